Source: an optimization exercise on an open RTL-to-GDS flow (aim: small area, a short achievable clock period and few clock cycles). Production flows keep margins and buffers that such runs may drop.
RTL that was checked went through simulation tests only; none was proved equivalent to the original.
Runs are listed by start time; runs that overlapped did not see each other's results, and the first one shown may already differ from the original design.
Some runs may be left out. An edit can pass the tests and still lose a function that they never use.
The RTL of runs 2 to 5, 8, 9, 19, 22 to 25 and 28 was laid out without a check of its function.
Power and IR drop assume default switching activity.

==> design.v <==
`timescale 1ns / 1ps
module top(clk,rst,imem_addr,imem_data,led,halted);
        input clk;
        input rst;
        output [0:7] imem_addr;
        input [0:31] imem_data;
        output [0:7]led;
        output halted;
        reg [0:7] led;
        reg halted;
        reg [0:7] regfile [0:31];
        reg [0:7] pc;
		  reg [0:3] sw;
		  reg [0:31] temp;
		  reg [0:4] inp1;
		  reg [0:4] inp2;
		  reg [0:4] out;
		  reg [0:7] imm;
        reg [0:7] add;
        integer k;
        assign imem_addr = pc;
        reg [0:7] arr_add;
        always @(*) begin
                case (add)
                8'd0: arr_add = 8'b10011100;
                8'd1: arr_add = 8'b10001111;
                8'd2: arr_add = 8'b01110000;
                8'd3: arr_add = 8'b00111011;
                8'd4: arr_add = 8'b00100000;
                8'd5: arr_add = 8'b01010000;
                8'd6: arr_add = 8'b00000111;
                8'd7: arr_add = 8'b00001000;
                8'd8: arr_add = 8'b00001001;
                8'd9: arr_add = 8'b00001010;
                8'd10: arr_add = 8'b00000110;
                default: arr_add = 8'b00000000;
                endcase
        end
        always @(posedge clk) begin
                        if (rst) begin
                                pc<=12;
                                led<=1;
                                sw<=0;
                                halted<=0;
                                for (k=0; k<32; k=k+1)
                                        regfile[k]<=8'b00000000;
                        end
                        else begin
								if(sw==0) begin
									temp<=imem_data;
									sw<=sw+1;
								end
								if (sw==1) begin
									if(temp[0:5]==9) begin
										inp1<=temp[6:10];
										out<=temp[11:15];
										imm<=temp[24:31];
									end
									else if(temp[0:5]==0)begin
										if(temp[26:31]==42) begin
											inp1<=temp[6:10];
											out<=temp[16:20];
											inp2<=temp[11:15];
										end
										if(temp[26:31]==33) begin
											inp1<=temp[6:10];
											out<=temp[16:20];
											inp2<=temp[11:15];
										end
										if(temp[26:31]==8) begin
											inp1<=temp[6:10];
											out<=temp[16:20];
											inp2<=temp[11:15];
										end
									end
									else if (temp[0:5]==4)begin
										inp1<=temp[6:10];
										inp2<=temp[11:15];
										imm<=temp[24:31];
									end
									else if(temp[0:5]==35)begin
										inp1<=temp[6:10];
										out<=temp[11:15];
										imm<=temp[24:31];
									end
									else if (temp[0:5]==5)begin
										inp1<=temp[6:10];
										inp2<=temp[11:15];
										imm<=temp[24:31];
									end
									else if(temp[0:5]==3)begin
										imm<=temp[24:31];
									end
									sw<=sw+1;
								end
								if(sw==2) begin
									if(temp[0:5]==9) begin
										regfile[out]<=regfile[inp1]+imm;
										pc<=pc+1;
									end
									else if(temp[0:5]==0)begin
										if(temp[26:31]==42) begin
											if($signed(regfile[inp1])<$signed(regfile[inp2])) begin
												regfile[out]<=1;
												pc<=pc+1;
											end
											else begin
												regfile[out]<=0;
												pc<=pc+1;
											end
										end
										if(temp[26:31]==33) begin
											regfile[out]<=regfile[inp1]+regfile[inp2];
											pc<=pc+1;
										end
										if(temp[26:31]==8) begin
											pc<=regfile[31];
										end
									end
									else if (temp[0:5]==4)begin
										if(regfile[inp1]==regfile[inp2])begin
											pc<=pc+imm;
										end
										else begin
											pc<=pc+1;
										end
									end
									else if(temp[0:5]==35)begin
											add<=imm+regfile[inp1];
											pc<=pc+1;
									end
									else if (temp[0:5]==5)begin
										if(regfile[inp1] != regfile[inp2])begin
											pc<=pc+imm;
										end
										else begin
											pc<=pc+1;
										end
									end
									else if(temp[0:5]==3)begin
										regfile[31]<=pc+1;
										pc<=imm;
									end
									sw<=sw+1;
								end
                        if(sw==3) begin
									sw<=sw+1;
                        end
								if(sw==4) begin
									if(temp[0:5]==35)begin
										regfile[out]<=arr_add;
									end
									sw<=sw+1;
								end
                        if(sw==5) begin
									if(pc<14)begin
										sw<=0;
									end
									else begin
										sw<=6;
									end
                        end
								if(sw==6)begin
									led<=regfile[2];
									halted<=1;
								end
                        end
         end
endmodule
==> run.sh <==
#!/bin/bash
# synth_recipe.tcl (not shown) runs the flow's synth.tcl, then flattens the netlist and writes it again
# the make line also repeats each setting of config.mk as NAME=value (left out here)
make -C /OpenROAD-flow-scripts/flow DESIGN_CONFIG=/design/flow/config.mk WORK_HOME=/design/flow/orfs CLKGATE_MAP_FILE= SYNTH_SCRIPT=/design/flow/synth_recipe.tcl finish
==> config.mk <==
export PLATFORM = sky130hd
export DESIGN_NAME = top
export DESIGN_NICKNAME = top
export VERILOG_FILES = /design/flow/design.v
export SDC_FILE = /design/flow/constraint.sdc
export NUM_CORES = 4
export LEC_CHECK = 0
export CAP_MARGIN = 20
export CORE_MARGIN = 2
export CORE_UTILIZATION = 40
export SLEW_MARGIN = 20
==> constraint.sdc <==
create_clock -name core_clock -period 7.0 [get_ports {clk}]
set_input_delay 1.4000 -clock core_clock [delete_from_list [all_inputs] [get_ports {clk}]]
set_output_delay 1.4000 -clock core_clock [all_outputs]
set_load 0.01 [all_outputs]
==> results of run 1 <==
## through the flow
stage               instances  power, mW  hold WS (ns)  instance area, um2  worst slack (ns)
global placement         1989       3.11         0.409               19700              1.45
detailed placement       1990       3.13         0.408               19800              1.37
floorplan                1400       2.88         0.400               18600              2.35
finish                   2062       5.24         0.433               21100              1.39
CTS                      2062       5.27         0.437               21100              1.37
global route             2062       5.40         0.439               21100              1.02
## power by group
part	total, mW	switching [mW]	internal [mW]	leakage (nW)
Sequential	2.48	0.0785	2.40	3.52
Clock	2.15	0.860	1.29	0.654
Combinational	0.610	0.387	0.223	3.61
## flip-flops by register name (all words and copies together), names as in the netlist, named ones only
signal	count
halted	1
out	5
inp1	5
regfile	256
add	8
temp	29
imm	8
inp2	5
pc	8
led	8
sw	4
## worst max-delay path by stage
stage	to	slack, ns	from	cells after the start
finish	regfile[31][4]	1.39	flip-flop	15
global route	regfile[31][5]	1.02	flip-flop	14
CTS	regfile[31][4]	1.37	flip-flop	15
detailed placement	regfile[31][4]	1.37	flip-flop	15
global placement	regfile[31][4]	1.45	flip-flop	15
floorplan	regfile[3][7]	2.35	flip-flop	16
## final cells by class
cell class	count	area [um2]	share of cell area [%]
repair buffers	74	706	3.34
inverters	41	154	0.729
clock buffers	56	1140	5.42
flip-flops and latches	355	10300	48.7
well taps	600	751	3.56
clock inverters	16	193	0.913
multi-input cells	920	7870	37.3
## critical path, delay by kind of cell (launching register included)
kind	cells	cell delay [ns]
adders and majority gates	2	0.67
buffers and inverters	3	0.88
DFF	1	0.95
AOI/OAI and AO/OA	5	1.25
muxes	3	1.31
xor gates and xnor gates	1	0.13
and+or+nand+nor	1	0.10
## logic make-up (layout without fill, tap and decap cells)
logic type / count (synthesis) / after routing
simple gates: 531 / 531
xor+xnor: 26 / 26
flops: 355 / 355
buf+inv: 125 / 187
fa+ha+maj: 41 / 41
mux: 185 / 185
compound gates: 137 / 137
## cell usage after synthesis (4+ instances only)
cell | number | share of area (%)
a211oi_1 | 7 | 0.28
a21o_1 | 8 | 0.32
a21oi_1 | 45 | 1.2
and2_1 | 4 | 0.13
and3_1 | 9 | 0.30
buf_1 | 15 | 0.30
buf_2 | 25 | 0.67
buf_4 | 6 | 0.24
clkbuf_1 | 38 | 0.77
dfxtp_1 | 39 | 4.2
edfxtp_1 | 316 | 51
ha_1 | 38 | 2.6
inv_1 | 41 | 0.83
mux2_2 | 8 | 0.48
mux2i_1 | 20 | 1.1
mux4_2 | 157 | 19
nand2_1 | 122 | 2.5
nand2_2 | 33 | 1.1
nand3_1 | 27 | 0.73
nand4_1 | 4 | 0.13
nor2_1 | 291 | 5.9
nor2b_1 | 5 | 0.17
nor3_1 | 9 | 0.24
nor3b_1 | 9 | 0.36
o211ai_1 | 4 | 0.16
o21ai_0 | 21 | 0.57
o21bai_1 | 4 | 0.16
o221ai_1 | 6 | 0.28
o22ai_1 | 9 | 0.30
xnor2_1 | 14 | 0.66
xor2_1 | 11 | 0.52
## per-layer routing
| layer | vias up | GRT usage, % | routed length, um |
|---|---|---|---|
| met2 | 588 | 33.8 | 23600 |
| met3 | 72 | 4.61 | 4590 |
| met1 | 6220 | 29.2 | 20600 |
| met5 | - | 0 | 0 |
| met4 | 0 | 6.58 | 1330 |
| li1 | 5352 | - | - |
==> flow_summary_export.csv, run 1 <==
group,metric,value,unit
yosys,yosys_warnings,1,
finish,drive_above_1_share,20.6,%
timing,min_period_over_period,80.1,%
critical_path,crit_path_end_kind,"flip-flop",
worst_hold_path,min_to,"imm[0]",
yosys,postSynth.asyncResetShare,0,%
clock_tree,clock_latency,0.57,ns
clock_tree,cts_hold_buf,0,
status,status,"no timing/DRC/antenna violations",
floorplan,initial_utilization,40.8,%
critical_path,slowest_stage,"dfxtp_4",
yosys,synthCells,1400,
clock_tree,h-tree-depth,2,
grt,overflow,0,
route,drt_iter0_drc,1393,
placement,gp_congestion,0.924,
critical_path,slowest_delay,0.95,ns
timing,slew_viol_final,0,
clock_tree,cts_buffers,39,
clock_tree,clk_pin_slew,0.06,ns
power_and_ir_drop,powerDensity,248,mW/mm2
critical_path,cp.required,7.30,ns
yosys,yosys.area_share.simple,12.4,%
timing,min_period,5.61,ns
route,vias,12200,
timing,clock-skew-final,0.0245,ns
yosys,synth-edff-count,316,
critical_path,r2r_cells,15,
grt,grt_pass1_wl,75200,um
yosys,synth_top_family_by_area,"multiplexers",
finish,diodes,0,
finish,final_common_cell,"edfxtp_1",
floorplan,coreArea,0.0456,mm2
yosys,synth_cell_types,62,
yosys,syn_area_per_cell,13.3,um2
clock_tree,clockBufferDepth,3,
timing,rsz0062_at_grt,"false",
critical_path,setup.worst_path.start_class,"flip-flop",
floorplan,die_h,220,um
timing,finalHoldViolations,0,
floorplan,ios,51,
grt,grt_pass1_vias,12000,
floorplan,rows,78,
grt,grt_start_max_net_pins,61,
finish,utilization,46.3,%
finish,nFillCells,3973,
yosys,synth_ff_type,"edfxtp_1",
worst_hold_path,hold_path_depth,0,
placement,dpl.hpwl,35200,um
timing,setup_violations,0,
critical_path,crit_chain,"buf_4 > mux4_2 > mux4_2 > mux2i_1 > inv_1 > ha_1 > fa_1 > a21o_1 > a21oi_1 > xnor2_1 > nand2_1 > o21ai_0 > a21oi_4 > buf_4 > o22ai_1",
placement,portBuffers,47,
worst_hold_path,hold_start,"temp[24]",
yosys,muxShareOfSynthArea,20.6,%
yosys,syn_nets,1475,
timing,fmax,178,MHz
clock_tree,ctsResizeCount,0,
route,drt_wl_total,50000,um
finish,final_cell_mix,"316 x edfxtp_1, 291 x nor2_1, 157 x mux4_2, 122 x nand2_1, 47 x clkdlybuf4s50_1",
power_and_ir_drop,ir_drop,213,uV
clock_tree,clkSinkCount,355,
floorplan,design.die.area,0.0482,mm2
floorplan,die_x,220,um
power_and_ir_drop,p_leak,7.78,nW
timing,tightest_slew,1.07,ns
finish,nets,1506,
yosys,synth_compound_area_share,4.78,%
timing,max-slew-margin-rel,28.0,%
route,wl_per_cell,24.3,um
timing,tns,0,ns
worst_hold_path,hp-class,"flip-flop to flip-flop",
job,drv_cap,0,
critical_path,r2r-end,"regfile[31][4]",
route,drc,0,
clock_tree,cts_tree,"done",
route,antenna_left,0,
grt,antenna_found_initial,0,
yosys,ys_seq_elements,355,
clock_tree,cts-root-buf,"clkbuf_16",
critical_path,r2r_setup_slack,1.39,ns
yosys,netlist_area,0.0186,mm2
finish,area_growth,13.6,%
critical_path,setup.worst_path.class,"flip-flop to flip-flop",
yosys,ys_seq_area_share,55.3,%
yosys,yosys.area_share.xor_xnor,1.30,%
critical_path,critPathArrivalTime,5.91,ns
yosys,synth_fa_ha_area_share,2.88,%
route,via_per_inst,5.93,
route,drt_first_pass_iters,5,
clock_tree,cts_setup_buffers,0,
critical_path,critPathMaxFanout,46,
grt,grtUsageTotal,21.2,%
Testbench counts, summed over its fixed seeds: cycles 286,912.
==> inputs of run 2 (changes only) <==
==> design.v (replaced) <==
`timescale 1ns / 1ps
module top(clk,rst,imem_addr,imem_data,led,halted);
        input clk;
        input rst;
        output [0:7] imem_addr;
        input [0:31] imem_data;
        output [0:7] led;
        output halted;
        wire [31:0] ins = imem_data;
        wire [5:0] op  = ins[31:26];
        wire [4:0] rs  = ins[25:21];
        wire [4:0] rt  = ins[20:16];
        wire [4:0] rd  = ins[15:11];
        wire [7:0] imm = ins[7:0];
        wire [5:0] fn  = ins[5:0];
        reg  [7:0] R [0:31];
        reg  [7:0] x_a, x_b;           
        reg  [7:0] x_seq;              
        reg  [7:0] x_tgt;              
        reg  [4:0] x_dst;
        reg        x_we, x_lw, x_slt, x_jal, x_beq, x_bne, x_jr, x_w2;
        wire [7:0] sum = x_a + x_b;
        reg [7:0] rom;
        always @(*) begin
                case (sum)
                8'd0: rom = 8'b10011100;
                8'd1: rom = 8'b10001111;
                8'd2: rom = 8'b01110000;
                8'd3: rom = 8'b00111011;
                8'd4: rom = 8'b00100000;
                8'd5: rom = 8'b01010000;
                8'd6: rom = 8'b00000111;
                8'd7: rom = 8'b00001000;
                8'd8: rom = 8'b00001001;
                8'd9: rom = 8'b00001010;
                8'd10: rom = 8'b00000110;
                default: rom = 8'b00000000;
                endcase
        end
        wire lt = $signed(x_a) < $signed(x_b);
        wire [7:0] res = x_lw  ? rom :
                         x_slt ? {7'b0, lt} :
                         x_jal ? x_seq : sum;
        wire eq = (x_a == x_b);
        wire taken = x_jal | (x_beq & eq) | (x_bne & ~eq);
        wire [7:0] npc = x_jr ? R[31] : taken ? x_tgt : x_seq;
        wire stop = (npc >= 8'd14);
        assign imem_addr = npc;
        assign halted = stop & ~x_w2;
        assign led = R[2];
        wire d_lw   = op[5];                           
        wire d_addi = op[3];                           
        wire d_jal  = op[1] & ~op[5];                  
        wire d_beq  = op[2] & ~op[0];                  
        wire d_bne  = op[2] & op[0];                   
        wire d_r    = ~(op[5] | op[3] | op[2] | op[1]);  
        wire d_jr   = d_r & ~fn[5];                    
        wire d_slt  = d_r & fn[5] & fn[1];             
        wire d_we   = d_lw | d_addi | d_jal | (d_r & fn[5]);
        wire [4:0] d_dst = d_r ? rd : d_jal ? 5'd31 : rt;
        wire d_imm  = d_lw | d_addi;
        wire fwd_a = x_we & (x_dst == rs);
        wire fwd_b = x_we & (x_dst == rt);
        wire [7:0] rf_a = R[rs];
        wire [7:0] rf_b = R[rt];
        wire [7:0] d_a = fwd_a ? res : rf_a;
        wire [7:0] d_b = d_imm ? imm : fwd_b ? res : rf_b;
        always @(posedge clk) begin
                if (rst | stop) begin
                        x_we  <= 1'b0;
                        x_lw  <= 1'b0;
                        x_slt <= 1'b0;
                        x_jal <= 1'b0;
                        x_beq <= 1'b0;
                        x_bne <= 1'b0;
                        x_jr  <= 1'b0;
                        x_w2  <= 1'b0;
                        x_seq <= rst ? 8'd12 : npc;
                end
                else begin
                        x_we  <= d_we;
                        x_lw  <= d_lw;
                        x_slt <= d_slt;
                        x_jal <= d_jal;
                        x_beq <= d_beq;
                        x_bne <= d_bne;
                        x_jr  <= d_jr;
                        x_w2  <= d_we & (d_dst == 5'd2);
                        x_seq <= npc + 8'd1;
                end
                x_dst <= d_dst;
                x_a   <= d_a;
                x_b   <= d_b;
                x_tgt <= d_jal ? imm : npc + imm;
        end
        wire [7:0] wd = rst ? 8'd0 : res;
        genvar k;
        generate
                for (k = 0; k < 32; k = k + 1) begin : g_rf
                        always @(posedge clk)
                                if (rst | (x_we & (x_dst == k)))
                                        R[k] <= wd;
                end
        endgenerate
endmodule
==> flow_summary_export.csv, run 2 <==
group,metric,value,unit
clock_tree,cts_buffers,35,
yosys,postSynth.asyncResetShare,0,%
clock_tree,h-tree-depth,2,
grt,grt_start_max_net_pins,50,
yosys,yosysMostFrequentCell,"edfxtp_1",
route,via_per_inst,6.87,
critical_path,slowest_stage,"a2111oi_4",
grt,grtUsageTotal,34.9,%
route,drc,0,
timing,min_period_over_period,79.0,%
finish,largest_reg_flops,256,
worst_hold_path,hp-class,"flip-flop to flip-flop",
yosys,netlist_area,0.0148,mm2
timing,fmax,181,MHz
timing,tns,0,ns
route,top_layer_used,"met5",
grt,grt_pass1_wl,93200,um
status,status,"no timing/DRC/antenna violations",
yosys,synth_cell_types,79,
yosys,synthCells,1280,
clock_tree,clk_pin_slew,0.06,ns
clock_tree,cts_hold_buf,0,
floorplan,rows,70,
critical_path,crit_buf_inv,2,
critical_path,crit_path_end_kind,"output port",
timing,finalHoldViolations,0,
finish,top_register,"R",
yosys,yosys-top-cells-area,"edfxtp_1 52%, a22oi_1 11%, dfxtp_1 6.1%",
power_and_ir_drop,seqPwrFrac,45.8,%
timing,rsz0062_at_grt,"false",
yosys,ys_seq_area_share,57.9,%
yosys,ys_seq_elements,301,
clock_tree,clockBufferDepth,3,
floorplan,initial_utilization,40.5,%
yosys,yosys_warnings,2,
job,drv_cap,0,
route,wl_per_cell,36.3,um
critical_path,crit_chain,"inv_1 > ha_1 > nand4_1 > o21ai_1 > nand2_2 > a2111oi_4 > ha_1 > o211ai_1 > a21oi_1 > clkdlybuf4s50_1",
power_and_ir_drop,powerDensity,393,mW/mm2
finish,area_growth,16.9,%
timing,min_period,5.53,ns
timing,slew_viol_final,0,
power_and_ir_drop,ir_drop,233,uV
yosys,synth_top_area_share,51.8,%
critical_path,cp.required,5.60,ns
placement,dpl.hpwl,48200,um
finish,final_cell_mix,"256 x edfxtp_1, 222 x a22oi_1, 115 x nand2_1, 100 x nor2_1",
route,vias,12800,
power_and_ir_drop,total_power,6.82,mW
power_and_ir_drop,p_leak,6.43,nW
yosys,synth-edff-count,256,
timing,tightest_slew,1.35,ns
floorplan,coreArea,0.0366,mm2
timing,clock-skew-final,0.0224,ns
critical_path,slowest_delay,0.70,ns
floorplan,design.die.area,0.0387,mm2
floorplan,ios,51,
critical_path,setup.worst_path.class,"flip-flop to output port",
route,drt_wl_total,67700,um
power_and_ir_drop,netSwitchingPower,2.37,mW
clock_tree,clkSinkCount,301,
yosys,syn_nets,1343,
route,wl_met1,25800,um
power_and_ir_drop,p_sw_share,34.7,%
critical_path,critPathMaxFanout,11,
placement,portBuffers,46,
finish,utilization,47.4,%
timing,hold_slack,0.602,ns
finish,fin_area,0.0174,mm2
critical_path,critPathArrivalTime,4.13,ns
clock_tree,clock_latency,0.53,ns
floorplan,die_x,197,um
route,routed-wl-met2,29300,um
placement,gp_congestion,1.03,
critical_path,path_common_cell,"ha_1",
power_and_ir_drop,internal_power,4.45,mW
critical_path,path_delay_family,"compound AO/OA/AOI/OAI gates",
route,met3_length,8470,um
finish,drive_above_1_share,12.3,%
yosys,synth_top_area_cell,"edfxtp_1",
grt,antenna_found_initial,4,
yosys,syn_area_per_cell,11.6,um2
route,antenna_left,0,
finish,final_common_cell,"edfxtp_1",
grt,grt_pass1_vias,12000,
power_and_ir_drop,pwr-share-clk,28.0,%
yosys,synth_ff_type,"edfxtp_1",
critical_path,setup.worst_path.start_class,"flip-flop",
placement,placed_area,0.0161,mm2
floorplan,die_h,197,um
route,drt_first_pass_iters,7,
clock_tree,ctsResizeCount,0,
route,drt_iter0_drc,1951,
yosys,yosys-top-cells-count,"256 x edfxtp_1, 222 x a22oi_1, 115 x nand2_1, 107 x nor2_1, 45 x dfxtp_1",
timing,setup_violations,0,
clock_tree,cts-root-buf,"clkbuf_16",
power_and_ir_drop,p_comb_share,26.1,%
clock_tree,cts_tree,"done",
grt,overflow,0,
timing,max-slew-margin-rel,9.98,%
finish,nets,1432,
clock_tree,cts_setup_buffers,0,
==> run 2: cell count changes in the layout (fill, tap and decap cells not counted), sizes merged, moves of 17 or more <==
cell	delta
nor4	+18
mux4	-157
nor3	+20
nand2	-37
nand4	+20
nand2b	+17
a22oi	+219
buf	+21
edfxtp	-60
nor2	-184
==> run 2: power by group through the flow <==
stage               Sequential [mW]  Clock (mW)  Combinational, mW
floorplan                      2.92           0               1.12
finish                         3.13        1.91               1.78
global placement               3.14           0               1.73
CTS                            3.10        1.92               1.75
global route                   3.16        1.99               1.92
detailed placement             3.13           0               1.74
==> run 2: metal layers <==
layer / vias to the layer above / track usage (%)
li1: 5281 / -
met1: 6244 / 45.8
met2: 1034 / 52.6
met3: 231 / 10.5
met4: 8 / 17.6
met5: - / 0.639
==> run 2: tightest hold or removal path, cell delays in order, from the launching register on <==
cell and delay, ns:
edfxtp_1 0.34, o211ai_1 0.11, o21ai_1 0.11
==> run 2: kinds of logic after synthesis <==
family	after synthesis	share of synthesized area, %
xor+xnor	19	1.12
fa+ha+maj	29	2.55
buf+inv	69	1.95
mux	12	0.860
compound gates	402	20.2
simple gates	448	15.4
flops	301	57.9
==> run 2: cell type report <==
type	count	area (um2)
Antenna cell	3	7.51
Clock buffer	44	1040
Clock inverter	17	156
Tap cell	468	586
Multi-Input combinational cell	910	6050
Timing Repair Buffer	93	816
Inverter	28	105
Fill cell	3353	19300
Sequential cell	301	8590
==> run 2: metrics by stage <==
step	instances	setup slack (ns)
after global routing	1861	1.26
after global placement	1796	2.06
after detailed placement	1799	2.02
final	1864	1.47
after floorplan	1280	2.95
after CTS	1860	1.46
==> run 2: path summary, 6_finish.rpt <==
| check | start | end | slack (ns) | cells after the start |
|---|---|---|---|---|
| worst min-delay path | R[0][3] | x_a[3] | 0.60 | 2 |
| worst min register to register | R[0][3] | x_a[3] | 0.60 | 2 |
| worst max register to register | x_b[6] | x_tgt[6] | 2.89 | 15 |
| worst max-delay path | x_b[6] | halted | 1.47 | 10 |
==> inputs of run 3 (changes only) <==
--- a/config.mk
+++ b/config.mk
@@ -5,7 +5,9 @@
 export SDC_FILE = /design/flow/constraint.sdc
 export NUM_CORES = 4
 export LEC_CHECK = 0
+export ABC_CLOCK_PERIOD_IN_PS = 3000
 export CAP_MARGIN = 20
 export CORE_MARGIN = 2
 export CORE_UTILIZATION = 40
+export SETUP_SLACK_MARGIN = 4.0
 export SLEW_MARGIN = 20
==> flow_summary_export.csv, run 3 <==
group,metric,value,unit
finish,final_cell_mix,"256 x edfxtp_1, 215 x a22oi_1, 118 x buf_4, 112 x nand2_1, 55 x nor2_1",
timing,max-slew-margin-rel,23.2,%
yosys,syn_area_per_cell,11.6,um2
grt,overflow,0,
placement,portBuffers,46,
grt,antenna_found_initial,1,
yosys,netlist_area,0.0148,mm2
finish,nets,1565,
route,vias,13900,
clock_tree,clockBufferDepth,3,
yosys,synth_top_area_share,51.8,%
finish,final_common_cell,"edfxtp_1",
timing,rsz0062_at_grt,"true",
route,drt_iter0_drc,2189,
clock_tree,cts_tree,"done",
critical_path,cp.required,5.60,ns
critical_path,crit_path_end_kind,"output port",
critical_path,cp-startpoint,"x_b[5]",
finish,area_growth,35.1,%
floorplan,ios,51,
floorplan,die_x,197,um
finish,nFillCells,3067,
yosys,ys_seq_area_share,57.9,%
timing,layout_setup_ws,2.65,ns
yosys,yosysMostFrequentCell,"edfxtp_1",
power_and_ir_drop,ir_drop,233,uV
yosys,synth_ff_type,"edfxtp_1",
placement,dpl.hpwl,48000,um
floorplan,design.die.area,0.0387,mm2
route,via_per_inst,6.93,
critical_path,setup.worst_path.class,"flip-flop to output port",
clock_tree,h-tree-depth,2,
timing,tightest_slew,1.15,ns
critical_path,critPathArrivalTime,2.95,ns
timing,min_period_over_period,62.2,%
yosys,synth-edff-count,256,
yosys,yosys-top-cells-area,"edfxtp_1 52%, a22oi_1 11%, dfxtp_1 6.1%",
grt,grtUsageTotal,36.9,%
yosys,postSynth.asyncResetShare,0,%
power_and_ir_drop,powerDensity,415,mW/mm2
floorplan,initial_utilization,40.5,%
job,drv_cap,0,
clock_tree,clkSinkCount,301,
floorplan,rows,70,
timing,setup_violations,0,
power_and_ir_drop,p_leak,7.48,nW
yosys,ys_seq_elements,301,
route,wl_per_cell,36.7,um
timing,slew_viol_final,0,
timing,clock-skew-final,0.0322,ns
yosys,syn_nets,1343,
route,drc,0,
route,drt_wl_total,73400,um
clock_tree,cts-root-buf,"clkbuf_16",
critical_path,critPathMaxFanout,5,
timing,min_period,4.35,ns
floorplan,coreArea,0.0366,mm2
timing,finalHoldViolations,0,
placement,gp_congestion,1.06,
finish,largest_reg_flops,256,
clock_tree,cts_buffers,36,
placement,dpl_worst_slack,2.22,ns
finish,drive_above_1_share,30.9,%
timing,fmax,230,MHz
grt,grt_start_max_net_pins,56,
finish,top_register,"R",
yosys,synth_cell_types,79,
grt,grt_pass1_vias,12900,
yosys,yosys_warnings,2,
route,antenna_left,0,
yosys,yosys-top-cells-count,"256 x edfxtp_1, 222 x a22oi_1, 115 x nand2_1, 107 x nor2_1, 45 x dfxtp_1",
worst_hold_path,hold_start,"R[0][3]",
clock_tree,cts_hold_buf,0,
clock_tree,clk_pin_slew,0.06,ns
critical_path,setup.worst_path.start_class,"flip-flop",
yosys,synth_top_area_cell,"edfxtp_1",
clock_tree,clock_latency,0.58,ns
status,status,"no timing/DRC/antenna violations",
grt,grt_pass1_wl,98200,um
route,drt_first_pass_iters,7,
yosys,synthCells,1280,
worst_hold_path,hp-class,"flip-flop to flip-flop",
timing,tns,0,ns
floorplan,die_h,197,um
critical_path,reg2reg_from,"x_b[5]",
-- run 3: cells by family (layout without fill, tap and decap cells) --
family	count (synthesis)	count (layout)	share of synthesized area, %
flops	301	301	57.9
mux	12	12	0.860
buf+inv	69	312	1.95
fa+ha+maj	29	29	2.55
xor+xnor	19	19	1.12
simple gates	448	454	15.4
compound gates	402	402	20.2
other cells	0	2	0
-- run 3: area by class of cell --
| cell class | count | area, um2 | share of cell area [%] |
|---|---|---|---|
| Sequential cell | 301 | 8610 | 42.9 |
| Multi-Input combinational cell | 916 | 7240 | 36.1 |
| Timing Repair Buffer | 219 | 2220 | 11.1 |
| Clock buffer | 43 | 980 | 4.89 |
| Tap cell | 468 | 586 | 2.92 |
| Clock inverter | 22 | 307 | 1.53 |
| Inverter | 28 | 108 | 0.537 |
| Antenna cell | 2 | 5.00 | 0.0250 |
-- run 3: worst paths after layout --
check                  end  slack [ns]  depth (start not counted)
setup / recovery    halted        2.65                         10
hold / removal      x_a[3]        0.64                          2
setup reg to reg  x_tgt[7]        3.34                         20
hold reg to reg     x_a[3]        0.64                          2
-- run 3: layer usage --
metal / GRT usage, % / routed length [um] / share of wire, % / vias to the layer above
li1: - / - / - / 5553
met1: 47.1 / 27200 / 37 / 6816
met2: 54.6 / 30800 / 42 / 1182
met3: 13.0 / 10200 / 14 / 300
met4: 21.0 / 5120 / 7.0 / 0
met5: 0.639 / 0 / 0 / -
-- run 3: report_power, final --
part | leakage [nW] | internal (mW) | switching, mW
combinational | 3.87 | 1.42 | 1.69
clock | 0.619 | 1.26 | 0.796
sequential | 2.99 | 2.70 | 0.457
-- run 3: stage by stage --
stage / hold slack (ns) / power [mW] / std cells / utilization (%) / cell area, um2
detailed placement: 0.658 / 4.97 / 1785 / 44.5 / 16300
global route: 0.659 / 8.57 / 1998 / 54.8 / 20000
finish: 0.642 / 8.33 / 1999 / 54.8 / 20100
global placement: 0.618 / 4.97 / 1784 / 44.4 / 16300
floorplan: 0.500 / 4.16 / 1280 / - / 15300
CTS: 0.684 / 7.79 / 1951 / 52.4 / 19200
-- run 3: critical path, stage by stage (launching register included) --
cell and delay (ns):
dfxtp_2 0.34, inv_2 0.04, ha_4 0.26, nand4_1 0.21, o21ai_2 0.29, nand2_4 0.12
a2111oi_4 0.38, ha_2 0.26, o211ai_1 0.15, a21oi_2 0.18, buf_2 0.14
-- run 3: timing repair --
action,in CTS,in global routing
endpoints found under the hold margin,0,0
cloned,6,8
endpoints found under the setup margin,300,303
resized for setup,265,85
buffers inserted,95,38
pin swaps,60,44
==> inputs of run 4 (changes only) <==
--- a/design.v
+++ b/design.v
@@ -14,11 +14,10 @@
         wire [7:0] imm = ins[7:0];
         wire [5:0] fn  = ins[5:0];
         reg  [7:0] R [0:31];
+        reg  [7:0] pc;
         reg  [7:0] x_a, x_b;           
-        reg  [7:0] x_seq;              
-        reg  [7:0] x_tgt;              
         reg  [4:0] x_dst;
-        reg        x_we, x_lw, x_slt, x_jal, x_beq, x_bne, x_jr, x_w2;
+        reg        x_we, x_lw, x_slt, x_w2;
         wire [7:0] sum = x_a + x_b;
         reg [7:0] rom;
         always @(*) begin
@@ -39,15 +38,8 @@
         end
         wire lt = $signed(x_a) < $signed(x_b);
         wire [7:0] res = x_lw  ? rom :
-                         x_slt ? {7'b0, lt} :
-                         x_jal ? x_seq : sum;
-        wire eq = (x_a == x_b);
-        wire taken = x_jal | (x_beq & eq) | (x_bne & ~eq);
-        wire [7:0] npc = x_jr ? R[31] : taken ? x_tgt : x_seq;
-        wire stop = (npc >= 8'd14);
-        assign imem_addr = npc;
-        assign halted = stop & ~x_w2;
-        assign led = R[2];
+                         x_slt ? {7'b0, lt} : sum;
+        wire stop = (pc >= 8'd14);
         wire d_lw   = op[5];                           
         wire d_addi = op[3];                           
         wire d_jal  = op[1] & ~op[5];                  
@@ -59,39 +51,43 @@
         wire d_we   = d_lw | d_addi | d_jal | (d_r & fn[5]);
         wire [4:0] d_dst = d_r ? rd : d_jal ? 5'd31 : rt;
         wire d_imm  = d_lw | d_addi;
-        wire fwd_a = x_we & (x_dst == rs);
-        wire fwd_b = x_we & (x_dst == rt);
+        wire fwd_a  = x_we & (x_dst == rs);
+        wire fwd_b  = x_we & (x_dst == rt);
+        wire fwd_31 = x_we & (x_dst == 5'd31);
         wire [7:0] rf_a = R[rs];
         wire [7:0] rf_b = R[rt];
         wire [7:0] d_a = fwd_a ? res : rf_a;
-        wire [7:0] d_b = d_imm ? imm : fwd_b ? res : rf_b;
+        wire [7:0] d_b = fwd_b ? res : rf_b;
+        wire [7:0] r31 = fwd_31 ? res : R[31];
+        wire eq_rr = (rf_a == rf_b);
+        wire eq_xr = (res == rf_b);
+        wire eq_rx = (rf_a == res);
+        wire eq = fwd_a ? (fwd_b | eq_xr) : (fwd_b ? eq_rx : eq_rr);
+        wire [7:0] pc1 = pc + 8'd1;
+        wire [7:0] tgt = d_jal ? imm : pc + imm;
+        wire taken = d_jal | (d_beq & eq) | (d_bne & ~eq);
+        wire [7:0] npc = d_jr ? r31 : taken ? tgt : pc1;
+        assign imem_addr = pc;
+        assign halted = stop & ~x_w2;
+        assign led = R[2];
         always @(posedge clk) begin
                 if (rst | stop) begin
                         x_we  <= 1'b0;
                         x_lw  <= 1'b0;
                         x_slt <= 1'b0;
-                        x_jal <= 1'b0;
-                        x_beq <= 1'b0;
-                        x_bne <= 1'b0;
-                        x_jr  <= 1'b0;
                         x_w2  <= 1'b0;
-                        x_seq <= rst ? 8'd12 : npc;
+                        if (rst) pc <= 8'd12;
                 end
                 else begin
                         x_we  <= d_we;
                         x_lw  <= d_lw;
                         x_slt <= d_slt;
-                        x_jal <= d_jal;
-                        x_beq <= d_beq;
-                        x_bne <= d_bne;
-                        x_jr  <= d_jr;
                         x_w2  <= d_we & (d_dst == 5'd2);
-                        x_seq <= npc + 8'd1;
+                        pc    <= npc;
                 end
                 x_dst <= d_dst;
-                x_a   <= d_a;
-                x_b   <= d_b;
-                x_tgt <= d_jal ? imm : npc + imm;
+                x_a   <= d_jal ? pc1 : d_a;
+                x_b   <= d_imm ? imm : d_jal ? 8'd0 : d_b;
         end
         wire [7:0] wd = rst ? 8'd0 : res;
         genvar k;
==> config.mk (replaced) <==
export PLATFORM = sky130hd
export DESIGN_NAME = top
export DESIGN_NICKNAME = top
export VERILOG_FILES = /design/flow/design.v
export SDC_FILE = /design/flow/constraint.sdc
export NUM_CORES = 4
export LEC_CHECK = 0
export CAP_MARGIN = 20
export CORE_MARGIN = 2
export CORE_UTILIZATION = 40
export SLEW_MARGIN = 20
==> flow_summary_export.csv, run 4 <==
group,metric,value,unit
status,status,"no timing/DRC/antenna violations",
yosys,postSynth.asyncResetShare,0,%
route,wl_per_cell,39.5,um
timing,min_period_over_period,82.2,%
critical_path,cp.required,7.30,ns
yosys,yosys_warnings,2,
critical_path,critPathArrivalTime,6.06,ns
finish,drive_above_1_share,14.2,%
yosys,synth_fa_ha_area_share,2.39,%
yosys,netlist_area,0.0163,mm2
critical_path,setup.worst_path.class,"input pin to flip-flop",
clock_tree,cts-root-buf,"clkbuf_16",
clock_tree,cts_buffers,36,
finish,largest_reg_flops,256,
clock_tree,clockBufferDepth,3,
finish,top_register,"R",
grt,grt_pass1_wl,115000,um
placement,dpl.hpwl,59800,um
grt,grt_start_max_net_pins,44,
critical_path,setup.worst_path.start_class,"input pin",
timing,min_period,5.75,ns
grt,overflow,0,
finish,nets,1646,
grt,grt_pass1_vias,14300,
clock_tree,cts_setup_buffers,0,
grt,use_met2,61.7,%
finish,area_growth,15.7,%
yosys,synthCells,1522,
grt,antenna_found_initial,4,
route,drt_first_pass_iters,6,
yosys,yosys.area_share.simple,18.7,%
clock_tree,clkSinkCount,289,
timing,max-slew-margin-rel,12.6,%
floorplan,coreArea,0.0400,mm2
finish,fin_area,0.0189,mm2
clock_tree,cts_tree,"done",
yosys,syn_nets,1586,
timing,rsz0062_at_grt,"false",
yosys,ys_seq_area_share,51.7,%
finish,nFillCells,3774,
timing,fmax,174,MHz
yosys,ys_seq_elements,289,
grt,grtUsageTotal,40.0,%
finish,final_cell_mix,"264 x edfxtp_1, 163 x nand3_1, 88 x nand2_1, 86 x nor2_1, 85 x buf_4",
timing,slew_viol_final,0,
yosys,yosys.area_share.xor_xnor,2.31,%
timing,finalHoldViolations,0,
worst_hold_path,hp-class,"flip-flop to flip-flop",
yosys,synth_top_area_cell,"edfxtp_1",
floorplan,rows,73,
grt,use_met1,48.3,%
yosys,synth_cell_types,89,
timing,tns,0,ns
clock_tree,cts_hold_buf,0,
route,drt_iter0_drc,2159,
power_and_ir_drop,powerDensity,306,mW/mm2
yosys,yosysMostFrequentCell,"edfxtp_1",
clock_tree,clock_latency,0.55,ns
grt,grt.busiest_layer,"met2",
yosys,synth_top_family_by_area,"simple AND/OR/NAND/NOR gates",
route,via_per_inst,7.01,
yosys,synth_ff_type,"edfxtp_1",
floorplan,initial_utilization,40.8,%
yosys,synth_top_area_share,48.6,%
timing,tightest_slew,1.31,ns
route,vias,14900,
placement,portBuffers,46,
route,antenna_left,0,
floorplan,die_h,206,um
finish,multi_input_area,0.00741,mm2
clock_tree,ctsResizeCount,0,
clock_tree,clk_pin_slew,0.06,ns
yosys,yosys-top-cells-area,"edfxtp_1 49%, nand3_1 5.0%, dfxtp_1 3.1%",
yosys,yosys-top-cells-count,"264 x edfxtp_1, 163 x nand3_1, 92 x nor2_1, 88 x nand2_1",
finish,diodes,0,
route,drc,0,
job,drv_cap,0,
floorplan,die_x,206,um
power_and_ir_drop,ir_drop,191,uV
critical_path,critPathMaxFanout,22,
timing,clock-skew-final,0.0199,ns
floorplan,design.die.area,0.0424,mm2
finish,seq_area,0.00843,mm2
grt,met3_usage,10.7,%
yosys,muxShareOfSynthArea,4.01,%
placement,placed_area,0.0177,mm2
placement,gp_congestion,1.02,
route,drt_wl_total,84300,um
yosys,synth_compound_area_share,17.1,%
timing,setup_violations,0,
critical_path,crit_path_end_kind,"flip-flop",
finish,final_common_cell,"edfxtp_1",
power_and_ir_drop,p_leak,6.77,nW
clock_tree,h-tree-depth,2,
yosys,synth-edff-count,264,
yosys,syn_area_per_cell,10.7,um2
floorplan,ios,51,
[run 4: per-layer routing]
layer	share of wire, %	routed length [um]	up-vias
met5	0.018	15	-
met4	8.7	7370	2
met3	11	9390	325
met2	44	36800	1162
met1	36	30700	7383
li1	-	-	6075
[run 4: final timing paths]
check	start	end	slack, ns	cells past startpoint
max	imem_data[12]	pc[1]	1.25	13
min	pc[7]	x_a[7]	0.79	2
max reg2reg	x_b[3]	pc[1]	2.27	15
min reg2reg	pc[7]	x_a[7]	0.79	2
[run 4: final cells by class]
type / count / area share [%]
Tap cell: 525 / 3.48
Inverter: 32 / 0.637
Clock buffer: 42 / 5.01
Multi-Input combinational cell: 1089 / 39.3
Sequential cell: 289 / 44.7
Clock inverter: 22 / 1.03
Timing Repair Buffer: 134 / 5.88
[run 4: stage by stage]
stage | instances | util, % | power, mW | hold slack [ns] | setup slack [ns]
2_1_floorplan | 1522 | - | 3.22 | 0.605 | 2.40
3_3_place_gp | 2069 | 44.2 | 3.89 | 0.738 | 0.950
3_5_place_dp | 2069 | 44.2 | 3.89 | 0.742 | 0.895
4_1_cts | 2133 | 47.1 | 5.72 | 0.802 | 1.47
5_1_grt | 2133 | 47.2 | 5.91 | 0.831 | 1.08
6_report | 2133 | 47.2 | 5.77 | 0.792 | 1.25
[run 4: power by group]
group	switching, mW	internal (mW)	leakage [nW]	total (mW)
registers	0.265	2.33	2.90	2.59
logic	0.895	0.429	3.31	1.32
clock network	0.773	1.08	0.560	1.85
[run 4: worst max-delay path, cell delays in order]
cell	delay, ns
buf_2	0.20
buf_4	0.29
nor3_4	0.98
nand2_1	0.76
nor2_1	0.24
a31oi_1	0.13
or3b_1	0.42
a2111oi_0	0.42
nand4_1	0.20
and3_4	0.24
o21ai_4	0.31
mux2i_1	0.13
a32o_1	0.26
[run 4: kinds of logic after synthesis]
family	after synthesis
xor gates and xnor gates	43
DFF	289
buffers and inverters	144
and+or+nand+nor	578
AOI/OAI and AO/OA	379
adders and majority gates	30
muxes	59
==> inputs of run 5 (changes only) <==
--- a/config.mk
+++ b/config.mk
@@ -8,4 +8,5 @@
 export CAP_MARGIN = 20
 export CORE_MARGIN = 2
 export CORE_UTILIZATION = 40
+export SETUP_SLACK_MARGIN = 3.6
 export SLEW_MARGIN = 20
==> flow_summary_export.csv, run 5 <==
group,metric,value,unit
job,drv_cap,0,
yosys,synth_top_area_cell,"edfxtp_1",
placement,dpl.hpwl,57200,um
grt,grt_start_max_net_pins,45,
power_and_ir_drop,ir_drop,225,uV
yosys,synth_compound_area_share,17.1,%
timing,tns,0,ns
yosys,yosys-top-cells-area,"edfxtp_1 49%, nand3_1 5.0%, dfxtp_1 3.1%",
timing,min_period,4.52,ns
yosys,ys_seq_area_share,51.7,%
floorplan,die_x,206,um
timing,finalHoldViolations,0,
floorplan,rows,73,
floorplan,coreArea,0.0400,mm2
finish,final_cell_mix,"264 x edfxtp_1, 159 x nand3_1, 150 x buf_4, 85 x nand2_1, 76 x nor2_1",
grt,grt_pass1_vias,14500,
power_and_ir_drop,netSwitchingPower,2.05,mW
yosys,synth_top_area_share,48.6,%
power_and_ir_drop,total_power,6.03,mW
route,wl_per_cell,37.9,um
finish,area_growth,30.2,%
status,status,"no timing/DRC/antenna violations",
grt,grt.busiest_layer,"met2",
clock_tree,clock_latency,0.60,ns
critical_path,cp.required,7.29,ns
route,antenna_left,0,
critical_path,setup.worst_path.class,"input pin to flip-flop",
timing,max-slew-margin-rel,20.1,%
finish,drive_above_1_share,26.4,%
critical_path,crit_path_end_kind,"flip-flop",
critical_path,r2r-end,"pc[0]",
yosys,synth_fa_ha_area_share,2.39,%
route,via_per_inst,7.10,
finish,nets,1770,
grt,antenna_found_initial,2,
yosys,yosys.area_share.simple,18.7,%
timing,slew_viol_final,0,
clock_tree,cts-root-buf,"clkbuf_16",
critical_path,critPathArrivalTime,4.81,ns
grt,overflow,0,
yosys,synth_top_family_by_area,"simple AND/OR/NAND/NOR gates",
timing,min_period_over_period,64.6,%
yosys,netlist_area,0.0163,mm2
placement,dpl_worst_slack,0.769,ns
critical_path,crit_chain,"buf_16 > nor3b_4 > buf_6 > nand3_1 > nand4_1 > nor4_4 > a31oi_4 > buf_6 > nand3_1 > a2111oi_4 > nand4_1 > and3_4 > o21ai_4 > mux2i_1 > o41ai_2",
yosys,synth_ff_type,"edfxtp_1",
critical_path,slowest_delay,0.58,ns
timing,clock-skew-final,0.0369,ns
route,drt_iter0_drc,3096,
finish,largest_reg_flops,256,
finish,top_register,"R",
power_and_ir_drop,p_leak,7.82,nW
route,vias,16000,
placement,gp_congestion,1.05,
yosys,ys_seq_elements,289,
critical_path,setup.worst_path.start_class,"input pin",
floorplan,ios,51,
yosys,synthCells,1522,
route,drt_first_pass_iters,9,
clock_tree,cts_tree,"done",
placement,place_inst,2070,
critical_path,worstSetupEndpoint,"pc[0]",
worst_hold_path,hp-class,"flip-flop to flip-flop",
finish,fin_area,0.0212,mm2
critical_path,r2r_setup_slack,2.77,ns
critical_path,cp-startpoint,"imem_data[13]",
grt,grt_pass1_wl,114000,um
power_and_ir_drop,internal_power,3.98,mW
critical_path,critPathMaxFanout,16,
grt,grtUsageTotal,39.3,%
timing,tightest_slew,1.20,ns
clock_tree,clockBufferDepth,3,
yosys,yosys-top-cells-count,"264 x edfxtp_1, 163 x nand3_1, 92 x nor2_1, 88 x nand2_1",
floorplan,die_h,206,um
route,drc,0,
finish,final_common_cell,"edfxtp_1",
yosys,yosys_warnings,2,
clock_tree,clk_pin_slew,0.06,ns
power_and_ir_drop,pwr-share-clk,31.0,%
timing,rsz0062_at_grt,"true",
floorplan,initial_utilization,40.8,%
timing,setup_violations,0,
timing,layout_setup_ws,2.48,ns
clock_tree,cts_hold_buf,0,
placement,placed_area,0.0177,mm2
critical_path,slowest_stage,"nor3b_4",
yosys,syn_area_per_cell,10.7,um2
yosys,yosys.area_share.xor_xnor,2.31,%
clock_tree,cts_buffers,34,
grt,use_met2,55.1,%
yosys,synth-edff-count,264,
yosys,syn_nets,1586,
yosys,yosysMostFrequentCell,"edfxtp_1",
floorplan,design.die.area,0.0424,mm2
timing,fmax,221,MHz
grt,met3_usage,13.5,%
power_and_ir_drop,p_sw_share,34.0,%
yosys,synth_cell_types,89,
yosys,postSynth.asyncResetShare,0,%
grt,use_met1,51.0,%
finish,fin_cells,2258,
yosys,muxShareOfSynthArea,4.01,%
power_and_ir_drop,powerDensity,284,mW/mm2
clock_tree,h-tree-depth,2,
power_and_ir_drop,p_comb_share,25.9,%
power_and_ir_drop,seqPwrFrac,43.1,%
clock_tree,clkSinkCount,289,
route,drt_wl_total,85700,um
critical_path,r2r_cells,14,
placement,portBuffers,46,
critical_path,reg2reg_from,"x_b[1]",
## run 5: cell types whose count changed in the layout (fill, tap and decap cells not counted), moves of 7 or more
cell	delta
buf_12	+20
nor2b_4	+7
buf_16	+10
buf_4	+65
buf_6	+24
nor2_1	-10
buf_2	-8
## run 5: cells by family after synthesis
logic type                 count (synthesis)
and+or+nand+nor                          578
xor gates and xnor gates                  43
DFF                                      289
adders and majority gates                 30
muxes                                     59
AOI/OAI and AO/OA                        379
buffers and inverters                    144
## run 5: timing repair
action | in CTS | in global routing
cloned | 5 | 7
setup endpoints to repair | 153 | 143
pin swaps | 32 | 42
gates resized for setup | 182 | 94
setup buffers | 36 | 77
## run 5: layout make-up
class | instances | area (um2)
Fill cell | 3549 | 18800
Sequential cell | 289 | 8430
Multi-Input combinational cell | 1092 | 8130
Timing Repair Buffer | 257 | 2760
Clock buffer | 39 | 891
Tap cell | 525 | 657
Clock inverter | 22 | 240
Inverter | 32 | 120
Antenna cell | 2 | 5.00
## run 5: worst min path at each step
stage,to,cells past startpoint,from,slack [ns]
2_1_floorplan,x_a[0],1,pc[0],0.60
3_3_place_gp,x_a[0],1,pc[0],0.70
3_5_place_dp,x_a[0],1,pc[0],0.71
4_1_cts,x_a[0],2,pc[0],0.68
5_1_grt,x_a[0],2,pc[0],0.72
6_report,x_a[0],2,pc[0],0.69
## run 5: power by group through the flow
| stage | logic [mW] | registers (mW) | clock network [mW] |
|---|---|---|---|
| after global placement | 1.24 | 2.61 | 0 |
| final | 1.56 | 2.60 | 1.87 |
| after global routing | 1.61 | 2.61 | 1.94 |
| after CTS | 1.37 | 2.57 | 1.86 |
| after detailed placement | 1.24 | 2.61 | 0 |
| after floorplan | 0.757 | 2.47 | 0 |
## run 5: stage by stage
step                      hold WS, ns  utilization, %
after detailed placement        0.705            44.3
after global routing            0.720            53.1
after global placement          0.700            44.2
final                           0.687            53.1
after floorplan                 0.605               -
after CTS                       0.681            49.9
## run 5: critical path: cells and delay by family
kind	cells	cell delay [ns]
simple gates	7	1.60
mux	1	0.26
buf+inv	3	0.53
compound gates	4	1.00
## run 5: metal layers
metal | share of wire, % | routed length [um] | vias to the layer above
li1 | - | - | 6327
met1 | 37 | 31300 | 7823
met2 | 40 | 33900 | 1461
met3 | 15 | 12900 | 424
met4 | 8.9 | 7630 | 2
met5 | 0.0093 | 8 | -
==> inputs of run 6 (changes only) <==
--- a/design.v
+++ b/design.v
@@ -16,8 +16,9 @@
         reg  [7:0] R [0:31];
         reg  [7:0] pc;
         reg  [7:0] x_a, x_b;           
+        reg  [7:0] x_alt;              
         reg  [4:0] x_dst;
-        reg        x_we, x_lw, x_slt, x_w2;
+        reg        x_we, x_lw, x_slt, x_w2, x_br, x_bne, x_pt;
         wire [7:0] sum = x_a + x_b;
         reg [7:0] rom;
         always @(*) begin
@@ -39,11 +40,13 @@
         wire lt = $signed(x_a) < $signed(x_b);
         wire [7:0] res = x_lw  ? rom :
                          x_slt ? {7'b0, lt} : sum;
+        wire eq = (x_a == x_b);
+        wire miss = x_br & (eq ^ x_bne ^ x_pt);
         wire stop = (pc >= 8'd14);
         wire d_lw   = op[5];                           
         wire d_addi = op[3];                           
         wire d_jal  = op[1] & ~op[5];                  
-        wire d_beq  = op[2] & ~op[0];                  
+        wire d_br   = op[2];                           
         wire d_bne  = op[2] & op[0];                   
         wire d_r    = ~(op[5] | op[3] | op[2] | op[1]);  
         wire d_jr   = d_r & ~fn[5];                    
@@ -51,6 +54,7 @@
         wire d_we   = d_lw | d_addi | d_jal | (d_r & fn[5]);
         wire [4:0] d_dst = d_r ? rd : d_jal ? 5'd31 : rt;
         wire d_imm  = d_lw | d_addi;
+        wire d_pt   = imm[7];                          
         wire fwd_a  = x_we & (x_dst == rs);
         wire fwd_b  = x_we & (x_dst == rt);
         wire fwd_31 = x_we & (x_dst == 5'd31);
@@ -59,32 +63,33 @@
         wire [7:0] d_a = fwd_a ? res : rf_a;
         wire [7:0] d_b = fwd_b ? res : rf_b;
         wire [7:0] r31 = fwd_31 ? res : R[31];
-        wire eq_rr = (rf_a == rf_b);
-        wire eq_xr = (res == rf_b);
-        wire eq_rx = (rf_a == res);
-        wire eq = fwd_a ? (fwd_b | eq_xr) : (fwd_b ? eq_rx : eq_rr);
         wire [7:0] pc1 = pc + 8'd1;
-        wire [7:0] tgt = d_jal ? imm : pc + imm;
-        wire taken = d_jal | (d_beq & eq) | (d_bne & ~eq);
-        wire [7:0] npc = d_jr ? r31 : taken ? tgt : pc1;
+        wire [7:0] pci = pc + imm;
+        wire [7:0] npc = d_jr ? r31 : d_jal ? imm : (d_br & d_pt) ? pci : pc1;
         assign imem_addr = pc;
-        assign halted = stop & ~x_w2;
+        assign halted = stop & ~x_br & ~x_w2;
         assign led = R[2];
         always @(posedge clk) begin
-                if (rst | stop) begin
+                if (rst | miss | stop) begin
                         x_we  <= 1'b0;
                         x_lw  <= 1'b0;
                         x_slt <= 1'b0;
                         x_w2  <= 1'b0;
+                        x_br  <= 1'b0;
                         if (rst) pc <= 8'd12;
+                        else if (miss) pc <= x_alt;
                 end
                 else begin
                         x_we  <= d_we;
                         x_lw  <= d_lw;
                         x_slt <= d_slt;
                         x_w2  <= d_we & (d_dst == 5'd2);
+                        x_br  <= d_br;
                         pc    <= npc;
                 end
+                x_bne <= d_bne;
+                x_pt  <= d_pt;
+                x_alt <= d_pt ? pc1 : pci;
                 x_dst <= d_dst;
                 x_a   <= d_jal ? pc1 : d_a;
                 x_b   <= d_imm ? imm : d_jal ? 8'd0 : d_b;
--- a/config.mk
+++ b/config.mk
@@ -8,5 +8,5 @@
 export CAP_MARGIN = 20
 export CORE_MARGIN = 2
 export CORE_UTILIZATION = 40
-export SETUP_SLACK_MARGIN = 3.6
+export SETUP_SLACK_MARGIN = 4.0
 export SLEW_MARGIN = 20
==> flow_summary_export.csv, run 6 <==
group,metric,value,unit
critical_path,setup.worst_path.class,"input pin to flip-flop",
timing,finalHoldViolations,0,
clock_tree,clock_latency,0.55,ns
finish,final_common_cell,"edfxtp_1",
yosys,netlist_area,0.0149,mm2
finish,largest_reg_flops,256,
route,drt_iter0_drc,2120,
grt,grtUsageTotal,37.9,%
finish,drive_above_1_share,26.4,%
finish,fin_cells,2006,
yosys,synthCells,1324,
route,drc,0,
timing,tightest_slew,1.15,ns
timing,clock-skew-final,0.0207,ns
grt,antenna_found_initial,1,
power_and_ir_drop,p_leak,7.06,nW
clock_tree,clk_pin_slew,0.06,ns
route,vias,13900,
floorplan,die_x,197,um
finish,area_growth,29.7,%
power_and_ir_drop,ir_drop,187,uV
yosys,syn_area_per_cell,11.3,um2
critical_path,r2r_setup_slack,4.13,ns
critical_path,path_delay_family,"compound AO/OA/AOI/OAI gates",
yosys,ys_seq_area_share,58.0,%
yosys,synth_top_family_by_area,"compound AO/OA/AOI/OAI gates",
yosys,postSynth.asyncResetShare,0,%
floorplan,die_h,197,um
job,drv_cap,0,
floorplan,rows,70,
timing,rsz0062_at_grt,"true",
yosys,yosys-top-cells-area,"edfxtp_1 53%, a22oi_1 11%, dfxtp_1 4.8%",
yosys,synth_cell_types,72,
clock_tree,clockBufferDepth,3,
placement,portBuffers,46,
route,antenna_left,0,
yosys,yosys.area_share.xor_xnor,1.82,%
power_and_ir_drop,total_power,6.26,mW
power_and_ir_drop,powerDensity,324,mW/mm2
floorplan,coreArea,0.0367,mm2
yosys,yosys_warnings,2,
yosys,yosys-top-cells-count,"264 x edfxtp_1, 212 x a22oi_1, 131 x nor2_1, 126 x nand2_1, 40 x o21ai_0",
yosys,synth_fa_ha_area_share,2.57,%
route,drt_wl_total,74000,um
timing,tns,0,ns
floorplan,initial_utilization,40.7,%
timing,slew_viol_final,0,
route,via_per_inst,6.90,
critical_path,critPathMaxFanout,6,
worst_hold_path,hp-class,"flip-flop to flip-flop",
finish,nets,1578,
critical_path,crit_path_end_kind,"flip-flop",
yosys,yosys.area_share.simple,15.3,%
clock_tree,h-tree-depth,2,
yosys,muxShareOfSynthArea,0.554,%
grt,grt_pass1_wl,101000,um
critical_path,critPathArrivalTime,3.48,ns
yosys,yosysMostFrequentCell,"edfxtp_1",
grt,grt_start_max_net_pins,33,
placement,place_inst,1851,
yosys,synth_top_area_share,53.1,%
timing,min_period_over_period,43.8,%
finish,nFillCells,3211,
grt,overflow,0,
floorplan,ios,51,
status,status,"no timing/DRC/antenna violations",
yosys,synth_top_area_cell,"edfxtp_1",
clock_tree,clkSinkCount,300,
clock_tree,cts_buffers,35,
finish,top_register,"R",
critical_path,crit_buf_inv,2,
yosys,syn_nets,1388,
grt,grt_pass1_vias,13000,
timing,fmax,326,MHz
timing,setup_violations,0,
floorplan,design.die.area,0.0389,mm2
critical_path,cp.required,7.41,ns
yosys,synth_compound_area_share,19.6,%
critical_path,slowest_delay,0.57,ns
yosys,ys_seq_elements,300,
yosys,synth_ff_type,"edfxtp_1",
route,wl_per_cell,36.9,um
placement,dpl.hpwl,49700,um
timing,max-slew-margin-rel,23.1,%
finish,final_cell_mix,"264 x edfxtp_1, 198 x a22oi_1, 132 x buf_4, 106 x nand2_1, 82 x nor2_1",
critical_path,setup.worst_path.start_class,"input pin",
critical_path,slowest_stage,"a222oi_1",
placement,gp_congestion,1.04,
route,drt_first_pass_iters,7,
clock_tree,cts_tree,"done",
clock_tree,cts-root-buf,"clkbuf_16",
timing,min_period,3.06,ns
yosys,synth-edff-count,264,
critical_path,crit_chain,"buf_8 > buf_12 > or3b_4 > nor2_4 > a222oi_1 > nand3_1 > nor3_4 > a211oi_2 > a221o_1",
==> run 6: cell count changes after synthesis, sizes merged, moves of 31 or more <==
cell and delta:
a22oi +158, buf -32, mux2i -31, nand2 +38
nand3 -124, nor2 +40
==> run 6: cell type report <==
cell class,instances,area [um2],share of cell area [%]
sequential,300,8650,44.7
multi-input combinational,946,6970,36.0
timing repair buffer,204,1920,9.92
clock buffer,40,895,4.62
tap,468,586,3.03
clock inverter,20,226,1.17
inverter,27,101,0.524
antenna,1,2.50,0.0129
==> run 6: stage by stage <==
step / setup WS (ns) / hold WS (ns) / util [%] / area, um2
global route: 3.88 / 0.576 / 52.7 / 19300
global placement: 1.83 / 0.554 / 44.4 / 16300
CTS: 3.91 / 0.576 / 50.8 / 18600
floorplan: 3.98 / 0.515 / - / 15000
finish: 3.94 / 0.575 / 52.7 / 19400
detailed placement: 1.86 / 0.563 / 44.4 / 16300
==> run 6: worst paths after layout <==
path                 from       to  cells after the start
max          imem_data[8]   x_a[6]                      9
min              x_alt[0]    pc[0]                      2
max reg2reg        x_b[1]  R[5][0]                     10
min reg2reg      x_alt[0]    pc[0]                      2
==> run 6: logic make-up after synthesis <==
| group | Yosys count |
|---|---|
| AND/OR/NAND/NOR | 472 |
| AO/OA/AOI/OAI | 405 |
| flip-flops | 300 |
| buffers and inverters | 78 |
| XOR/XNOR | 31 |
| adder cells (fa/ha/maj) | 30 |
| multiplexers | 8 |
==> run 6: report_power, final <==
| group | total (mW) | internal [mW] | switching (mW) |
|---|---|---|---|
| combinational | 1.55 | 0.565 | 0.983 |
| clock | 1.86 | 1.10 | 0.761 |
| sequential | 2.85 | 2.52 | 0.327 |
| total | 6.26 | 4.19 | 2.07 |
==> run 6: routing by layer <==
| metal | part of all wire, % | vias to the layer above | global-route usage, % |
|---|---|---|---|
| met5 | 0.11 | - | 0 |
| met4 | 7.9 | 2 | 23.7 |
| met3 | 14 | 320 | 12.8 |
| met2 | 42 | 1198 | 56.3 |
| met1 | 35 | 6691 | 47.5 |
| li1 | - | 5639 | - |
==> run 6: timing repair <==
action | 4_1_cts | 5_1_grt
hold buffers | 0 | 0
resized for setup | 241 | 89
endpoints found under the setup margin | 473 | 312
buffers inserted | 56 | 35
cloned | 2 | 1
pin swaps | 35 | 35
==> run 6: worst min-delay path: cells and delay by family, from the launching register on <==
kind	cells	cell delay (ns)
compound gates	2	0.16
flops	1	0.31
Testbench counts for the RTL of run 6, summed over its fixed seeds: cycles 53,224.
==> inputs of run 7 (changes only) <==
--- a/config.mk
+++ b/config.mk
@@ -8,5 +8,5 @@
 export CAP_MARGIN = 20
 export CORE_MARGIN = 2
 export CORE_UTILIZATION = 40
-export SETUP_SLACK_MARGIN = 4.0
+export SETUP_SLACK_MARGIN = 4.4
 export SLEW_MARGIN = 20
==> flow_summary_export.csv, run 7 <==
group,metric,value,unit
yosys,postSynth.asyncResetShare,0,%
timing,rsz0062_at_grt,"true",
clock_tree,clk_pin_slew,0.06,ns
critical_path,critPathArrivalTime,1.70,ns
yosys,synth_top_area_share,53.1,%
grt,grt_pass1_wl,111000,um
timing,clock-skew-final,0.0224,ns
timing,setup_violations,0,
finish,final_common_cell,"edfxtp_1",
yosys,yosys-top-cells-count,"264 x edfxtp_1, 212 x a22oi_1, 131 x nor2_1, 126 x nand2_1, 40 x o21ai_0",
timing,tightest_slew,1.09,ns
yosys,synth-edff-count,264,
finish,nets,1767,
floorplan,coreArea,0.0367,mm2
floorplan,initial_utilization,40.7,%
critical_path,crit_chain,"ha_4 > o211ai_1 > a211oi_2 > buf_2",
clock_tree,clock_latency,0.57,ns
placement,gp_congestion,0.966,
yosys,synth_top_area_cell,"edfxtp_1",
clock_tree,clockBufferDepth,3,
timing,hold_slack,0.603,ns
yosys,yosys-top-cells-area,"edfxtp_1 53%, a22oi_1 11%, dfxtp_1 4.8%",
route,vias,15500,
finish,area_growth,54.0,%
yosys,yosys_warnings,2,
critical_path,critPathMaxFanout,3,
yosys,synth_cell_types,72,
critical_path,setup.worst_path.class,"flip-flop to output port",
timing,tns,0,ns
timing,slew_viol_final,0,
yosys,netlist_area,0.0149,mm2
clock_tree,cts_tree,"done",
power_and_ir_drop,ir_drop,218,uV
power_and_ir_drop,p_leak,8.45,nW
finish,top_register,"R",
floorplan,design.die.area,0.0389,mm2
critical_path,slowest_delay,0.48,ns
critical_path,r2r_setup_slack,4.32,ns
yosys,ys_seq_area_share,58.0,%
route,drt_wl_total,84800,um
placement,dpl_worst_slack,1.81,ns
yosys,synth_ff_type,"edfxtp_1",
route,via_per_inst,7.06,
worst_hold_path,hp-class,"flip-flop to flip-flop",
grt,grt_start_max_net_pins,35,
job,drv_cap,0,
timing,layout_setup_ws,3.90,ns
timing,min_period_over_period,44.3,%
timing,fmax,322,MHz
floorplan,ios,51,
yosys,syn_area_per_cell,11.3,um2
floorplan,die_h,197,um
yosys,ys_seq_elements,300,
route,drc,0,
clock_tree,cts-root-buf,"clkbuf_16",
route,antenna_left,0,
grt,antenna_found_initial,2,
placement,dpl.hpwl,50500,um
grt,grt_pass1_vias,14300,
critical_path,cp.required,5.60,ns
finish,utilization,62.6,%
grt,grtUsageTotal,42.1,%
yosys,yosysMostFrequentCell,"edfxtp_1",
finish,largest_reg_flops,256,
clock_tree,cts_buffers,36,
yosys,syn_nets,1388,
clock_tree,clkSinkCount,300,
timing,max-slew-margin-rel,27.0,%
route,drt_iter0_drc,2714,
critical_path,setup.worst_path.start_class,"flip-flop",
power_and_ir_drop,powerDensity,300,mW/mm2
floorplan,rows,70,
yosys,synthCells,1324,
timing,min_period,3.10,ns
clock_tree,h-tree-depth,2,
status,status,"no timing/DRC/antenna violations",
timing,finalHoldViolations,0,
critical_path,crit_path_end_kind,"output port",
route,drt_first_pass_iters,6,
route,wl_per_cell,38.6,um
placement,portBuffers,46,
grt,overflow,0,
floorplan,die_x,197,um
finish,final_cell_mix,"264 x edfxtp_1, 205 x buf_4, 144 x a22oi_1, 88 x nand2_1, 77 x buf_6",
finish,drive_above_1_share,46.2,%
critical_path,slowest_stage,"edfxtp_1",
-- run 7: final timing paths --
path,start,to,depth (start not counted)
worst min register to register,x_alt[1],pc[1],2
worst min-delay path,x_alt[1],pc[1],2
worst max register to register,pc[0],pc[6],13
worst max-delay path,pc[1],halted,4
-- run 7: logic make-up after synthesis --
logic type,share of synthesized area [%]
AO/OA/AOI/OAI,19.6
XOR/XNOR,1.82
adder cells (fa/ha/maj),2.57
buffers and inverters,2.17
flip-flops,58.0
multiplexers,0.554
AND/OR/NAND/NOR,15.3
-- run 7: final cells by class --
class | count | area [um2]
Antenna cell | 2 | 5.00
Timing Repair Buffer | 385 | 4140
Tap cell | 468 | 586
Fill cell | 2765 | 13700
Multi-Input combinational cell | 953 | 8370
Sequential cell | 300 | 8650
Clock inverter | 15 | 114
Clock buffer | 50 | 1000
Inverter | 27 | 101
-- run 7: timing repair --
item	4_1_cts	5_1_grt
pin swaps	174	126
gates cloned	8	5
setup buffers	231	77
setup endpoints to repair	575	324
hold buffers	0	0
resized for setup	481	173
-- run 7: through the flow --
step                      cell area [um2]  total power [mW]  cells
final                               23000              6.88   2200
after global routing                23000              7.04   2199
after CTS                           21600              6.44   2116
after detailed placement            16600              4.14   1812
after global placement              16600              4.13   1811
after floorplan                     15800              3.53   1324
-- run 7: routing by layer --
metal / up-vias / global-route usage [%] / wire (um)
li1: 6026 / - / -
met1: 7506 / 53.4 / 29500
met2: 1514 / 59.5 / 34600
met3: 477 / 15.7 / 13100
met4: 8 / 28.8 / 7530
met5: - / 0.383 / 146
-- run 7: critical path: cells and delay by family (launching register included) --
| kind | cells | cell delay [ns] |
|---|---|---|
| buffers and inverters | 1 | 0.15 |
| adder cells (fa/ha/maj) | 1 | 0.20 |
| AO/OA/AOI/OAI | 2 | 0.31 |
| flip-flops | 1 | 0.48 |
-- run 7: power by group --
part | internal (mW) | switching, mW
registers | 2.53 | 0.348
logic | 0.936 | 1.25
clock network | 1.04 | 0.781
==> inputs of run 8 (changes only) <==
--- a/design.v
+++ b/design.v
@@ -18,7 +18,8 @@
         reg  [7:0] x_a, x_b;           
         reg  [7:0] x_alt;              
         reg  [4:0] x_dst;
-        reg        x_we, x_lw, x_slt, x_w2, x_br, x_bne, x_pt;
+        reg        x_we, x_lw, x_slt, x_w2, x_br, x_bne, x_pt, x_alt_end;
+        reg        stop, hq;
         wire [7:0] sum = x_a + x_b;
         reg [7:0] rom;
         always @(*) begin
@@ -42,7 +43,6 @@
                          x_slt ? {7'b0, lt} : sum;
         wire eq = (x_a == x_b);
         wire miss = x_br & (eq ^ x_bne ^ x_pt);
-        wire stop = (pc >= 8'd14);
         wire d_lw   = op[5];                           
         wire d_addi = op[3];                           
         wire d_jal  = op[1] & ~op[5];                  
@@ -66,11 +66,20 @@
         wire [7:0] pc1 = pc + 8'd1;
         wire [7:0] pci = pc + imm;
         wire [7:0] npc = d_jr ? r31 : d_jal ? imm : (d_br & d_pt) ? pci : pc1;
+        wire [7:0] alt = d_pt ? pc1 : pci;
+        wire npc_end = d_jr ? (r31 >= 8'd14) : d_jal ? (imm >= 8'd14) :
+                       (d_br & d_pt) ? (pci >= 8'd14) : (pc1 >= 8'd14);
+        wire kill = rst | miss | stop;
+        wire stop_n = rst ? 1'b0 : miss ? x_alt_end : stop ? 1'b1 : npc_end;
+        wire br_n = ~kill & d_br;
+        wire w2_n = ~kill & d_we & (d_dst == 5'd2);
         assign imem_addr = pc;
-        assign halted = stop & ~x_br & ~x_w2;
+        assign halted = hq;
         assign led = R[2];
         always @(posedge clk) begin
-                if (rst | miss | stop) begin
+                stop <= stop_n;
+                hq   <= stop_n & ~br_n & ~w2_n;
+                if (kill) begin
                         x_we  <= 1'b0;
                         x_lw  <= 1'b0;
                         x_slt <= 1'b0;
@@ -83,13 +92,14 @@
                         x_we  <= d_we;
                         x_lw  <= d_lw;
                         x_slt <= d_slt;
-                        x_w2  <= d_we & (d_dst == 5'd2);
-                        x_br  <= d_br;
+                        x_w2  <= w2_n;
+                        x_br  <= br_n;
                         pc    <= npc;
                 end
                 x_bne <= d_bne;
                 x_pt  <= d_pt;
-                x_alt <= d_pt ? pc1 : pci;
+                x_alt <= alt;
+                x_alt_end <= (alt >= 8'd14);
                 x_dst <= d_dst;
                 x_a   <= d_jal ? pc1 : d_a;
                 x_b   <= d_imm ? imm : d_jal ? 8'd0 : d_b;
--- a/config.mk
+++ b/config.mk
@@ -8,5 +8,5 @@
 export CAP_MARGIN = 20
 export CORE_MARGIN = 2
 export CORE_UTILIZATION = 40
-export SETUP_SLACK_MARGIN = 4.4
+export SETUP_SLACK_MARGIN = 4.0
 export SLEW_MARGIN = 20
==> flow_summary_export.csv, run 8 <==
group,metric,value,unit
grt,grt_pass1_vias,12800,
finish,area_growth,34.0,%
placement,gp_congestion,1.02,
timing,tns,0,ns
yosys,synth_cell_types,79,
finish,final_common_cell,"edfxtp_1",
grt,overflow,0,
floorplan,coreArea,0.0374,mm2
yosys,ys_seq_area_share,57.7,%
route,wl_met1,25500,um
yosys,muxShareOfSynthArea,0.939,%
yosys,postSynth.asyncResetShare,0,%
critical_path,slowest_delay,0.38,ns
critical_path,crit_path_end_kind,"flip-flop",
route,drc,0,
floorplan,design.die.area,0.0392,mm2
yosys,ys_seq_elements,302,
yosys,yosys_warnings,2,
critical_path,critPathMaxFanout,7,
status,status,"no timing/DRC/antenna violations",
critical_path,setup.worst_path.start_class,"input pin",
critical_path,r2r_setup_slack,3.99,ns
yosys,yosys-top-cells-area,"edfxtp_1 53%, dfxtp_1 5.1%, a221oi_1 4.4%",
floorplan,ios,51,
clock_tree,clock_latency,0.55,ns
clock_tree,cts_tree,"done",
worst_hold_path,hold_start,"x_alt[1]",
yosys,synth_top_area_cell,"edfxtp_1",
timing,fmax,318,MHz
clock_tree,h-tree-depth,2,
worst_hold_path,hold_path_depth,2,
power_and_ir_drop,seqPwrFrac,43.4,%
grt,grtUsageTotal,36.5,%
floorplan,die_h,198,um
finish,drive_above_1_share,31.6,%
clock_tree,clockBufferDepth,3,
power_and_ir_drop,internal_power,4.22,mW
power_and_ir_drop,powerDensity,309,mW/mm2
finish,nets,1524,
power_and_ir_drop,pwr-share-clk,30.1,%
route,wl_per_cell,36.2,um
placement,portBuffers,46,
finish,utilization,53.9,%
power_and_ir_drop,netSwitchingPower,2.01,mW
finish,fin_cells,2001,
grt,antenna_found_initial,3,
timing,min_period_over_period,45.0,%
critical_path,slowest_stage,"nor4_4",
clock_tree,clkSinkCount,302,
route,via_per_inst,6.87,
placement,place_inst,1794,
yosys,synth_ff_type,"edfxtp_1",
timing,max-slew-margin-rel,23.4,%
route,drt_wl_total,72400,um
placement,dpl.hpwl,45500,um
clock_tree,cts_hold_buf,0,
yosys,yosys.area_share.simple,13.0,%
floorplan,die_x,198,um
finish,final_cell_mix,"264 x edfxtp_1, 123 x buf_4, 78 x a22oi_1, 73 x a22o_1, 67 x nor2_1",
route,antenna_left,0,
floorplan,rows,71,
finish,top_register,"R",
critical_path,setup.worst_path.class,"input pin to flip-flop",
power_and_ir_drop,p_comb_share,26.5,%
power_and_ir_drop,p_sw_share,32.3,%
critical_path,cp.required,7.41,ns
clock_tree,cts_buffers,34,
yosys,syn_nets,1326,
floorplan,initial_utilization,40.3,%
yosys,synth_top_area_share,52.7,%
yosys,synth_top_family_by_area,"compound AO/OA/AOI/OAI gates",
worst_hold_path,min_to,"pc[1]",
critical_path,r2r_cells,11,
route,routed-wl-met2,31100,um
critical_path,critPathArrivalTime,3.56,ns
route,top_layer_used,"met4",
finish,largest_reg_flops,256,
yosys,syn_area_per_cell,11.9,um2
route,drt_iter0_drc,1919,
clock_tree,cts-root-buf,"clkbuf_16",
power_and_ir_drop,total_power,6.23,mW
timing,rsz0062_at_grt,"true",
timing,finalHoldViolations,0,
power_and_ir_drop,ir_drop,192,uV
yosys,synth_fa_ha_area_share,2.54,%
grt,grt_start_max_net_pins,56,
timing,tightest_slew,1.15,ns
grt,grt_pass1_wl,98200,um
route,vias,13800,
timing,clock-skew-final,0.0241,ns
critical_path,path_delay_family,"simple AND/OR/NAND/NOR gates",
critical_path,crit_buf_inv,3,
yosys,yosys.area_share.xor_xnor,1.90,%
timing,slew_viol_final,0,
timing,setup_violations,0,
critical_path,reg2reg_from,"x_b[0]",
yosys,synth_compound_area_share,21.7,%
critical_path,r2r-end,"pc[6]",
job,drv_cap,0,
critical_path,crit_chain,"buf_12 > buf_2 > nand3_2 > nor2_1 > buf_4 > a22o_1 > a221oi_1 > nand4_1 > nor4_4 > nor3_1 > a21oi_1 > o21ai_0",
yosys,synthCells,1262,
yosys,yosys-top-cells-count,"264 x edfxtp_1, 122 x nor2_1, 80 x a22oi_1, 76 x a221oi_1, 73 x a22o_1",
clock_tree,clk_pin_slew,0.06,ns
yosys,synth-edff-count,264,
route,met3_length,9970,um
yosys,yosysMostFrequentCell,"edfxtp_1",
power_and_ir_drop,p_leak,7.30,nW
timing,min_period,3.15,ns
route,drt_first_pass_iters,6,
yosys,netlist_area,0.0151,mm2
worst_hold_path,hp-class,"flip-flop to flip-flop",
run 8: how the worst max path moves through the flow:
stage | startpoint | to | cells after the start
finish | imem_data[14] | x_b[1] | 12
global route | imem_data[13] | x_b[1] | 11
CTS | imem_data[14] | x_b[1] | 11
detailed placement | imem_data[11] | x_b[1] | 11
global placement | imem_data[6] | x_a[5] | 9
floorplan | imem_data[31] | x_alt_end | 11
run 8: worst min-delay path: stages (launching register included):
cell     delay, ns
dfxtp_1       0.30
nand2_1       0.05
a21oi_1       0.06
run 8: through the flow:
step,cell area (um2),setup WS (ns),hold slack [ns]
after floorplan,15600,3.70,0.518
after global placement,16600,1.94,0.546
after detailed placement,16600,1.96,0.556
after CTS,19200,3.91,0.564
after global routing,20200,3.83,0.595
final,20200,3.85,0.563
run 8: final cells by class:
cell class | instances | area (um2)
flip-flops and latches | 302 | 8690
well taps | 511 | 639
clock buffers | 45 | 933
repair buffers | 212 | 2150
fillers | 3119 | 17200
inverters | 23 | 86.3
diodes | 4 | 10.0
clock inverters | 17 | 214
multi-input cells | 887 | 7460
run 8: what timing repair did:
item,CTS,global route
endpoints found under the setup margin,291,239
gates resized for setup,214,90
pin swaps,55,64
buffers inserted,78,56
cloned,3,4
run 8: power groups by stage:
stage	Combinational, mW	Clock [mW]	Sequential, mW
floorplan	0.771	0	2.61
global placement	1.15	0	2.72
detailed placement	1.16	0	2.72
CTS	1.42	1.87	2.69
global route	1.73	1.94	2.73
finish	1.65	1.88	2.70
run 8: logic make-up after synthesis:
logic type | Yosys count
compound gates | 420
simple gates | 387
flops | 302
buf+inv | 78
xor+xnor | 31
fa+ha+maj | 30
mux | 14
run 8: routing by layer:
metal | track usage, % | up-vias
li1 | - | 5537
met1 | 44.5 | 6655
met2 | 56.1 | 1178
met3 | 12.3 | 384
met4 | 22.0 | 0
met5 | 0.383 | -
==> inputs of run 9 (changes only) <==
--- a/design.v
+++ b/design.v
@@ -17,10 +17,14 @@
         reg  [7:0] pc;
         reg  [7:0] x_a, x_b;           
         reg  [7:0] x_alt;              
+        reg  [7:0] x_last;             
+        reg        x_fa, x_fb, x_jal;
         reg  [4:0] x_dst;
         reg        x_we, x_lw, x_slt, x_w2, x_br, x_bne, x_pt, x_alt_end;
         reg        stop, hq;
-        wire [7:0] sum = x_a + x_b;
+        wire [7:0] ea = x_fa ? x_last : x_a;
+        wire [7:0] eb = x_fb ? x_last : x_b;
+        wire [7:0] sum = ea + eb;
         reg [7:0] rom;
         always @(*) begin
                 case (sum)
@@ -38,10 +42,11 @@
                 default: rom = 8'b00000000;
                 endcase
         end
-        wire lt = $signed(x_a) < $signed(x_b);
+        wire lt = $signed(ea) < $signed(eb);
         wire [7:0] res = x_lw  ? rom :
-                         x_slt ? {7'b0, lt} : sum;
-        wire eq = (x_a == x_b);
+                         x_slt ? {7'b0, lt} :
+                         x_jal ? x_alt : sum;
+        wire eq = (ea == eb);
         wire miss = x_br & (eq ^ x_bne ^ x_pt);
         wire d_lw   = op[5];                           
         wire d_addi = op[3];                           
@@ -60,13 +65,11 @@
         wire fwd_31 = x_we & (x_dst == 5'd31);
         wire [7:0] rf_a = R[rs];
         wire [7:0] rf_b = R[rt];
-        wire [7:0] d_a = fwd_a ? res : rf_a;
-        wire [7:0] d_b = fwd_b ? res : rf_b;
         wire [7:0] r31 = fwd_31 ? res : R[31];
         wire [7:0] pc1 = pc + 8'd1;
         wire [7:0] pci = pc + imm;
         wire [7:0] npc = d_jr ? r31 : d_jal ? imm : (d_br & d_pt) ? pci : pc1;
-        wire [7:0] alt = d_pt ? pc1 : pci;
+        wire [7:0] alt = (d_pt | d_jal) ? pc1 : pci;
         wire npc_end = d_jr ? (r31 >= 8'd14) : d_jal ? (imm >= 8'd14) :
                        (d_br & d_pt) ? (pci >= 8'd14) : (pc1 >= 8'd14);
         wire kill = rst | miss | stop;
@@ -85,6 +88,7 @@
                         x_slt <= 1'b0;
                         x_w2  <= 1'b0;
                         x_br  <= 1'b0;
+                        x_jal <= 1'b0;
                         if (rst) pc <= 8'd12;
                         else if (miss) pc <= x_alt;
                 end
@@ -94,6 +98,7 @@
                         x_slt <= d_slt;
                         x_w2  <= w2_n;
                         x_br  <= br_n;
+                        x_jal <= d_jal;
                         pc    <= npc;
                 end
                 x_bne <= d_bne;
@@ -101,8 +106,11 @@
                 x_alt <= alt;
                 x_alt_end <= (alt >= 8'd14);
                 x_dst <= d_dst;
-                x_a   <= d_jal ? pc1 : d_a;
-                x_b   <= d_imm ? imm : d_jal ? 8'd0 : d_b;
+                x_a   <= rf_a;
+                x_b   <= d_imm ? imm : rf_b;
+                x_fa  <= fwd_a;
+                x_fb  <= fwd_b & ~d_imm;
+                x_last <= res;
         end
         wire [7:0] wd = rst ? 8'd0 : res;
         genvar k;
==> flow_summary_export.csv, run 9 <==
group,metric,value,unit
placement,dpl.hpwl,44900,um
yosys,yosysMostFrequentCell,"edfxtp_1",
timing,clock-skew-final,0.0158,ns
grt,antenna_found_initial,2,
placement,gp_congestion,1.01,
yosys,postSynth.asyncResetShare,0,%
critical_path,setup.worst_path.start_class,"flip-flop",
critical_path,cp.required,7.45,ns
yosys,yosys-top-cells-area,"edfxtp_1 53%, dfxtp_1 6.5%, a221oi_1 5.8%",
grt,grtUsageTotal,36.1,%
placement,placed_area,0.0165,mm2
yosys,synth_top_area_share,52.8,%
timing,setup_violations,0,
grt,grt_start_max_net_pins,63,
critical_path,crit_chain,"mux2_4 > ha_4 > inv_4 > a311o_1 > a221oi_2 > xor2_1 > buf_4 > or4_4 > o32ai_4 > buf_6 > buf_6 > nor2b_4 > buf_6",
route,vias,13500,
clock_tree,clockBufferDepth,3,
critical_path,r2r_cells,13,
power_and_ir_drop,ir_drop,153,uV
yosys,yosys_warnings,2,
timing,slew_viol_final,0,
finish,drive_above_1_share,27.7,%
clock_tree,cts_buffers,31,
worst_hold_path,hold_path_depth,1,
finish,utilization,53.1,%
grt,grt_pass1_vias,12600,
yosys,synth-edff-count,264,
route,drt_first_pass_iters,8,
worst_hold_path,hp-class,"flip-flop to flip-flop",
critical_path,r2r_setup_slack,3.45,ns
critical_path,cp-startpoint,"x_fa",
finish,final_cell_mix,"264 x edfxtp_1, 103 x buf_4, 97 x a22o_1, 89 x a221oi_1, 84 x nor2_1",
power_and_ir_drop,total_power,6.42,mW
clock_tree,cts_hold_buf,0,
yosys,synthCells,1214,
yosys,netlist_area,0.0150,mm2
clock_tree,clkSinkCount,313,
timing,rsz0062_at_grt,"true",
critical_path,crit_buf_inv,5,
timing,tns,0,ns
clock_tree,clock_latency,0.59,ns
finish,final_common_cell,"edfxtp_1",
timing,hold_slack,0.559,ns
route,antenna_left,0,
floorplan,die_h,198,um
route,drc,0,
finish,fin_area,0.0195,mm2
critical_path,setup.worst_path.class,"flip-flop to flip-flop",
floorplan,die_x,198,um
placement,portBuffers,46,
yosys,ys_seq_elements,313,
critical_path,path_delay_family,"compound AO/OA/AOI/OAI gates",
power_and_ir_drop,powerDensity,328,mW/mm2
grt,overflow,0,
finish,area_growth,30.0,%
route,via_per_inst,7.13,
floorplan,ios,51,
critical_path,r2r-end,"R[0][0]",
critical_path,critPathMaxFanout,8,
floorplan,initial_utilization,40.8,%
power_and_ir_drop,p_leak,7.11,nW
status,status,"no timing/DRC/antenna violations",
critical_path,path_common_cell,"buf_6",
critical_path,critPathArrivalTime,4.00,ns
floorplan,design.die.area,0.0391,mm2
yosys,ys_seq_area_share,59.3,%
worst_hold_path,min_to,"x_a[6]",
worst_hold_path,hold_start,"R[0][6]",
yosys,syn_nets,1278,
clock_tree,cts_tree,"done",
job,drv_cap,0,
timing,min_period_over_period,50.7,%
clock_tree,cts-root-buf,"clkbuf_16",
route,drt_iter0_drc,2303,
timing,fmax,282,MHz
finish,top_register,"R",
timing,tightest_slew,1.18,ns
timing,min_period,3.55,ns
critical_path,crit_path_end_kind,"flip-flop",
yosys,synth_cell_types,71,
route,drt_wl_total,71600,um
critical_path,slowest_delay,0.55,ns
clock_tree,h-tree-depth,1,
floorplan,coreArea,0.0368,mm2
timing,finalHoldViolations,0,
yosys,syn_area_per_cell,12.4,um2
finish,largest_reg_flops,256,
yosys,synth_top_area_cell,"edfxtp_1",
finish,nets,1470,
yosys,synth_ff_type,"edfxtp_1",
timing,max-slew-margin-rel,21.3,%
critical_path,slowest_stage,"or4_4",
yosys,yosys-top-cells-count,"264 x edfxtp_1, 108 x nor2_1, 99 x a221oi_1, 97 x a22o_1, 54 x nand2_1",
floorplan,rows,70,
route,wl_per_cell,37.8,um
critical_path,reg2reg_from,"x_fa",
clock_tree,clk_pin_slew,0.07,ns
grt,grt_pass1_wl,97200,um
==> run 9: worst max path at each step <==
| stage | end | slack [ns] | cells after the start |
|---|---|---|---|
| after CTS | R[20][0] | 3.43 | 12 |
| final | R[0][0] | 3.45 | 13 |
| after detailed placement | hq | 2.42 | 7 |
| after global routing | R[17][0] | 3.34 | 13 |
| after global placement | hq | 2.44 | 7 |
| after floorplan | R[0][7] | 3.50 | 12 |
==> run 9: per-stage QoR <==
stage	setup WS (ns)	std cells
CTS	3.43	1873
global route	3.34	1896
detailed placement	2.42	1731
finish	3.45	1897
floorplan	3.50	1214
global placement	2.44	1731
==> run 9: logic make-up (layout without fill, tap and decap cells) <==
kind of cell,Yosys count,count (layout),synth area share (%)
compound gates,419,419,22.0
xor+xnor,31,31,1.81
fa+ha+maj,30,30,2.60
buf+inv,77,282,2.01
flops,313,313,59.3
mux,20,20,1.39
other cells,0,1,0
simple gates,324,333,10.9
==> run 9: report_power, final <==
group	total, mW	internal, mW	switching [mW]
registers	2.84	2.54	0.299
logic	1.81	0.792	1.02
clock network	1.77	1.03	0.740
==> run 9: timing repair <==
action                     4_1_cts  5_1_grt
setup endpoints to repair      315      301
hold endpoints to repair         0        0
gates cloned                    11        1
resized for setup              147       99
pin swaps                       23       42
buffers inserted                76       22
==> run 9: area by class of cell <==
class,count,area (um2)
Fill cell,3119,17300
Sequential cell,313,8920
Multi-Input combinational cell,833,6930
Timing Repair Buffer,199,1930
Clock buffer,33,783
Tap cell,468,586
Clock inverter,22,272
Inverter,28,110
Antenna cell,1,2.50
==> run 9: per-layer routing <==
metal | track usage, % | part of all wire, % | routed length (um)
met1 | 45.2 | 36 | 26100
met2 | 53.8 | 42 | 29900
met3 | 13.5 | 14 | 10000
met4 | 20.4 | 7.7 | 5500
met5 | 1.53 | 0.017 | 12
==> run 9: worst reg2reg max path, cell delays in order, from the launching register on <==
cell      delay, ns
dfxtp_4        0.44
mux2_4         0.36
ha_4           0.30
inv_4          0.03
a311o_1        0.38
a221oi_2       0.31
xor2_1         0.13
buf_4          0.15
or4_4          0.55
o32ai_4        0.16
buf_6          0.15
buf_6          0.11
nor2b_4        0.20
buf_6          0.15
==> inputs of run 10 (changes only) <==
==> design.v: back to that of run 6 <==
--- a/config.mk
+++ b/config.mk
@@ -8,5 +8,6 @@
 export CAP_MARGIN = 20
 export CORE_MARGIN = 2
 export CORE_UTILIZATION = 40
+export PLACE_DENSITY = 0.7
 export SETUP_SLACK_MARGIN = 4.0
 export SLEW_MARGIN = 20
==> flow_summary_export.csv, run 10 <==
group,metric,value,unit
clock_tree,cts_tree,"done",
floorplan,rows,70,
yosys,syn_nets,1388,
worst_hold_path,min_to,"pc[1]",
floorplan,initial_utilization,40.7,%
placement,gp_congestion,1.06,
clock_tree,cts_buffers,36,
power_and_ir_drop,p_leak,6.96,nW
yosys,yosysMostFrequentCell,"edfxtp_1",
finish,nets,1566,
floorplan,die_h,197,um
floorplan,die_x,197,um
finish,final_cell_mix,"264 x edfxtp_1, 205 x a22oi_1, 119 x buf_4, 105 x nand2_1, 78 x nor2_1",
critical_path,r2r_setup_slack,4.09,ns
power_and_ir_drop,netSwitchingPower,2.06,mW
critical_path,critPathArrivalTime,3.59,ns
yosys,postSynth.asyncResetShare,0,%
worst_hold_path,hold_start,"x_alt[1]",
timing,min_period,3.11,ns
timing,clock-skew-final,0.0333,ns
floorplan,coreArea,0.0367,mm2
yosys,yosys-top-cells-area,"edfxtp_1 53%, a22oi_1 11%, dfxtp_1 4.8%",
power_and_ir_drop,p_comb_share,24.7,%
critical_path,crit_path_end_kind,"flip-flop",
yosys,netlist_area,0.0149,mm2
clock_tree,clock_latency,0.55,ns
status,status,"no timing/DRC/antenna violations",
critical_path,r2r-end,"pc[2]",
grt,antenna_found_initial,3,
power_and_ir_drop,ir_drop,178,uV
finish,largest_reg_flops,256,
critical_path,setup.worst_path.start_class,"input pin",
clock_tree,clockBufferDepth,3,
grt,grt_pass1_wl,99500,um
critical_path,reg2reg_from,"x_b[4]",
yosys,synth-edff-count,264,
route,wl_per_cell,36.2,um
yosys,syn_area_per_cell,11.3,um2
grt,grt_pass1_vias,13200,
placement,dpl.hpwl,48400,um
grt,grtUsageTotal,36.9,%
yosys,ys_seq_elements,300,
yosys,yosys_warnings,2,
yosys,synth_top_area_cell,"edfxtp_1",
grt,overflow,0,
power_and_ir_drop,internal_power,4.19,mW
finish,final_common_cell,"edfxtp_1",
job,drv_cap,0,
timing,setup_violations,0,
floorplan,design.die.area,0.0389,mm2
route,drt_iter0_drc,2209,
route,antenna_left,0,
timing,rsz0062_at_grt,"true",
route,drc,0,
yosys,synthCells,1324,
grt,grt_start_max_net_pins,39,
power_and_ir_drop,seqPwrFrac,45.2,%
yosys,synth_cell_types,72,
timing,tightest_slew,1.14,ns
timing,tns,0,ns
yosys,yosys-top-cells-count,"264 x edfxtp_1, 212 x a22oi_1, 131 x nor2_1, 126 x nand2_1, 40 x o21ai_0",
timing,slew_viol_final,0,
clock_tree,cts-root-buf,"clkbuf_16",
route,drt_first_pass_iters,7,
critical_path,r2r_cells,9,
timing,hold_slack,0.595,ns
route,drt_wl_total,72400,um
finish,drive_above_1_share,25.6,%
timing,finalHoldViolations,0,
timing,min_period_over_period,44.4,%
clock_tree,h-tree-depth,2,
timing,fmax,322,MHz
power_and_ir_drop,powerDensity,326,mW/mm2
finish,top_register,"R",
power_and_ir_drop,pwr-share-clk,30.1,%
finish,area_growth,28.4,%
floorplan,ios,51,
placement,place_inst,1848,
route,vias,14000,
worst_hold_path,hold_path_depth,2,
critical_path,critPathMaxFanout,18,
power_and_ir_drop,p_sw_share,33.0,%
finish,utilization,52.2,%
yosys,synth_ff_type,"edfxtp_1",
route,via_per_inst,7.01,
yosys,synth_top_area_share,53.1,%
critical_path,cp.required,7.48,ns
critical_path,setup.worst_path.class,"input pin to flip-flop",
clock_tree,clkSinkCount,300,
placement,portBuffers,46,
power_and_ir_drop,total_power,6.24,mW
timing,max-slew-margin-rel,23.7,%
clock_tree,clk_pin_slew,0.06,ns
yosys,ys_seq_area_share,58.0,%
finish,fin_cells,1998,
worst_hold_path,hp-class,"flip-flop to flip-flop",
run 10: changes by cell type after synthesis, sizes merged, moves of 12 or more:
cell    delta
a22oi    +167
o211ai    +12
buf       +18
clkbuf    -16
dfxtp     -13
nor3      +22
o21bai    -18
nor4      +13
a221oi    -92
o21ai     +14
nand2     +72
a22o      -91
nor2      +24
run 10: worst max path at each step:
stage | cells past startpoint | slack [ns] | start | end
after floorplan | 10 | 3.98 | imem_data[31] | pc[6]
after CTS | 6 | 3.89 | rst | pc[3]
final | 9 | 3.89 | imem_data[14] | x_b[6]
after detailed placement | 8 | 2.00 | imem_data[6] | x_a[7]
after global routing | 5 | 3.84 | pc[0] | halted
after global placement | 8 | 1.99 | imem_data[6] | x_a[7]
run 10: per-stage QoR:
stage               area (um2)  setup slack (ns)
floorplan                15000              3.98
global placement         16300              1.99
detailed placement       16300              2.00
CTS                      18400              3.89
global route             19200              3.84
finish                   19200              3.89
run 10: repair_timing:
item	CTS	global route
hold buffers	0	0
setup buffers	35	46
pin swaps	26	34
setup endpoints to repair	444	475
cloned	2	1
resized for setup	239	85
run 10: power by group through the flow:
stage / combinational (mW) / sequential (mW) / clock, mW
after CTS: 1.37 / 2.80 / 1.88
after detailed placement: 1.22 / 2.85 / 0
after global placement: 1.19 / 2.85 / 0
after floorplan: 0.749 / 2.72 / 0
final: 1.54 / 2.82 / 1.88
after global routing: 1.62 / 2.85 / 1.94
run 10: critical path: stages:
cell and delay, ns:
buf_6 0.15, or3_4 0.45, nor2_2 0.50, buf_4 0.30, a221oi_1 0.12, nand3_1 0.15
nor2_1 0.07, a211oi_1 0.26, a221o_1 0.18
run 10: final cells by class:
class / instances / area [um2]
inverters: 27 / 101
repair buffers: 189 / 1760
multi-input cells: 948 / 6900
flip-flops and latches: 300 / 8650
clock inverters: 18 / 163
well taps: 468 / 586
clock buffers: 46 / 1000
fillers: 3122 / 17500
diodes: 2 / 5.00
run 10: layer usage:
layer / up-vias / GRT usage (%) / part of all wire (%)
li1: 5615 / - / -
met2: 1317 / 55.4 / 42
met4: 2 / 26.8 / 9.4
met3: 410 / 13.4 / 15
met1: 6655 / 43.8 / 33
met5: - / 0 / 0.014
run 10: logic make-up (layout without fill, tap and decap cells):
logic type	after synthesis	count (layout)	synth area share, %
simple gates	472	474	15.3
compound gates	405	405	19.6
mux	8	8	0.554
other cells	0	2	0
buf+inv	78	280	2.17
flops	300	300	58.0
xor+xnor	31	31	1.82
fa+ha+maj	30	30	2.57
Testbench counts for the RTL of run 10, summed over its fixed seeds: cycles 53,224.
==> inputs of run 11 (changes only) <==
--- a/config.mk
+++ b/config.mk
@@ -8,6 +8,7 @@
 export CAP_MARGIN = 20
 export CORE_MARGIN = 2
 export CORE_UTILIZATION = 40
-export PLACE_DENSITY = 0.7
+export CTS_CLUSTER_DIAMETER = 80
+export CTS_CLUSTER_SIZE = 20
 export SETUP_SLACK_MARGIN = 4.0
 export SLEW_MARGIN = 20
==> flow_summary_export.csv, run 11 <==
group,metric,value,unit
status,status,"no timing/DRC/antenna violations",
placement,place_inst,1851,
clock_tree,clk_pin_slew,0.09,ns
clock_tree,clkSinkCount,300,
critical_path,path_delay_family,"buffers and inverters",
clock_tree,cts_tree,"done",
critical_path,slowest_delay,0.60,ns
clock_tree,clock_latency,0.57,ns
route,wl_per_cell,37.6,um
route,via_per_inst,7.01,
placement,dpl_worst_slack,1.86,ns
yosys,yosys-top-cells-count,"264 x edfxtp_1, 212 x a22oi_1, 131 x nor2_1, 126 x nand2_1, 40 x o21ai_0",
clock_tree,cts_buffers,22,
worst_hold_path,hold_start,"x_alt[0]",
power_and_ir_drop,ir_drop,187,uV
power_and_ir_drop,p_comb_share,26.5,%
yosys,postSynth.asyncResetShare,0,%
clock_tree,cts-root-buf,"clkbuf_16",
floorplan,ios,51,
finish,utilization,50.7,%
power_and_ir_drop,total_power,5.73,mW
critical_path,critPathMaxFanout,5,
critical_path,crit_path_end_kind,"output port",
placement,portBuffers,46,
timing,clock-skew-final,0.0245,ns
timing,rsz0062_at_grt,"true",
yosys,synth_cell_types,72,
floorplan,initial_utilization,40.7,%
finish,diodes,0,
timing,fmax,323,MHz
critical_path,critPathArrivalTime,1.70,ns
yosys,synth_ff_type,"edfxtp_1",
critical_path,setup.worst_path.start_class,"flip-flop",
route,vias,13700,
power_and_ir_drop,p_sw_share,35.0,%
placement,gp_congestion,1.04,
timing,tns,0,ns
finish,area_growth,24.8,%
grt,met3_usage,11.6,%
floorplan,die_h,197,um
power_and_ir_drop,seqPwrFrac,49.6,%
yosys,synth_top_area_share,53.1,%
grt,grtUsageTotal,37.4,%
route,drt_iter0_drc,2047,
worst_hold_path,hp-class,"flip-flop to flip-flop",
floorplan,coreArea,0.0367,mm2
finish,drive_above_1_share,23.9,%
grt,grt_pass1_vias,12700,
timing,setup_violations,0,
floorplan,die_x,197,um
critical_path,reg2reg_from,"x_b[2]",
timing,min_period,3.10,ns
critical_path,cp.required,5.60,ns
clock_tree,clockBufferDepth,3,
clock_tree,cts_hold_buf,0,
timing,max-slew-margin-rel,24.3,%
placement,dpl.hpwl,49700,um
job,drv_cap,0,
floorplan,design.die.area,0.0389,mm2
yosys,netlist_area,0.0149,mm2
timing,slew_viol_final,0,
yosys,syn_area_per_cell,11.3,um2
timing,min_period_over_period,44.3,%
yosys,yosys_warnings,2,
route,drt_wl_total,73400,um
power_and_ir_drop,p_leak,6.70,nW
route,drt_first_pass_iters,6,
grt,grt_pass1_wl,99600,um
critical_path,crit_buf_inv,1,
grt,antenna_found_initial,0,
timing,layout_setup_ws,3.90,ns
critical_path,setup.worst_path.class,"flip-flop to output port",
yosys,ys_seq_elements,300,
timing,tightest_slew,1.14,ns
critical_path,crit_chain,"clkdlybuf4s50_1",
timing,hold_slack,0.587,ns
power_and_ir_drop,netSwitchingPower,2.01,mW
yosys,yosys-top-cells-area,"edfxtp_1 53%, a22oi_1 11%, dfxtp_1 4.8%",
critical_path,cp-startpoint,"pc[6]",
yosys,synth_top_area_cell,"edfxtp_1",
finish,final_cell_mix,"264 x edfxtp_1, 202 x a22oi_1, 111 x buf_4, 106 x nand2_1, 81 x nor2_1",
grt,grt.busiest_layer,"met2",
finish,largest_reg_flops,256,
grt,grt_start_max_net_pins,33,
finish,fin_cells,1953,
yosys,syn_nets,1388,
route,antenna_left,0,
yosys,ys_seq_area_share,58.0,%
route,drc,0,
grt,use_met2,56.6,%
grt,use_met1,47.6,%
finish,nets,1535,
floorplan,rows,70,
finish,top_register,"R",
placement,placed_area,0.0163,mm2
grt,overflow,0,
critical_path,slowest_stage,"clkdlybuf4s50_1",
yosys,synthCells,1324,
yosys,yosysMostFrequentCell,"edfxtp_1",
yosys,synth-edff-count,264,
timing,finalHoldViolations,0,
power_and_ir_drop,pwr-share-clk,23.8,%
power_and_ir_drop,internal_power,3.72,mW
finish,fin_area,0.0186,mm2
clock_tree,h-tree-depth,1,
finish,final_common_cell,"edfxtp_1",
power_and_ir_drop,powerDensity,308,mW/mm2
run 11: cell counts after synthesis:
No cell type changed its count.
run 11: cell type report:
type	instances	area, um2
Tap cell	468	586
Timing Repair Buffer	174	1620
Multi-Input combinational cell	946	6940
Sequential cell	300	8650
Clock inverter	11	128
Clock buffer	27	591
Inverter	27	101
Fill cell	3271	18100
run 11: power by group through the flow:
stage                     registers (mW)  logic [mW]  clock network (mW)
after floorplan                     2.72       0.749                   0
after global placement              2.88        1.23                   0
after detailed placement            2.88        1.24                   0
after CTS                           2.83        1.39                1.36
after global routing                2.87        1.61                1.42
final                               2.85        1.52                1.37
run 11: cell families after synthesis:
| logic type | after synthesis | synth area share [%] |
|---|---|---|
| and+or+nand+nor | 472 | 15.3 |
| xor gates and xnor gates | 31 | 1.82 |
| adders and majority gates | 30 | 2.57 |
| muxes | 8 | 0.554 |
| AOI/OAI and AO/OA | 405 | 19.6 |
| buffers and inverters | 78 | 2.17 |
| DFF | 300 | 58.0 |
run 11: path summary, 6_finish.rpt:
check | slack [ns] | depth (start not counted) | to
max reg2reg | 4.12 | 10 | R[19][0]
min | 0.59 | 2 | pc[0]
min reg2reg | 0.59 | 2 | pc[0]
max | 3.90 | 1 | imem_addr[1]
run 11: metal layers:
| layer | share of wire (%) | routed length [um] |
|---|---|---|
| met1 | 36 | 26700 |
| met2 | 43 | 31400 |
| met3 | 13 | 9890 |
| met4 | 7.4 | 5430 |
| met5 | 0 | 0 |
run 11: what timing repair did:
| action | in CTS | in global routing |
|---|---|---|
| buffers inserted | 40 | 20 |
| resized for setup | 230 | 81 |
| cloned | 3 | 1 |
| pin swaps | 29 | 30 |
| endpoints found under the setup margin | 474 | 295 |
==> inputs of run 12 (changes only) <==
--- a/config.mk
+++ b/config.mk
@@ -8,7 +8,7 @@
 export CAP_MARGIN = 20
 export CORE_MARGIN = 2
 export CORE_UTILIZATION = 40
-export CTS_CLUSTER_DIAMETER = 80
-export CTS_CLUSTER_SIZE = 20
+export CTS_CLUSTER_DIAMETER = 100
+export CTS_CLUSTER_SIZE = 25
 export SETUP_SLACK_MARGIN = 4.0
 export SLEW_MARGIN = 20
==> flow_summary_export.csv, run 12 <==
group,metric,value,unit
status,status,"no timing/DRC/antenna violations",
floorplan,design.die.area,0.0389,mm2
timing,tns,0,ns
critical_path,crit_path_end_kind,"flip-flop",
grt,antenna_found_initial,1,
yosys,synth-edff-count,264,
grt,grt_start_max_net_pins,33,
finish,multi_input_area,0.00692,mm2
yosys,synth_top_area_share,53.1,%
finish,area_growth,23.5,%
finish,final_common_cell,"edfxtp_1",
finish,seq_area,0.00865,mm2
timing,rsz0062_at_grt,"true",
grt,grt_pass1_wl,99400,um
yosys,synthCells,1324,
power_and_ir_drop,powerDensity,298,mW/mm2
clock_tree,cts_hold_buf,0,
grt,grt_pass1_vias,12700,
critical_path,cp.required,7.44,ns
route,via_per_inst,7.00,
critical_path,setup.worst_path.class,"input pin to flip-flop",
clock_tree,cts-root-buf,"clkbuf_16",
grt,overflow,0,
yosys,postSynth.asyncResetShare,0,%
clock_tree,cts_tree,"done",
yosys,syn_nets,1388,
timing,slew_viol_final,0,
timing,max-slew-margin-rel,21.0,%
clock_tree,clockBufferDepth,3,
finish,nets,1533,
yosys,yosys-top-cells-area,"edfxtp_1 53%, a22oi_1 11%, dfxtp_1 4.8%",
yosys,yosys.area_share.xor_xnor,1.82,%
placement,gp_congestion,1.04,
yosys,yosys_warnings,2,
timing,min_period_over_period,45.4,%
critical_path,critPathArrivalTime,3.61,ns
timing,clock-skew-final,0.0328,ns
finish,drive_above_1_share,23.3,%
timing,finalHoldViolations,0,
route,antenna_left,0,
floorplan,die_h,197,um
worst_hold_path,hp-class,"flip-flop to flip-flop",
route,drc,0,
floorplan,initial_utilization,40.7,%
timing,fmax,315,MHz
critical_path,setup.worst_path.start_class,"input pin",
route,drt_iter0_drc,2176,
finish,largest_reg_flops,256,
yosys,synth_top_family_by_area,"compound AO/OA/AOI/OAI gates",
yosys,yosysMostFrequentCell,"edfxtp_1",
critical_path,critPathMaxFanout,5,
yosys,synth_fa_ha_area_share,2.57,%
finish,nFillCells,3320,
finish,utilization,50.2,%
yosys,synth_cell_types,72,
yosys,syn_area_per_cell,11.3,um2
timing,setup_violations,0,
power_and_ir_drop,total_power,5.50,mW
route,drt_first_pass_iters,7,
yosys,muxShareOfSynthArea,0.554,%
clock_tree,cts_buffers,16,
floorplan,rows,70,
clock_tree,clock_latency,0.55,ns
floorplan,coreArea,0.0367,mm2
route,drt_wl_total,73200,um
timing,min_period,3.18,ns
yosys,netlist_area,0.0149,mm2
yosys,yosys.area_share.simple,15.3,%
yosys,ys_seq_elements,300,
finish,top_register,"R",
yosys,synth_top_area_cell,"edfxtp_1",
yosys,synth_ff_type,"edfxtp_1",
job,drv_cap,0,
placement,dpl.hpwl,49700,um
placement,portBuffers,46,
floorplan,ios,51,
yosys,yosys-top-cells-count,"264 x edfxtp_1, 212 x a22oi_1, 131 x nor2_1, 126 x nand2_1, 40 x o21ai_0",
clock_tree,clkSinkCount,300,
grt,grtUsageTotal,37.1,%
yosys,ys_seq_area_share,58.0,%
clock_tree,clk_pin_slew,0.11,ns
floorplan,die_x,197,um
route,wl_per_cell,37.6,um
power_and_ir_drop,p_leak,6.61,nW
timing,tightest_slew,1.18,ns
finish,final_cell_mix,"264 x edfxtp_1, 204 x a22oi_1, 115 x buf_4, 106 x nand2_1, 83 x nor2_1",
power_and_ir_drop,ir_drop,192,uV
yosys,synth_compound_area_share,19.6,%
route,vias,13600,
clock_tree,h-tree-depth,1,
[run 12: cell count changes in the layout (fill, tap and decap cells not counted), sizes merged, moves of 3 or more]
cell | previous run | this run
buf | 135 | 140
clkinv | 6 | 2
inv | 31 | 27
clkbuf | 31 | 28
[run 12: cells by family (layout without fill, tap and decap cells)]
family / count (synthesis) / after routing
AO/OA/AOI/OAI: 405 / 405
AND/OR/NAND/NOR: 472 / 472
flip-flops: 300 / 300
buffers and inverters: 78 / 233
adder cells (fa/ha/maj): 30 / 30
multiplexers: 8 / 8
XOR/XNOR: 31 / 31
other: 0 / 1
[run 12: report_power, final]
part / total (mW) / internal [mW] / switching (mW)
Sequential: 2.84 / 2.52 / 0.326
Clock: 1.12 / 0.487 / 0.633
Combinational: 1.53 / 0.556 / 0.978
[run 12: worst max-delay path, cell delays in order]
cell and delay [ns]:
buf_8 0.11, buf_12 0.13, or3b_4 0.31, nor2_4 0.09, a222oi_1 0.65, nand3_1 0.28
nor3_4 0.22, a211oi_2 0.12, a221o_1 0.29
[run 12: final timing paths]
check                                  start       end  slack (ns)  cells after the start
worst max register to register        x_b[1]  R[22][0]        4.12                     10
worst min register to register      x_alt[1]     pc[1]        0.58                      2
worst max-delay path            imem_data[8]    x_a[6]        3.82                      9
worst min-delay path                x_alt[1]     pc[1]        0.58                      2
[run 12: final cells by class]
| class | instances | share of cell area (%) |
|---|---|---|
| Antenna cell | 1 | 0.0136 |
| Clock buffer | 25 | 2.61 |
| Clock inverter | 3 | 0.156 |
| Inverter | 27 | 0.550 |
| Multi-Input combinational cell | 946 | 37.6 |
| Sequential cell | 300 | 46.9 |
| Tap cell | 468 | 3.18 |
| Timing Repair Buffer | 178 | 9.01 |
[run 12: metal layers]
layer,GRT usage [%],vias to the layer above,routed length (um)
li1,-,5523,-
met1,47.4,6645,26800
met2,56.4,1174,31400
met3,11.2,289,9520
met4,20.9,4,5350
met5,0,-,92
[run 12: metrics by stage]
stage | std cells | hold slack, ns | cell area (um2) | setup WS, ns
after floorplan | 1324 | 0.515 | 15000 | 3.98
after global placement | 1850 | 0.554 | 16300 | 1.83
after detailed placement | 1851 | 0.563 | 16300 | 1.86
after CTS | 1924 | 0.584 | 17900 | 3.90
after global routing | 1947 | 0.590 | 18400 | 3.85
final | 1948 | 0.576 | 18400 | 3.82
[run 12: repair_timing]
item	in CTS	in global routing
hold endpoints to repair	0	0
gates cloned	3	1
gates resized for setup	231	82
setup endpoints to repair	474	308
buffers inserted	42	22
pin swaps	30	32
==> inputs of run 13 (changes only) <==
--- a/config.mk
+++ b/config.mk
@@ -8,7 +8,7 @@
 export CAP_MARGIN = 20
 export CORE_MARGIN = 2
 export CORE_UTILIZATION = 40
-export CTS_CLUSTER_DIAMETER = 100
-export CTS_CLUSTER_SIZE = 25
-export SETUP_SLACK_MARGIN = 4.0
+export CTS_CLUSTER_DIAMETER = 80
+export CTS_CLUSTER_SIZE = 20
+export SETUP_SLACK_MARGIN = 4.2
 export SLEW_MARGIN = 20
==> flow_summary_export.csv, run 13 <==
group,metric,value,unit
critical_path,crit_path_end_kind,"flip-flop",
timing,rsz0062_at_grt,"true",
floorplan,initial_utilization,40.7,%
timing,fmax,315,MHz
floorplan,die_x,197,um
placement,dpl_worst_slack,1.96,ns
clock_tree,clock_latency,0.56,ns
yosys,ys_seq_elements,300,
critical_path,setup.worst_path.class,"input pin to flip-flop",
clock_tree,h-tree-depth,1,
route,drt_iter0_drc,2541,
timing,hold_slack,0.599,ns
yosys,synth_top_area_cell,"edfxtp_1",
finish,final_common_cell,"edfxtp_1",
yosys,yosys_warnings,2,
finish,fin_area,0.0207,mm2
job,drv_cap,0,
yosys,syn_nets,1388,
critical_path,slowest_stage,"nor4_2",
placement,portBuffers,46,
floorplan,rows,70,
clock_tree,clk_pin_slew,0.09,ns
placement,placed_area,0.0165,mm2
clock_tree,cts-root-buf,"clkbuf_16",
yosys,syn_area_per_cell,11.3,um2
floorplan,design.die.area,0.0389,mm2
finish,top_register,"R",
clock_tree,cts_hold_buf,0,
critical_path,reg2reg_from,"x_a[1]",
clock_tree,clockBufferDepth,3,
clock_tree,cts_tree,"done",
route,vias,14700,
yosys,synth_cell_types,72,
finish,fin_cells,2091,
floorplan,coreArea,0.0367,mm2
finish,utilization,56.5,%
critical_path,setup.worst_path.start_class,"input pin",
grt,grt_start_max_net_pins,33,
route,wl_per_cell,38.0,um
yosys,ys_seq_area_share,58.0,%
floorplan,ios,51,
yosys,synth_top_area_share,53.1,%
placement,gp_congestion,1.02,
critical_path,critPathArrivalTime,3.62,ns
placement,dpl.hpwl,50600,um
status,status,"no timing/DRC/antenna violations",
yosys,synth-edff-count,264,
yosys,postSynth.asyncResetShare,0,%
timing,layout_setup_ws,3.83,ns
timing,clock-skew-final,0.0183,ns
clock_tree,clkSinkCount,300,
finish,largest_reg_flops,256,
yosys,synth_ff_type,"edfxtp_1",
floorplan,die_h,197,um
grt,grt_pass1_wl,107000,um
timing,tightest_slew,1.23,ns
critical_path,cp-startpoint,"imem_data[9]",
yosys,netlist_area,0.0149,mm2
timing,max-slew-margin-rel,18.2,%
critical_path,path_delay_family,"simple AND/OR/NAND/NOR gates",
finish,area_growth,39.0,%
route,drt_wl_total,79600,um
yosys,synthCells,1324,
route,via_per_inst,7.01,
timing,finalHoldViolations,0,
critical_path,cp.required,7.45,ns
timing,min_period,3.17,ns
power_and_ir_drop,powerDensity,288,mW/mm2
finish,drive_above_1_share,34.5,%
worst_hold_path,hold_start,"x_alt[6]",
timing,slew_viol_final,0,
worst_hold_path,hp-class,"flip-flop to flip-flop",
yosys,yosys-top-cells-count,"264 x edfxtp_1, 212 x a22oi_1, 131 x nor2_1, 126 x nand2_1, 40 x o21ai_0",
timing,setup_violations,0,
finish,seq_area,0.00865,mm2
critical_path,slowest_delay,0.45,ns
clock_tree,cts_buffers,21,
finish,multi_input_area,0.00759,mm2
finish,final_cell_mix,"264 x edfxtp_1, 184 x a22oi_1, 183 x buf_4, 114 x nand2_1, 63 x nor2_4",
power_and_ir_drop,p_leak,7.60,nW
grt,grtUsageTotal,40.2,%
critical_path,crit_buf_inv,5,
timing,min_period_over_period,45.3,%
grt,grt_pass1_vias,13600,
placement,place_inst,1813,
route,drc,0,
yosys,yosysMostFrequentCell,"edfxtp_1",
finish,nFillCells,3043,
power_and_ir_drop,total_power,5.97,mW
route,antenna_left,0,
critical_path,crit_chain,"buf_12 > buf_12 > buf_8 > buf_6 > nand3b_1 > buf_6 > nor2_4 > a22oi_1 > nand4_1 > nor4_2 > a211oi_2 > a221o_1",
grt,antenna_found_initial,1,
critical_path,critPathMaxFanout,6,
grt,overflow,0,
timing,tns,0,ns
yosys,yosys-top-cells-area,"edfxtp_1 53%, a22oi_1 11%, dfxtp_1 4.8%",
finish,nets,1671,
route,drt_first_pass_iters,6,
power_and_ir_drop,ir_drop,182,uV
-- run 13: cell types whose count changed in the layout (fill, tap and decap cells not counted), sizes merged, moves of 2 or more --
cell and change:
clkinv +2, dlygate4sd2 +8, clkdlybuf4s50 -14, clkinvlp +2
inv +4, buf +136, clkbuf +5, dlymetal6s2s -2
-- run 13: logic make-up after synthesis --
group           synth area share [%]
simple gates                    15.3
fa+ha+maj                       2.57
buf+inv                         2.17
flops                           58.0
xor+xnor                        1.82
compound gates                  19.6
mux                            0.554
-- run 13: per-layer routing --
layer | share of wire [%] | vias to the layer above | global-route usage, %
met5 | 0 | - | 0
met4 | 8.7 | 0 | 26.7
met3 | 15 | 382 | 14.4
met2 | 40 | 1358 | 56.7
met1 | 36 | 7103 | 51.9
li1 | - | 5811 | -
-- run 13: final cells by class --
class,instances,area share (%)
diodes,1,0.0121
clock buffers,28,2.66
clock inverters,10,0.416
inverters,27,0.507
multi-input cells,949,36.6
flip-flops and latches,300,41.7
well taps,468,2.82
repair buffers,307,15.2
repair inverters,1,0.0362
-- run 13: final timing paths --
check | depth (start not counted) | to | slack [ns]
worst max-delay path | 12 | x_a[7] | 3.83
worst min-delay path | 2 | pc[6] | 0.60
worst max register to register | 10 | R[30][4] | 4.23
worst min register to register | 2 | pc[6] | 0.60
-- run 13: power by group --
part | internal [mW] | switching (mW)
Sequential | 2.52 | 0.353
Combinational | 0.728 | 1.11
Clock | 0.577 | 0.682
-- run 13: repair_timing --
action	CTS	global route
gates resized for setup	310	110
endpoints found under the setup margin	571	365
setup buffers	171	59
hold endpoints to repair	0	0
pin swaps	86	93
cloned	6	3
-- run 13: worst reg2reg max path: stages, from the launching register on --
cell      delay (ns)
dfxtp_1         0.41
ha_4            0.27
nor2b_2         0.21
o21ai_2         0.13
a2111o_1        0.43
a21oi_4         0.21
and2_4          0.26
buf_4           0.13
a21oi_2         0.08
nor2_4          0.27
buf_12          0.20
==> inputs of run 14 (changes only) <==
==> config.mk (replaced) <==
export PLATFORM = sky130hd
export DESIGN_NAME = top
export DESIGN_NICKNAME = top
export VERILOG_FILES = /design/flow/design.v
export SDC_FILE = /design/flow/constraint.sdc
export NUM_CORES = 4
export LEC_CHECK = 0
export CAP_MARGIN = 10
export CORE_MARGIN = 2
export CORE_UTILIZATION = 40
export CTS_CLUSTER_DIAMETER = 80
export CTS_CLUSTER_SIZE = 20
export SETUP_SLACK_MARGIN = 3.8
export SLEW_MARGIN = 10
==> flow_summary_export.csv, run 14 <==
group,metric,value,unit
placement,dpl.hpwl,50900,um
finish,diodes,0,
yosys,yosys.area_share.simple,15.3,%
grt,antenna_found_initial,2,
timing,setup_violations,0,
floorplan,design.die.area,0.0389,mm2
floorplan,initial_utilization,40.7,%
grt,grt_pass1_vias,13300,
finish,final_cell_mix,"264 x edfxtp_1, 205 x a22oi_1, 146 x buf_4, 120 x nand2_1, 66 x nor2_1",
finish,largest_reg_flops,256,
yosys,yosys_warnings,2,
yosys,yosys-top-cells-area,"edfxtp_1 53%, a22oi_1 11%, dfxtp_1 4.8%",
clock_tree,cts_buffers,21,
worst_hold_path,hold_path_depth,2,
grt,grtUsageTotal,38.8,%
worst_hold_path,hp-class,"flip-flop to flip-flop",
critical_path,reg2reg_from,"x_b[1]",
critical_path,slowest_delay,0.43,ns
finish,final_common_cell,"edfxtp_1",
route,drt_iter0_drc,2363,
timing,min_period_over_period,46.7,%
yosys,synth-edff-count,264,
clock_tree,cts_tree,"done",
yosys,synth_top_area_share,53.1,%
route,wl_per_cell,37.9,um
power_and_ir_drop,seqPwrFrac,50.3,%
yosys,ys_seq_elements,300,
yosys,synthCells,1324,
clock_tree,clk_pin_slew,0.09,ns
yosys,yosys.area_share.xor_xnor,1.82,%
finish,area_growth,26.3,%
floorplan,coreArea,0.0367,mm2
timing,rsz0062_at_grt,"true",
floorplan,die_h,197,um
critical_path,r2r_cells,10,
finish,nets,1578,
power_and_ir_drop,internal_power,3.66,mW
clock_tree,clock_latency,0.54,ns
timing,tns,0,ns
yosys,synth_fa_ha_area_share,2.57,%
power_and_ir_drop,total_power,5.63,mW
critical_path,slowest_stage,"nor2_4",
yosys,synth_cell_types,72,
floorplan,rows,70,
route,via_per_inst,6.93,
grt,grt_start_max_net_pins,39,
timing,fmax,306,MHz
route,antenna_left,0,
route,drt_wl_total,75700,um
power_and_ir_drop,p_sw_share,35.0,%
route,drc,0,
yosys,syn_nets,1388,
placement,gp_congestion,1.05,
critical_path,r2r_setup_slack,3.97,ns
critical_path,critPathMaxFanout,11,
job,drv_cap,0,
yosys,netlist_area,0.0149,mm2
power_and_ir_drop,netSwitchingPower,1.97,mW
critical_path,setup.worst_path.start_class,"input pin",
power_and_ir_drop,pwr-share-clk,22.9,%
route,drt_first_pass_iters,6,
clock_tree,cts-root-buf,"clkbuf_16",
yosys,postSynth.asyncResetShare,0,%
floorplan,die_x,197,um
timing,finalHoldViolations,0,
critical_path,cp.required,7.41,ns
timing,min_period,3.27,ns
yosys,yosys-top-cells-count,"264 x edfxtp_1, 212 x a22oi_1, 131 x nor2_1, 126 x nand2_1, 40 x o21ai_0",
placement,portBuffers,46,
clock_tree,clkSinkCount,300,
clock_tree,clockBufferDepth,3,
yosys,synth_top_area_cell,"edfxtp_1",
yosys,ys_seq_area_share,58.0,%
critical_path,critPathArrivalTime,3.68,ns
grt,grt_pass1_wl,103000,um
worst_hold_path,min_to,"pc[1]",
timing,slew_viol_final,0,
clock_tree,h-tree-depth,1,
yosys,syn_area_per_cell,11.3,um2
worst_hold_path,hold_start,"x_alt[1]",
critical_path,setup.worst_path.class,"input pin to flip-flop",
power_and_ir_drop,ir_drop,172,uV
power_and_ir_drop,p_comb_share,26.8,%
power_and_ir_drop,p_leak,6.84,nW
floorplan,ios,51,
timing,max-slew-margin-rel,24.3,%
critical_path,path_common_cell,"buf_4",
yosys,synth_top_family_by_area,"compound AO/OA/AOI/OAI gates",
yosys,synth_compound_area_share,19.6,%
finish,top_register,"R",
timing,tightest_slew,1.14,ns
finish,drive_above_1_share,24.3,%
yosys,muxShareOfSynthArea,0.554,%
critical_path,crit_path_end_kind,"flip-flop",
grt,overflow,0,
power_and_ir_drop,powerDensity,299,mW/mm2
yosys,yosysMostFrequentCell,"edfxtp_1",
timing,clock-skew-final,0.0160,ns
yosys,synth_ff_type,"edfxtp_1",
route,vias,13800,
critical_path,r2r-end,"R[13][0]",
critical_path,crit_chain,"dlygate4sd2_1 > buf_12 > nand3b_1 > buf_4 > buf_4 > nor2_4 > a22oi_1 > nand3_1 > a211oi_1 > a211o_1 > o211ai_1",
status,status,"no timing/DRC/antenna violations",
-- run 14: cell types whose count changed in the layout (fill, tap and decap cells not counted), moves of 13 or more --
cell	change
nor2_4	-18
nor2_2	+13
a22oi_1	+21
buf_4	-37
clkdlybuf4s50_1	+21
buf_6	-28
a22oi_2	-21
buf_12	-28
-- run 14: logic make-up after synthesis --
family / Yosys count
buffers and inverters: 78
flip-flops: 300
multiplexers: 8
XOR/XNOR: 31
adder cells (fa/ha/maj): 30
AND/OR/NAND/NOR: 472
AO/OA/AOI/OAI: 405
-- run 14: power groups by stage --
stage / sequential (mW) / combinational [mW] / clock, mW
4_1_cts: 2.83 / 1.38 / 1.29
3_5_place_dp: 2.87 / 1.25 / 0
6_report: 2.83 / 1.51 / 1.29
5_1_grt: 2.86 / 1.59 / 1.35
3_3_place_gp: 2.87 / 1.24 / 0
2_1_floorplan: 2.72 / 0.740 / 0
-- run 14: repair_timing --
item | 4_1_cts | 5_1_grt
hold buffers | 0 | 0
cloned | 4 | 1
endpoints found under the setup margin | 234 | 150
buffers inserted | 77 | 27
gates resized for setup | 237 | 37
pin swaps | 45 | 13
-- run 14: cell type report --
type | instances | area, um2
Tap cell | 468 | 586
Inverter | 27 | 101
Fill cell | 3270 | 17900
Multi-Input combinational cell | 947 | 6870
Clock buffer | 29 | 587
Clock inverter | 8 | 70.1
Sequential cell | 300 | 8650
Timing Repair Buffer | 217 | 1980
-- run 14: worst max-delay path by stage --
stage | startpoint | end | slack [ns] | cells past startpoint
global placement | imem_data[10] | x_a[4] | 2.00 | 9
finish | imem_data[14] | x_b[2] | 3.73 | 11
detailed placement | imem_data[15] | x_b[3] | 2.06 | 9
global route | imem_data[14] | x_b[7] | 3.77 | 10
floorplan | imem_data[31] | pc[6] | 3.83 | 10
CTS | imem_data[11] | x_b[3] | 3.77 | 9
-- run 14: through the flow --
step | util, % | setup slack, ns | hold slack, ns | cell area, um2 | instances
floorplan | - | 3.83 | 0.515 | 14900 | 1324
global placement | 44.4 | 2.00 | 0.543 | 16300 | 1850
detailed placement | 44.4 | 2.06 | 0.545 | 16300 | 1850
CTS | 50.6 | 3.77 | 0.567 | 18600 | 1968
global route | 51.3 | 3.77 | 0.594 | 18800 | 1996
finish | 51.3 | 3.73 | 0.572 | 18800 | 1996
-- run 14: metal layers --
metal | part of all wire (%) | wire length [um] | track usage [%]
met1 | 36 | 27100 | 48.9
met2 | 42 | 32100 | 58.5
met3 | 14 | 10300 | 11.7
met4 | 8.2 | 6220 | 23.8
met5 | 0.059 | 45 | 0
-- run 14: worst max-delay path, delay by kind of cell --
family / cells / cell delay, ns
and+or+nand+nor: 3 / 0.82
AOI/OAI and AO/OA: 4 / 0.76
buffers and inverters: 4 / 0.71
==> inputs of run 15 (changes only) <==
--- a/config.mk
+++ b/config.mk
@@ -10,5 +10,5 @@
 export CORE_UTILIZATION = 40
 export CTS_CLUSTER_DIAMETER = 80
 export CTS_CLUSTER_SIZE = 20
-export SETUP_SLACK_MARGIN = 3.8
+export SETUP_SLACK_MARGIN = 3.5
 export SLEW_MARGIN = 10
==> flow_summary_export.csv, run 15 <==
group,metric,value,unit
yosys,synth_top_area_cell,"edfxtp_1",
clock_tree,h-tree-depth,1,
yosys,syn_nets,1388,
worst_hold_path,hp-class,"flip-flop to flip-flop",
clock_tree,cts-root-buf,"clkbuf_16",
clock_tree,clk_pin_slew,0.09,ns
route,drc,0,
yosys,ys_seq_area_share,58.0,%
yosys,postSynth.asyncResetShare,0,%
yosys,ys_seq_elements,300,
floorplan,ios,51,
yosys,yosys_warnings,2,
critical_path,r2r_cells,10,
finish,fin_cells,1898,
power_and_ir_drop,powerDensity,317,mW/mm2
timing,max-slew-margin-rel,20.0,%
critical_path,r2r_setup_slack,3.74,ns
grt,grt_pass1_wl,100000,um
clock_tree,clock_latency,0.57,ns
critical_path,reg2reg_from,"x_b[1]",
finish,final_common_cell,"edfxtp_1",
placement,gp_congestion,1.06,
clock_tree,cts_buffers,22,
status,status,"no timing/DRC/antenna violations",
grt,grt_pass1_vias,12600,
finish,area_growth,16.4,%
critical_path,setup.worst_path.class,"input pin to flip-flop",
route,via_per_inst,7.04,
route,antenna_left,0,
yosys,synth-edff-count,264,
critical_path,cp.required,7.35,ns
critical_path,r2r-end,"R[14][0]",
worst_hold_path,hold_path_depth,1,
timing,slew_viol_final,0,
yosys,synth_ff_type,"edfxtp_1",
timing,clock-skew-final,0.0320,ns
timing,fmax,277,MHz
route,drt_iter0_drc,2147,
yosys,yosysMostFrequentCell,"edfxtp_1",
finish,diodes,0,
placement,portBuffers,46,
timing,setup_violations,0,
finish,top_register,"R",
job,drv_cap,0,
yosys,syn_area_per_cell,11.3,um2
yosys,netlist_area,0.0149,mm2
timing,min_period,3.62,ns
floorplan,rows,70,
placement,dpl_worst_slack,1.85,ns
yosys,yosys-top-cells-area,"edfxtp_1 53%, a22oi_1 11%, dfxtp_1 4.8%",
clock_tree,clockBufferDepth,3,
yosys,yosys-top-cells-count,"264 x edfxtp_1, 212 x a22oi_1, 131 x nor2_1, 126 x nand2_1, 40 x o21ai_0",
route,drt_first_pass_iters,6,
worst_hold_path,min_to,"x_alt[7]",
yosys,synth_cell_types,72,
floorplan,die_h,197,um
worst_hold_path,hold_start,"pc[7]",
critical_path,crit_path_end_kind,"flip-flop",
power_and_ir_drop,p_leak,6.15,nW
timing,min_period_over_period,51.6,%
critical_path,critPathArrivalTime,3.97,ns
floorplan,die_x,197,um
floorplan,initial_utilization,40.7,%
yosys,synthCells,1324,
floorplan,design.die.area,0.0389,mm2
timing,rsz0062_at_grt,"true",
yosys,synth_top_area_share,53.1,%
timing,layout_setup_ws,3.38,ns
finish,nets,1480,
critical_path,critPathMaxFanout,11,
power_and_ir_drop,total_power,5.51,mW
clock_tree,clkSinkCount,300,
critical_path,setup.worst_path.start_class,"input pin",
grt,grtUsageTotal,37.4,%
route,wl_per_cell,38.5,um
finish,final_cell_mix,"264 x edfxtp_1, 209 x a22oi_1, 122 x nand2_1, 92 x nor2_1, 71 x buf_4",
grt,overflow,0,
finish,nFillCells,3411,
grt,antenna_found_initial,1,
finish,largest_reg_flops,256,
clock_tree,cts_tree,"done",
placement,place_inst,1853,
timing,tns,0,ns
power_and_ir_drop,ir_drop,189,uV
route,drt_wl_total,73000,um
timing,tightest_slew,1.20,ns
placement,dpl.hpwl,51400,um
finish,drive_above_1_share,15.0,%
floorplan,coreArea,0.0367,mm2
timing,finalHoldViolations,0,
grt,grt_start_max_net_pins,33,
route,vias,13400,
[run 15: cell counts after synthesis]
No cell type changed its count.
[run 15: area by class of cell]
class	instances	area, um2	area share [%]
flip-flops and latches	300	8650	49.8
multi-input cells	946	6340	36.5
repair buffers	118	990	5.70
clock buffers	28	594	3.42
well taps	468	586	3.37
inverters	27	105	0.605
clock inverters	10	100	0.576
repair inverters	1	7.51	0.0432
[run 15: cell families (layout without fill, tap and decap cells)]
family	after synthesis	in the layout	synth area share (%)
and+or+nand+nor	472	472	15.3
AOI/OAI and AO/OA	405	405	19.6
DFF	300	300	58.0
buffers and inverters	78	184	2.17
xor gates and xnor gates	31	31	1.82
adders and majority gates	30	30	2.57
muxes	8	8	0.554
[run 15: how the worst max path moves through the flow]
stage / to / from
floorplan: pc[6] / imem_data[31]
global placement: x_a[0] / imem_data[6]
detailed placement: x_a[0] / imem_data[6]
CTS: pc[4] / imem_data[31]
global route: pc[4] / imem_data[29]
finish: x_a[0] / imem_data[6]
[run 15: where the power goes]
group	switching [mW]	internal (mW)
Clock	0.704	0.626
Combinational	0.900	0.435
Sequential	0.323	2.52
Total	1.93	3.58
[run 15: through the flow]
stage	utilization (%)	area, um2	hold WS, ns
after global routing	47.3	17400	0.601
after global placement	44.4	16300	0.540
final	47.3	17400	0.590
after detailed placement	44.4	16300	0.570
after CTS	47.1	17300	0.593
after floorplan	-	14900	0.515
[run 15: what timing repair did]
action / in CTS / in global routing
hold buffers: 0 / 0
setup buffers: 4 / 2
hold endpoints to repair: 0 / 0
gates resized for setup: 107 / 36
cloned: 1 / 0
pin swaps: 4 / 6
setup endpoints to repair: 254 / 165
[run 15: routing by layer]
| metal | GRT usage [%] | routed length, um | vias up |
|---|---|---|---|
| met5 | 0 | 0 | - |
| met4 | 21.0 | 5600 | 0 |
| met3 | 9.08 | 9190 | 284 |
| met2 | 56.7 | 30700 | 1091 |
| met1 | 49.2 | 27500 | 6569 |
| li1 | - | - | 5409 |
[run 15: worst max-delay path, stage by stage]
cell      delay (ns)
buf_2           0.39
nand2b_2        0.36
nor2_1          0.08
buf_4           0.23
a22oi_1         0.28
nand4_1         0.13
nor2_1          0.13
nor4b_2         0.60
o221ai_1        0.35
==> inputs of run 16 (changes only) <==
--- a/config.mk
+++ b/config.mk
@@ -10,5 +10,6 @@
 export CORE_UTILIZATION = 40
 export CTS_CLUSTER_DIAMETER = 80
 export CTS_CLUSTER_SIZE = 20
-export SETUP_SLACK_MARGIN = 3.5
+export SETUP_SLACK_MARGIN = 4.3
 export SLEW_MARGIN = 10
+export TNS_END_PERCENT = 5
==> flow_summary_export.csv, run 16 <==
group,metric,value,unit
yosys,synthCells,1324,
clock_tree,cts-root-buf,"clkbuf_16",
yosys,synth_top_family_by_area,"compound AO/OA/AOI/OAI gates",
timing,setup_violations,0,
yosys,yosys.area_share.xor_xnor,1.82,%
timing,max-slew-margin-rel,22.4,%
finish,nFillCells,3089,
critical_path,setup.worst_path.start_class,"flip-flop",
yosys,synth_top_area_share,53.1,%
grt,grtUsageTotal,38.7,%
floorplan,coreArea,0.0367,mm2
timing,tns,0,ns
clock_tree,clk_pin_slew,0.09,ns
finish,largest_reg_flops,256,
finish,area_growth,35.6,%
timing,slew_viol_final,0,
route,drt_first_pass_iters,7,
worst_hold_path,hp-class,"flip-flop to flip-flop",
placement,dpl.hpwl,49300,um
grt,overflow,0,
route,drt_iter0_drc,2347,
yosys,synth-edff-count,264,
finish,final_cell_mix,"264 x edfxtp_1, 181 x a22oi_1, 151 x buf_4, 104 x nand2_1, 76 x nor2_1",
timing,fmax,325,MHz
floorplan,rows,70,
yosys,syn_area_per_cell,11.3,um2
timing,finalHoldViolations,0,
critical_path,setup.worst_path.class,"flip-flop to output port",
critical_path,slowest_stage,"edfxtp_1",
yosys,synth_top_area_cell,"edfxtp_1",
grt,use_met1,48.1,%
finish,top_register,"R",
route,via_per_inst,7.00,
placement,gp_congestion,1.03,
grt,grt_pass1_wl,104000,um
floorplan,ios,51,
grt,grt_pass1_vias,13800,
timing,clock-skew-final,0.0254,ns
route,drt_wl_total,76100,um
grt,use_met2,58.0,%
finish,fin_area,0.0202,mm2
floorplan,die_x,197,um
clock_tree,h-tree-depth,1,
power_and_ir_drop,p_leak,7.42,nW
clock_tree,clock_latency,0.57,ns
placement,placed_area,0.0163,mm2
placement,portBuffers,46,
floorplan,die_h,197,um
route,drc,0,
power_and_ir_drop,powerDensity,287,mW/mm2
route,antenna_left,0,
status,status,"no timing/DRC/antenna violations",
yosys,yosys_warnings,2,
timing,rsz0062_at_grt,"true",
yosys,postSynth.asyncResetShare,0,%
critical_path,crit_path_end_kind,"output port",
clock_tree,clockBufferDepth,3,
route,wl_per_cell,37.0,um
yosys,ys_seq_area_share,58.0,%
grt,antenna_found_initial,2,
critical_path,cp.required,5.60,ns
critical_path,crit_chain,"inv_2 > ha_4 > o211ai_1 > a211oi_1 > buf_2",
timing,min_period,3.08,ns
yosys,synth_fa_ha_area_share,2.57,%
grt,grt_start_max_net_pins,33,
grt,grt.busiest_layer,"met2",
timing,tightest_slew,1.16,ns
yosys,yosysMostFrequentCell,"edfxtp_1",
yosys,yosys-top-cells-count,"264 x edfxtp_1, 212 x a22oi_1, 131 x nor2_1, 126 x nand2_1, 40 x o21ai_0",
yosys,netlist_area,0.0149,mm2
yosys,syn_nets,1388,
floorplan,initial_utilization,40.7,%
yosys,ys_seq_elements,300,
job,drv_cap,0,
yosys,yosys.area_share.simple,15.3,%
yosys,synth_ff_type,"edfxtp_1",
critical_path,critPathArrivalTime,1.68,ns
critical_path,critPathMaxFanout,2,
critical_path,slowest_delay,0.42,ns
finish,final_common_cell,"edfxtp_1",
clock_tree,clkSinkCount,300,
finish,nets,1642,
clock_tree,cts_buffers,22,
yosys,synth_cell_types,72,
grt,met3_usage,11.4,%
power_and_ir_drop,ir_drop,176,uV
clock_tree,cts_tree,"done",
yosys,synth_compound_area_share,19.6,%
yosys,muxShareOfSynthArea,0.554,%
timing,min_period_over_period,44.0,%
floorplan,design.die.area,0.0389,mm2
finish,drive_above_1_share,31.8,%
yosys,yosys-top-cells-area,"edfxtp_1 53%, a22oi_1 11%, dfxtp_1 4.8%",
route,vias,14400,
run 16: path summary, 6_finish.rpt:
kind / from / endpoint / slack [ns] / cells after the start
setup / recovery: pc[0] / halted / 3.92 / 5
hold / removal: x_alt[1] / pc[1] / 0.57 / 2
setup reg to reg: x_b[1] / R[4][0] / 4.04 / 10
hold reg to reg: x_alt[1] / pc[1] / 0.57 / 2
run 16: timing repair:
action,CTS,global route
setup endpoints to repair,567,324
gates cloned,10,3
resized for setup,418,19
hold buffers,0,0
buffers inserted,159,0
pin swaps,120,1
run 16: per-layer routing:
layer / wire length [um] / up-vias / part of all wire, %
li1: - / 5762 / -
met1: 26900 / 7014 / 35
met2: 32300 / 1247 / 42
met3: 10100 / 384 / 13
met4: 6690 / 6 / 8.8
met5: 103 / - / 0.14
run 16: stage by stage:
stage / worst slack [ns] / total power, mW / utilization (%) / hold WS (ns) / instances
3_3_place_gp: 2.02 / 4.10 / 44.4 / 0.555 / 1850
4_1_cts: 3.93 / 5.68 / 54.9 / 0.584 / 2055
6_report: 3.92 / 5.80 / 55.1 / 0.574 / 2059
5_1_grt: 3.88 / 5.96 / 55.1 / 0.595 / 2058
3_5_place_dp: 2.09 / 4.10 / 44.4 / 0.560 / 1850
2_1_floorplan: 3.96 / 3.48 / - / 0.515 / 1324
run 16: report_power, final:
part,switching (mW),internal (mW),total (mW)
Combinational,1.02,0.614,1.63
Clock,0.713,0.613,1.33
Sequential,0.328,2.52,2.85
run 16: cells by family after synthesis:
family,count (synthesis)
AND/OR/NAND/NOR,472
AO/OA/AOI/OAI,405
flip-flops,300
buffers and inverters,78
XOR/XNOR,31
adder cells (fa/ha/maj),30
multiplexers,8
run 16: layout make-up:
type / count / area, um2 / share of cell area, %
well taps: 468 / 586 / 2.89
clock inverters: 10 / 114 / 0.563
repair buffers: 276 / 2930 / 14.5
diodes: 1 / 2.50 / 0.0124
flip-flops and latches: 300 / 8650 / 42.8
inverters: 27 / 101 / 0.501
multi-input cells: 951 / 7270 / 35.9
clock buffers: 26 / 576 / 2.85
run 16: worst max-delay path: cells and delay by family, from the launching register on:
kind | cells | cell delay (ns)
adders and majority gates | 1 | 0.12
buffers and inverters | 2 | 0.26
DFF | 1 | 0.42
AOI/OAI and AO/OA | 2 | 0.31
==> inputs of run 17 (changes only) <==
--- a/config.mk
+++ b/config.mk
@@ -10,6 +10,6 @@
 export CORE_UTILIZATION = 40
 export CTS_CLUSTER_DIAMETER = 80
 export CTS_CLUSTER_SIZE = 20
-export SETUP_SLACK_MARGIN = 4.3
+export SETUP_SLACK_MARGIN = 4.0
 export SLEW_MARGIN = 10
 export TNS_END_PERCENT = 5
==> flow_summary_export.csv, run 17 <==
group,metric,value,unit
yosys,synth-edff-count,264,
placement,portBuffers,46,
yosys,netlist_area,0.0149,mm2
power_and_ir_drop,total_power,5.65,mW
placement,dpl_worst_slack,1.77,ns
finish,fin_area,0.0180,mm2
timing,rsz0062_at_grt,"true",
route,via_per_inst,6.94,
route,drt_iter0_drc,2034,
finish,utilization,49.1,%
placement,placed_area,0.0163,mm2
finish,final_common_cell,"edfxtp_1",
yosys,synth_cell_types,72,
clock_tree,clock_latency,0.57,ns
power_and_ir_drop,pwr-share-clk,24.1,%
route,wl_met1,26100,um
placement,dpl.hpwl,49800,um
critical_path,slowest_stage,"a222oi_1",
clock_tree,clk_pin_slew,0.09,ns
grt,overflow,0,
critical_path,crit_buf_inv,2,
finish,largest_reg_flops,256,
clock_tree,cts_tree,"done",
floorplan,coreArea,0.0367,mm2
yosys,syn_nets,1388,
timing,fmax,313,MHz
critical_path,cp.required,7.46,ns
route,vias,13400,
critical_path,crit_path_end_kind,"flip-flop",
timing,tightest_slew,1.19,ns
finish,nets,1516,
critical_path,critPathArrivalTime,3.66,ns
power_and_ir_drop,p_sw_share,35.0,%
route,drt_wl_total,72100,um
job,drv_cap,0,
critical_path,path_delay_family,"compound AO/OA/AOI/OAI gates",
timing,min_period,3.20,ns
timing,setup_violations,0,
yosys,yosys-top-cells-count,"264 x edfxtp_1, 212 x a22oi_1, 131 x nor2_1, 126 x nand2_1, 40 x o21ai_0",
yosys,synth_top_area_cell,"edfxtp_1",
finish,nFillCells,3317,
clock_tree,h-tree-depth,1,
floorplan,die_x,197,um
grt,grtUsageTotal,37.0,%
clock_tree,cts-root-buf,"clkbuf_16",
critical_path,critPathMaxFanout,13,
floorplan,rows,70,
grt,grt_pass1_vias,12800,
yosys,synth_top_area_share,53.1,%
clock_tree,cts_hold_buf,0,
yosys,yosys-top-cells-area,"edfxtp_1 53%, a22oi_1 11%, dfxtp_1 4.8%",
yosys,ys_seq_area_share,58.0,%
finish,area_growth,20.7,%
power_and_ir_drop,netSwitchingPower,1.97,mW
critical_path,slowest_delay,0.81,ns
yosys,synth_ff_type,"edfxtp_1",
status,status,"no timing/DRC/antenna violations",
critical_path,crit_chain,"buf_6 > buf_12 > or3b_4 > nor2_4 > a222oi_1 > nand3_1 > nor3_2 > a211oi_1 > a221o_1",
clock_tree,clkSinkCount,300,
power_and_ir_drop,p_comb_share,25.7,%
critical_path,setup.worst_path.class,"input pin to flip-flop",
finish,final_cell_mix,"264 x edfxtp_1, 208 x a22oi_1, 111 x nand2_1, 107 x buf_4, 87 x nor2_1",
route,wl_per_cell,37.3,um
timing,clock-skew-final,0.0242,ns
grt,antenna_found_initial,1,
power_and_ir_drop,internal_power,3.67,mW
floorplan,die_h,197,um
yosys,yosysMostFrequentCell,"edfxtp_1",
floorplan,initial_utilization,40.7,%
yosys,syn_area_per_cell,11.3,um2
placement,gp_congestion,1.07,
power_and_ir_drop,powerDensity,314,mW/mm2
route,top_layer_used,"met4",
clock_tree,cts_buffers,23,
yosys,postSynth.asyncResetShare,0,%
timing,finalHoldViolations,0,
power_and_ir_drop,seqPwrFrac,50.2,%
yosys,ys_seq_elements,300,
grt,grt_pass1_wl,98900,um
timing,min_period_over_period,45.7,%
yosys,synthCells,1324,
route,drt_first_pass_iters,6,
finish,top_register,"R",
floorplan,ios,51,
route,drc,0,
route,routed-wl-met2,30800,um
route,antenna_left,0,
timing,tns,0,ns
timing,max-slew-margin-rel,20.4,%
route,met3_length,9460,um
power_and_ir_drop,ir_drop,170,uV
timing,layout_setup_ws,3.80,ns
floorplan,design.die.area,0.0389,mm2
clock_tree,clockBufferDepth,3,
yosys,yosys_warnings,2,
power_and_ir_drop,p_leak,6.43,nW
finish,drive_above_1_share,20.7,%
worst_hold_path,hp-class,"flip-flop to flip-flop",
critical_path,setup.worst_path.start_class,"input pin",
grt,grt_start_max_net_pins,33,
timing,slew_viol_final,0,
[run 17: routing by layer]
layer	track usage, %	vias up
li1	-	5493
met1	46.9	6503
met2	55.5	1129
met3	11.4	305
met4	22.6	0
met5	0	-
[run 17: tightest hold or removal path: cells and delay by family, from the launching register on]
family	cells	cell delay (ns)
AOI/OAI and AO/OA	2	0.15
DFF	1	0.32
[run 17: kinds of logic (layout without fill, tap and decap cells)]
| family | count (synthesis) | in the layout | share of synthesized area, % |
|---|---|---|---|
| mux | 8 | 8 | 0.554 |
| flops | 300 | 300 | 58.0 |
| other cells | 0 | 1 | 0 |
| xor+xnor | 31 | 31 | 1.82 |
| simple gates | 472 | 472 | 15.3 |
| compound gates | 405 | 405 | 19.6 |
| buf+inv | 78 | 220 | 2.17 |
| fa+ha+maj | 30 | 30 | 2.57 |
[run 17: stage by stage]
stage                     hold slack, ns  instances
after CTS                          0.574       1927
after floorplan                    0.515       1324
final                              0.585       1935
after global routing               0.619       1934
after global placement             0.540       1849
after detailed placement           0.554       1850
[run 17: final cells by class]
class,count,area [um2],share of cell area (%)
inverters,27,101,0.563
multi-input cells,946,6640,36.8
repair buffers,154,1320,7.31
flip-flops and latches,300,8650,48.0
well taps,468,586,3.25
clock buffers,24,579,3.22
clock inverters,15,141,0.785
diodes,1,2.50,0.0139
[run 17: path summary, 6_finish.rpt]
path	from	endpoint	slack, ns	cells past startpoint
max	imem_data[9]	x_a[6]	3.80	9
min	x_alt[0]	pc[0]	0.58	2
max reg2reg	x_b[1]	R[6][3]	4.05	10
min reg2reg	x_alt[0]	pc[0]	0.58	2
[run 17: repair_timing]
| action | CTS | global route |
|---|---|---|
| setup buffers | 38 | 7 |
| resized for setup | 197 | 43 |
| pin swaps | 20 | 10 |
| endpoints found under the setup margin | 505 | 521 |
[run 17: power groups by stage]
stage / registers, mW / clock network [mW] / logic [mW]
global route: 2.87 / 1.42 / 1.55
detailed placement: 2.86 / 0 / 1.24
global placement: 2.87 / 0 / 1.22
CTS: 2.82 / 1.36 / 1.37
floorplan: 2.73 / 0 / 0.744
finish: 2.83 / 1.36 / 1.45
==> inputs of run 18 (changes only) <==
--- a/config.mk
+++ b/config.mk
@@ -12,4 +12,3 @@
 export CTS_CLUSTER_SIZE = 20
 export SETUP_SLACK_MARGIN = 4.0
 export SLEW_MARGIN = 10
-export TNS_END_PERCENT = 5
==> flow_summary_export.csv, run 18 <==
group,metric,value,unit
yosys,yosys-top-cells-area,"edfxtp_1 53%, a22oi_1 11%, dfxtp_1 4.8%",
timing,min_period_over_period,43.6,%
timing,tns,0,ns
clock_tree,cts_buffers,21,
route,top_layer_used,"met5",
floorplan,initial_utilization,40.7,%
power_and_ir_drop,powerDensity,306,mW/mm2
timing,min_period,3.05,ns
grt,antenna_found_initial,1,
yosys,ys_seq_area_share,58.0,%
yosys,syn_area_per_cell,11.3,um2
route,wl_met1,26400,um
power_and_ir_drop,ir_drop,201,uV
clock_tree,clk_pin_slew,0.09,ns
critical_path,critPathMaxFanout,2,
timing,slew_viol_final,0,
critical_path,crit_chain,"inv_2 > ha_1 > o211ai_1 > a211oi_2 > buf_2",
yosys,ys_seq_elements,300,
finish,final_common_cell,"edfxtp_1",
yosys,yosys-top-cells-count,"264 x edfxtp_1, 212 x a22oi_1, 131 x nor2_1, 126 x nand2_1, 40 x o21ai_0",
status,status,"no timing/DRC/antenna violations",
clock_tree,clock_latency,0.56,ns
placement,placed_area,0.0163,mm2
route,vias,13700,
floorplan,rows,70,
yosys,yosysMostFrequentCell,"edfxtp_1",
yosys,synth_top_area_share,53.1,%
finish,largest_reg_flops,256,
timing,max-slew-margin-rel,24.5,%
critical_path,cp.required,5.60,ns
worst_hold_path,hp-class,"flip-flop to flip-flop",
timing,fmax,327,MHz
grt,grt_start_max_net_pins,33,
worst_hold_path,hold_start,"x_alt[1]",
critical_path,path_delay_family,"flip-flops",
floorplan,design.die.area,0.0389,mm2
critical_path,setup.worst_path.start_class,"flip-flop",
power_and_ir_drop,total_power,5.68,mW
yosys,synth_ff_type,"edfxtp_1",
yosys,synthCells,1324,
finish,utilization,50.5,%
grt,overflow,0,
finish,area_growth,24.2,%
finish,top_register,"R",
critical_path,slowest_stage,"edfxtp_1",
clock_tree,h-tree-depth,1,
critical_path,crit_buf_inv,2,
critical_path,setup.worst_path.class,"flip-flop to output port",
route,met3_length,10000,um
critical_path,reg2reg_from,"x_b[4]",
worst_hold_path,hold_path_depth,2,
floorplan,die_h,197,um
placement,dpl.hpwl,49700,um
route,wl_per_cell,37.4,um
timing,finalHoldViolations,0,
yosys,synth_cell_types,72,
critical_path,r2r_setup_slack,4.13,ns
route,drt_first_pass_iters,7,
worst_hold_path,min_to,"pc[1]",
finish,drive_above_1_share,23.6,%
placement,portBuffers,46,
finish,nFillCells,3292,
critical_path,slowest_delay,0.42,ns
yosys,synth_top_area_cell,"edfxtp_1",
clock_tree,cts_tree,"done",
critical_path,r2r_cells,10,
yosys,syn_nets,1388,
route,drc,0,
floorplan,die_x,197,um
timing,hold_slack,0.581,ns
grt,grt_pass1_wl,99900,um
route,routed-wl-met2,31500,um
clock_tree,cts-root-buf,"clkbuf_16",
route,drt_wl_total,73400,um
route,antenna_left,0,
floorplan,ios,51,
grt,grtUsageTotal,37.4,%
yosys,yosys_warnings,2,
timing,tightest_slew,1.13,ns
yosys,postSynth.asyncResetShare,0,%
job,drv_cap,0,
critical_path,crit_path_end_kind,"output port",
finish,nets,1541,
critical_path,critPathArrivalTime,1.65,ns
clock_tree,clkSinkCount,300,
finish,fin_area,0.0185,mm2
yosys,netlist_area,0.0149,mm2
timing,setup_violations,0,
critical_path,r2r-end,"R[2][6]",
power_and_ir_drop,p_leak,6.64,nW
timing,rsz0062_at_grt,"true",
yosys,synth-edff-count,264,
finish,final_cell_mix,"264 x edfxtp_1, 204 x a22oi_1, 110 x buf_4, 105 x nand2_1, 80 x nor2_1",
grt,grt_pass1_vias,12800,
clock_tree,clockBufferDepth,3,
placement,gp_congestion,1.04,
route,drt_iter0_drc,2111,
floorplan,coreArea,0.0367,mm2
route,via_per_inst,7.01,
timing,clock-skew-final,0.0215,ns
run 18: cell counts after synthesis:
Identical to the previous run, type by type.
run 18: per-stage QoR:
step / worst slack [ns] / std cells
floorplan: 3.98 / 1324
detailed placement: 1.90 / 1850
global route: 3.82 / 1958
CTS: 3.90 / 1940
finish: 3.95 / 1959
global placement: 1.83 / 1850
run 18: cells by family after synthesis:
group	Yosys count	share of synthesized area, %
xor gates and xnor gates	31	1.82
muxes	8	0.554
buffers and inverters	78	2.17
adders and majority gates	30	2.57
and+or+nand+nor	472	15.3
DFF	300	58.0
AOI/OAI and AO/OA	405	19.6
run 18: repair_timing:
item	4_1_cts	5_1_grt
pin swaps	30	29
resized for setup	242	66
hold endpoints to repair	0	0
cloned	2	2
hold buffers	0	0
endpoints found under the setup margin	476	342
setup buffers	52	16
run 18: layout make-up:
cell class                 instances  area, um2  area share (%)
clock inverter                    12        130           0.702
antenna                            1       2.50          0.0135
multi-input combinational        947       6840            36.9
timing repair buffer             180       1690            9.13
clock buffer                      24        537            2.90
sequential                       300       8650            46.7
tap                              468        586            3.16
inverter                          27        101           0.547
run 18: power breakdown:
| part | total, mW | internal, mW | switching [mW] |
|---|---|---|---|
| Sequential | 2.84 | 2.52 | 0.322 |
| Clock | 1.32 | 0.638 | 0.684 |
| Combinational | 1.51 | 0.545 | 0.967 |
run 18: how the worst max path moves through the flow:
| stage | start | to | cells after the start |
|---|---|---|---|
| global route | pc[0] | halted | 5 |
| CTS | pc[0] | halted | 5 |
| detailed placement | imem_data[6] | x_a[0] | 8 |
| finish | pc[0] | halted | 5 |
| floorplan | imem_data[31] | pc[6] | 10 |
| global placement | imem_data[6] | x_a[0] | 8 |
run 18: metal layers:
metal | GRT usage [%] | vias up
met4 | 22.4 | 2
li1 | - | 5539
met3 | 11.0 | 289
met5 | 0 | -
met2 | 56.6 | 1165
met1 | 47.5 | 6739
run 18: worst register-to-register path, stage by stage, from the launching register on:
cell and delay (ns):
dfxtp_1 0.34, inv_1 0.05, ha_1 0.41, nor3_1 0.21, o21ai_0 0.12, a31oi_1 0.27, xnor2_1 0.29, and2_4 0.33
a21o_1 0.19, and2_1 0.19, buf_8 0.25
==> inputs of run 19 (changes only) <==
--- a/design.v
+++ b/design.v
@@ -18,7 +18,7 @@
         reg  [7:0] x_a, x_b;           
         reg  [7:0] x_alt;              
         reg  [4:0] x_dst;
-        reg        x_we, x_lw, x_slt, x_w2, x_br, x_bne, x_pt;
+        reg        x_we, x_lw, x_slt, x_w2, x_br, x_bne, x_pt, x_jal;
         wire [7:0] sum = x_a + x_b;
         reg [7:0] rom;
         always @(*) begin
@@ -39,7 +39,8 @@
         end
         wire lt = $signed(x_a) < $signed(x_b);
         wire [7:0] res = x_lw  ? rom :
-                         x_slt ? {7'b0, lt} : sum;
+                         x_slt ? {7'b0, lt} :
+                         x_jal ? x_alt : sum;
         wire eq = (x_a == x_b);
         wire miss = x_br & (eq ^ x_bne ^ x_pt);
         wire stop = (pc >= 8'd14);
@@ -76,6 +77,7 @@
                         x_slt <= 1'b0;
                         x_w2  <= 1'b0;
                         x_br  <= 1'b0;
+                        x_jal <= 1'b0;
                         if (rst) pc <= 8'd12;
                         else if (miss) pc <= x_alt;
                 end
@@ -85,14 +87,15 @@
                         x_slt <= d_slt;
                         x_w2  <= d_we & (d_dst == 5'd2);
                         x_br  <= d_br;
+                        x_jal <= d_jal;
                         pc    <= npc;
                 end
                 x_bne <= d_bne;
                 x_pt  <= d_pt;
-                x_alt <= d_pt ? pc1 : pci;
+                x_alt <= (d_pt | d_jal) ? pc1 : pci;
                 x_dst <= d_dst;
-                x_a   <= d_jal ? pc1 : d_a;
-                x_b   <= d_imm ? imm : d_jal ? 8'd0 : d_b;
+                x_a   <= d_a;
+                x_b   <= d_imm ? imm : d_b;
         end
         wire [7:0] wd = rst ? 8'd0 : res;
         genvar k;
==> flow_summary_export.csv, run 19 <==
group,metric,value,unit
finish,final_cell_mix,"264 x edfxtp_1, 131 x a22oi_1, 119 x buf_4, 93 x nand2_1, 64 x nor2_1",
critical_path,worstSetupEndpoint,"x_b[1]",
route,via_per_inst,7.11,
power_and_ir_drop,ir_drop,278,uV
clock_tree,clkSinkCount,301,
critical_path,setup.worst_path.start_class,"input pin",
critical_path,slowest_delay,0.64,ns
critical_path,setup.worst_path.class,"input pin to flip-flop",
clock_tree,cts_tree,"done",
grt,antenna_found_initial,2,
finish,largest_reg_flops,256,
timing,min_period_over_period,46.0,%
route,wl_per_cell,39.1,um
floorplan,design.die.area,0.0381,mm2
placement,portBuffers,46,
critical_path,critPathArrivalTime,3.64,ns
power_and_ir_drop,p_comb_share,30.7,%
critical_path,path_common_cell,"o211ai_1",
yosys,synthCells,1215,
route,drt_iter0_drc,2094,
timing,tns,0,ns
grt,grt_pass1_wl,97900,um
power_and_ir_drop,p_sw_share,34.9,%
placement,gp_congestion,1.03,
critical_path,critical_path_cell_count,8,
grt,use_met2,54.7,%
clock_tree,cts_hold_buf,0,
floorplan,die_h,195,um
power_and_ir_drop,seqPwrFrac,48.1,%
critical_path,r2r-end,"R[8][7]",
grt,grt.busiest_layer,"met2",
grt,use_met1,48.4,%
critical_path,path_delay_family,"simple AND/OR/NAND/NOR gates",
finish,nets,1459,
yosys,synth_top_family_by_area,"compound AO/OA/AOI/OAI gates",
timing,max-slew-margin-rel,26.7,%
yosys,postSynth.asyncResetShare,0,%
yosys,yosys-top-cells-count,"264 x edfxtp_1, 135 x a22oi_1, 106 x nor2_1, 97 x nand2_1, 52 x a22o_1",
critical_path,reg2reg_from,"x_b[3]",
clock_tree,h-tree-depth,1,
yosys,yosysMostFrequentCell,"edfxtp_1",
route,vias,13300,
route,drt_first_pass_iters,9,
clock_tree,cts-root-buf,"clkbuf_16",
critical_path,r2r_setup_slack,3.93,ns
clock_tree,clockBufferDepth,3,
critical_path,crit_path_end_kind,"flip-flop",
yosys,synth_top_area_cell,"edfxtp_1",
power_and_ir_drop,p_leak,6.66,nW
floorplan,die_x,195,um
status,status,"no timing/DRC/antenna violations",
finish,utilization,51.2,%
critical_path,r2r_cells,13,
timing,clock-skew-final,0.0281,ns
yosys,synth_compound_area_share,21.3,%
grt,grt_start_max_net_pins,58,
job,drv_cap,0,
floorplan,initial_utilization,40.3,%
yosys,ys_seq_area_share,59.2,%
route,drt_wl_total,73300,um
grt,grt_pass1_vias,12400,
clock_tree,cts_buffers,21,
critical_path,crit_chain,"buf_4 > nand2b_4 > nor2_1 > a22oi_2 > nand4_1 > or4_4 > o211ai_1 > o211ai_1",
clock_tree,clk_pin_slew,0.09,ns
timing,slew_viol_final,0,
yosys,synth-edff-count,264,
clock_tree,clock_latency,0.56,ns
yosys,ys_seq_elements,301,
floorplan,ios,51,
grt,grtUsageTotal,37.2,%
grt,overflow,0,
critical_path,cp-startpoint,"imem_data[11]",
yosys,yosys-top-cells-area,"edfxtp_1 54%, a22oi_1 6.9%, dfxtp_1 5.1%",
timing,setup_violations,0,
yosys,yosys.area_share.simple,12.2,%
timing,fmax,311,MHz
timing,min_period,3.22,ns
yosys,synth_top_area_share,54.2,%
floorplan,coreArea,0.0363,mm2
finish,area_growth,27.1,%
yosys,synth_cell_types,68,
power_and_ir_drop,total_power,6.03,mW
critical_path,slowest_stage,"or4_4",
yosys,syn_area_per_cell,12.0,um2
critical_path,crit_buf_inv,1,
yosys,netlist_area,0.0146,mm2
route,antenna_left,0,
power_and_ir_drop,netSwitchingPower,2.10,mW
critical_path,cp.required,7.42,ns
yosys,yosys.area_share.xor_xnor,1.86,%
yosys,muxShareOfSynthArea,1.21,%
route,drc,0,
power_and_ir_drop,powerDensity,324,mW/mm2
yosys,synth_ff_type,"edfxtp_1",
finish,drive_above_1_share,26.5,%
power_and_ir_drop,pwr-share-clk,21.2,%
timing,rsz0062_at_grt,"true",
worst_hold_path,hp-class,"flip-flop to flip-flop",
yosys,synth_fa_ha_area_share,2.62,%
grt,met3_usage,12.6,%
yosys,yosys_warnings,2,
yosys,syn_nets,1279,
critical_path,critPathMaxFanout,12,
power_and_ir_drop,internal_power,3.93,mW
finish,top_register,"R",
placement,dpl.hpwl,47400,um
floorplan,rows,70,
timing,tightest_slew,1.10,ns
finish,final_common_cell,"edfxtp_1",
timing,finalHoldViolations,0,
[run 19: changes by cell type after synthesis, moves of 16 or more]
| cell | delta |
|---|---|
| o21bai_1 | +17 |
| a22oi_1 | -77 |
| a22o_1 | +46 |
| a221oi_1 | +41 |
| buf_2 | -16 |
| nor2_1 | -25 |
| nand2_1 | -29 |
| nor3_1 | -17 |
[run 19: cell type report]
cell class	instances	area, um2
antenna	1	2.50
clock buffer	28	552
clock inverter	7	96.3
fill	3120	17700
inverter	21	81.3
multi-input combinational	860	6820
sequential	301	8670
tap	468	586
timing repair buffer	190	1790
[run 19: power groups by stage]
stage          Sequential, mW  Combinational, mW  Clock [mW]
6_report                 2.90               1.85        1.28
2_1_floorplan            2.73              0.730           0
5_1_grt                  2.92               1.93        1.35
3_5_place_dp             2.91               1.15           0
3_3_place_gp             2.93               1.14           0
4_1_cts                  2.86               1.54        1.28
[run 19: kinds of logic after synthesis]
family	count (synthesis)
buffers and inverters	61
AOI/OAI and AO/OA	411
and+or+nand+nor	364
muxes	17
DFF	301
xor gates and xnor gates	31
adders and majority gates	30
[run 19: worst register-to-register path, stage by stage (launching register included)]
cell	delay, ns
dfxtp_2	0.36
inv_2	0.05
ha_4	0.33
inv_4	0.06
a21oi_4	0.18
o31a_1	0.21
mux2_4	0.33
nor4_4	0.31
buf_6	0.17
buf_6	0.10
a22oi_2	0.08
buf_6	0.18
nor2_4	0.29
clkbuf_16	0.25
[run 19: timing repair]
action	CTS	global route
gates resized for setup	194	98
endpoints found under the setup margin	294	282
buffers inserted	54	40
cloned	8	3
endpoints found under the hold margin	0	0
pin swaps	29	36
[run 19: metrics by stage]
| step | setup WS (ns) | hold WS (ns) | instances | cell area, um2 |
|---|---|---|---|---|
| 2_1_floorplan | 3.83 | 0.502 | 1215 | 14800 |
| 3_3_place_gp | 2.12 | 0.579 | 1735 | 16100 |
| 3_5_place_dp | 2.16 | 0.571 | 1735 | 16100 |
| 4_1_cts | 3.88 | 0.613 | 1832 | 17800 |
| 5_1_grt | 3.82 | 0.655 | 1875 | 18600 |
| 6_report | 3.78 | 0.611 | 1876 | 18600 |
[run 19: per-layer routing]
metal / vias to the layer above / share of wire (%)
li1: 5272 / -
met1: 6585 / 37
met2: 1184 / 42
met3: 288 / 14
met4: 0 / 6.9
met5: - / 0
[run 19: worst min-delay path by stage]
stage,depth (start not counted),slack (ns),from,endpoint
floorplan,2,0.50,R[0][4],x_b[4]
global placement,2,0.58,R[0][2],x_a[2]
detailed placement,2,0.57,R[0][2],x_a[2]
CTS,2,0.61,R[0][4],x_b[4]
global route,2,0.65,x_alt[3],pc[3]
finish,2,0.61,R[0][4],x_b[4]
==> inputs of run 20 (changes only) <==
--- a/design.v
+++ b/design.v
@@ -18,7 +18,7 @@
         reg  [7:0] x_a, x_b;           
         reg  [7:0] x_alt;              
         reg  [4:0] x_dst;
-        reg        x_we, x_lw, x_slt, x_w2, x_br, x_bne, x_pt, x_jal;
+        reg        x_we, x_lw, x_slt, x_w2, x_br, x_bne, x_pt;
         wire [7:0] sum = x_a + x_b;
         reg [7:0] rom;
         always @(*) begin
@@ -39,8 +39,7 @@
         end
         wire lt = $signed(x_a) < $signed(x_b);
         wire [7:0] res = x_lw  ? rom :
-                         x_slt ? {7'b0, lt} :
-                         x_jal ? x_alt : sum;
+                         x_slt ? {7'b0, lt} : sum;
         wire eq = (x_a == x_b);
         wire miss = x_br & (eq ^ x_bne ^ x_pt);
         wire stop = (pc >= 8'd14);
@@ -77,7 +76,6 @@
                         x_slt <= 1'b0;
                         x_w2  <= 1'b0;
                         x_br  <= 1'b0;
-                        x_jal <= 1'b0;
                         if (rst) pc <= 8'd12;
                         else if (miss) pc <= x_alt;
                 end
@@ -87,15 +85,14 @@
                         x_slt <= d_slt;
                         x_w2  <= d_we & (d_dst == 5'd2);
                         x_br  <= d_br;
-                        x_jal <= d_jal;
                         pc    <= npc;
                 end
                 x_bne <= d_bne;
                 x_pt  <= d_pt;
-                x_alt <= (d_pt | d_jal) ? pc1 : pci;
+                x_alt <= d_pt ? pc1 : pci;
                 x_dst <= d_dst;
-                x_a   <= d_a;
-                x_b   <= d_imm ? imm : d_b;
+                x_a   <= d_jal ? pc1 : d_a;
+                x_b   <= d_imm ? imm : d_jal ? 8'd0 : d_b;
         end
         wire [7:0] wd = rst ? 8'd0 : res;
         genvar k;
==> flow/run.sh (new file) <==
#!/bin/bash
# Standard layout (standard.sh, standard synthesis), with the port
# buffers made of buf_2 cells instead of buffer_ports' default choice.
set -euo pipefail
echo 'export BUFFER_PORTS_ARGS = -buffer_cell sky130_fd_sc_hd__buf_2' >> config.mk
bash standard.sh > standard.log 2>&1
==> standard.sh (new file) <==
#!/bin/bash
# synth_recipe.tcl (not shown) runs the flow's synth.tcl, then flattens the netlist and writes it again
# the make line also repeats each setting of config.mk as NAME=value (left out here)
make -C /OpenROAD-flow-scripts/flow DESIGN_CONFIG=/design/flow/config.mk WORK_HOME=/design/flow/orfs CLKGATE_MAP_FILE= SYNTH_SCRIPT=/design/flow/synth_recipe.tcl "${@:-finish}"
--- a/config.mk
+++ b/config.mk
@@ -12,3 +12,4 @@
 export CTS_CLUSTER_SIZE = 20
 export SETUP_SLACK_MARGIN = 4.0
 export SLEW_MARGIN = 10
+export BUFFER_PORTS_ARGS = -buffer_cell sky130_fd_sc_hd__buf_2
removed: run.sh
==> flow_summary_export.csv, run 20 <==
group,metric,value,unit
route,via_per_inst,6.98,
yosys,synth_top_area_share,53.1,%
floorplan,die_x,197,um
timing,rsz0062_at_grt,"true",
yosys,yosys-top-cells-area,"edfxtp_1 53%, a22oi_1 11%, dfxtp_1 4.8%",
placement,dpl.hpwl,48500,um
timing,setup_violations,0,
finish,top_register,"R",
yosys,synth-edff-count,264,
timing,min_period_over_period,43.7,%
critical_path,setup.worst_path.class,"input pin to flip-flop",
critical_path,slowest_delay,0.48,ns
finish,utilization,48.2,%
yosys,ys_seq_area_share,58.0,%
yosys,synthCells,1324,
grt,overflow,0,
finish,seq_area,0.00865,mm2
yosys,synth_cell_types,72,
timing,max-slew-margin-rel,22.7,%
job,drv_cap,0,
grt,grt_pass1_vias,12600,
critical_path,cp-startpoint,"imem_data[9]",
grt,grtUsageTotal,35.3,%
worst_hold_path,hp-class,"flip-flop to flip-flop",
route,drc,0,
critical_path,reg2reg_from,"x_b[1]",
clock_tree,clockBufferDepth,3,
finish,final_common_cell,"edfxtp_1",
placement,dpl_worst_slack,2.57,ns
route,routed-wl-met2,29500,um
yosys,yosys-top-cells-count,"264 x edfxtp_1, 212 x a22oi_1, 131 x nor2_1, 126 x nand2_1, 40 x o21ai_0",
critical_path,critPathArrivalTime,3.54,ns
finish,area_growth,18.6,%
critical_path,crit_chain,"buf_8 > or3_1 > nor2_1 > buf_4 > a22oi_1 > nand4_1 > a21oi_1 > a211oi_1 > a221o_1",
finish,nFillCells,3341,
timing,clock-skew-final,0.0160,ns
floorplan,rows,70,
critical_path,critPathMaxFanout,23,
placement,gp_congestion,1.05,
floorplan,coreArea,0.0367,mm2
route,wl_met1,25400,um
timing,tightest_slew,1.16,ns
floorplan,die_h,197,um
clock_tree,cts_buffers,20,
route,drt_wl_total,69800,um
floorplan,ios,51,
route,top_layer_used,"met4",
timing,slew_viol_final,0,
yosys,postSynth.asyncResetShare,0,%
floorplan,design.die.area,0.0389,mm2
critical_path,slowest_stage,"or3_1",
yosys,syn_area_per_cell,11.3,um2
clock_tree,clkSinkCount,300,
grt,grt_pass1_wl,95300,um
clock_tree,clk_pin_slew,0.09,ns
finish,final_cell_mix,"264 x edfxtp_1, 206 x a22oi_1, 123 x nand2_1, 92 x buf_4, 80 x nor2_1",
timing,finalHoldViolations,0,
route,drt_iter0_drc,2327,
power_and_ir_drop,ir_drop,188,uV
yosys,synth_top_area_cell,"edfxtp_1",
timing,min_period,3.06,ns
timing,tns,0,ns
critical_path,worstSetupEndpoint,"x_a[7]",
timing,layout_setup_ws,3.94,ns
critical_path,cp.required,7.48,ns
route,antenna_left,0,
route,met3_length,9670,um
finish,nets,1501,
status,status,"no timing/DRC/antenna violations",
critical_path,r2r-end,"R[1][6]",
route,vias,13400,
clock_tree,cts_tree,"done",
yosys,syn_nets,1388,
yosys,yosysMostFrequentCell,"edfxtp_1",
yosys,ys_seq_elements,300,
route,drt_first_pass_iters,8,
yosys,yosys_warnings,2,
critical_path,r2r_cells,9,
finish,diodes,0,
critical_path,setup.worst_path.start_class,"input pin",
floorplan,initial_utilization,40.7,%
clock_tree,h-tree-depth,1,
clock_tree,cts-root-buf,"clkbuf_16",
finish,multi_input_area,0.00669,mm2
placement,portBuffers,46,
clock_tree,cts_hold_buf,0,
finish,drive_above_1_share,21.3,%
critical_path,r2r_setup_slack,4.09,ns
timing,fmax,327,MHz
yosys,synth_ff_type,"edfxtp_1",
grt,grt_start_max_net_pins,33,
route,wl_per_cell,36.4,um
critical_path,crit_path_end_kind,"flip-flop",
power_and_ir_drop,p_leak,6.34,nW
yosys,netlist_area,0.0149,mm2
finish,largest_reg_flops,256,
grt,antenna_found_initial,0,
clock_tree,clock_latency,0.54,ns
power_and_ir_drop,powerDensity,310,mW/mm2
-- run 20: cell types whose count changed after synthesis, moves of 11 or more --
cell      change
nand2_1      +29
a221oi_1     -41
o21bai_1     -17
nor3_1       +17
a22oi_1      +77
clkbuf_1     -11
buf_2        +16
nor2_1       +25
a21o_1       -11
a22o_1       -46
nand3_1      +11
-- run 20: report_power, final --
group / switching, mW / leakage [nW] / internal, mW
Clock: 0.651 / 0.310 / 0.599
Sequential: 0.335 / 2.99 / 2.52
Combinational: 0.913 / 3.03 / 0.474
-- run 20: kinds of logic (layout without fill, tap and decap cells) --
group | Yosys count | in the layout | synth area share, %
AND/OR/NAND/NOR | 472 | 472 | 15.3
AO/OA/AOI/OAI | 405 | 405 | 19.6
flip-flops | 300 | 300 | 58.0
buffers and inverters | 78 | 205 | 2.17
XOR/XNOR | 31 | 31 | 1.82
adder cells (fa/ha/maj) | 30 | 30 | 2.57
multiplexers | 8 | 8 | 0.554
-- run 20: layer usage --
metal / GRT usage (%) / vias up
li1: - / 5458
met1: 45.3 / 6475
met2: 53.4 / 1175
met3: 10.4 / 288
met4: 20.3 / 0
met5: 0.128 / -
-- run 20: layout make-up --
| class | count | share of cell area, % |
|---|---|---|
| flip-flops and latches | 300 | 48.9 |
| multi-input cells | 946 | 37.8 |
| repair buffers | 142 | 5.83 |
| clock buffers | 31 | 3.37 |
| well taps | 468 | 3.31 |
| inverters | 27 | 0.573 |
| clock inverters | 5 | 0.247 |
-- run 20: worst min-delay path by stage --
stage | from | to | slack (ns) | cells after the start
after global placement | x_alt[0] | pc[0] | 0.54 | 2
final | x_alt[0] | pc[0] | 0.56 | 2
after detailed placement | x_alt[0] | pc[0] | 0.54 | 2
after CTS | x_alt[0] | pc[0] | 0.56 | 2
after global routing | x_alt[0] | pc[0] | 0.58 | 2
after floorplan | x_alt[5] | pc[5] | 0.51 | 2
-- run 20: worst max-delay path, delay by kind of cell --
family,cells,cell delay (ns)
AND/OR/NAND/NOR,3,0.88
AO/OA/AOI/OAI,4,0.80
buffers and inverters,2,0.44
-- run 20: timing repair --
item / CTS / global route
gates resized for setup: 129 / 48
setup buffers: 19 / 16
endpoints found under the setup margin: 216 / 243
pin swaps: 9 / 9
-- run 20: through the flow --
step	std cells	hold WS [ns]	total power, mW	instance area (um2)
floorplan	1324	0.515	3.47	15000
global placement	1848	0.538	4.06	16000
detailed placement	1848	0.542	4.07	16000
CTS	1903	0.556	5.36	17300
global route	1919	0.581	5.67	17700
finish	1919	0.563	5.49	17700
Testbench counts for the RTL of run 20, summed over its fixed seeds: cycles 53,224.
==> inputs of run 21 (changes only) <==
--- a/config.mk
+++ b/config.mk
@@ -10,6 +10,7 @@
 export CORE_UTILIZATION = 40
 export CTS_CLUSTER_DIAMETER = 80
 export CTS_CLUSTER_SIZE = 20
-export SETUP_SLACK_MARGIN = 4.0
+export SETUP_SLACK_MARGIN = 4.3
 export SLEW_MARGIN = 10
+export TNS_END_PERCENT = 20
 export BUFFER_PORTS_ARGS = -buffer_cell sky130_fd_sc_hd__buf_2
==> flow_summary_export.csv, run 21 <==
group,metric,value,unit
status,status,"no timing/DRC/antenna violations",
grt,grt_start_max_net_pins,33,
grt,grt_pass1_vias,13200,
finish,top_register,"R",
critical_path,critPathMaxFanout,2,
power_and_ir_drop,netSwitchingPower,2.06,mW
yosys,yosys-top-cells-area,"edfxtp_1 53%, a22oi_1 11%, dfxtp_1 4.8%",
timing,clock-skew-final,0.0220,ns
critical_path,cp-startpoint,"pc[0]",
grt,grt.busiest_layer,"met2",
timing,slew_viol_final,0,
clock_tree,cts_tree,"done",
critical_path,worstSetupEndpoint,"halted",
clock_tree,cts_buffers,22,
floorplan,initial_utilization,40.7,%
timing,min_period_over_period,44.4,%
route,antenna_left,0,
timing,fmax,322,MHz
grt,met3_usage,11.9,%
critical_path,slowest_stage,"edfxtp_1",
power_and_ir_drop,seqPwrFrac,48.9,%
yosys,synth_cell_types,72,
power_and_ir_drop,p_leak,6.98,nW
power_and_ir_drop,powerDensity,306,mW/mm2
finish,final_common_cell,"edfxtp_1",
power_and_ir_drop,ir_drop,208,uV
yosys,synthCells,1324,
clock_tree,cts-root-buf,"clkbuf_16",
finish,final_cell_mix,"264 x edfxtp_1, 194 x a22oi_1, 124 x buf_4, 116 x nand2_1, 76 x nor2_1",
clock_tree,cts_hold_buf,0,
grt,overflow,0,
placement,dpl.hpwl,48500,um
grt,use_met1,48.7,%
yosys,ys_seq_area_share,58.0,%
critical_path,reg2reg_from,"x_a[2]",
route,drt_wl_total,73300,um
clock_tree,clockBufferDepth,3,
grt,grt_pass1_wl,101000,um
finish,seq_area,0.00865,mm2
route,drt_first_pass_iters,6,
yosys,postSynth.asyncResetShare,0,%
critical_path,slowest_delay,0.42,ns
route,via_per_inst,7.05,
finish,multi_input_area,0.00711,mm2
floorplan,rows,70,
timing,rsz0062_at_grt,"true",
yosys,synth_top_area_cell,"edfxtp_1",
yosys,ys_seq_elements,300,
power_and_ir_drop,p_comb_share,27.1,%
finish,nets,1573,
critical_path,setup.worst_path.class,"flip-flop to output port",
timing,setup_violations,0,
placement,portBuffers,46,
yosys,synth-edff-count,264,
job,drv_cap,0,
timing,tightest_slew,1.15,ns
floorplan,die_h,197,um
finish,utilization,52.4,%
floorplan,design.die.area,0.0389,mm2
yosys,yosys_warnings,2,
yosys,synth_top_area_share,53.1,%
yosys,synth_ff_type,"edfxtp_1",
critical_path,r2r_setup_slack,4.28,ns
critical_path,r2r_cells,9,
yosys,netlist_area,0.0149,mm2
worst_hold_path,hp-class,"flip-flop to flip-flop",
timing,tns,0,ns
grt,antenna_found_initial,3,
clock_tree,clock_latency,0.56,ns
clock_tree,clkSinkCount,300,
yosys,syn_area_per_cell,11.3,um2
critical_path,cp.required,5.60,ns
critical_path,crit_chain,"inv_2 > ha_4 > o211ai_1 > a211oi_1 > buf_2",
grt,use_met2,54.4,%
floorplan,coreArea,0.0367,mm2
critical_path,r2r-end,"R[19][4]",
finish,nFillCells,3144,
yosys,yosys-top-cells-count,"264 x edfxtp_1, 212 x a22oi_1, 131 x nor2_1, 126 x nand2_1, 40 x o21ai_0",
finish,area_growth,28.8,%
timing,max-slew-margin-rel,23.4,%
floorplan,ios,51,
floorplan,die_x,197,um
critical_path,setup.worst_path.start_class,"flip-flop",
finish,largest_reg_flops,256,
timing,finalHoldViolations,0,
clock_tree,h-tree-depth,1,
critical_path,path_delay_family,"flip-flops",
power_and_ir_drop,p_sw_share,35.0,%
clock_tree,clk_pin_slew,0.08,ns
critical_path,crit_path_end_kind,"output port",
timing,min_period,3.11,ns
critical_path,critical_path_cell_count,5,
critical_path,crit_buf_inv,2,
worst_hold_path,hold_start,"x_alt[0]",
route,wl_per_cell,36.8,um
finish,drive_above_1_share,28.8,%
critical_path,critPathArrivalTime,1.71,ns
grt,grtUsageTotal,37.3,%
yosys,yosysMostFrequentCell,"edfxtp_1",
route,drc,0,
route,vias,14000,
power_and_ir_drop,pwr-share-clk,24.0,%
route,drt_iter0_drc,2380,
placement,gp_congestion,1.04,
yosys,syn_nets,1388,
power_and_ir_drop,internal_power,3.81,mW
[run 21: worst min path at each step]
stage	endpoint	slack [ns]	cells past startpoint
floorplan	pc[5]	0.51	2
global placement	pc[0]	0.56	2
detailed placement	pc[0]	0.56	2
CTS	pc[0]	0.60	2
global route	pc[0]	0.63	2
finish	pc[0]	0.60	2
[run 21: cells by family after synthesis]
family | count (synthesis) | share of synthesized area, %
compound gates | 405 | 19.6
simple gates | 472 | 15.3
buf+inv | 78 | 2.17
xor+xnor | 31 | 1.82
mux | 8 | 0.554
fa+ha+maj | 30 | 2.57
flops | 300 | 58.0
[run 21: metal layers]
layer | vias to the layer above | part of all wire, %
met5 | - | 0
met3 | 374 | 14
met1 | 6774 | 37
met4 | 0 | 7.8
met2 | 1287 | 41
li1 | 5610 | -
[run 21: metrics by stage]
stage | std cells | hold WS (ns) | setup WS [ns] | total power, mW | area [um2]
after floorplan | 1324 | 0.515 | 3.96 | 3.48 | 15000
after global placement | 1838 | 0.561 | 2.56 | 4.07 | 16000
after detailed placement | 1838 | 0.565 | 2.58 | 4.07 | 16000
after CTS | 1985 | 0.598 | 3.92 | 5.68 | 19000
after global routing | 1992 | 0.626 | 3.84 | 6.03 | 19200
final | 1993 | 0.596 | 3.89 | 5.87 | 19200
[run 21: power groups by stage]
stage	Sequential, mW	Combinational [mW]	Clock, mW
final	2.87	1.59	1.41
after global routing	2.90	1.67	1.46
after CTS	2.85	1.43	1.40
after detailed placement	2.88	1.19	0
after global placement	2.89	1.18	0
after floorplan	2.72	0.753	0
[run 21: final cells by class]
type	count	area share, %
Tap cell	468	3.05
Clock buffer	29	3.13
Clock inverter	10	0.788
Sequential cell	300	45.0
Inverter	27	0.527
Timing Repair Buffer	210	10.5
Multi-Input combinational cell	948	37.0
Antenna cell	1	0.0130
[run 21: worst min-delay path, stage by stage, from the launching register on]
cell and delay (ns):
dfxtp_1 0.32, a31oi_1 0.09, o221ai_1 0.07
[run 21: what timing repair did]
| action | 4_1_cts | 5_1_grt |
|---|---|---|
| endpoints found under the setup margin | 372 | 535 |
| pin swaps | 85 | 12 |
| resized for setup | 261 | 43 |
| buffers inserted | 102 | 6 |
| gates cloned | 6 | 1 |
==> inputs of run 22 (changes only) <==
--- a/design.v
+++ b/design.v
@@ -17,32 +17,43 @@
         reg  [7:0] pc;
         reg  [7:0] x_a, x_b;           
         reg  [7:0] x_alt;              
+        reg  [7:0] x_last;             
+        reg        x_fa, x_fb, x_jal;
         reg  [4:0] x_dst;
-        reg        x_we, x_lw, x_slt, x_w2, x_br, x_bne, x_pt;
-        wire [7:0] sum = x_a + x_b;
+        reg        x_we, x_lw, x_slt, x_w2, x_br, x_bne, x_pt, x_alt_end;
+        reg        stop, hq;
+        wire [7:0] ea = x_fa ? x_last : x_a;
+        wire [7:0] eb = x_fb ? x_last : x_b;
+        wire [7:0] sum = ea + eb;
+        wire [4:0] slo = {1'b0, ea[3:0]} + {1'b0, eb[3:0]};
+        wire [3:0] ah = ea[7:4], bh = eb[7:4];
+        wire hz0 = ((ah ^ bh) == {(ah[2:0] | bh[2:0]), 1'b0});
+        wire hz1 = (~(ah ^ bh) == {(ah[2:0] & bh[2:0]), 1'b0});
+        wire hz = slo[4] ? hz1 : hz0;
         reg [7:0] rom;
         always @(*) begin
-                case (sum)
-                8'd0: rom = 8'b10011100;
-                8'd1: rom = 8'b10001111;
-                8'd2: rom = 8'b01110000;
-                8'd3: rom = 8'b00111011;
-                8'd4: rom = 8'b00100000;
-                8'd5: rom = 8'b01010000;
-                8'd6: rom = 8'b00000111;
-                8'd7: rom = 8'b00001000;
-                8'd8: rom = 8'b00001001;
-                8'd9: rom = 8'b00001010;
-                8'd10: rom = 8'b00000110;
+                case (slo[3:0])
+                4'd0: rom = 8'b10011100;
+                4'd1: rom = 8'b10001111;
+                4'd2: rom = 8'b01110000;
+                4'd3: rom = 8'b00111011;
+                4'd4: rom = 8'b00100000;
+                4'd5: rom = 8'b01010000;
+                4'd6: rom = 8'b00000111;
+                4'd7: rom = 8'b00001000;
+                4'd8: rom = 8'b00001001;
+                4'd9: rom = 8'b00001010;
+                4'd10: rom = 8'b00000110;
                 default: rom = 8'b00000000;
                 endcase
+                if (!hz) rom = 8'b00000000;
         end
-        wire lt = $signed(x_a) < $signed(x_b);
+        wire lt = $signed(ea) < $signed(eb);
         wire [7:0] res = x_lw  ? rom :
-                         x_slt ? {7'b0, lt} : sum;
-        wire eq = (x_a == x_b);
+                         x_slt ? {7'b0, lt} :
+                         x_jal ? x_alt : sum;
+        wire eq = (ea == eb);
         wire miss = x_br & (eq ^ x_bne ^ x_pt);
-        wire stop = (pc >= 8'd14);
         wire d_lw   = op[5];                           
         wire d_addi = op[3];                           
         wire d_jal  = op[1] & ~op[5];                  
@@ -60,22 +71,30 @@
         wire fwd_31 = x_we & (x_dst == 5'd31);
         wire [7:0] rf_a = R[rs];
         wire [7:0] rf_b = R[rt];
-        wire [7:0] d_a = fwd_a ? res : rf_a;
-        wire [7:0] d_b = fwd_b ? res : rf_b;
         wire [7:0] r31 = fwd_31 ? res : R[31];
         wire [7:0] pc1 = pc + 8'd1;
         wire [7:0] pci = pc + imm;
         wire [7:0] npc = d_jr ? r31 : d_jal ? imm : (d_br & d_pt) ? pci : pc1;
+        wire [7:0] alt = (d_pt | d_jal) ? pc1 : pci;
+        wire npc_end = d_jr ? (r31 >= 8'd14) : d_jal ? (imm >= 8'd14) :
+                       (d_br & d_pt) ? (pci >= 8'd14) : (pc1 >= 8'd14);
+        wire kill = rst | miss | stop;
+        wire stop_n = rst ? 1'b0 : miss ? x_alt_end : stop ? 1'b1 : npc_end;
+        wire br_n = ~kill & d_br;
+        wire w2_n = ~kill & d_we & (d_dst == 5'd2);
         assign imem_addr = pc;
-        assign halted = stop & ~x_br & ~x_w2;
+        assign halted = hq;
         assign led = R[2];
         always @(posedge clk) begin
-                if (rst | miss | stop) begin
+                stop <= stop_n;
+                hq   <= stop_n & ~br_n & ~w2_n;
+                if (kill) begin
                         x_we  <= 1'b0;
                         x_lw  <= 1'b0;
                         x_slt <= 1'b0;
                         x_w2  <= 1'b0;
                         x_br  <= 1'b0;
+                        x_jal <= 1'b0;
                         if (rst) pc <= 8'd12;
                         else if (miss) pc <= x_alt;
                 end
@@ -83,16 +102,21 @@
                         x_we  <= d_we;
                         x_lw  <= d_lw;
                         x_slt <= d_slt;
-                        x_w2  <= d_we & (d_dst == 5'd2);
-                        x_br  <= d_br;
+                        x_w2  <= w2_n;
+                        x_br  <= br_n;
+                        x_jal <= d_jal;
                         pc    <= npc;
                 end
                 x_bne <= d_bne;
                 x_pt  <= d_pt;
-                x_alt <= d_pt ? pc1 : pci;
+                x_alt <= alt;
+                x_alt_end <= (alt >= 8'd14);
                 x_dst <= d_dst;
-                x_a   <= d_jal ? pc1 : d_a;
-                x_b   <= d_imm ? imm : d_jal ? 8'd0 : d_b;
+                x_a   <= rf_a;
+                x_b   <= d_imm ? imm : rf_b;
+                x_fa  <= fwd_a;
+                x_fb  <= fwd_b & ~d_imm;
+                x_last <= res;
         end
         wire [7:0] wd = rst ? 8'd0 : res;
         genvar k;
--- a/config.mk
+++ b/config.mk
@@ -10,7 +10,6 @@
 export CORE_UTILIZATION = 40
 export CTS_CLUSTER_DIAMETER = 80
 export CTS_CLUSTER_SIZE = 20
-export SETUP_SLACK_MARGIN = 4.3
+export SETUP_SLACK_MARGIN = 4.0
 export SLEW_MARGIN = 10
-export TNS_END_PERCENT = 20
 export BUFFER_PORTS_ARGS = -buffer_cell sky130_fd_sc_hd__buf_2
==> flow_summary_export.csv, run 22 <==
group,metric,value,unit
status,status,"no timing/DRC/antenna violations",
yosys,yosysMostFrequentCell,"edfxtp_1",
worst_hold_path,min_to,"stop",
critical_path,critPathMaxFanout,16,
yosys,synth-edff-count,264,
clock_tree,cts_buffers,21,
floorplan,coreArea,0.0377,mm2
timing,tightest_slew,1.25,ns
floorplan,die_x,199,um
critical_path,r2r_setup_slack,3.66,ns
finish,top_register,"R",
placement,gp_congestion,1.01,
clock_tree,clk_pin_slew,0.08,ns
placement,portBuffers,46,
timing,clock-skew-final,0.0404,ns
yosys,ys_seq_area_share,58.3,%
finish,nFillCells,3223,
timing,setup_violations,0,
yosys,synth_top_area_cell,"edfxtp_1",
route,drt_first_pass_iters,8,
grt,grt_pass1_vias,12600,
timing,finalHoldViolations,0,
clock_tree,cts-root-buf,"clkbuf_16",
worst_hold_path,hold_path_depth,2,
job,drv_cap,0,
floorplan,initial_utilization,40.6,%
grt,grtUsageTotal,34.8,%
floorplan,design.die.area,0.0398,mm2
floorplan,ios,51,
critical_path,path_common_cell,"buf_6",
yosys,yosys_warnings,2,
floorplan,die_h,199,um
critical_path,critPathArrivalTime,3.63,ns
grt,grt_start_max_net_pins,64,
yosys,syn_area_per_cell,12.4,um2
timing,max-slew-margin-rel,16.4,%
power_and_ir_drop,ir_drop,227,uV
critical_path,slowest_stage,"dfxtp_4",
timing,rsz0062_at_grt,"true",
yosys,yosys-top-cells-area,"edfxtp_1 52%, dfxtp_1 6.4%, a221oi_1 5.7%",
critical_path,r2r-end,"R[24][4]",
yosys,synth_top_area_share,51.9,%
critical_path,path_delay_family,"buffers and inverters",
grt,grt_pass1_wl,95100,um
yosys,synthCells,1232,
critical_path,cp.required,7.29,ns
clock_tree,clkSinkCount,313,
route,vias,13400,
placement,dpl.hpwl,44800,um
timing,fmax,299,MHz
critical_path,r2r_cells,14,
grt,antenna_found_initial,3,
route,via_per_inst,6.88,
worst_hold_path,hold_start,"x_alt_end",
finish,drive_above_1_share,32.5,%
route,drt_iter0_drc,1955,
clock_tree,cts_hold_buf,0,
critical_path,crit_path_end_kind,"flip-flop",
worst_hold_path,hp-class,"flip-flop to flip-flop",
yosys,synth_ff_type,"edfxtp_1",
clock_tree,clockBufferDepth,3,
critical_path,crit_chain,"buf_6 > mux2_4 > ha_4 > buf_6 > nand2b_4 > a21oi_4 > mux2i_4 > buf_4 > nor3b_2 > a221o_2 > buf_6 > buf_12 > nor2b_4 > buf_12",
critical_path,crit_buf_inv,6,
route,wl_per_cell,36.3,um
finish,final_common_cell,"edfxtp_1",
finish,utilization,52.4,%
yosys,syn_nets,1301,
clock_tree,cts_tree,"done",
route,antenna_left,0,
yosys,synth_cell_types,77,
timing,min_period_over_period,47.7,%
timing,min_period,3.34,ns
power_and_ir_drop,p_leak,7.08,nW
route,drc,0,
yosys,ys_seq_elements,313,
clock_tree,h-tree-depth,1,
grt,overflow,0,
yosys,postSynth.asyncResetShare,0,%
timing,slew_viol_final,0,
critical_path,setup.worst_path.start_class,"flip-flop",
floorplan,rows,71,
finish,nets,1498,
critical_path,setup.worst_path.class,"flip-flop to flip-flop",
critical_path,slowest_delay,0.44,ns
power_and_ir_drop,powerDensity,311,mW/mm2
yosys,yosys-top-cells-count,"264 x edfxtp_1, 115 x nor2_1, 99 x a221oi_1, 99 x a22o_1, 58 x nand2_1",
finish,area_growth,29.0,%
yosys,netlist_area,0.0153,mm2
route,drt_wl_total,70700,um
finish,largest_reg_flops,256,
critical_path,reg2reg_from,"x_fa",
finish,final_cell_mix,"264 x edfxtp_1, 103 x buf_4, 98 x a22o_1, 87 x a221oi_1, 75 x nor2_1",
clock_tree,clock_latency,0.57,ns
timing,tns,0,ns
==> run 22: through the flow <==
stage / cell area, um2 / total power, mW / setup WS (ns) / hold slack [ns] / cells
after floorplan: 15600 / 3.46 / 3.71 / 0.466 / 1232
after global placement: 16500 / 3.96 / 2.81 / 0.492 / 1782
after detailed placement: 16500 / 3.96 / 2.82 / 0.504 / 1782
after CTS: 19000 / 5.89 / 3.66 / 0.524 / 1909
after global routing: 19700 / 6.30 / 3.60 / 0.533 / 1950
final: 19700 / 6.13 / 3.66 / 0.505 / 1950
==> run 22: worst reg2reg max path, delay by kind of cell, from the launching register on <==
| family | cells | cell delay [ns] |
|---|---|---|
| AND/OR/NAND/NOR | 3 | 0.33 |
| adder cells (fa/ha/maj) | 1 | 0.25 |
| buffers and inverters | 6 | 0.88 |
| flip-flops | 1 | 0.44 |
| AO/OA/AOI/OAI | 2 | 0.55 |
| multiplexers | 2 | 0.65 |
==> run 22: where the power goes <==
group	internal (mW)	total (mW)	switching (mW)
Sequential	2.53	2.85	0.320
Combinational	0.927	1.99	1.07
Clock	0.619	1.29	0.668
Total	4.08	6.13	2.05
==> run 22: cell families (layout without fill, tap and decap cells) <==
group	Yosys count	count (layout)	share of synthesized area, %
AOI/OAI and AO/OA	392	392	20.5
xor gates and xnor gates	34	34	2.07
adders and majority gates	35	35	3.06
buffers and inverters	72	269	2.09
DFF	313	313	58.3
muxes	28	28	1.93
other	0	1	0
and+or+nand+nor	358	367	12.1
==> run 22: how the worst max path moves through the flow <==
stage | start | end | slack [ns] | cells after the start
after floorplan | imem_data[31] | x_alt_end | 3.71 | 9
after global placement | imem_data[11] | x_b[0] | 2.81 | 9
after detailed placement | imem_data[11] | x_b[0] | 2.82 | 9
after CTS | x_fb | hq | 3.66 | 13
after global routing | x_fa | hq | 3.60 | 13
final | x_fa | R[24][4] | 3.66 | 14
==> run 22: what timing repair did <==
item / in CTS / in global routing
gates resized for setup: 170 / 96
endpoints found under the setup margin: 304 / 287
hold endpoints to repair: 0 / 0
pin swaps: 36 / 48
setup buffers: 83 / 37
cloned: 12 / 2
==> run 22: area by class of cell <==
| type | count | area [um2] | area share [%] |
|---|---|---|---|
| repair buffers | 213 | 2020 | 10.2 |
| clock buffers | 24 | 558 | 2.83 |
| clock inverters | 8 | 91.3 | 0.463 |
| flip-flops and latches | 313 | 8920 | 45.2 |
| well taps | 511 | 639 | 3.24 |
| inverters | 24 | 95.1 | 0.482 |
| diodes | 1 | 2.50 | 0.0127 |
| multi-input cells | 856 | 7400 | 37.5 |
==> run 22: layer usage <==
layer | track usage (%) | vias up | wire length (um)
met4 | 19.3 | 2 | 5590
met3 | 12.1 | 366 | 9150
met2 | 54.6 | 1147 | 30700
met1 | 41.9 | 6511 | 25200
met5 | 0 | - | 16
li1 | - | 5386 | -
==> inputs of run 23 (changes only) <==
==> design.v: back to that of run 8 <==
==> flow_summary_export.csv, run 23 <==
group,metric,value,unit
critical_path,setup.worst_path.class,"flip-flop to flip-flop",
timing,rsz0062_at_grt,"true",
grt,antenna_found_initial,2,
placement,dpl.hpwl,46100,um
finish,nFillCells,3150,
yosys,synth_cell_types,79,
finish,nets,1536,
clock_tree,cts_tree,"done",
grt,overflow,0,
finish,final_cell_mix,"264 x edfxtp_1, 142 x buf_4, 79 x a22oi_1, 74 x nor2_1, 73 x a22o_1",
critical_path,critPathMaxFanout,17,
finish,seq_area,0.00869,mm2
finish,area_growth,32.2,%
job,drv_cap,0,
yosys,synthCells,1262,
worst_hold_path,hp-class,"flip-flop to flip-flop",
clock_tree,clkSinkCount,302,
floorplan,rows,71,
placement,portBuffers,46,
timing,min_period_over_period,44.7,%
yosys,synth_ff_type,"edfxtp_1",
clock_tree,cts_buffers,21,
floorplan,ios,51,
route,wl_per_cell,36.8,um
floorplan,die_x,198,um
critical_path,critPathArrivalTime,3.42,ns
route,drc,0,
floorplan,coreArea,0.0374,mm2
yosys,postSynth.asyncResetShare,0,%
route,antenna_left,0,
finish,multi_input_area,0.00747,mm2
timing,slew_viol_final,0,
yosys,syn_area_per_cell,11.9,um2
power_and_ir_drop,p_leak,7.21,nW
power_and_ir_drop,powerDensity,288,mW/mm2
yosys,ys_seq_elements,302,
grt,grtUsageTotal,36.4,%
finish,largest_reg_flops,256,
route,via_per_inst,6.91,
finish,drive_above_1_share,33.5,%
route,drt_first_pass_iters,8,
yosys,yosys_warnings,2,
yosys,synth_top_area_cell,"edfxtp_1",
floorplan,die_h,198,um
clock_tree,clock_latency,0.57,ns
route,vias,13800,
timing,tightest_slew,1.16,ns
clock_tree,clk_pin_slew,0.08,ns
timing,max-slew-margin-rel,22.9,%
finish,top_register,"R",
yosys,yosys-top-cells-area,"edfxtp_1 53%, dfxtp_1 5.1%, a221oi_1 4.4%",
timing,clock-skew-final,0.0383,ns
clock_tree,cts-root-buf,"clkbuf_16",
timing,tns,0,ns
route,drt_wl_total,73500,um
grt,grt_pass1_wl,97900,um
floorplan,initial_utilization,40.3,%
yosys,ys_seq_area_share,57.7,%
yosys,netlist_area,0.0151,mm2
yosys,yosysMostFrequentCell,"edfxtp_1",
yosys,yosys-top-cells-count,"264 x edfxtp_1, 122 x nor2_1, 80 x a22oi_1, 76 x a221oi_1, 73 x a22o_1",
grt,grt_pass1_vias,12800,
timing,finalHoldViolations,0,
clock_tree,clockBufferDepth,3,
timing,fmax,320,MHz
clock_tree,cts_hold_buf,0,
critical_path,cp.required,7.30,ns
finish,final_common_cell,"edfxtp_1",
clock_tree,h-tree-depth,1,
finish,utilization,53.2,%
route,drt_iter0_drc,1854,
grt,grt_start_max_net_pins,57,
yosys,syn_nets,1326,
status,status,"no timing/DRC/antenna violations",
yosys,synth_top_area_share,52.7,%
timing,setup_violations,0,
yosys,synth-edff-count,264,
critical_path,crit_path_end_kind,"flip-flop",
floorplan,design.die.area,0.0392,mm2
critical_path,setup.worst_path.start_class,"flip-flop",
power_and_ir_drop,ir_drop,277,uV
timing,min_period,3.13,ns
placement,gp_congestion,0.978,
run 23: cell types whose count changed after synthesis, sizes merged, moves of 8 or more:
cell    before  now
nand3       29   37
mux2         9    1
o21ai       27   42
o22ai        1   12
a22o        99   73
dfxtp       49   38
a221oi      99   76
a222oi       0    8
a22oi       46   80
o32a         9    1
run 23: cells by family after synthesis:
kind of cell	after synthesis	synth area share (%)
muxes	14	0.939
xor gates and xnor gates	31	1.90
buffers and inverters	78	2.17
AOI/OAI and AO/OA	420	21.7
DFF	302	57.7
and+or+nand+nor	387	13.0
adders and majority gates	30	2.54
run 23: per-stage QoR:
step	total power, mW	instances	hold slack [ns]	worst slack (ns)	cell area, um2
4_1_cts	5.48	1929	0.564	3.94	18700
3_5_place_dp	3.86	1795	0.547	2.63	16400
5_1_grt	5.89	1994	0.602	3.86	19900
2_1_floorplan	3.38	1262	0.518	3.70	15600
6_report	5.74	1997	0.568	3.87	19900
3_3_place_gp	3.86	1795	0.551	2.64	16400
run 23: cell type report:
cell class                 count  share of cell area, %
sequential                   302                   43.7
antenna                        3                 0.0377
timing repair buffer         237                   11.5
inverter                      23                  0.434
tap                          511                   3.21
clock buffer                  23                   2.68
multi-input combinational    887                   37.6
clock inverter                11                  0.899
run 23: power by group:
group          switching, mW  internal [mW]
Combinational          0.975          0.663
Clock                  0.668          0.711
Sequential             0.283           2.43
Total                   1.93           3.81
run 23: worst paths after layout:
kind / startpoint / to / slack (ns) / depth (start not counted)
setup reg to reg: x_a[2] / pc[2] / 3.87 / 10
hold / removal: x_alt[1] / pc[1] / 0.57 / 2
hold reg to reg: x_alt[1] / pc[1] / 0.57 / 2
setup / recovery: x_a[2] / pc[2] / 3.87 / 10
run 23: what timing repair did:
item | 4_1_cts | 5_1_grt
endpoints found under the setup margin | 283 | 195
buffers inserted | 96 | 60
gates resized for setup | 132 | 114
cloned | 4 | 5
pin swaps | 66 | 94
run 23: metal layers:
layer  up-vias  global-route usage (%)  routed length (um)  share of wire [%]
li1       5541                       -                   -                  -
met1      6691                    44.4               26100                 36
met2      1161                    56.7               31800                 43
met3       404                    11.2                9320                 13
met4         2                    21.7                6320                8.6
met5         -                       0                  12              0.016
run 23: worst max-delay path, cell delays in order, from the launching register on:
cell      delay [ns]
dfxtp_1         0.44
ha_4            0.29
and2b_1         0.22
a21oi_2         0.27
xnor2_4         0.14
buf_4           0.17
xnor2_1         0.12
a21oi_1         0.43
o221ai_1        0.33
a31oi_1         0.35
o21bai_1        0.12
==> inputs of run 24 (changes only) <==
--- a/design.v
+++ b/design.v
@@ -18,8 +18,7 @@
         reg  [7:0] x_a, x_b;           
         reg  [7:0] x_alt;              
         reg  [4:0] x_dst;
-        reg        x_we, x_lw, x_slt, x_w2, x_br, x_bne, x_pt, x_alt_end;
-        reg        stop, hq;
+        reg        x_we, x_lw, x_slt, x_w2, x_br, x_bne, x_pt;
         wire [7:0] sum = x_a + x_b;
         reg [7:0] rom;
         always @(*) begin
@@ -43,6 +42,7 @@
                          x_slt ? {7'b0, lt} : sum;
         wire eq = (x_a == x_b);
         wire miss = x_br & (eq ^ x_bne ^ x_pt);
+        wire stop = (pc >= 8'd14);
         wire d_lw   = op[5];                           
         wire d_addi = op[3];                           
         wire d_jal  = op[1] & ~op[5];                  
@@ -66,20 +66,11 @@
         wire [7:0] pc1 = pc + 8'd1;
         wire [7:0] pci = pc + imm;
         wire [7:0] npc = d_jr ? r31 : d_jal ? imm : (d_br & d_pt) ? pci : pc1;
-        wire [7:0] alt = d_pt ? pc1 : pci;
-        wire npc_end = d_jr ? (r31 >= 8'd14) : d_jal ? (imm >= 8'd14) :
-                       (d_br & d_pt) ? (pci >= 8'd14) : (pc1 >= 8'd14);
-        wire kill = rst | miss | stop;
-        wire stop_n = rst ? 1'b0 : miss ? x_alt_end : stop ? 1'b1 : npc_end;
-        wire br_n = ~kill & d_br;
-        wire w2_n = ~kill & d_we & (d_dst == 5'd2);
         assign imem_addr = pc;
-        assign halted = hq;
+        assign halted = stop & ~x_br & ~x_w2;
         assign led = R[2];
         always @(posedge clk) begin
-                stop <= stop_n;
-                hq   <= stop_n & ~br_n & ~w2_n;
-                if (kill) begin
+                if (rst | miss | stop) begin
                         x_we  <= 1'b0;
                         x_lw  <= 1'b0;
                         x_slt <= 1'b0;
@@ -87,19 +78,19 @@
                         x_br  <= 1'b0;
                         if (rst) pc <= 8'd12;
                         else if (miss) pc <= x_alt;
+                        else pc <= 8'd255;
                 end
                 else begin
                         x_we  <= d_we;
                         x_lw  <= d_lw;
                         x_slt <= d_slt;
-                        x_w2  <= w2_n;
-                        x_br  <= br_n;
+                        x_w2  <= d_we & (d_dst == 5'd2);
+                        x_br  <= d_br;
                         pc    <= npc;
                 end
                 x_bne <= d_bne;
                 x_pt  <= d_pt;
-                x_alt <= alt;
-                x_alt_end <= (alt >= 8'd14);
+                x_alt <= d_pt ? pc1 : pci;
                 x_dst <= d_dst;
                 x_a   <= d_jal ? pc1 : d_a;
                 x_b   <= d_imm ? imm : d_jal ? 8'd0 : d_b;
--- a/config.mk
+++ b/config.mk
@@ -10,6 +10,7 @@
 export CORE_UTILIZATION = 40
 export CTS_CLUSTER_DIAMETER = 80
 export CTS_CLUSTER_SIZE = 20
-export SETUP_SLACK_MARGIN = 4.0
+export SETUP_SLACK_MARGIN = 4.3
 export SLEW_MARGIN = 10
+export TNS_END_PERCENT = 20
 export BUFFER_PORTS_ARGS = -buffer_cell sky130_fd_sc_hd__buf_2
==> flow_summary_export.csv, run 24 <==
group,metric,value,unit
status,status,"no timing/DRC/antenna violations",
floorplan,initial_utilization,40.6,%
clock_tree,h-tree-depth,1,
worst_hold_path,min_to,"pc[6]",
critical_path,slowest_stage,"or4_4",
route,via_per_inst,7.22,
clock_tree,cts_buffers,20,
yosys,syn_area_per_cell,11.2,um2
timing,tightest_slew,1.39,ns
floorplan,rows,71,
critical_path,crit_path_end_kind,"flip-flop",
finish,fin_area,0.0204,mm2
power_and_ir_drop,p_sw_share,33.7,%
route,drt_iter0_drc,2521,
yosys,ys_seq_elements,300,
yosys,synth-edff-count,256,
critical_path,setup.worst_path.start_class,"input pin",
critical_path,crit_chain,"buf_12 > buf_16 > nand3b_1 > buf_4 > nor2_4 > a22oi_2 > nand2_1 > or4_4 > o221ai_4 > o221ai_1",
finish,final_common_cell,"edfxtp_1",
critical_path,slowest_delay,0.57,ns
grt,grt_pass1_vias,14000,
clock_tree,clock_latency,0.56,ns
timing,rsz0062_at_grt,"true",
placement,placed_area,0.0164,mm2
route,vias,15200,
yosys,synth_ff_type,"edfxtp_1",
floorplan,ios,51,
worst_hold_path,hold_start,"x_alt[6]",
grt,grtUsageTotal,41.6,%
timing,tns,0,ns
grt,antenna_found_initial,1,
route,drt_first_pass_iters,7,
timing,max-slew-margin-rel,7.58,%
timing,finalHoldViolations,0,
finish,drive_above_1_share,33.1,%
yosys,yosys-top-cells-area,"edfxtp_1 50%, a22oi_1 7.8%, dfxtp_1 5.8%",
power_and_ir_drop,seqPwrFrac,49.6,%
job,drv_cap,0,
finish,nets,1643,
clock_tree,clkSinkCount,300,
floorplan,design.die.area,0.0398,mm2
critical_path,r2r-end,"R[7][0]",
route,drt_wl_total,84200,um
critical_path,r2r_cells,11,
critical_path,critPathArrivalTime,3.48,ns
route,drc,0,
timing,min_period_over_period,43.7,%
route,antenna_left,0,
clock_tree,cts_tree,"done",
worst_hold_path,hp-class,"flip-flop to flip-flop",
grt,grt_start_max_net_pins,43,
clock_tree,clk_pin_slew,0.08,ns
finish,final_cell_mix,"256 x edfxtp_1, 136 x buf_4, 132 x a22oi_1, 111 x nand2_1, 63 x o21ai_0",
placement,portBuffers,46,
finish,largest_reg_flops,256,
yosys,synthCells,1372,
floorplan,coreArea,0.0377,mm2
power_and_ir_drop,total_power,5.32,mW
power_and_ir_drop,internal_power,3.53,mW
critical_path,cp.required,7.42,ns
timing,fmax,327,MHz
yosys,yosysMostFrequentCell,"edfxtp_1",
critical_path,setup.worst_path.class,"input pin to flip-flop",
yosys,ys_seq_area_share,56.0,%
yosys,synth_top_area_cell,"edfxtp_1",
yosys,syn_nets,1436,
yosys,yosys_warnings,2,
critical_path,r2r_setup_slack,4.23,ns
yosys,synth_cell_types,81,
power_and_ir_drop,p_comb_share,25.5,%
yosys,yosys-top-cells-count,"256 x edfxtp_1, 158 x a22oi_1, 119 x nor2_1, 117 x nand2_1, 71 x o21ai_0",
timing,min_period,3.06,ns
finish,top_register,"R",
grt,grt_pass1_wl,112000,um
critical_path,reg2reg_from,"x_a[2]",
finish,utilization,54.2,%
placement,gp_congestion,1.06,
floorplan,die_x,200,um
grt,overflow,0,
clock_tree,cts_hold_buf,0,
timing,slew_viol_final,0,
timing,hold_slack,0.513,ns
power_and_ir_drop,p_leak,7.31,nW
power_and_ir_drop,pwr-share-clk,24.9,%
worst_hold_path,hold_path_depth,2,
clock_tree,cts-root-buf,"clkbuf_16",
yosys,synth_top_area_share,50.2,%
route,wl_per_cell,40.0,um
yosys,postSynth.asyncResetShare,0,%
power_and_ir_drop,powerDensity,261,mW/mm2
yosys,netlist_area,0.0153,mm2
timing,clock-skew-final,0.0135,ns
critical_path,critPathMaxFanout,7,
placement,dpl.hpwl,52900,um
floorplan,die_h,200,um
finish,area_growth,33.5,%
clock_tree,clockBufferDepth,3,
power_and_ir_drop,netSwitchingPower,1.80,mW
power_and_ir_drop,ir_drop,178,uV
timing,setup_violations,0,
-- run 24: layout make-up --
class	count	area [um2]
diodes	3	7.51
inverters	35	134
multi-input cells	975	7710
repair buffers	247	2690
fillers	3246	17200
flip-flops and latches	300	8580
well taps	511	639
clock buffers	29	576
clock inverters	6	93.8
-- run 24: worst max path at each step --
stage                       start     end  slack, ns  cells after the start
floorplan            imem_data[7]  x_a[2]       3.95                      9
global placement    imem_data[15]  x_b[7]       2.44                      7
detailed placement  imem_data[15]  x_b[7]       2.48                      7
CTS                         pc[0]  halted       3.95                      6
global route                pc[0]  halted       3.93                      6
finish               imem_data[9]  x_a[4]       3.94                     10
-- run 24: routing by layer --
layer	part of all wire [%]	global-route usage, %	up-vias
met3	17	19.6	461
li1	-	-	5862
met5	0.013	0	-
met2	38	55.4	1527
met4	9.6	28.6	2
met1	35	53.0	7355
-- run 24: metrics by stage --
step                setup WS, ns  instances
detailed placement          2.48       1903
floorplan                   3.95       1372
global route                3.93       2103
CTS                         3.95       2067
finish                      3.94       2106
global placement            2.44       1903
-- run 24: kinds of logic (layout without fill, tap and decap cells) --
logic type | after synthesis | count (layout) | synth area share [%]
mux | 21 | 21 | 1.42
fa+ha+maj | 30 | 30 | 2.50
buf+inv | 100 | 317 | 2.88
flops | 300 | 300 | 56.0
other cells | 0 | 3 | 0
xor+xnor | 31 | 31 | 1.82
simple gates | 483 | 486 | 15.9
compound gates | 407 | 407 | 19.4
-- run 24: what timing repair did --
item                                    CTS  global route
setup buffers                           111            33
cloned                                   18             3
resized for setup                       270            86
endpoints found under the setup margin  293           374
pin swaps                                89            36
-- run 24: power by group through the flow --
stage | combinational (mW) | sequential, mW | clock [mW]
final | 1.36 | 2.64 | 1.32
after global routing | 1.40 | 2.66 | 1.36
after CTS | 1.10 | 2.62 | 1.31
after detailed placement | 0.897 | 2.65 | 0
after global placement | 0.890 | 2.65 | 0
after floorplan | 0.552 | 2.52 | 0
-- run 24: worst max-delay path, delay by kind of cell --
family / cells / cell delay [ns]
AOI/OAI and AO/OA: 3 / 0.74
buffers and inverters: 3 / 0.44
and+or+nand+nor: 4 / 0.89
==> inputs of run 25 (changes only) <==
--- a/config.mk
+++ b/config.mk
@@ -10,7 +10,6 @@
 export CORE_UTILIZATION = 40
 export CTS_CLUSTER_DIAMETER = 80
 export CTS_CLUSTER_SIZE = 20
-export SETUP_SLACK_MARGIN = 4.3
+export SETUP_SLACK_MARGIN = 4.0
 export SLEW_MARGIN = 10
-export TNS_END_PERCENT = 20
 export BUFFER_PORTS_ARGS = -buffer_cell sky130_fd_sc_hd__buf_2
==> flow_summary_export.csv, run 25 <==
group,metric,value,unit
placement,place_inst,1923,
yosys,yosys-top-cells-area,"edfxtp_1 50%, a22oi_1 7.8%, dfxtp_1 5.8%",
yosys,ys_seq_area_share,56.0,%
route,wl_per_cell,39.3,um
floorplan,initial_utilization,40.6,%
finish,fin_area,0.0191,mm2
yosys,ys_seq_elements,300,
grt,use_met1,48.3,%
timing,min_period_over_period,44.0,%
floorplan,design.die.area,0.0398,mm2
clock_tree,clock_latency,0.57,ns
finish,fin_cells,2055,
finish,largest_reg_flops,256,
clock_tree,clk_pin_slew,0.09,ns
job,drv_cap,0,
power_and_ir_drop,ir_drop,176,uV
clock_tree,h-tree-depth,1,
timing,max-slew-margin-rel,26.5,%
yosys,synth_ff_type,"edfxtp_1",
yosys,yosys-top-cells-count,"256 x edfxtp_1, 158 x a22oi_1, 119 x nor2_1, 117 x nand2_1, 71 x o21ai_0",
route,drt_first_pass_iters,8,
route,via_per_inst,7.06,
timing,fmax,325,MHz
yosys,synth-edff-count,256,
critical_path,slowest_stage,"nor3_4",
route,drt_wl_total,80800,um
timing,tightest_slew,1.10,ns
critical_path,setup.worst_path.class,"input pin to flip-flop",
grt,grt_start_max_net_pins,42,
timing,rsz0062_at_grt,"true",
yosys,yosys_warnings,2,
power_and_ir_drop,powerDensity,269,mW/mm2
yosys,syn_nets,1436,
route,drc,0,
grt,grtUsageTotal,39.7,%
yosys,netlist_area,0.0153,mm2
route,antenna_left,0,
critical_path,cp.required,7.43,ns
grt,grt_pass1_vias,13300,
grt,met3_usage,13.1,%
finish,drive_above_1_share,26.9,%
timing,tns,0,ns
finish,final_common_cell,"edfxtp_1",
timing,min_period,3.08,ns
finish,seq_area,0.00858,mm2
finish,top_register,"R",
floorplan,rows,71,
finish,final_cell_mix,"256 x edfxtp_1, 146 x a22oi_1, 120 x buf_4, 113 x nand2_1, 69 x nor2_1",
yosys,postSynth.asyncResetShare,0,%
route,vias,14500,
grt,use_met2,59.4,%
critical_path,crit_path_end_kind,"flip-flop",
yosys,synth_cell_types,81,
clock_tree,clockBufferDepth,3,
floorplan,die_h,200,um
finish,area_growth,24.8,%
critical_path,setup.worst_path.start_class,"input pin",
critical_path,crit_chain,"buf_2 > buf_12 > or2_4 > buf_4 > nor2_4 > buf_4 > a22oi_2 > nand4_1 > nor3_4 > o221ai_1",
floorplan,die_x,200,um
grt,antenna_found_initial,1,
grt,overflow,0,
finish,nFillCells,3458,
timing,hold_slack,0.537,ns
finish,utilization,50.7,%
yosys,yosysMostFrequentCell,"edfxtp_1",
status,status,"no timing/DRC/antenna violations",
critical_path,slowest_delay,0.41,ns
critical_path,critPathArrivalTime,3.51,ns
yosys,syn_area_per_cell,11.2,um2
critical_path,path_common_cell,"buf_4",
clock_tree,cts_buffers,22,
timing,slew_viol_final,0,
floorplan,coreArea,0.0377,mm2
placement,portBuffers,46,
timing,clock-skew-final,0.0230,ns
floorplan,ios,51,
power_and_ir_drop,p_leak,6.81,nW
placement,gp_congestion,1.06,
finish,diodes,0,
yosys,synth_top_area_share,50.2,%
finish,nets,1595,
finish,multi_input_area,0.00720,mm2
critical_path,path_delay_family,"simple AND/OR/NAND/NOR gates",
clock_tree,cts-root-buf,"clkbuf_16",
grt,grt_pass1_wl,106000,um
critical_path,crit_buf_inv,4,
timing,finalHoldViolations,0,
route,drt_iter0_drc,2492,
placement,placed_area,0.0164,mm2
yosys,synthCells,1372,
worst_hold_path,hp-class,"flip-flop to flip-flop",
grt,grt.busiest_layer,"met2",
critical_path,critPathMaxFanout,8,
yosys,synth_top_area_cell,"edfxtp_1",
clock_tree,cts_tree,"done",
timing,setup_violations,0,
clock_tree,clkSinkCount,300,
placement,dpl.hpwl,53700,um
-- run 25: cell counts after synthesis --
Identical to the previous run, type by type.
-- run 25: stage by stage --
stage | setup slack, ns | power [mW]
final | 3.92 | 5.13
after global routing | 3.89 | 5.25
after floorplan | 3.92 | 3.06
after CTS | 3.89 | 4.95
after detailed placement | 2.34 | 3.53
after global placement | 2.27 | 3.53
-- run 25: cell type report --
| cell class | instances | share of cell area, % |
|---|---|---|
| Inverter | 35 | 0.701 |
| Sequential cell | 300 | 44.9 |
| Multi-Input combinational cell | 974 | 37.7 |
| Clock buffer | 27 | 3.09 |
| Timing Repair Buffer | 198 | 9.58 |
| Clock inverter | 10 | 0.642 |
| Tap cell | 511 | 3.35 |
-- run 25: path summary, 6_finish.rpt --
path            startpoint        to  slack, ns  cells after the start
max reg2reg         x_b[3]  R[16][4]       4.09                     10
min reg2reg       x_alt[1]     pc[1]       0.54                      2
max          imem_data[15]    x_b[5]       3.92                     10
min               x_alt[1]     pc[1]       0.54                      2
-- run 25: power breakdown --
group / internal, mW / switching (mW) / total (mW)
logic: 0.383 / 0.779 / 1.16
clock network: 0.660 / 0.704 / 1.36
registers: 2.37 / 0.243 / 2.61
total: 3.41 / 1.73 / 5.13
-- run 25: cell families (layout without fill, tap and decap cells) --
kind of cell | Yosys count | count (layout) | synth area share (%)
AND/OR/NAND/NOR | 483 | 485 | 15.9
flip-flops | 300 | 300 | 56.0
AO/OA/AOI/OAI | 407 | 407 | 19.4
buffers and inverters | 100 | 270 | 2.88
XOR/XNOR | 31 | 31 | 1.82
adder cells (fa/ha/maj) | 30 | 30 | 2.50
multiplexers | 21 | 21 | 1.42
-- run 25: layer usage --
layer / part of all wire (%) / routed length, um
met1: 35 / 28300
met2: 42 / 33800
met3: 14 / 11200
met4: 9.3 / 7500
met5: 0.017 / 14
-- run 25: worst reg2reg max path, delay by kind of cell, from the launching register on --
family	cells	cell delay, ns
adder cells (fa/ha/maj)	1	0.43
multiplexers	1	0.29
buffers and inverters	3	0.49
AO/OA/AOI/OAI	3	0.53
AND/OR/NAND/NOR	2	0.53
flip-flops	1	0.42
-- run 25: repair_timing --
item / in CTS / in global routing
endpoints found under the setup margin: 166 / 276
hold endpoints to repair: 0 / 0
gates cloned: 2 / 7
hold buffers: 0 / 0
pin swaps: 23 / 36
gates resized for setup: 184 / 78
buffers inserted: 45 / 41
==> inputs of run 26 (changes only) <==
--- a/design.v
+++ b/design.v
@@ -78,7 +78,6 @@
                         x_br  <= 1'b0;
                         if (rst) pc <= 8'd12;
                         else if (miss) pc <= x_alt;
-                        else pc <= 8'd255;
                 end
                 else begin
                         x_we  <= d_we;
--- a/config.mk
+++ b/config.mk
@@ -7,7 +7,7 @@
 export LEC_CHECK = 0
 export CAP_MARGIN = 10
 export CORE_MARGIN = 2
-export CORE_UTILIZATION = 40
+export CORE_UTILIZATION = 50
 export CTS_CLUSTER_DIAMETER = 80
 export CTS_CLUSTER_SIZE = 20
 export SETUP_SLACK_MARGIN = 4.0
==> flow_summary_export.csv, run 26 <==
group,metric,value,unit
status,status,"no timing/DRC/antenna violations",
clock_tree,cts_hold_buf,0,
finish,nFillCells,2466,
yosys,yosysMostFrequentCell,"edfxtp_1",
critical_path,critPathArrivalTime,3.40,ns
timing,tightest_slew,1.15,ns
finish,top_register,"R",
finish,drive_above_1_share,21.7,%
yosys,syn_nets,1388,
floorplan,die_x,177,um
route,drt_first_pass_iters,6,
clock_tree,cts_tree,"done",
timing,clock-skew-final,0.0227,ns
power_and_ir_drop,seqPwrFrac,51.7,%
timing,layout_setup_ws,3.84,ns
finish,final_cell_mix,"264 x edfxtp_1, 206 x a22oi_1, 123 x nand2_1, 95 x buf_4, 82 x nor2_1",
power_and_ir_drop,netSwitchingPower,1.95,mW
yosys,ys_seq_area_share,58.0,%
route,drc,0,
floorplan,initial_utilization,50.6,%
clock_tree,clk_pin_slew,0.08,ns
route,via_per_inst,7.40,
timing,finalHoldViolations,0,
power_and_ir_drop,total_power,5.50,mW
power_and_ir_drop,pwr-share-clk,22.3,%
yosys,synthCells,1324,
finish,seq_area,0.00865,mm2
finish,nets,1509,
grt,grt_start_max_net_pins,33,
floorplan,design.die.area,0.0312,mm2
yosys,yosys-top-cells-count,"264 x edfxtp_1, 212 x a22oi_1, 131 x nor2_1, 126 x nand2_1, 40 x o21ai_0",
clock_tree,clock_latency,0.54,ns
timing,max-slew-margin-rel,22.6,%
grt,grt_pass1_wl,94700,um
power_and_ir_drop,p_leak,6.37,nW
grt,overflow,0,
power_and_ir_drop,ir_drop,261,uV
critical_path,setup.worst_path.class,"input pin to flip-flop",
yosys,synth_ff_type,"edfxtp_1",
clock_tree,cts_buffers,20,
floorplan,ios,51,
yosys,synth-edff-count,264,
worst_hold_path,hold_path_depth,2,
finish,final_common_cell,"edfxtp_1",
power_and_ir_drop,p_comb_share,25.9,%
timing,min_period,3.16,ns
yosys,synth_cell_types,72,
yosys,synth_top_area_share,53.1,%
yosys,syn_area_per_cell,11.3,um2
yosys,synth_top_area_cell,"edfxtp_1",
timing,tns,0,ns
yosys,yosys-top-cells-area,"edfxtp_1 53%, a22oi_1 11%, dfxtp_1 4.8%",
critical_path,crit_path_end_kind,"flip-flop",
timing,rsz0062_at_grt,"true",
route,vias,13700,
route,drt_iter0_drc,2481,
power_and_ir_drop,p_sw_share,35.3,%
floorplan,rows,63,
floorplan,coreArea,0.0295,mm2
clock_tree,clockBufferDepth,3,
yosys,netlist_area,0.0149,mm2
critical_path,cp.required,7.23,ns
grt,antenna_found_initial,2,
placement,portBuffers,46,
timing,setup_violations,0,
finish,multi_input_area,0.00673,mm2
job,drv_cap,0,
clock_tree,cts-root-buf,"clkbuf_16",
clock_tree,clkSinkCount,300,
timing,slew_viol_final,0,
route,antenna_left,0,
yosys,ys_seq_elements,300,
placement,dpl_worst_slack,2.58,ns
timing,fmax,316,MHz
placement,gp_congestion,1.08,
critical_path,setup.worst_path.start_class,"input pin",
clock_tree,h-tree-depth,1,
finish,largest_reg_flops,256,
yosys,yosys_warnings,2,
floorplan,die_h,177,um
placement,dpl.hpwl,48200,um
timing,min_period_over_period,45.2,%
worst_hold_path,hp-class,"flip-flop to flip-flop",
yosys,postSynth.asyncResetShare,0,%
finish,diodes,0,
critical_path,critPathMaxFanout,19,
grt,grtUsageTotal,44.3,%
route,drt_wl_total,70200,um
finish,area_growth,18.6,%
power_and_ir_drop,internal_power,3.56,mW
grt,grt_pass1_vias,12600,
route,wl_per_cell,38.0,um
power_and_ir_drop,powerDensity,311,mW/mm2
critical_path,r2r_cells,10,
[run 26: cell types whose count changed after synthesis, sizes merged, moves of 8 or more]
cell    previous run  this run
a32oi             14         3
dfxtp             44        36
o221ai            20         5
edfxtp           256       264
buf               40        24
nor2             121       132
and3              16         6
o21ai             71        43
a221oi            15         7
nand4             43        35
mux2i             15         6
a22oi            158       213
nand2            118       126
[run 26: per-stage QoR]
| step | std cells | hold WS (ns) | cell area (um2) | utilization [%] |
|---|---|---|---|---|
| finish | 1848 | 0.568 | 17700 | 60.0 |
| global route | 1848 | 0.598 | 17700 | 60.0 |
| CTS | 1824 | 0.569 | 17100 | 58.1 |
| detailed placement | 1761 | 0.549 | 15900 | 53.8 |
| global placement | 1761 | 0.538 | 15900 | 53.8 |
| floorplan | 1324 | 0.515 | 15000 | - |
[run 26: power groups by stage]
stage / Clock, mW / Sequential, mW / Combinational (mW)
after floorplan: 0 / 2.72 / 0.749
after global placement: 0 / 2.87 / 1.18
after detailed placement: 0 / 2.87 / 1.20
after CTS: 1.22 / 2.82 / 1.29
after global routing: 1.28 / 2.87 / 1.49
final: 1.23 / 2.85 / 1.43
[run 26: layout make-up]
cell class                 count  area share [%]
tap                          390            2.76
inverter                      27           0.594
clock inverter                 6           0.297
clock buffer                  29            3.14
multi-input combinational    948            38.0
sequential                   300            48.9
timing repair buffer         147            6.32
timing repair inverter         1          0.0424
[run 26: timing repair]
action                                  CTS  global route
cloned                                    2             1
pin swaps                                12            22
endpoints found under the setup margin  351           318
setup buffers                            26            23
gates resized for setup                 118            81
hold endpoints to repair                  0             0
[run 26: routing by layer]
layer	routed length [um]	global-route usage, %	part of all wire [%]	up-vias
li1	-	-	-	5471
met1	24000	55.2	34	6594
met2	29000	64.4	41	1247
met3	10500	15.0	15	361
met4	6560	31.6	9.3	6
met5	62	0.321	0.088	-
[run 26: cells by family after synthesis]
group | after synthesis | synth area share, %
adder cells (fa/ha/maj) | 30 | 2.57
buffers and inverters | 78 | 2.17
AO/OA/AOI/OAI | 405 | 19.6
XOR/XNOR | 31 | 1.82
multiplexers | 8 | 0.554
flip-flops | 300 | 58.0
AND/OR/NAND/NOR | 472 | 15.3
[run 26: final timing paths]
path / from / to / slack (ns)
min reg2reg: x_alt[0] / pc[0] / 0.57
max reg2reg: x_b[1] / R[14][6] / 4.08
max: rst / R[25][4] / 3.84
min: x_alt[0] / pc[0] / 0.57
[run 26: critical path, stage by stage]
cell	delay, ns
buf_2	0.46
clkinvlp_4	0.53
o21ai_0	0.59
buf_4	0.39
Testbench counts for the RTL of run 26, summed over its fixed seeds: cycles 53,224.
==> inputs of run 27 (changes only) <==
--- a/config.mk
+++ b/config.mk
@@ -7,9 +7,10 @@
 export LEC_CHECK = 0
 export CAP_MARGIN = 10
 export CORE_MARGIN = 2
-export CORE_UTILIZATION = 50
+export CORE_UTILIZATION = 40
 export CTS_CLUSTER_DIAMETER = 80
 export CTS_CLUSTER_SIZE = 20
+export PLACE_DENSITY = 0.5
 export SETUP_SLACK_MARGIN = 4.0
 export SLEW_MARGIN = 10
 export BUFFER_PORTS_ARGS = -buffer_cell sky130_fd_sc_hd__buf_2
==> flow_summary_export.csv, run 27 <==
group,metric,value,unit
yosys,synth-edff-count,264,
yosys,synth_ff_type,"edfxtp_1",
yosys,yosys-top-cells-area,"edfxtp_1 53%, a22oi_1 11%, dfxtp_1 4.8%",
critical_path,critPathArrivalTime,3.44,ns
clock_tree,cts-root-buf,"clkbuf_16",
finish,nets,1508,
route,drt_iter0_drc,2026,
timing,slew_viol_final,0,
clock_tree,cts_tree,"done",
yosys,netlist_area,0.0149,mm2
timing,fmax,307,MHz
critical_path,r2r_cells,11,
critical_path,crit_buf_inv,2,
yosys,ys_seq_area_share,58.0,%
clock_tree,h-tree-depth,1,
critical_path,slowest_delay,1.00,ns
critical_path,setup.worst_path.start_class,"input pin",
job,drv_cap,0,
grt,antenna_found_initial,3,
power_and_ir_drop,p_leak,6.42,nW
timing,finalHoldViolations,0,
placement,gp_congestion,1.06,
route,drt_first_pass_iters,9,
power_and_ir_drop,internal_power,3.67,mW
finish,nFillCells,3313,
finish,largest_reg_flops,256,
yosys,yosysMostFrequentCell,"edfxtp_1",
power_and_ir_drop,ir_drop,256,uV
route,vias,13500,
floorplan,die_h,197,um
timing,min_period_over_period,46.5,%
yosys,yosys-top-cells-count,"264 x edfxtp_1, 212 x a22oi_1, 131 x nor2_1, 126 x nand2_1, 40 x o21ai_0",
floorplan,ios,51,
yosys,syn_nets,1388,
clock_tree,clkSinkCount,300,
timing,min_period,3.25,ns
timing,tns,0,ns
yosys,syn_area_per_cell,11.3,um2
route,drc,0,
grt,grtUsageTotal,37.6,%
grt,grt_start_max_net_pins,39,
critical_path,r2r_setup_slack,4.11,ns
status,status,"no timing/DRC/antenna violations",
floorplan,initial_utilization,40.7,%
power_and_ir_drop,seqPwrFrac,50.5,%
floorplan,design.die.area,0.0389,mm2
yosys,yosys_warnings,2,
finish,final_cell_mix,"264 x edfxtp_1, 206 x a22oi_1, 122 x nand2_1, 85 x buf_4, 74 x nor2_1",
critical_path,path_delay_family,"buffers and inverters",
yosys,synth_top_area_cell,"edfxtp_1",
power_and_ir_drop,powerDensity,317,mW/mm2
critical_path,setup.worst_path.class,"input pin to flip-flop",
clock_tree,clockBufferDepth,3,
critical_path,critPathMaxFanout,38,
worst_hold_path,hold_start,"x_alt[5]",
placement,place_inst,1834,
critical_path,slowest_stage,"nand2_1",
placement,dpl.hpwl,52300,um
finish,drive_above_1_share,22.6,%
critical_path,crit_chain,"buf_2 > clkinvlp_4 > nand2_1",
floorplan,die_x,197,um
yosys,synth_cell_types,72,
finish,final_common_cell,"edfxtp_1",
clock_tree,clock_latency,0.57,ns
clock_tree,cts_hold_buf,0,
critical_path,reg2reg_from,"x_b[1]",
power_and_ir_drop,pwr-share-clk,24.0,%
critical_path,crit_path_end_kind,"flip-flop",
grt,overflow,0,
route,antenna_left,0,
timing,setup_violations,0,
timing,clock-skew-final,0.0222,ns
finish,area_growth,20.7,%
yosys,postSynth.asyncResetShare,0,%
grt,grt_pass1_vias,12500,
power_and_ir_drop,p_sw_share,35.7,%
clock_tree,clk_pin_slew,0.08,ns
timing,tightest_slew,1.29,ns
yosys,synthCells,1324,
timing,rsz0062_at_grt,"true",
grt,grt_pass1_wl,99900,um
route,via_per_inst,7.00,
floorplan,coreArea,0.0367,mm2
yosys,synth_top_area_share,53.1,%
yosys,ys_seq_elements,300,
placement,portBuffers,46,
power_and_ir_drop,p_comb_share,25.5,%
route,wl_per_cell,38.4,um
finish,fin_cells,1928,
route,drt_wl_total,73900,um
worst_hold_path,hp-class,"flip-flop to flip-flop",
finish,top_register,"R",
power_and_ir_drop,netSwitchingPower,2.04,mW
timing,max-slew-margin-rel,13.4,%
worst_hold_path,hold_path_depth,2,
critical_path,cp.required,7.18,ns
floorplan,rows,70,
worst_hold_path,min_to,"pc[5]",
critical_path,r2r-end,"R[14][2]",
clock_tree,cts_buffers,22,
run 27: final cells by class:
class,instances,area (um2),share of cell area [%]
Inverter,27,105,0.584
Multi-Input combinational cell,947,6760,37.5
Antenna cell,2,5.00,0.0278
Clock buffer,30,623,3.46
Clock inverter,8,91.3,0.507
Tap cell,468,586,3.25
Timing Repair Buffer,146,1190,6.63
Sequential cell,300,8650,48.0
run 27: worst min-delay path, stage by stage, from the launching register on:
cell	delay, ns
dfxtp_1	0.32
a2bb2oi_1	0.08
o211ai_1	0.07
run 27: through the flow:
step           setup WS [ns]  hold slack [ns]  utilization [%]  cell area, um2  total power [mW]
3_3_place_gp            2.41            0.550             43.4           15900              4.15
3_5_place_dp            2.43            0.561             43.4           15900              4.13
6_report                3.75            0.587             49.1           18000              5.71
2_1_floorplan           3.98            0.515                -           15000              3.47
5_1_grt                 3.72            0.607             49.1           18000              5.88
4_1_cts                 3.82            0.580             47.6           17500              5.56
run 27: worst max-delay path by stage:
| stage | startpoint | slack [ns] | cells past startpoint | to |
|---|---|---|---|---|
| floorplan | imem_data[31] | 3.98 | 10 | pc[6] |
| global placement | imem_data[9] | 2.41 | 8 | x_a[7] |
| detailed placement | imem_data[9] | 2.43 | 8 | x_a[7] |
| CTS | imem_data[9] | 3.82 | 8 | x_a[7] |
| global route | rst | 3.72 | 3 | R[8][3] |
| finish | rst | 3.75 | 3 | R[8][1] |
run 27: power groups by stage:
stage	sequential, mW	clock (mW)	combinational [mW]
after floorplan	2.72	0	0.749
after global placement	2.92	0	1.23
after detailed placement	2.90	0	1.23
after CTS	2.86	1.36	1.34
after global routing	2.90	1.44	1.55
final	2.88	1.37	1.46
run 27: metal layers:
metal | track usage, % | share of wire, %
met5 | 0 | 0.023
met4 | 23.5 | 7.9
met3 | 10.1 | 12
met2 | 58.4 | 44
met1 | 46.7 | 36
run 27: repair_timing:
| action | in CTS | in global routing |
|---|---|---|
| resized for setup | 154 | 65 |
| setup buffers | 31 | 22 |
| gates cloned | 0 | 1 |
| endpoints found under the setup margin | 353 | 390 |
| pin swaps | 24 | 19 |
| endpoints found under the hold margin | 0 | 0 |
run 27: cell families after synthesis:
group           count (synthesis)  share of synthesized area (%)
buf+inv                        78                           2.17
mux                             8                          0.554
flops                         300                           58.0
compound gates                405                           19.6
simple gates                  472                           15.3
xor+xnor                       31                           1.82
fa+ha+maj                      30                           2.57
==> inputs of run 28 (changes only) <==
--- a/design.v
+++ b/design.v
@@ -18,7 +18,7 @@
         reg  [7:0] x_a, x_b;           
         reg  [7:0] x_alt;              
         reg  [4:0] x_dst;
-        reg        x_we, x_lw, x_slt, x_w2, x_br, x_bne, x_pt;
+        reg        x_we, x_lw, x_slt, x_w2, x_br, x_bne, x_pt, x_jal;
         wire [7:0] sum = x_a + x_b;
         reg [7:0] rom;
         always @(*) begin
@@ -39,7 +39,8 @@
         end
         wire lt = $signed(x_a) < $signed(x_b);
         wire [7:0] res = x_lw  ? rom :
-                         x_slt ? {7'b0, lt} : sum;
+                         x_slt ? {7'b0, lt} :
+                         x_jal ? x_alt : sum;
         wire eq = (x_a == x_b);
         wire miss = x_br & (eq ^ x_bne ^ x_pt);
         wire stop = (pc >= 8'd14);
@@ -76,6 +77,7 @@
                         x_slt <= 1'b0;
                         x_w2  <= 1'b0;
                         x_br  <= 1'b0;
+                        x_jal <= 1'b0;
                         if (rst) pc <= 8'd12;
                         else if (miss) pc <= x_alt;
                 end
@@ -85,14 +87,15 @@
                         x_slt <= d_slt;
                         x_w2  <= d_we & (d_dst == 5'd2);
                         x_br  <= d_br;
+                        x_jal <= d_jal;
                         pc    <= npc;
                 end
                 x_bne <= d_bne;
                 x_pt  <= d_pt;
-                x_alt <= d_pt ? pc1 : pci;
+                x_alt <= (d_pt | d_jal) ? pc1 : pci;
                 x_dst <= d_dst;
-                x_a   <= d_jal ? pc1 : d_a;
-                x_b   <= d_imm ? imm : d_jal ? 8'd0 : d_b;
+                x_a   <= d_a;
+                x_b   <= d_imm ? imm : d_b;
         end
         wire [7:0] wd = rst ? 8'd0 : res;
         genvar k;
--- a/config.mk
+++ b/config.mk
@@ -10,7 +10,6 @@
 export CORE_UTILIZATION = 40
 export CTS_CLUSTER_DIAMETER = 80
 export CTS_CLUSTER_SIZE = 20
-export PLACE_DENSITY = 0.5
 export SETUP_SLACK_MARGIN = 4.0
 export SLEW_MARGIN = 10
 export BUFFER_PORTS_ARGS = -buffer_cell sky130_fd_sc_hd__buf_2
==> flow_summary_export.csv, run 28 <==
group,metric,value,unit
floorplan,die_h,195,um
power_and_ir_drop,p_sw_share,34.8,%
timing,min_period,3.09,ns
floorplan,rows,70,
timing,fmax,324,MHz
floorplan,ios,51,
grt,grt_pass1_wl,99800,um
clock_tree,clock_latency,0.55,ns
timing,max-slew-margin-rel,21.0,%
worst_hold_path,hp-class,"flip-flop to flip-flop",
floorplan,die_x,195,um
yosys,synth_top_area_cell,"edfxtp_1",
critical_path,critPathMaxFanout,3,
finish,utilization,50.3,%
grt,use_met1,49.0,%
yosys,synth_ff_type,"edfxtp_1",
yosys,postSynth.asyncResetShare,0,%
finish,drive_above_1_share,28.0,%
finish,final_cell_mix,"264 x edfxtp_1, 125 x a22oi_1, 105 x buf_4, 94 x nand2_1, 61 x nor2_1",
finish,nFillCells,3217,
critical_path,critPathArrivalTime,1.69,ns
timing,hold_slack,0.625,ns
timing,layout_setup_ws,3.91,ns
grt,met3_usage,11.1,%
power_and_ir_drop,internal_power,3.80,mW
timing,tns,0,ns
yosys,yosys-top-cells-area,"edfxtp_1 54%, a22oi_1 6.9%, dfxtp_1 5.1%",
placement,dpl_worst_slack,2.60,ns
critical_path,setup.worst_path.class,"flip-flop to output port",
finish,area_growth,25.0,%
finish,fin_area,0.0183,mm2
yosys,syn_nets,1279,
yosys,synth_top_area_share,54.2,%
finish,largest_reg_flops,256,
placement,dpl.hpwl,48500,um
route,drt_first_pass_iters,6,
power_and_ir_drop,ir_drop,188,uV
status,status,"no timing/DRC/antenna violations",
floorplan,initial_utilization,40.3,%
route,drt_iter0_drc,1916,
critical_path,reg2reg_from,"x_b[3]",
route,wl_per_cell,39.8,um
timing,tightest_slew,1.18,ns
finish,diodes,0,
yosys,ys_seq_elements,301,
clock_tree,cts_buffers,21,
critical_path,cp.required,5.60,ns
placement,portBuffers,46,
yosys,yosys_warnings,2,
critical_path,crit_path_end_kind,"output port",
grt,grt_start_max_net_pins,58,
critical_path,worstSetupEndpoint,"halted",
critical_path,setup.worst_path.start_class,"flip-flop",
power_and_ir_drop,p_comb_share,28.5,%
power_and_ir_drop,powerDensity,318,mW/mm2
route,drc,0,
yosys,synthCells,1215,
grt,grt.busiest_layer,"met2",
timing,setup_violations,0,
floorplan,coreArea,0.0363,mm2
timing,clock-skew-final,0.0206,ns
yosys,ys_seq_area_share,59.2,%
power_and_ir_drop,pwr-share-clk,22.1,%
grt,use_met2,57.9,%
floorplan,design.die.area,0.0381,mm2
critical_path,r2r_cells,11,
route,vias,13200,
route,via_per_inst,7.12,
critical_path,r2r_setup_slack,4.03,ns
placement,gp_congestion,1.01,
grt,overflow,0,
power_and_ir_drop,p_leak,6.56,nW
power_and_ir_drop,seqPwrFrac,49.4,%
clock_tree,cts_tree,"done",
placement,place_inst,1727,
critical_path,cp-startpoint,"pc[0]",
clock_tree,clkSinkCount,301,
clock_tree,cts-root-buf,"clkbuf_16",
timing,rsz0062_at_grt,"true",
grt,grt_pass1_vias,12400,
timing,slew_viol_final,0,
yosys,synth-edff-count,264,
critical_path,r2r-end,"pc[4]",
power_and_ir_drop,netSwitchingPower,2.03,mW
finish,final_common_cell,"edfxtp_1",
yosys,synth_cell_types,68,
timing,min_period_over_period,44.1,%
yosys,syn_area_per_cell,12.0,um2
finish,nets,1442,
finish,fin_cells,1858,
route,drt_wl_total,73900,um
finish,top_register,"R",
job,drv_cap,0,
clock_tree,h-tree-depth,1,
clock_tree,clockBufferDepth,3,
yosys,yosysMostFrequentCell,"edfxtp_1",
clock_tree,clk_pin_slew,0.09,ns
placement,placed_area,0.0158,mm2
grt,grtUsageTotal,38.1,%
yosys,yosys-top-cells-count,"264 x edfxtp_1, 135 x a22oi_1, 106 x nor2_1, 97 x nand2_1, 52 x a22o_1",
yosys,netlist_area,0.0146,mm2
power_and_ir_drop,total_power,5.82,mW
timing,finalHoldViolations,0,
route,antenna_left,0,
grt,antenna_found_initial,2,
## run 28: worst min path at each step
stage	from	endpoint	slack (ns)	cells past startpoint
final	R[0][4]	x_b[4]	0.62	2
after global routing	R[0][4]	x_b[4]	0.67	2
after CTS	R[0][4]	x_b[4]	0.64	2
after detailed placement	pc[7]	x_alt[7]	0.60	1
after global placement	R[0][7]	x_a[7]	0.57	2
after floorplan	R[0][4]	x_b[4]	0.50	2
## run 28: area by class of cell
type | instances | area, um2 | area share [%]
inverter | 21 | 78.8 | 0.431
sequential | 301 | 8670 | 47.4
tap | 468 | 586 | 3.20
multi-input combinational | 860 | 6790 | 37.1
clock inverter | 8 | 97.6 | 0.533
timing repair buffer | 173 | 1520 | 8.28
clock buffer | 27 | 558 | 3.05
## run 28: cells by family after synthesis
family | Yosys count | synth area share (%)
AOI/OAI and AO/OA | 411 | 21.3
and+or+nand+nor | 364 | 12.2
DFF | 301 | 59.2
buffers and inverters | 61 | 1.58
xor gates and xnor gates | 31 | 1.86
adders and majority gates | 30 | 2.62
muxes | 17 | 1.21
## run 28: power by group through the flow
| stage | logic [mW] | registers [mW] | clock network (mW) |
|---|---|---|---|
| floorplan | 0.730 | 2.73 | 0 |
| detailed placement | 1.14 | 2.90 | 0 |
| global placement | 1.14 | 2.91 | 0 |
| finish | 1.66 | 2.88 | 1.29 |
| CTS | 1.50 | 2.85 | 1.29 |
| global route | 1.74 | 2.90 | 1.35 |
## run 28: timing repair
item	CTS	global route
hold buffers	0	0
setup buffers	58	30
gates resized for setup	118	91
setup endpoints to repair	281	280
pin swaps	34	32
cloned	7	1
## run 28: critical path, stage by stage, from the launching register on
cell and delay, ns:
edfxtp_1 0.44, inv_1 0.08, ha_1 0.16, o21ai_2 0.08, a211oi_2 0.21, buf_2 0.17
## run 28: metal layers
layer  vias up  routed length [um]
met2      1097               31900
met3       288                9430
met1      6597               27800
met5         -                  25
met4         4                4830
li1       5247                   -
==> inputs of run 29 (changes only) <==
--- a/design.v
+++ b/design.v
@@ -18,7 +18,7 @@
         reg  [7:0] x_a, x_b;           
         reg  [7:0] x_alt;              
         reg  [4:0] x_dst;
-        reg        x_we, x_lw, x_slt, x_w2, x_br, x_bne, x_pt, x_jal;
+        reg        x_we, x_lw, x_slt, x_w2, x_br, x_bne, x_pt;
         wire [7:0] sum = x_a + x_b;
         reg [7:0] rom;
         always @(*) begin
@@ -39,8 +39,7 @@
         end
         wire lt = $signed(x_a) < $signed(x_b);
         wire [7:0] res = x_lw  ? rom :
-                         x_slt ? {7'b0, lt} :
-                         x_jal ? x_alt : sum;
+                         x_slt ? {7'b0, lt} : sum;
         wire eq = (x_a == x_b);
         wire miss = x_br & (eq ^ x_bne ^ x_pt);
         wire stop = (pc >= 8'd14);
@@ -77,7 +76,6 @@
                         x_slt <= 1'b0;
                         x_w2  <= 1'b0;
                         x_br  <= 1'b0;
-                        x_jal <= 1'b0;
                         if (rst) pc <= 8'd12;
                         else if (miss) pc <= x_alt;
                 end
@@ -87,15 +85,14 @@
                         x_slt <= d_slt;
                         x_w2  <= d_we & (d_dst == 5'd2);
                         x_br  <= d_br;
-                        x_jal <= d_jal;
                         pc    <= npc;
                 end
                 x_bne <= d_bne;
                 x_pt  <= d_pt;
-                x_alt <= (d_pt | d_jal) ? pc1 : pci;
+                x_alt <= d_pt ? pc1 : pci;
                 x_dst <= d_dst;
-                x_a   <= d_a;
-                x_b   <= d_imm ? imm : d_b;
+                x_a   <= d_jal ? pc1 : d_a;
+                x_b   <= d_imm ? imm : d_jal ? 8'd0 : d_b;
         end
         wire [7:0] wd = rst ? 8'd0 : res;
         genvar k;
==> flow/run.sh (replaced) <==
#!/bin/bash
# Standard layout (standard.sh, standard synthesis), with the port
# buffers made of buf_2 cells instead of buffer_ports' default choice, and
# ORFS's power recovery (downsizing of cells off the critical paths) after
# global routing.
set -euo pipefail
echo 'export BUFFER_PORTS_ARGS = -buffer_cell sky130_fd_sc_hd__buf_2' >> config.mk
echo 'export RECOVER_POWER = 100' >> config.mk
bash standard.sh > standard.log 2>&1
--- a/config.mk
+++ b/config.mk
@@ -13,3 +13,4 @@
 export SETUP_SLACK_MARGIN = 4.0
 export SLEW_MARGIN = 10
 export BUFFER_PORTS_ARGS = -buffer_cell sky130_fd_sc_hd__buf_2
+export RECOVER_POWER = 100
==> flow_summary_export.csv, run 29 <==
group,metric,value,unit
clock_tree,clockBufferDepth,3,
yosys,ys_seq_area_share,58.0,%
clock_tree,cts_buffers,20,
grt,use_met2,53.4,%
grt,antenna_found_initial,0,
grt,use_met1,45.3,%
route,drt_iter0_drc,2236,
placement,gp_congestion,1.05,
timing,max-slew-margin-rel,-111,%
route,via_per_inst,6.96,
placement,dpl.hpwl,48500,um
timing,min_period,4.64,ns
route,drt_wl_total,69900,um
finish,nets,1501,
yosys,synth_top_area_share,53.1,%
yosys,synth_cell_types,72,
worst_hold_path,min_to,"pc[0]",
critical_path,r2r_cells,10,
critical_path,setup.worst_path.class,"input pin to flip-flop",
yosys,synthCells,1324,
clock_tree,clk_pin_slew,0.09,ns
floorplan,ios,51,
timing,slew_viol_final,252,
worst_hold_path,hold_start,"x_alt[0]",
yosys,synth_top_area_cell,"edfxtp_1",
grt,grt_pass1_vias,12600,
route,vias,13400,
finish,nFillCells,3402,
yosys,yosys_warnings,2,
critical_path,crit_path_end_kind,"flip-flop",
critical_path,r2r_setup_slack,2.49,ns
clock_tree,cts_hold_buf,0,
finish,seq_area,0.00865,mm2
yosys,synth_ff_type,"edfxtp_1",
finish,final_common_cell,"edfxtp_1",
grt,overflow,0,
critical_path,critPathMaxFanout,31,
finish,top_register,"R",
finish,multi_input_area,0.00656,mm2
route,drt_first_pass_iters,7,
yosys,postSynth.asyncResetShare,0,%
yosys,netlist_area,0.0149,mm2
grt,met3_usage,10.4,%
timing,clock-skew-final,0.0174,ns
critical_path,cp.required,6.84,ns
clock_tree,cts_tree,"done",
placement,dpl_worst_slack,2.57,ns
job,drv_cap,12,
worst_hold_path,hp-class,"flip-flop to flip-flop",
floorplan,design.die.area,0.0389,mm2
route,antenna_left,0,
yosys,yosysMostFrequentCell,"edfxtp_1",
yosys,syn_nets,1388,
route,wl_per_cell,36.4,um
worst_hold_path,hold_path_depth,2,
status,so.violations,"max-capacitance violations, max-slew violations",
placement,portBuffers,46,
floorplan,rows,70,
power_and_ir_drop,powerDensity,311,mW/mm2
grt,grt_start_max_net_pins,33,
floorplan,coreArea,0.0367,mm2
timing,rsz0062_at_grt,"true",
timing,fmax,216,MHz
critical_path,cp-startpoint,"rst",
grt,grt_pass1_wl,95300,um
finish,area_growth,16.8,%
route,drc,0,
critical_path,r2r-end,"R[2][1]",
timing,finalHoldViolations,0,
finish,largest_reg_flops,256,
yosys,yosys-top-cells-count,"264 x edfxtp_1, 212 x a22oi_1, 131 x nor2_1, 126 x nand2_1, 40 x o21ai_0",
power_and_ir_drop,ir_drop,188,uV
finish,final_cell_mix,"264 x edfxtp_1, 208 x a22oi_1, 124 x nand2_1, 80 x nor2_1, 76 x buf_4",
floorplan,die_h,197,um
timing,tightest_slew,3.13,ns
timing,setup_violations,0,
yosys,ys_seq_elements,300,
floorplan,die_x,197,um
clock_tree,cts-root-buf,"clkbuf_16",
critical_path,setup.worst_path.start_class,"input pin",
timing,tns,0,ns
clock_tree,clkSinkCount,300,
yosys,synth-edff-count,264,
clock_tree,clock_latency,0.54,ns
timing,layout_setup_ws,2.36,ns
status,status,"finished with violations",
floorplan,initial_utilization,40.7,%
yosys,syn_area_per_cell,11.3,um2
critical_path,reg2reg_from,"x_b[1]",
grt,grtUsageTotal,35.3,%
yosys,yosys-top-cells-area,"edfxtp_1 53%, a22oi_1 11%, dfxtp_1 4.8%",
timing,min_period_over_period,66.3,%
critical_path,critPathArrivalTime,4.48,ns
clock_tree,h-tree-depth,1,
power_and_ir_drop,p_leak,6.14,nW
finish,drive_above_1_share,16.5,%
grt,grt.busiest_layer,"met2",
-- run 29: changes by cell type in the layout (fill, tap and decap cells not counted), sizes merged, moves of 22 or more --
cell	before	now
a22o	52	6
clkbuf	30	75
nand2	97	126
buf	170	98
a221oi	48	7
nor2	110	132
a22oi	136	213
-- run 29: power breakdown --
group | switching [mW] | total [mW] | internal, mW | leakage, nW
Sequential | 0.334 | 2.87 | 2.54 | 2.99
Clock | 0.646 | 1.24 | 0.599 | 0.310
Combinational | 0.894 | 1.31 | 0.420 | 2.84
Total | 1.87 | 5.43 | 3.55 | 6.14
-- run 29: metal layers --
layer,vias up,part of all wire (%)
met5,-,0
met4,0,7.4
met3,281,14
met2,1190,42
met1,6446,36
li1,5460,-
-- run 29: logic make-up after synthesis --
group	Yosys count	synth area share, %
xor gates and xnor gates	31	1.82
buffers and inverters	78	2.17
adders and majority gates	30	2.57
and+or+nand+nor	472	15.3
AOI/OAI and AO/OA	405	19.6
muxes	8	0.554
DFF	300	58.0
-- run 29: how the worst max path moves through the flow --
stage	depth (start not counted)	end
2_1_floorplan	10	pc[6]
3_3_place_gp	8	x_a[5]
5_1_grt	10	R[15][3]
3_5_place_dp	8	x_a[5]
4_1_cts	5	halted
6_report	4	R[22][5]
-- run 29: final cells by class --
type | count | area share, %
sequential | 300 | 49.6
timing repair buffer | 142 | 5.10
tap | 468 | 3.36
antenna | 2 | 0.0287
multi-input combinational | 946 | 37.7
inverter | 27 | 0.581
clock inverter | 5 | 0.251
clock buffer | 31 | 3.42
-- run 29: timing repair --
action                                  CTS  global route
cloned                                    0             0
setup buffers                            19            16
resized for setup                       129            48
endpoints found under the setup margin  216           243
pin swaps                                 9             9
hold endpoints to repair                  0             0
-- run 29: through the flow --
stage | std cells | area [um2] | total power, mW | util [%] | hold slack [ns]
after floorplan | 1324 | 15000 | 3.47 | - | 0.515
after global placement | 1848 | 16000 | 4.06 | 43.7 | 0.538
after detailed placement | 1848 | 16000 | 4.07 | 43.7 | 0.542
after CTS | 1903 | 17300 | 5.36 | 47.2 | 0.556
after global routing | 1919 | 17400 | 5.61 | 47.5 | 0.581
final | 1921 | 17400 | 5.43 | 47.5 | 0.554
-- run 29: critical path, stage by stage --
cell,delay (ns)
clkbuf_1,0.34
inv_1,0.41
clkbuf_1,0.82
o21ai_0,1.49
Testbench counts for the RTL of run 29, summed over its fixed seeds: cycles 53,224.
==> inputs of run 30 (changes only) <==
==> flow/run.sh (replaced) <==
#!/bin/bash
# Standard layout (standard.sh, standard synthesis), with the port
# buffers made of buf_2 cells instead of buffer_ports' default choice.
set -euo pipefail
echo 'export BUFFER_PORTS_ARGS = -buffer_cell sky130_fd_sc_hd__buf_2' >> config.mk
bash standard.sh > standard.log 2>&1
--- a/config.mk
+++ b/config.mk
@@ -8,9 +8,9 @@
 export CAP_MARGIN = 10
 export CORE_MARGIN = 2
 export CORE_UTILIZATION = 40
-export CTS_CLUSTER_DIAMETER = 80
-export CTS_CLUSTER_SIZE = 20
+export CTS_BUF_LIST = sky130_fd_sc_hd__clkbuf_8
+export CTS_CLUSTER_DIAMETER = 60
+export CTS_CLUSTER_SIZE = 12
 export SETUP_SLACK_MARGIN = 4.0
 export SLEW_MARGIN = 10
 export BUFFER_PORTS_ARGS = -buffer_cell sky130_fd_sc_hd__buf_2
-export RECOVER_POWER = 100
==> flow_summary_export.csv, run 30 <==
group,metric,value,unit
status,status,"no timing/DRC/antenna violations",
yosys,ys_seq_area_share,58.0,%
placement,dpl.hpwl,48500,um
timing,fmax,319,MHz
finish,nets,1503,
yosys,synth_top_area_share,53.1,%
power_and_ir_drop,netSwitchingPower,1.94,mW
finish,nFillCells,3365,
grt,grt_pass1_wl,95700,um
route,drt_first_pass_iters,7,
clock_tree,clock_latency,0.64,ns
grt,grt_start_max_net_pins,33,
yosys,syn_area_per_cell,11.3,um2
finish,area_growth,17.6,%
timing,tightest_slew,1.18,ns
floorplan,ios,51,
route,via_per_inst,6.98,
yosys,syn_nets,1388,
clock_tree,cts_tree,"done",
critical_path,r2r_setup_slack,4.14,ns
floorplan,die_x,197,um
clock_tree,clockBufferDepth,3,
grt,grt_pass1_vias,12700,
finish,final_cell_mix,"264 x edfxtp_1, 209 x a22oi_1, 124 x nand2_1, 86 x buf_4, 78 x nor2_1",
yosys,synth_cell_types,72,
power_and_ir_drop,p_leak,6.30,nW
power_and_ir_drop,p_comb_share,24.8,%
grt,overflow,0,
route,drt_wl_total,69800,um
finish,fin_area,0.0175,mm2
clock_tree,cts-root-buf,"clkbuf_8",
route,drc,0,
critical_path,cp.required,5.60,ns
grt,grtUsageTotal,35.7,%
floorplan,coreArea,0.0367,mm2
worst_hold_path,hold_path_depth,2,
critical_path,setup.worst_path.class,"flip-flop to output port",
placement,portBuffers,46,
critical_path,critPathMaxFanout,5,
floorplan,die_h,197,um
yosys,synth-edff-count,264,
critical_path,r2r_cells,9,
timing,min_period,3.13,ns
grt,met3_usage,12.2,%
route,drt_iter0_drc,2323,
grt,use_met1,45.7,%
power_and_ir_drop,total_power,5.52,mW
worst_hold_path,min_to,"pc[0]",
power_and_ir_drop,p_sw_share,35.1,%
timing,finalHoldViolations,0,
route,vias,13400,
critical_path,setup.worst_path.start_class,"flip-flop",
timing,min_period_over_period,44.8,%
finish,largest_reg_flops,256,
yosys,synth_top_area_cell,"edfxtp_1",
floorplan,initial_utilization,40.7,%
timing,tns,0,ns
yosys,synth_ff_type,"edfxtp_1",
critical_path,reg2reg_from,"x_b[1]",
grt,use_met2,53.3,%
job,drv_cap,0,
power_and_ir_drop,internal_power,3.58,mW
finish,final_common_cell,"edfxtp_1",
grt,grt.busiest_layer,"met2",
timing,setup_violations,0,
clock_tree,clk_pin_slew,0.08,ns
floorplan,rows,70,
yosys,postSynth.asyncResetShare,0,%
yosys,yosys-top-cells-area,"edfxtp_1 53%, a22oi_1 11%, dfxtp_1 4.8%",
timing,rsz0062_at_grt,"true",
power_and_ir_drop,pwr-share-clk,23.6,%
timing,max-slew-margin-rel,21.6,%
yosys,yosysMostFrequentCell,"edfxtp_1",
critical_path,r2r-end,"R[30][6]",
yosys,netlist_area,0.0149,mm2
placement,gp_congestion,1.05,
timing,slew_viol_final,0,
route,antenna_left,0,
critical_path,crit_path_end_kind,"output port",
critical_path,critPathArrivalTime,1.73,ns
worst_hold_path,hold_start,"x_alt[0]",
yosys,yosys-top-cells-count,"264 x edfxtp_1, 212 x a22oi_1, 131 x nor2_1, 126 x nand2_1, 40 x o21ai_0",
floorplan,design.die.area,0.0389,mm2
clock_tree,h-tree-depth,2,
power_and_ir_drop,seqPwrFrac,51.7,%
worst_hold_path,hp-class,"flip-flop to flip-flop",
finish,top_register,"R",
power_and_ir_drop,powerDensity,314,mW/mm2
finish,drive_above_1_share,21.3,%
power_and_ir_drop,ir_drop,166,uV
finish,diodes,0,
yosys,synthCells,1324,
timing,clock-skew-final,0.0403,ns
clock_tree,cts_buffers,35,
grt,antenna_found_initial,1,
yosys,ys_seq_elements,300,
placement,placed_area,0.0160,mm2
route,wl_per_cell,36.2,um
clock_tree,clkSinkCount,300,
yosys,yosys_warnings,2,
==> run 30: worst max path at each step <==
stage,from,endpoint,slack (ns)
3_3_place_gp,imem_data[8],x_a[5],2.56
2_1_floorplan,imem_data[31],pc[6],3.98
3_5_place_dp,imem_data[8],x_a[5],2.57
6_report,pc[6],halted,3.87
4_1_cts,pc[0],halted,3.85
5_1_grt,pc[1],halted,3.76
==> run 30: metrics by stage <==
step	hold slack [ns]	setup WS, ns	util (%)	instances
2_1_floorplan	0.515	3.98	-	1324
3_3_place_gp	0.538	2.56	43.7	1848
3_5_place_dp	0.542	2.57	43.7	1848
4_1_cts	0.574	3.85	47.0	1915
5_1_grt	0.598	3.76	47.8	1926
6_report	0.574	3.87	47.8	1926
==> run 30: power by group through the flow <==
| stage | registers (mW) | logic, mW | clock network, mW |
|---|---|---|---|
| global route | 2.88 | 1.45 | 1.37 |
| floorplan | 2.72 | 0.749 | 0 |
| global placement | 2.88 | 1.18 | 0 |
| CTS | 2.83 | 1.27 | 1.30 |
| finish | 2.85 | 1.37 | 1.30 |
| detailed placement | 2.87 | 1.19 | 0 |
==> run 30: routing by layer <==
metal	part of all wire [%]	wire length [um]
met1	36	25400
met2	43	29700
met3	14	9830
met4	6.9	4820
met5	0.092	64
==> run 30: cell families (layout without fill, tap and decap cells) <==
kind of cell	count (synthesis)	after routing	synth area share, %
buffers and inverters	78	212	2.17
AND/OR/NAND/NOR	472	472	15.3
flip-flops	300	300	58.0
adder cells (fa/ha/maj)	30	30	2.57
AO/OA/AOI/OAI	405	405	19.6
multiplexers	8	8	0.554
XOR/XNOR	31	31	1.82
==> run 30: cell type report <==
cell class                      instances  area, um2  share of cell area, %
Clock buffer                           36        495                   2.82
Inverter                               27        101                  0.577
Sequential cell                       300       8650                   49.3
Clock inverter                         20        190                   1.08
Multi-Input combinational cell        946       6620                   37.7
Tap cell                              468        586                   3.34
Timing Repair Buffer                  129        905                   5.15
==> run 30: repair_timing <==
action                                  CTS  global route
gates resized for setup                 109            48
setup buffers                            11            11
hold buffers                              0             0
pin swaps                                 7             5
endpoints found under the setup margin  213           240
==> run 30: worst max-delay path, cell delays in order, from the launching register on <==
cell and delay (ns):
edfxtp_1 0.53, nor4_4 0.33, a211oi_2 0.10, buf_2 0.15
==> inputs of run 31 (changes only) <==
--- a/config.mk
+++ b/config.mk
@@ -8,9 +8,9 @@
 export CAP_MARGIN = 10
 export CORE_MARGIN = 2
 export CORE_UTILIZATION = 40
-export CTS_BUF_LIST = sky130_fd_sc_hd__clkbuf_8
-export CTS_CLUSTER_DIAMETER = 60
-export CTS_CLUSTER_SIZE = 12
+export CTS_BUF_LIST = sky130_fd_sc_hd__clkbuf_8 sky130_fd_sc_hd__clkbuf_16
+export CTS_CLUSTER_DIAMETER = 80
+export CTS_CLUSTER_SIZE = 20
 export SETUP_SLACK_MARGIN = 4.0
 export SLEW_MARGIN = 10
 export BUFFER_PORTS_ARGS = -buffer_cell sky130_fd_sc_hd__buf_2
==> flow_summary_export.csv, run 31 <==
group,metric,value,unit
yosys,ys_seq_elements,300,
yosys,muxShareOfSynthArea,0.554,%
finish,final_cell_mix,"264 x edfxtp_1, 206 x a22oi_1, 123 x nand2_1, 92 x buf_4, 80 x nor2_1",
clock_tree,clockBufferDepth,3,
floorplan,coreArea,0.0367,mm2
yosys,synth_ff_type,"edfxtp_1",
yosys,yosysMostFrequentCell,"edfxtp_1",
timing,rsz0062_at_grt,"true",
grt,grt_pass1_vias,12600,
timing,min_period,3.07,ns
route,drt_wl_total,69800,um
timing,max-slew-margin-rel,21.1,%
critical_path,reg2reg_from,"x_b[1]",
timing,min_period_over_period,43.8,%
critical_path,cp.required,5.60,ns
clock_tree,clk_pin_slew,0.09,ns
floorplan,die_x,197,um
clock_tree,clock_latency,0.54,ns
finish,diodes,0,
timing,slew_viol_final,0,
finish,top_register,"R",
route,vias,13400,
route,drc,0,
placement,gp_congestion,1.05,
yosys,netlist_area,0.0149,mm2
placement,portBuffers,46,
critical_path,crit_chain,"o211ai_1 > a211oi_2 > buf_2",
critical_path,slowest_delay,0.56,ns
grt,grt_start_max_net_pins,33,
grt,overflow,0,
clock_tree,clkSinkCount,300,
finish,area_growth,18.6,%
clock_tree,cts_tree,"done",
grt,grtUsageTotal,35.3,%
yosys,postSynth.asyncResetShare,0,%
critical_path,path_delay_family,"flip-flops",
yosys,syn_nets,1388,
critical_path,critPathArrivalTime,1.67,ns
grt,antenna_found_initial,0,
power_and_ir_drop,ir_drop,188,uV
job,drv_cap,0,
yosys,yosys-top-cells-count,"264 x edfxtp_1, 212 x a22oi_1, 131 x nor2_1, 126 x nand2_1, 40 x o21ai_0",
clock_tree,cts_buffers,20,
worst_hold_path,hp-class,"flip-flop to flip-flop",
timing,clock-skew-final,0.0203,ns
floorplan,initial_utilization,40.7,%
critical_path,setup.worst_path.start_class,"flip-flop",
yosys,syn_area_per_cell,11.3,um2
finish,nets,1501,
yosys,synth_top_area_cell,"edfxtp_1",
yosys,synth_compound_area_share,19.6,%
finish,largest_reg_flops,256,
route,wl_per_cell,36.4,um
yosys,synthCells,1324,
yosys,synth_top_area_share,53.1,%
placement,dpl.hpwl,48500,um
critical_path,slowest_stage,"edfxtp_1",
route,antenna_left,0,
critical_path,crit_buf_inv,1,
yosys,yosys.area_share.xor_xnor,1.82,%
timing,tightest_slew,1.18,ns
critical_path,r2r_setup_slack,4.11,ns
status,status,"no timing/DRC/antenna violations",
floorplan,ios,51,
yosys,synth_cell_types,72,
clock_tree,cts_hold_buf,0,
timing,setup_violations,0,
timing,fmax,326,MHz
power_and_ir_drop,p_leak,6.37,nW
critical_path,crit_path_end_kind,"output port",
timing,finalHoldViolations,0,
yosys,yosys_warnings,2,
finish,fin_cells,1919,
yosys,synth_fa_ha_area_share,2.57,%
placement,place_inst,1848,
yosys,synth_top_family_by_area,"compound AO/OA/AOI/OAI gates",
route,drt_iter0_drc,2264,
floorplan,die_h,197,um
route,drt_first_pass_iters,7,
finish,drive_above_1_share,21.2,%
worst_hold_path,hold_start,"x_alt[0]",
floorplan,rows,70,
route,via_per_inst,6.98,
yosys,ys_seq_area_share,58.0,%
grt,grt_pass1_wl,95300,um
critical_path,setup.worst_path.class,"flip-flop to output port",
yosys,yosys.area_share.simple,15.3,%
yosys,synth-edff-count,264,
power_and_ir_drop,powerDensity,310,mW/mm2
floorplan,design.die.area,0.0389,mm2
critical_path,critPathMaxFanout,8,
clock_tree,cts-root-buf,"clkbuf_16",
finish,final_common_cell,"edfxtp_1",
clock_tree,h-tree-depth,1,
yosys,yosys-top-cells-area,"edfxtp_1 53%, a22oi_1 11%, dfxtp_1 4.8%",
timing,tns,0,ns
critical_path,cp-startpoint,"pc[2]",
[run 31: cell count changes in the layout (fill, tap and decap cells not counted), sizes merged]
cell and change:
clkinvlp -2, clkbuf -13, buf +13, bufinv -3, clkinv -5, inv +3
[run 31: power breakdown]
group / internal [mW] / total, mW / switching [mW] / leakage [nW]
registers: 2.52 / 2.86 / 0.336 / 2.99
logic: 0.474 / 1.39 / 0.914 / 3.03
clock network: 0.586 / 1.23 / 0.648 / 0.340
[run 31: timing repair]
| item | in CTS | in global routing |
|---|---|---|
| gates resized for setup | 129 | 48 |
| setup endpoints to repair | 216 | 243 |
| pin swaps | 9 | 9 |
| setup buffers | 19 | 16 |
[run 31: worst min-delay path, stage by stage (launching register included)]
cell,delay (ns)
dfxtp_1,0.32
a31oi_1,0.07
o221ai_1,0.06
[run 31: per-stage QoR]
stage	util, %	area, um2	setup slack, ns	total power [mW]	hold slack (ns)
after global placement	43.7	16000	2.56	4.06	0.538
final	48.2	17700	3.93	5.48	0.557
after detailed placement	43.7	16000	2.57	4.07	0.542
after CTS	47.2	17300	3.92	5.35	0.556
after floorplan	-	15000	3.98	3.47	0.515
after global routing	48.2	17700	3.84	5.65	0.581
[run 31: kinds of logic (layout without fill, tap and decap cells)]
logic type               Yosys count  count (layout)
XOR/XNOR                          31              31
AND/OR/NAND/NOR                  472             472
adder cells (fa/ha/maj)           30              30
multiplexers                       8               8
flip-flops                       300             300
buffers and inverters             78             205
AO/OA/AOI/OAI                    405             405
[run 31: cell type report]
type | count | area (um2)
multi-input combinational | 946 | 6690
clock inverter | 13 | 73.8
fill | 3339 | 19000
timing repair buffer | 142 | 1030
inverter | 27 | 101
sequential | 300 | 8650
clock buffer | 23 | 564
tap | 468 | 586
[run 31: per-layer routing]
| layer | vias up | part of all wire, % | GRT usage [%] |
|---|---|---|---|
| met2 | 1133 | 42 | 53.4 |
| li1 | 5461 | - | - |
| met1 | 6494 | 36 | 45.4 |
| met4 | 0 | 7.6 | 20.3 |
| met3 | 299 | 14 | 10.4 |
| met5 | - | 0 | 0.128 |
[run 31: worst paths after layout]
| path | to | cells past startpoint |
|---|---|---|
| setup / recovery | halted | 3 |
| hold / removal | pc[0] | 2 |
| setup reg to reg | R[12][6] | 9 |
| hold reg to reg | pc[0] | 2 |

what the ideal ports hide:
No port has a modelled driver above. Below, the same layouts with a new extraction and two added sets of constraints.
Step 1: set_driving_cell puts a clkbuf_16 on clk and a buf_2 on each other input, an assumption about the parent block.
Step 2, shift: input delay + t, output delay - t, t = (earliest + latest rising clock arrival at the registers) / 2. This alone moves slack from input paths to output paths.
Three values: no drivers, after step 1, after step 2; two values: the first two.
run | t (ns) | setup WS [ns] | hold WS [ns]
run 1 | 0.611 | 1.391 / 1.391 / 1.391 | 0.433 / 0.433 / 0.433
run 2 | 0.573 | 1.469 / 1.416 / 1.873 | 0.602 / 0.602 / 0.602
run 3 | 0.615 | 2.648 / 2.595 / 3.209 | 0.642 / 0.642 / 0.642
run 4 | 0.602 | 1.247 / 1.280 / 0.678 | 0.792 / 0.792 / 0.792
run 5 | 0.635 | 2.476 / 2.353 / 1.719 | 0.687 / 0.687 / 0.687
run 6 | 0.589 | 3.936 / 3.890 / 3.361 | 0.575 / 0.575 / 0.575
run 7 | 0.612 | 3.897 / 3.843 / 3.304 | 0.603 / 0.603 / 0.603
run 8 | 0.591 | 3.851 / 3.800 / 3.208 | 0.563 / 0.563 / 0.563
run 9 | 0.637 | 3.452 / 3.452 / 2.944 | 0.559 / 0.559 / 0.559
run 10 | 0.587 | 3.890 / 3.845 / 3.318 | 0.595 / 0.595 / 0.595
run 11 | 0.615 | 3.901 / 3.843 / 3.312 | 0.587 / 0.587 / 0.587
run 12 | 0.589 | 3.824 / 3.837 / 3.248 | 0.576 / 0.576 / 0.576
run 13 | 0.609 | 3.828 / 3.824 / 3.223 | 0.599 / 0.599 / 0.599
run 14 | 0.591 | 3.728 / 3.769 / 3.178 | 0.572 / 0.572 / 0.572
run 15 | 0.606 | 3.385 / 3.421 / 2.815 | 0.590 / 0.590 / 0.590
run 16 | 0.607 | 3.920 / 3.867 / 3.372 | 0.574 / 0.574 / 0.574
run 17 | 0.607 | 3.802 / 3.796 / 3.202 | 0.585 / 0.585 / 0.585
run 18 | 0.605 | 3.947 / 3.888 / 3.372 | 0.581 / 0.581 / 0.581
run 19 | 0.595 | 3.783 / 3.811 / 3.217 | 0.611 / 0.611 / 0.611
run 20 | 0.593 | 3.939 / 3.878 / 3.368 | 0.563 / 0.563 / 0.563
run 21 | 0.609 | 3.895 / 3.836 / 3.396 | 0.596 / 0.596 / 0.596
run 22 | 0.603 | 3.658 / 3.658 / 3.234 | 0.505 / 0.505 / 0.505
run 23 | 0.607 | 3.872 / 3.837 / 3.230 | 0.568 / 0.568 / 0.568
run 24 | 0.597 | 3.939 / 3.778 / 3.181 | 0.513 / 0.513 / 0.513
run 25 | 0.613 | 3.922 / 3.892 / 3.281 | 0.537 / 0.537 / 0.537
run 26 | 0.591 | 3.837 / 3.870 / 3.278 | 0.568 / 0.568 / 0.568
run 27 | 0.619 | 3.746 / 3.774 / 3.154 | 0.587 / 0.587 / 0.587
run 28 | 0.591 | 3.915 / 3.862 / 3.310 | 0.625 / 0.625 / 0.625
run 29 | 0.593 | 2.361 / 2.402 / 1.810 | 0.554 / 0.554 / 0.554
run 30 | 0.671 | 3.866 / 3.813 / 3.285 | 0.574 / 0.574 / 0.574
run 31 | 0.591 | 3.932 / 3.872 / 3.383 | 0.557 / 0.557 / 0.557
For run 24, which loses most, drivers alone change the setup slack by -0.161 ns; drivers and shift together by -0.758 ns.
